What follows belongs to an exercise in optimizing a design on an open flow for small area; a production flow would make more cautious choices.
At most, simulation tests tie the RTL to the original design; equivalence was not proved.
The runs stand in the order in which they began. Some may have run side by side, so a run need not build on the results above it, and the first need not be the original design.
Not every run is shown, and edits may drop behaviour that the tests do not exercise.
Function not checked in runs 1, 2, 5 to 8, 12, 14 and 16 to 18: the RTL went through the layout flow alone.
No driver is modelled on the clock port, so clocking that relies on it looks cheaper here than on a real chip.
Power figures rest on the tool's default switching activity, not on a simulated workload.

==> flow/design.v <==
module lab5 (input clk, SWO, input [15:0] IR_in, output logic [3:0] OPCODE, output logic [7:0] PC, alu_out, W_REG);
localparam IF=3'b000, ID=3'b001, FD=3'b010, EX=3'b011, RWB=3'b100, HLT=3'b101;
logic [2:0] state, next_state;
logic [15:0] IR;
logic reset;
logic [3:0] RA, RB, RD;
logic [7:0] D,A,B,next_PC;
assign IR = IR_in;
assign OPCODE = IR [15:12];
assign RA = IR [11:8];
assign RB = IR [7:4];
assign RD = IR [3:0];
assign reset = SWO;
		always_ff @ (posedge clk or posedge reset) begin
			if (reset) begin
			   state <= 3'b0;
			   PC <= 8'b0;
			   W_REG <= 8'b0;
			end
			else begin
			   state <= next_state;
			   PC <= next_PC;
			   W_REG <= alu_out;
			end
		   end
		always_comb begin
			next_state = state;
			case(state)
			   IF : next_state = ID;
			   ID : next_state = FD;
			   FD : next_state = EX;
			   EX : next_state = RWB;
			   default : next_state = state;
			   endcase
			if (state == RWB && OPCODE == 4'b0000) begin
				next_state = RWB;
				end
			if (state == RWB && OPCODE != 4'b0000)begin
				next_state = IF;
	       		        end
			end
		always_ff @ (posedge reset or posedge clk) begin
			if (reset)
			   next_PC <= 8'b0;
			else if ((state == RWB) && ~((OPCODE == 4'b0000)||(OPCODE == 4'b1101)||(OPCODE == 4'b1110)))
			   next_PC <= PC + 1;
			else if (state == RWB && OPCODE == 4'b0000)
			   next_PC <= PC;
			else if (state == RWB && OPCODE == 4'b1101)
			   next_PC <= {RA,RB};
			else if (state == RWB && OPCODE == 4'b1110) begin
			        if (A>=B)
				next_PC <= PC + RD;
				else 
				next_PC <= PC + 1;
		           end
			end
RegFile R1 (reset, clk, RA, RB, RD, OPCODE, state, W_REG, A, B);
ALU A1 (OPCODE, RA, RB, A, B, alu_out);
endmodule
module RegFile (input reset, clk, input [3:0] RA, RB, RD, OPCODE, input [2:0] current_state, input [7:0] RF_data_in, output logic [7:0] RF_data_out0, RF_data_out1);
localparam One = 8'd1, Zero = 8'd0, one = 1'b1, zero = 1'b0;
logic [7:0] RF [15:0];
parameter IF = 3'b000;
parameter ID = 3'b001;
parameter FD = 3'b010;
parameter EX = 3'b011;
parameter RWB = 3'b100;
parameter HLT = 3'b101;
	always_ff @ (posedge reset or posedge clk) begin
		if (reset) begin
		   RF_data_out0 <= Zero;
		   RF_data_out1 <= Zero;
		   for (int i = 0; i < 16; i = i + 1) RF[i] <= Zero;
		end
		else begin
		   RF_data_out0 <= RF[RA];
		   RF_data_out1 <= RF[RB];
		if ((current_state == RWB) && ~((OPCODE == 4'd13) || (OPCODE == 4'd14) || (OPCODE == 4'd15)))
		   RF[RD] <= RF_data_in;
	end
   end
endmodule
module ALU (input [3:0] OPCODE, RA, RB, input [7:0] A, B, output logic [7:0] alu_out);
always_comb begin
	alu_out = 8'b0;
	case (OPCODE)
	4'b0000 : alu_out = alu_out;  
	4'b0001 : alu_out = {RA,RB};  
	4'b0010 : alu_out = A + B;  
	4'b0011 : alu_out = A + RB;  
	4'b0100 : alu_out = A - B;  
	4'b0101 : alu_out = A*B;  
	4'b0110 : alu_out = (B == 8'd0) ? 8'd0 : A/B;  
	4'b0111 : alu_out = B + 1;  
	4'b1000 : alu_out = B - 1;  
	4'b1001 : alu_out = ~(A | B);  
	4'b1010 : alu_out = ~(A & B);  
	4'b1011 : alu_out = A^B;  
	4'b1100 : alu_out = ~B;  
	default : alu_out = 8'b0;
	endcase
end
endmodule
==> flow/run.sh <==
#!/bin/bash
# synth_recipe.tcl (not shown) runs the flow's synth.tcl, then flattens the netlist and writes it again
# the make line also repeats each setting of config.mk as NAME=value (left out here)
make -C /OpenROAD-flow-scripts/flow DESIGN_CONFIG=/design/flow/config.mk WORK_HOME=/design/flow/orfs CLKGATE_MAP_FILE= SYNTH_SCRIPT=/design/flow/synth_recipe.tcl finish
==> flow/config.mk <==
export PLATFORM = sky130hd
export DESIGN_NAME = lab5
export DESIGN_NICKNAME = lab5
export VERILOG_FILES = /design/flow/design.v
export SDC_FILE = /design/flow/constraint.sdc
export NUM_CORES = 4
export LEC_CHECK = 0
export CAP_MARGIN = 20
export CORE_MARGIN = 2
export CORE_UTILIZATION = 40
export SLEW_MARGIN = 20
==> flow/constraint.sdc <==
create_clock -name core_clock -period 17.0 [get_ports {clk}]
set_input_delay 3.4000 -clock core_clock [delete_from_list [all_inputs] [get_ports {clk}]]
set_output_delay 3.4000 -clock core_clock [all_outputs]
set_load 0.01 [all_outputs]
==> results of run 1 <==
==> registers in the layout, summed over array words and instances (netlist names) <==
name	flops
PC	8
R1.RF	128
R1.RF_data_out0	8
R1.RF_data_out1	8
W_REG	8
state	3
next_PC	8
==> through the flow <==
| step | hold WS, ns | setup WS [ns] | area [µm²] | util | power (mW) |
|---|---|---|---|---|---|
| global placement | 0.359 | 2.37 | 14200 | 0.433 | 2.12 |
| CTS | 0.376 | 1.52 | 14700 | 0.451 | 2.55 |
| detailed placement | 0.362 | 2.08 | 14200 | 0.433 | 2.14 |
| floorplan | 0.349 | 3.88 | 13300 | - | 1.75 |
| finish | 0.376 | 1.50 | 14800 | 0.451 | 2.55 |
| global route | 0.387 | 0.136 | 14800 | 0.451 | 2.76 |
==> routing by layer <==
metal,vias to the layer above,GRT usage,share of wire
met5,-,0,0.00027
met4,2,0.112,0.040
met3,106,0.0406,0.072
met2,504,0.405,0.45
met1,5699,0.353,0.44
li1,5258,-,-
==> placed cells by master (no fill, tap or decap), drive strengths merged, types with 6 or more instances in the layout <==
cell type / instances
nand3: 41
o221ai: 10
xnor2: 46
a311oi: 6
o21a: 15
a221oi: 14
nor2: 132
ha: 96
mux2i: 33
inv: 70
a2bb2oi: 6
or3: 6
nor2b: 25
xor2: 12
clkdlybuf4s50: 39
dfrtp: 171
nand2: 91
nor3: 34
o211ai: 7
fa: 16
buf: 29
a31oi: 17
and2: 9
nand2b: 18
mux2: 153
a22o: 11
a21oi: 84
a21o: 14
a22oi: 28
clkbuf: 18
o21ai: 89
a211oi: 9
o22ai: 16
==> logic make-up after synthesis <==
kind of cell | Yosys count | share of synthesized area
compound gates | 375 | 0.188
flops | 171 | 0.321
xor+xnor | 58 | 0.0381
simple gates | 385 | 0.137
buf+inv | 145 | 0.0430
fa+ha+maj | 112 | 0.114
mux | 189 | 0.159
==> cell type report <==
type / instances / area [µm²] / share of cell area
Multi-Input combinational cell: 1119 / 8500 / 0.576
Timing Repair Buffer: 68 / 593 / 0.0402
Sequential cell: 171 / 4280 / 0.290
Clock inverter: 14 / 154 / 0.0104
Clock buffer: 18 / 429 / 0.0291
Tap cell: 442 / 553 / 0.0375
Inverter: 64 / 245 / 0.0166
==> final timing paths <==
check / start / endpoint / slack, ns / cells after the start
worst max register to register: R1.RF_data_out1[6]$_DFF_PP0_ / W_REG[0]$_DFF_PP0_ / 5.77 / 49
worst min register to register: next_PC[6]$_DFFE_PP0P_ / PC[6]$_DFF_PP0_ / 0.38 / 0
worst min-delay path: next_PC[6]$_DFFE_PP0P_ / PC[6]$_DFF_PP0_ / 0.38 / 0
max in group asynchronous: SWO / R1.RF[10][0]$_DFFE_PP0P_ / 12.36 / 3
min in group asynchronous: SWO / R1.RF[10][2]$_DFFE_PP0P_ / 3.44 / 2
worst max-delay path: R1.RF_data_out1[6]$_DFF_PP0_ / alu_out[0] / 1.50 / 48
==> power by group <==
group	internal [mW]	total, mW	leakage, nW	switching, mW
Combinational	0.674	1.42	3.98	0.749
Clock	0.208	0.398	0.279	0.190
Sequential	0.551	0.732	2.27	0.181
==> flow_metrics.tcl, run 1 <==
set metrics [dict create \
    run_status "no timing/DRC/antenna violations" \
    row_count 66 \
    timing.final.max_slew_violations 0 \
    pwr_density_cell_mw_per_mm2 173 \
    timing.critical_path.mode_cell "o21ai_0" \
    synth_sequential_area_ratio 0.321 \
    groute.usage.overall 0.258 \
    worstHoldPathType "flip-flop to flip-flop" \
    via_per_inst 6.10 \
    most_frequently_used_cell_type_in_the_post_synthesis_netlist "dfrtp_1" \
    hold_fix_buffers_at_cts 0 \
    boundaryPins 46 \
    grt_antenna_before_repair 1 \
    worst-endpoint-required_ns 13.60 \
    fp.dieW_um 187 \
    drt_pass1_iterations 5 \
    place_congestion 0.962 \
    synth_seq_cells 171 \
    n_antenna_cell 0 \
    final-instance-count-excl-fill 1896 \
    worst_stage_delay_on_the_critical_path_ns 0.60 \
    cts_setup_buffers 0 \
    die-area_mm2 0.0348 \
    synth_cell_types 86 \
    slowest_cell_on_the_critical_path "clkdlybuf4s50_1" \
    grt_first_pass_wirelength_um 69400 \
    final_nets 1571 \
    vdd_drop_max_mv 0.0950 \
    cts.sinks 171 \
    synth_area_leaders "dfrtp_1, mux2_2, ha_1, nor2_1, o21ai_0" \
    worst_setup_path_start_kind "flip-flop" \
    cts_root_buf "clkbuf_16" \
    dominantRegCellSynth "dfrtp_1" \
    minimum_clock_period_ns 15.50 \
    clock_tree.htree_level_count 4 \
    critPathBufInv 1 \
    grt_pass1_vias 11315 \
    synth_top_cell_by_area "dfrtp_1" \
    max-slew-margin-rel 0.214 \
    hpwl_um 30800 \
    synth_edf_count 0 \
    cts_tree "built" \
    synthesis.area_mm2 0.0133 \
    mappedNetlistNets 1565 \
    worst-endpoint-arrival_ns 12.10 \
    synthArstFlopShare 1.00 \
    synth.avg_cell_area_um2 9.30 \
    hold_viol 0 \
    dp.cells 1864 \
    yosys.area.top_type_share 0.321 \
    worst_skew_ns 0.0111 \
    initial_utilization 0.408 \
    place.port_buffers 45 \
    clkSlewWorstSetupHoldPaths_ns 0.07 \
    final-setup-viol-count 0 \
    cts-resized-gates 0 \
    globalRouteOverflowTotal 0 \
    via_count 11569 \
    fmaxAchievable_ghz 0.0645 \
    insertion_delay_ns 0.44 \
    proportion_of_layout_cells_with_a_drive_suffix_above_1 0.165 \
    cpLargestDelayFamily "compound AO/OA/AOI/OAI gates" \
    cts.path.max_buffers 2 \
    crit_fanout 11 \
    grt_max_degree 73 \
    timing_worst_setup_path_type "flip-flop to output port" \
    leakage_power_nw 6.53 \
    critical_path.endpoint_type "output port" \
    fp.coreArea_mm2 0.0327 \
    finalCritPeriodShare 0.912 \
    detail_route.wirelength_um 45100 \
    synth_cell_count_leaders "dfrtp_1, mux2_2, nor2_1, ha_1, nand2_1" \
    drt-initial-drc-count 1080 \
    syn2layout_area_growth_pct 10.5 \
    drv_cap 0 \
    synth.yosys.warnings 4 \
    final_layout_fill_cell_count 3189 \
    tightestPinTransition_ns 1.17 \
    syn-instance-count 1435 \
    vertical_extent_of_the_die_um 187 \
    cts_inserted_buffers 17 \
    post_drt_wl_per_cell_um 23.8 \
    post-route-drc-count 0 \
    antenna_violating_nets_post_route 0 \
    rsz0062_at_grt "false" \
    finalSetupTns_ns 0 \
]
==> run 2: changes to the inputs <==
==> flow/design.v (replaced) <==
module lab5 (input clk, SWO, input [15:0] IR_in, output logic [3:0] OPCODE, output logic [7:0] PC, alu_out, W_REG);
localparam logic [2:0] IF0 = 3'd0, ID = 3'd1, FD = 3'd2, EX = 3'd3, RWB = 3'd4, IF = 3'd5;
logic [2:0] state;
logic [3:0] OP, RA, RB, RD;
logic [7:0] A, B;
logic [7:0] RF [0:15];
assign OP = IR_in[15:12];
assign RA = IR_in[11:8];
assign RB = IR_in[7:4];
assign RD = IR_in[3:0];
assign OPCODE = OP;
logic [7:0] ap, aq, asum;
logic [8:0] ac;
logic use_b;
always_comb begin
  use_b = (OP == 4'd7) || (OP == 4'd8);
  ap = use_b ? B : A;
  case (OP)
    4'd3:    aq = {4'b0, RB};
    4'd4, 4'd14: aq = ~B;
    4'd7:    aq = 8'h00;
    4'd8:    aq = 8'hFF;
    default: aq = B;
  endcase
  ac[0] = (OP == 4'd4) || (OP == 4'd7) || (OP == 4'd14);
  for (int i = 0; i < 8; i++) begin
    asum[i] = ap[i] ^ aq[i] ^ ac[i];
    ac[i+1] = (ap[i] & aq[i]) | (ap[i] & ac[i]) | (aq[i] & ac[i]);
  end
end
logic [7:0] mul;
always_comb begin
  logic [7:0] acc, row;
  logic c;
  acc = A & {8{B[0]}};
  for (int i = 1; i < 8; i++) begin
    row = (A << i) & {8{B[i]}};
    c = 1'b0;
    for (int j = i; j < 8; j++) begin
      logic s;
      s = acc[j] ^ row[j] ^ c;
      c = (acc[j] & row[j]) | (acc[j] & c) | (row[j] & c);
      acc[j] = s;
    end
  end
  mul = acc;
end
logic [7:0] quo;
always_comb begin
  logic [7:0] r, x, d;
  logic [8:0] c;
  logic bnz;
  r = 8'b0;
  for (int k = 7; k >= 0; k--) begin
    x = {r[6:0], A[k]};
    c[0] = 1'b1;
    for (int i = 0; i < 8 - k; i++) begin
      d[i] = x[i] ^ ~B[i] ^ c[i];
      c[i+1] = (x[i] & ~B[i]) | (x[i] & c[i]) | (~B[i] & c[i]);
    end
    quo[k] = c[8-k] && ((B >> (8 - k)) == 8'b0);
    r = 8'b0;
    for (int i = 0; i < 8 - k; i++) r[i] = quo[k] ? d[i] : x[i];
  end
  bnz = |B;
  quo = quo & {8{bnz}};
end
always_comb begin
  case (OP)
    4'd1:  alu_out = {RA, RB};
    4'd2, 4'd3, 4'd4, 4'd7, 4'd8: alu_out = asum;
    4'd5:  alu_out = mul;
    4'd6:  alu_out = quo;
    4'd9:  alu_out = ~(A | B);
    4'd10: alu_out = ~(A & B);
    4'd11: alu_out = A ^ B;
    4'd12: alu_out = ~B;
    default: alu_out = 8'b0;
  endcase
end
logic wr;
assign wr = (state == RWB) && !(OP == 4'd13 || OP == 4'd14 || OP == 4'd15);
logic [7:0] pc_inc, pc_next;
always_comb begin
  pc_inc = (OP == 4'd14 && ac[8]) ? {4'b0, RD} : 8'd1;
  pc_next = (OP == 4'd13) ? {RA, RB} : PC + pc_inc;
end
always_ff @(posedge clk or posedge SWO) begin
  if (SWO) begin
    state <= IF0;
    PC <= 8'b0;
    W_REG <= 8'b0;
    A <= 8'b0;
    B <= 8'b0;
  end else begin
    W_REG <= alu_out;
    A <= RF[RA];
    B <= RF[RB];
    if (state == IF) PC <= pc_next;
    case (state)
      IF0, IF: state <= ID;
      ID:      state <= FD;
      FD:      state <= EX;
      EX:      state <= RWB;
      default: state <= (OP == 4'd0) ? RWB : IF;
    endcase
  end
end
always_ff @(posedge clk or posedge SWO) begin
  if (SWO) begin
    for (int i = 0; i < 16; i++) RF[i] <= 8'b0;
  end else if (wr) begin
    RF[RD] <= W_REG;
  end
end
endmodule
--- a/flow/config.mk
+++ b/flow/config.mk
@@ -5,6 +5,7 @@
 export SDC_FILE = /design/flow/constraint.sdc
 export NUM_CORES = 4
 export LEC_CHECK = 0
+export ABC_AREA = 1
 export CAP_MARGIN = 20
 export CORE_MARGIN = 2
 export CORE_UTILIZATION = 40
==> run 2 against run 1 <==
  * Still clean
  * Power shrank 6.8%
  * Core utilization up 1.3 points
  * Critical path depth rose by 20
  * First-iteration DRC count shrank 9.2%
  * Combinational power about the same
  * Global-route usage increased by 0.62 points
  * Maximum frequency down 3.6%
  * Wire length down 18%
  * Register-to-register slack lost 1.0 ns
  * Final area fell by 15%
  * Via count shrank 11%
  * Synthesized cell count fell by 1.6%
  * Critical endpoint unchanged
==> flow_metrics.tcl, run 2 <==
set metrics [dict create \
    run_status "no timing/DRC/antenna violations" \
    detail_route.wirelength_um 37000 \
    insertion_delay_ns 0.43 \
    multi_input_combinational_cell_area_mm2 0.00615 \
    most_frequently_used_cell_type_in_the_post_synthesis_netlist "nand2_1" \
    synth-xor-area-share 0.0183 \
    syn-instance-count 1412 \
    drt_pass1_iterations 6 \
    finalSetupTns_ns 0 \
    slowest_cell_on_the_critical_path "fa_1" \
    clock_tree.htree_level_count 4 \
    synth_cell_count_leaders "nand2_1, o21ai_0, dfrtp_1, inv_1, nor2_1" \
    worst-endpoint-arrival_ns 12.68 \
    worst_setup_path_start_kind "flip-flop" \
    fmaxAchievable_ghz 0.0622 \
    p_total_mw 2.38 \
    timing.final.max_slew_violations 0 \
    drt-initial-drc-count 981 \
    grt_antenna_before_repair 1 \
    synthArstFlopShare 1.00 \
    layout.cells.most_common "nand2_1" \
    place.port_buffers 45 \
    grt_max_degree 105 \
    boundaryPins 46 \
    via_per_inst 5.67 \
    minimum_clock_period_ns 16.08 \
    holdPathStages 2 \
    hold_viol 0 \
    globalRouteOverflowTotal 0 \
    syn2layout_area_growth_pct 13.6 \
    synth_cell_types 52 \
    clkSlewWorstSetupHoldPaths_ns 0.07 \
    dominantRegCellSynth "dfrtp_1" \
    tightestPinTransition_ns 1.19 \
    synth_area_leaders "dfrtp_1, nand2_1, o21ai_0, fa_1, inv_1" \
    place_congestion 0.979 \
    rsz0062_at_grt "false" \
    cts_inserted_buffers 17 \
    yosys.area.top_type_share 0.371 \
    max-slew-margin-rel 0.185 \
    fp.coreArea_mm2 0.0270 \
    proportion_of_layout_cells_with_a_drive_suffix_above_1 0.0695 \
    hold_end "RF[2][6]$_DFFE_PP0P_" \
    hp-start "RF[2][6]$_DFFE_PP0P_" \
    initial_utilization 0.408 \
    cts_tree "built" \
    cts.path.max_buffers 2 \
    synth_top_cell_by_area "dfrtp_1" \
    crit_fanout 9 \
    final_nets 1559 \
    pwr_density_cell_mw_per_mm2 190 \
    finalCritPeriodShare 0.946 \
    worst-r2r-cell-count 67 \
    cts.sinks 163 \
    final_layout_fill_cell_count 2690 \
    ff2ff_setup_slack_ns 4.76 \
    crit-reg2reg-capture "W_REG[0]$_DFF_PP0_" \
    complex_gate_fraction_of_the_synthesized_area 0.170 \
    synth_sequential_area_ratio 0.371 \
    largest_register_ff_count 128 \
    grt_pass1_vias 9747 \
    critical_path.endpoint_type "output port" \
    fp.dieW_um 170 \
    worst-endpoint-required_ns 13.60 \
    worst_skew_ns 0.0104 \
    worst_stage_delay_on_the_critical_path_ns 0.44 \
    mappedNetlistNets 1516 \
    die-area_mm2 0.0289 \
    hpwl_um 27200 \
    hold_fix_buffers_at_cts 0 \
    timing.critical_path.mode_cell "nand2_1" \
    synth.avg_cell_area_um2 7.79 \
    synthesis.area_mm2 0.0110 \
    final-setup-viol-count 0 \
    post-route-drc-count 0 \
    yosys.area_share.simple 0.243 \
    main_combinational_cell_family_by_area_after_synthesis "simple AND/OR/NAND/NOR gates" \
    muxShareOfSynthArea 0 \
    synth_edf_count 0 \
    grt_first_pass_wirelength_um 57700 \
    leakage_power_nw 5.71 \
    regToRegStartpoint "B[7]$_DFF_PP0_" \
    regMostFlops "RF" \
    sequential_cell_area_mm2 0.00408 \
    drv_cap 0 \
    via_count 10264 \
    timing_worst_setup_path_type "flip-flop to output port" \
    synthAdderAreaFrac 0.124 \
    vdd_drop_max_mv 0.171 \
    synth.yosys.warnings 2 \
    groute.usage.overall 0.264 \
    final_cell_mix "nand2_1, o21ai_0, dfrtp_1" \
    vertical_extent_of_the_die_um 170 \
    post_drt_wl_per_cell_um 20.4 \
    row_count 60 \
    antenna_violating_nets_post_route 0 \
    cts_root_buf "clkbuf_16" \
    synth_seq_cells 163 \
    worstHoldPathType "flip-flop to flip-flop" \
]
## run 2: cell types whose count changed in the layout (fill, tap and decap cells not counted), sizes merged, moves of 28 or more
cell and change:
o21ai +90, nor2 -28, xnor2 -37, ha -49, nand2 +317, mux2 -153, a21oi -63, inv +105
mux2i -33
## run 2: repair_timing
action / in CTS / in global routing
setup buffers: 0 / 7
endpoints found under the setup margin: 0 / 2
gates resized for setup: 0 / 11
## run 2: power by group
group,internal (mW),switching [mW],total (mW)
Clock,0.209,0.185,0.394
Combinational,0.581,0.818,1.40
Sequential,0.488,0.0980,0.586
Total,1.28,1.10,2.38
## run 2: through the flow
step                hold slack (ns)  setup slack [ns]  cell area, µm²  utilization  instances
floorplan                     0.453              1.60           11000            -       1412
global placement              0.468             0.777           11800        0.438       1769
detailed placement            0.474             0.454           11800        0.438       1769
CTS                           0.491            0.0250           12400        0.460       1801
global route                  0.507           0.00250           12500        0.464       1809
finish                        0.485             0.919           12500        0.464       1810
## run 2: how the worst max path moves through the flow
| stage | from | to | slack (ns) | depth (start not counted) |
|---|---|---|---|---|
| 2_1_floorplan | B[2]$_DFF_PP0_ | alu_out[0] | 1.60 | 67 |
| 3_3_place_gp | B[6]$_DFF_PP0_ | alu_out[0] | 0.78 | 67 |
| 3_5_place_dp | B[6]$_DFF_PP0_ | alu_out[0] | 0.45 | 67 |
| 4_1_cts | B[6]$_DFF_PP0_ | alu_out[0] | 0.02 | 67 |
| 5_1_grt | B[7]$_DFF_PP0_ | alu_out[0] | 0.002 | 68 |
| 6_report | B[7]$_DFF_PP0_ | alu_out[0] | 0.92 | 68 |
## run 2: logic make-up after synthesis
logic type                 after synthesis
and+or+nand+nor                        623
AOI/OAI and AO/OA                      307
adders and majority gates               86
buffers and inverters                  210
xor gates and xnor gates                23
DFF                                    163
## run 2: layout make-up
type	count	area share
diodes	1	0.000200
clock buffers	18	0.0343
clock inverters	14	0.0129
inverters	169	0.0515
multi-input cells	1039	0.491
flip-flops and latches	163	0.326
well taps	341	0.0341
repair buffers	65	0.0492
## run 2: metal layers
layer,vias up,track usage,wire length [µm]
li1,4758,-,-
met1,4941,0.367,16300
met2,479,0.411,16800
met3,86,0.0421,2440
met4,0,0.110,1440
met5,-,0,0
## run 2: critical path: cells and delay by family, from the launching register on
family,cells,cell delay [ns]
flops,1,0.36
compound gates,11,1.14
fa+ha+maj,21,7.02
buf+inv,6,0.61
simple gates,30,3.09
==> run 3: changes to the inputs <==
--- a/flow/design.v
+++ b/flow/design.v
@@ -3,7 +3,9 @@
 logic [2:0] state;
 logic [3:0] OP, RA, RB, RD;
 logic [7:0] A, B;
-logic [7:0] RF [0:15];
+logic ph;
+logic [7:0] S0 [0:7];
+logic [7:0] S1 [0:7];
 assign OP = IR_in[15:12];
 assign RA = IR_in[11:8];
 assign RB = IR_in[7:4];
@@ -77,13 +79,19 @@
     4'd12: alu_out = ~B;
     default: alu_out = 8'b0;
   endcase
+  if (state == IF) alu_out = W_REG;
 end
 logic wr;
-assign wr = (state == RWB) && !(OP == 4'd13 || OP == 4'd14 || OP == 4'd15);
+assign wr = (state == EX || state == RWB) && (RD[0] != ph) && !(OP == 4'd13 || OP == 4'd14 || OP == 4'd15);
 logic [7:0] pc_inc, pc_next;
 always_comb begin
   pc_inc = (OP == 4'd14 && ac[8]) ? {4'b0, RD} : 8'd1;
   pc_next = (OP == 4'd13) ? {RA, RB} : PC + pc_inc;
+end
+logic [7:0] rda, rdb;
+always_comb begin
+  rda = (RA[0] ^ ph) ? S1[RA[3:1]] : S0[RA[3:1]];
+  rdb = (RB[0] ^ ph) ? S1[RB[3:1]] : S0[RB[3:1]];
 end
 always_ff @(posedge clk or posedge SWO) begin
   if (SWO) begin
@@ -92,10 +100,12 @@
     W_REG <= 8'b0;
     A <= 8'b0;
     B <= 8'b0;
+    ph <= 1'b0;
   end else begin
     W_REG <= alu_out;
-    A <= RF[RA];
-    B <= RF[RB];
+    A <= rda;
+    B <= rdb;
+    ph <= ~ph;
     if (state == IF) PC <= pc_next;
     case (state)
       IF0, IF: state <= ID;
@@ -108,9 +118,15 @@
 end
 always_ff @(posedge clk or posedge SWO) begin
   if (SWO) begin
-    for (int i = 0; i < 16; i++) RF[i] <= 8'b0;
-  end else if (wr) begin
-    RF[RD] <= W_REG;
+    for (int m = 0; m < 8; m++) begin
+      S0[m] <= 8'b0;
+      S1[m] <= 8'b0;
+    end
+  end else begin
+    for (int m = 0; m < 8; m++) begin
+      S1[m] <= S0[m];
+      S0[m] <= (wr && RD[3:1] == 3'(m)) ? W_REG : S1[m];
+    end
   end
 end
 endmodule
--- a/flow/config.mk
+++ b/flow/config.mk
@@ -9,4 +9,5 @@
 export CAP_MARGIN = 20
 export CORE_MARGIN = 2
 export CORE_UTILIZATION = 40
+export CTS_BUF_LIST = sky130_fd_sc_hd__clkbuf_8
 export SLEW_MARGIN = 20
==> run 3 against run 2 <==
  * Count of clock-buffer cells in the layout up 1
  * Register-to-register slack better by 0.03 ns
  * Final area down 5.0%
  * Global-route usage down 0.12 points
  * Still clean on timing, DRC and antenna
  * First-iteration DRC count down 0.82%
  * Combinational power down 15%
  * Highest routed layer unchanged
  * Worst hold slack worse by 0.10 ns
  * Core utilization up 0.52 points
  * Critical endpoint unchanged
  * Sequential share of layout area up 1.9 points
  * Die area down 5.7%
  * Wire length down 7.1%
==> flow_metrics.tcl, run 3 <==
set metrics [dict create \
    run_status "no timing/DRC/antenna violations" \
    grt_antenna_before_repair 0 \
    leakage_power_nw 5.63 \
    worstHoldPathType "flip-flop to flip-flop" \
    proportion_of_layout_cells_with_a_drive_suffix_above_1 0.0881 \
    critical_path.endpoint_type "output port" \
    syn2layout_area_growth_pct 14.7 \
    drt-initial-drc-count 973 \
    mappedNetlistNets 1345 \
    critPathBufInv 4 \
    insertion_delay_ns 0.49 \
    finalSetupTns_ns 0 \
    worst_stage_delay_on_the_critical_path_ns 0.50 \
    clock_tree.htree_level_count 4 \
    cpLargestDelayFamily "adder cells" \
    dominantRegCellSynth "dfrtp_1" \
    initial_utilization 0.409 \
    timing.critical_path.mode_cell "nand2_1" \
    synth_edf_count 0 \
    cts.sinks 164 \
    vdd_drop_max_mv 0.139 \
    synth.avg_cell_area_um2 8.35 \
    cts_inserted_buffers 17 \
    finalWorstSetupSlack_ns 0.823 \
    synth_cell_types 49 \
    synth.yosys.warnings 3 \
    synthArstFlopShare 1.00 \
    grt_first_pass_wirelength_um 53600 \
    antenna_violating_nets_post_route 0 \
    cts_root_buf "clkbuf_8" \
    drt_pass1_iterations 6 \
    pwr_density_cell_mw_per_mm2 189 \
    minimum_clock_period_ns 16.18 \
    post-route-drc-count 0 \
    detail_route.wirelength_um 34400 \
    final_nets 1409 \
    groute.usage.overall 0.263 \
    timing_worst_setup_path_type "flip-flop to output port" \
    cts_tree "built" \
    fp.dieW_um 165 \
    globalRouteOverflowTotal 0 \
    hpwl_um 24700 \
    max-slew-margin-rel 0.223 \
    final_cell_mix "nand2_1, inv_1, dfrtp_1" \
    place_congestion 0.989 \
    crit_fanout 7 \
    worst-endpoint-required_ns 13.60 \
    drv_cap 0 \
    clkSlewWorstSetupHoldPaths_ns 0.10 \
    place.port_buffers 45 \
    layout.cells.most_common "nand2_1" \
    post_drt_wl_per_cell_um 20.9 \
    synth_seq_cells 164 \
    syn-instance-count 1241 \
    fmaxAchievable_ghz 0.0618 \
    most_frequently_used_cell_type_in_the_post_synthesis_netlist "nand2_1" \
    slowest_cell_on_the_critical_path "dfrtp_2" \
    fp.coreArea_mm2 0.0253 \
    synth_top_cell_by_area "dfrtp_1" \
    hold_viol 0 \
    top_regs "S0: 64 flops, S1: 64 flops" \
    via_per_inst 5.63 \
    grt_pass1_vias 9161 \
    yosys.area.top_type_share 0.396 \
    die-area_mm2 0.0272 \
    worst_setup_path_start_kind "flip-flop" \
    finalCritPeriodShare 0.952 \
    cts.path.max_buffers 2 \
    via_count 9278 \
    synth_area_leaders "dfrtp_1, nand2_1, fa_1, o21ai_0, inv_1" \
    setup.worst_path.start "B[6]$_DFF_PP0_" \
    boundaryPins 46 \
    grt_max_degree 98 \
    regToRegStartpoint "B[6]$_DFF_PP0_" \
    vertical_extent_of_the_die_um 165 \
    row_count 58 \
    synth_cell_count_leaders "nand2_1, inv_1, dfrtp_1, o21ai_0, nor2_1" \
    hold_fix_buffers_at_cts 0 \
    final_layout_fill_cell_count 2480 \
    detailedPlace.worstSlack_ns 0.387 \
    synth_sequential_area_ratio 0.396 \
    synthesis.area_mm2 0.0104 \
    worst_skew_ns 0.0153 \
    final-setup-viol-count 0 \
    tightestPinTransition_ns 1.16 \
    worst-endpoint-arrival_ns 12.78 \
    timing.final.max_slew_violations 0 \
    hp-start "S0[4][1]$_DFF_PP0_" \
]
[run 3: cell type report]
cell class	instances	area (µm²)	share of cell area
diodes	1	2.50	0.000211
clock buffers	19	262	0.0220
clock inverters	12	240	0.0202
inverters	173	657	0.0553
multi-input cells	865	5460	0.459
flip-flops and latches	164	4110	0.346
well taps	330	413	0.0347
repair buffers	84	746	0.0628
[run 3: cells by family (layout without fill, tap and decap cells)]
family,Yosys count,in the layout,share of synthesized area
compound gates,297,297,0.179
other cells,0,1,0
flops,164,164,0.396
simple gates,457,457,0.191
fa+ha+maj,86,86,0.132
buf+inv,212,288,0.0803
xor+xnor,25,25,0.0211
[run 3: routing by layer]
metal	part of all wire	track usage	wire length (µm)
met1	0.44	0.363	15100
met3	0.081	0.0507	2780
met2	0.45	0.415	15400
met5	0	0	0
met4	0.033	0.0893	1140
[run 3: through the flow]
| stage | util | hold slack (ns) | cell area, µm² | total power [mW] | std cells |
|---|---|---|---|---|---|
| floorplan | - | 0.354 | 10400 | 1.46 | 1241 |
| global placement | 0.444 | 0.359 | 11300 | 1.81 | 1604 |
| detailed placement | 0.444 | 0.360 | 11300 | 1.83 | 1604 |
| CTS | 0.464 | 0.386 | 11800 | 2.20 | 1635 |
| global route | 0.469 | 0.392 | 11900 | 2.43 | 1647 |
| finish | 0.469 | 0.385 | 11900 | 2.24 | 1648 |
[run 3: path summary, 6_finish.rpt]
| path | to | cells after the start | slack [ns] |
|---|---|---|---|
| worst max-delay path | alu_out[0] | 72 | 0.82 |
| worst min-delay path | S1[4][1]$_DFF_PP0_ | 0 | 0.38 |
| worst max register to register | W_REG[0]$_DFF_PP0_ | 72 | 4.79 |
| worst min register to register | S1[4][1]$_DFF_PP0_ | 0 | 0.38 |
| max in group asynchronous | B[6]$_DFF_PP0_ | 3 | 12.06 |
| min in group asynchronous | S0[4][1]$_DFF_PP0_ | 2 | 3.47 |
[run 3: power breakdown]
part           switching, mW  leakage [nW]  total [mW]  internal, mW
clock                  0.165         0.257       0.366         0.201
sequential             0.145          2.19       0.690         0.544
combinational          0.709          3.18        1.19         0.477
total                   1.02          5.63        2.24          1.22
[run 3: what timing repair did]
| item | in CTS | in global routing |
|---|---|---|
| cloned | 0 | 0 |
| setup buffers | 0 | 12 |
| gates resized for setup | 3 | 11 |
| pin swaps | 0 | 3 |
| setup endpoints to repair | 1 | 1 |
[run 3: worst reg2reg max path: cells and delay by family (launching register included)]
kind / cells / cell delay [ns]
adder cells (fa/ha/maj): 21 / 7.09
AND/OR/NAND/NOR: 39 / 3.47
buffers and inverters: 4 / 0.33
flip-flops: 1 / 0.50
AO/OA/AOI/OAI: 8 / 0.71
==> run 4: changes to the inputs <==
==> flow/flow/run.sh (new file) <==
#!/bin/bash
# Own layout flow: the standard flow (standard.sh) with three changes.
#  - Synthesis maps the logic with an area-oriented ABC script (flow/abc_area.script)
#    and without Yosys's full-adder extraction; registers are mapped exactly as in the
#    standard synthesis (same script, same dfflibmap step).
#  - Port buffers use the smallest buffer cell.
#  - Clock tree synthesis uses small clock buffers and no dummy loads.
# Each make call's full output goes to a log file in the work folder.
set -euo pipefail
W=$PWD
rm -rf "$W/scripts_area"
cp -r "$FLOW_HOME/scripts" "$W/scripts_area"
cp "$W/flow/abc_area.script" "$W/scripts_area/abc_area.script"
KNOBS=(SCRIPTS_DIR="$W/scripts_area" ADDER_MAP_FILE= ABC_AREA=1
  BUFFER_PORTS_ARGS="-buffer_cell sky130_fd_sc_hd__buf_1"
  CTS_ARGS="-sink_clustering_enable -repair_clock_nets -dont_use_dummy_load -buf_list sky130_fd_sc_hd__clkbuf_8")
bash standard.sh "${KNOBS[@]}" synth > "$W/log_synth.txt" 2>&1
bash standard.sh "${KNOBS[@]}" finish > "$W/log_layout.txt" 2>&1
==> flow/flow/abc_area.script (new file) <==
strash
&get -n
&dch
&nf -R 1000
&put
topo
==> flow/standard.sh (new file) <==
#!/bin/bash
# synth_recipe.tcl (not shown) runs the flow's synth.tcl, then flattens the netlist and writes it again
# the make line also repeats each setting of config.mk as NAME=value (left out here)
make -C /OpenROAD-flow-scripts/flow DESIGN_CONFIG=/design/flow/config.mk WORK_HOME=/design/flow/orfs CLKGATE_MAP_FILE= SYNTH_SCRIPT=/design/flow/synth_recipe.tcl "${@:-finish}"
--- a/flow/config.mk
+++ b/flow/config.mk
@@ -8,6 +8,6 @@
 export ABC_AREA = 1
 export CAP_MARGIN = 20
 export CORE_MARGIN = 2
-export CORE_UTILIZATION = 40
-export CTS_BUF_LIST = sky130_fd_sc_hd__clkbuf_8
+export CORE_UTILIZATION = 60
+export GPL_TIMING_DRIVEN = 0
 export SLEW_MARGIN = 20
removed: flow/run.sh
==> run 4 against run 3 <==
  * Final cell count down 24%
  * Sequential power up 5.1%
  * Via count down 10%
  * Flip-flop and latch count unchanged
  * Core utilization up 22 points
  * First-iteration DRC count up 13%
  * Wire length down 20%
  * Register-to-register slack worse by 0.46 ns
  * Largest power group unchanged
==> flow_metrics.tcl, run 4 <==
set metrics [dict create \
    run_status "no timing/DRC/antenna violations" \
    multi_input_combinational_cell_area_mm2 0.00535 \
    drv_cap 0 \
    pwr_density_cell_mw_per_mm2 169 \
    synthesis.area_mm2 0.00942 \
    grt_max_degree 72 \
    utilization 0.692 \
    antenna_violating_nets_post_route 0 \
    final_nets 1066 \
    crit_fanout 12 \
    synth.yosys.warnings 3 \
    most_frequently_used_cell_type_in_the_post_synthesis_netlist "dfrtp_1" \
    critical_path.endpoint_type "output port" \
    post-route-drc-count 0 \
    via_count 8315 \
    final_layout_fill_cell_count 1200 \
    synth_cell_types 43 \
    boundaryPins 46 \
    sequential_cell_area_mm2 0.00412 \
    worstHoldPathType "flip-flop to flip-flop" \
    detailedPlace.worstSlack_ns -1.38 \
    worst-endpoint-arrival_ns 13.22 \
    minimum_clock_period_ns 16.62 \
    worst-endpoint-required_ns 13.60 \
    hold_viol 0 \
    fp.coreArea_mm2 0.0153 \
    final-setup-viol-count 0 \
    synth_edf_count 0 \
    finalWorstSetupSlack_ns 0.383 \
    clock_tree.htree_level_count 4 \
    place.port_buffers 45 \
    cts.sinks 164 \
    mappedNetlistNets 971 \
    n_antenna_cell 0 \
    top_regs "S0: 64 flops, S1: 64 flops" \
    timing.final.max_slew_violations 0 \
    vdd_drop_max_mv 0.151 \
    drt_pass1_iterations 8 \
    synth.avg_cell_area_um2 9.89 \
    syn2layout_area_growth_pct 12.0 \
    worst_skew_ns 0.0320 \
    grt_pass1_vias 7555 \
    cpLargestDelayFamily "adder cells" \
    max-slew-margin-rel 0.241 \
    cts_inserted_buffers 17 \
    synth_seq_cells 164 \
    proportion_of_layout_cells_with_a_drive_suffix_above_1 0.0851 \
    grt_antenna_before_repair 0 \
    vertical_extent_of_the_die_um 129 \
    die-area_mm2 0.0167 \
    synth_cell_count_leaders "dfrtp_1, nand2_1, nor2_1, a21oi_1, mux2_1" \
    timing_worst_setup_path_type "flip-flop to output port" \
    hold_fix_buffers_at_cts 0 \
    cts_tree "built" \
    detail_route.wirelength_um 27600 \
    cts.path.max_buffers 2 \
    grt_first_pass_wirelength_um 42200 \
    critPathBufInv 1 \
    cts_root_buf "clkbuf_8" \
    tightestPinTransition_ns 1.13 \
    hpwl_um 18700 \
    leakage_power_nw 4.38 \
    finalCritPeriodShare 0.977 \
    layout.cells.most_common "dfrtp_1" \
    worst_setup_path_start_kind "flip-flop" \
    synth_area_leaders "dfrtp_1, mux2_1, xnor2_1, a22oi_1, nand2_1" \
    final_cell_mix "dfrtp_1, nand2_1, nor2_1" \
    clkSlewWorstSetupHoldPaths_ns 0.08 \
    fp.dieW_um 129 \
    dominantRegCellSynth "dfrtp_1" \
    timing.critical_path.mode_cell "maj3_1" \
    slowest_cell_on_the_critical_path "dfrtp_2" \
    synth_sequential_area_ratio 0.436 \
    synthArstFlopShare 1.00 \
    fmaxAchievable_ghz 0.0602 \
    worst_stage_delay_on_the_critical_path_ns 0.52 \
    insertion_delay_ns 0.48 \
    post_drt_wl_per_cell_um 22.0 \
    row_count 45 \
    synth_top_cell_by_area "dfrtp_1" \
    initial_utilization 0.618 \
    syn-instance-count 953 \
    yosys.area.top_type_share 0.436 \
    drt-initial-drc-count 1102 \
    groute.usage.overall 0.336 \
    globalRouteOverflowTotal 0 \
    place_congestion 0.850 \
    via_per_inst 6.61 \
]
==> run 4: cell count changes in the layout (fill, tap and decap cells not counted), sizes merged, moves of 26 or more <==
cell,previous run,this run
a221oi,37,10
clkdlybuf4s50,44,0
ha,47,0
inv,179,0
nand2,294,93
maj3,0,32
xnor2,10,66
mux2,0,67
fa,39,0
o21ai,141,60
a21oi,35,67
a22oi,24,59
buf,39,80
a222oi,0,26
==> run 4: routing by layer <==
layer / GRT usage / part of all wire / up-vias
met5: 0 / 0 / -
met4: 0.123 / 0.036 / 0
met3: 0.0661 / 0.078 / 87
met2: 0.526 / 0.46 / 426
met1: 0.469 / 0.42 / 4021
li1: - / - / 3781
==> run 4: power by group <==
part	total, mW	switching (mW)	internal, mW
clock	0.210	0.122	0.0881
combinational	0.850	0.471	0.379
sequential	0.725	0.184	0.540
==> run 4: repair_timing <==
| item | in CTS | in global routing |
|---|---|---|
| gates resized for setup | 23 | 8 |
| endpoints found under the setup margin | 2 | 1 |
| pin swaps | 1 | 2 |
| endpoints found under the hold margin | 0 | 0 |
| buffers inserted | 1 | 16 |
==> run 4: final timing paths <==
| kind | from | end | slack [ns] | cells after the start |
|---|---|---|---|---|
| worst max-delay path | B[7]$_DFF_PP0_ | alu_out[0] | 0.38 | 49 |
| worst min-delay path | S0[3][6]$_DFF_PP0_ | S1[3][6]$_DFF_PP0_ | 0.38 | 0 |
| worst max register to register | B[7]$_DFF_PP0_ | W_REG[0]$_DFF_PP0_ | 4.33 | 48 |
| worst min register to register | S0[3][6]$_DFF_PP0_ | S1[3][6]$_DFF_PP0_ | 0.38 | 0 |
| max in group asynchronous | SWO | S0[0][3]$_DFF_PP0_ | 13.10 | 4 |
| min in group asynchronous | SWO | S0[7][5]$_DFF_PP0_ | 2.89 | 2 |
==> run 4: layout make-up <==
type,instances,share of cell area
multi-input cells,766,0.507
clock buffers,17,0.0222
repair buffers,76,0.0458
inverters,19,0.00723
plain buffers,4,0.00284
flip-flops and latches,164,0.390
well taps,211,0.0250
==> run 4: cells by family after synthesis <==
group | after synthesis | synth area share
AOI/OAI and AO/OA | 291 | 0.209
and+or+nand+nor | 271 | 0.131
DFF | 164 | 0.436
xor gates and xnor gates | 93 | 0.0864
muxes | 79 | 0.0928
adders and majority gates | 32 | 0.0340
buffers and inverters | 23 | 0.0108
==> run 4: metrics by stage <==
stage	TNS [ns]	power (mW)	instance area [µm²]	hold slack [ns]	std cells
floorplan	0	1.28	9420	0.373	953
global placement	-1.30	1.47	9860	0.382	1209
detailed placement	-1.38	1.50	10100	0.384	1223
CTS	0	1.74	10400	0.381	1241
global route	-0.168	1.91	10600	0.401	1257
finish	0	1.79	10600	0.380	1257
==> run 5: changes to the inputs <==
--- a/flow/design.v
+++ b/flow/design.v
@@ -13,18 +13,23 @@
 assign OPCODE = OP;
 logic [7:0] ap, aq, asum;
 logic [8:0] ac;
-logic use_b;
+logic ge_s;
 always_comb begin
-  use_b = (OP == 4'd7) || (OP == 4'd8);
-  ap = use_b ? B : A;
-  case (OP)
-    4'd3:    aq = {4'b0, RB};
-    4'd4, 4'd14: aq = ~B;
-    4'd7:    aq = 8'h00;
-    4'd8:    aq = 8'hFF;
-    default: aq = B;
-  endcase
-  ac[0] = (OP == 4'd4) || (OP == 4'd7) || (OP == 4'd14);
+  if (state == IF) begin
+    ap = PC;
+    aq = (OP == 4'd14 && ge_s) ? {4'b0, RD} : 8'd1;
+    ac[0] = 1'b0;
+  end else begin
+    ap = (OP == 4'd7 || OP == 4'd8) ? B : A;
+    case (OP)
+      4'd3:    aq = {4'b0, RB};
+      4'd4, 4'd14: aq = ~B;
+      4'd7:    aq = 8'h00;
+      4'd8:    aq = 8'hFF;
+      default: aq = B;
+    endcase
+    ac[0] = (OP == 4'd4) || (OP == 4'd7) || (OP == 4'd14);
+  end
   for (int i = 0; i < 8; i++) begin
     asum[i] = ap[i] ^ aq[i] ^ ac[i];
     ac[i+1] = (ap[i] & aq[i]) | (ap[i] & ac[i]) | (aq[i] & ac[i]);
@@ -83,11 +88,9 @@
 end
 logic wr;
 assign wr = (state == EX || state == RWB) && (RD[0] != ph) && !(OP == 4'd13 || OP == 4'd14 || OP == 4'd15);
-logic [7:0] pc_inc, pc_next;
-always_comb begin
-  pc_inc = (OP == 4'd14 && ac[8]) ? {4'b0, RD} : 8'd1;
-  pc_next = (OP == 4'd13) ? {RA, RB} : PC + pc_inc;
-end
+always_ff @(posedge clk) ge_s <= ac[8];
+logic [7:0] pc_next;
+assign pc_next = (OP == 4'd13) ? {RA, RB} : asum;
 logic [7:0] rda, rdb;
 always_comb begin
   rda = (RA[0] ^ ph) ? S1[RA[3:1]] : S0[RA[3:1]];
--- a/flow/config.mk
+++ b/flow/config.mk
@@ -8,6 +8,5 @@
 export ABC_AREA = 1
 export CAP_MARGIN = 20
 export CORE_MARGIN = 2
-export CORE_UTILIZATION = 60
-export GPL_TIMING_DRIVEN = 0
+export CORE_UTILIZATION = 40
 export SLEW_MARGIN = 20
==> run 5 against run 4 <==
  * Die area up 48%
  * Final area down 0.34%
  * Via count up 1.1%
  * Synthesized cell count up 1.7%
  * Critical endpoint unchanged
  * Critical path type unchanged
  * Clock power up 4%
  * Clock skew up 0.010 ns
==> flow_metrics.tcl, run 5 <==
set metrics [dict create \
    vdd_drop_max_mv 0.131 \
    final_cell_mix "dfrtp_1, nand2_1, nor2_1" \
    timing.final.max_slew_violations 0 \
    grt_pass1_vias 8135 \
    clkSlewWorstSetupHoldPaths_ns 0.10 \
    worst_setup_path_start_kind "flip-flop" \
    grt_max_degree 85 \
    groute.usage.overall 0.254 \
    syn-instance-count 969 \
    synthArstFlopShare 0.994 \
    row_count 56 \
    yosys.area.top_type_share 0.437 \
    most_frequently_used_cell_type_in_the_post_synthesis_netlist "dfrtp_1" \
    finalCritPeriodShare 0.964 \
    critical_path.endpoint_type "output port" \
    synth_area_leaders "dfrtp_1, mux2_1, xnor2_1, a22oi_1, o21ai_0" \
    insertion_delay_ns 0.47 \
    holdPathStages 0 \
    synthesis.area_mm2 0.00938 \
    timing_worst_setup_path_type "flip-flop to output port" \
    pwr_density_cell_mw_per_mm2 197 \
    netSwitchingPower_mw 0.946 \
    post-route-drc-count 0 \
    post_drt_wl_per_cell_um 22.2 \
    synth_edf_count 0 \
    timing.critical_path.mode_cell "maj3_1" \
    cts.sinks 165 \
    via_per_inst 6.09 \
    worst_stage_delay_on_the_critical_path_ns 0.42 \
    leakage_power_nw 4.35 \
    cts.path.max_buffers 2 \
    dominantRegCellSynth "dfrtp_1" \
    drv_cap 0 \
    worstHoldPathType "flip-flop to flip-flop" \
    grt_antenna_before_repair 0 \
    synth_cell_count_leaders "dfrtp_1, nand2_1, nor2_1, o21ai_0, a21oi_1" \
    switching_share 0.456 \
    synth_seq_cells 165 \
    max-slew-margin-rel 0.332 \
    fp.dieW_um 157 \
    globalRouteOverflowTotal 0 \
    fmaxAchievable_ghz 0.0610 \
    worst-endpoint-arrival_ns 12.98 \
    worst-r2r-cell-count 49 \
    tightestPinTransition_ns 0.995 \
    synth_sequential_area_ratio 0.439 \
    hold_viol 0 \
    crit_fanout 8 \
    n_antenna_cell 0 \
    power_frac_clock 0.105 \
    slowest_cell_on_the_critical_path "or3_4" \
    run_status "no timing/DRC/antenna violations" \
    final-setup-viol-count 0 \
    syn2layout_area_growth_pct 12.1 \
    final_nets 1081 \
    hpwl_um 20300 \
    synth_cell_types 43 \
    clock_tree.htree_level_count 4 \
    place_congestion 0.924 \
    via_count 8410 \
    detailedPlace.worstSlack_ns 0.261 \
    seq_power_share 0.340 \
    initial_utilization 0.403 \
    fp.coreArea_mm2 0.0233 \
    synth.avg_cell_area_um2 9.68 \
    place.port_buffers 45 \
    detail_route.wirelength_um 30700 \
    utilization 0.452 \
    finalWorstSetupSlack_ns 0.615 \
    antenna_violating_nets_post_route 0 \
    comb_power_share 0.555 \
    drt_pass1_iterations 6 \
    top_regs "S0: 64 flops, S1: 64 flops" \
    final_layout_fill_cell_count 2265 \
    grt_first_pass_wirelength_um 47700 \
    mappedNetlistNets 987 \
    p_int_mw 1.13 \
    layout.cells.most_common "dfrtp_1" \
    cts_inserted_buffers 17 \
    synth.yosys.warnings 3 \
    vertical_extent_of_the_die_um 157 \
    minimum_clock_period_ns 16.38 \
    cts_root_buf "clkbuf_8" \
    proportion_of_layout_cells_with_a_drive_suffix_above_1 0.0735 \
    drt-initial-drc-count 879 \
    boundaryPins 46 \
    die-area_mm2 0.0247 \
    worst-endpoint-required_ns 13.60 \
    worst_skew_ns 0.0421 \
    cts_tree "built" \
    synth_top_cell_by_area "dfrtp_1" \
]
==> run 5: cell types whose count changed in the layout (fill, tap and decap cells not counted), sizes merged, moves of 8 or more <==
| cell | change |
|---|---|
| a211oi | -10 |
| mux2i | -9 |
| nand2 | +8 |
| nor2 | +12 |
| o21ai | +24 |
==> run 5: metrics by stage <==
step                      cell area, µm²  total power, mW  hold slack, ns  TNS, ns  instances
after floorplan                     9380             1.48           0.369        0        969
after global placement             10200             1.77           0.381        0       1358
after detailed placement           10200             1.79           0.385        0       1358
after CTS                          10400             2.01           0.373        0       1375
after global routing               10500             2.24           0.392  -0.0368       1380
final                              10500             2.07           0.361        0       1380
==> run 5: logic make-up after synthesis <==
logic type,synth area share
fa+ha+maj,0.0299
simple gates,0.138
mux,0.0824
flops,0.439
compound gates,0.220
buf+inv,0.00880
xor+xnor,0.0812
==> run 5: path summary, 6_finish.rpt <==
kind / startpoint / slack (ns) / to
max in group asynchronous: SWO / 12.70 / W_REG[0]$_DFF_PP0_
hold reg to reg: S0[7][1]$_DFF_PP0_ / 0.36 / S1[7][1]$_DFF_PP0_
setup reg to reg: B[6]$_DFF_PP0_ / 4.53 / W_REG[0]$_DFF_PP0_
setup / recovery: B[6]$_DFF_PP0_ / 0.62 / alu_out[0]
min in group asynchronous: SWO / 3.07 / S0[5][3]$_DFF_PP0_
hold / removal: S0[7][1]$_DFF_PP0_ / 0.36 / S1[7][1]$_DFF_PP0_
==> run 5: repair_timing <==
action / CTS / global route
hold buffers: 0 / 0
setup buffers: 0 / 5
endpoints found under the setup margin: 1 / 1
pin swaps: 0 / 5
resized for setup: 3 / 18
gates cloned: 0 / 0
==> run 5: cell type report <==
type,instances,area [µm²],share of cell area
Inverter,14,57.6,0.00547
Tap cell,319,399,0.0379
Clock buffer,17,234,0.0222
Multi-Input combinational cell,786,5280,0.501
Sequential cell,165,4130,0.392
Timing Repair Buffer,79,429,0.0408
==> run 5: power groups by stage <==
stage	sequential [mW]	combinational (mW)	clock, mW
final	0.704	1.15	0.219
after detailed placement	0.708	1.08	0
after global placement	0.705	1.07	0
after floorplan	0.680	0.800	0
after CTS	0.701	1.09	0.223
after global routing	0.727	1.28	0.238
==> run 5: worst max-delay path, delay by kind of cell (launching register included) <==
family	cells	cell delay [ns]
xor+xnor	5	0.91
fa+ha+maj	17	6.47
buf+inv	2	0.33
flops	1	0.39
compound gates	14	2.53
simple gates	12	1.90
==> run 5: per-layer routing <==
metal | vias to the layer above | wire [µm] | global-route usage
li1 | 3849 | - | -
met1 | 4089 | 13200 | 0.344
met2 | 396 | 14200 | 0.409
met3 | 76 | 2330 | 0.0454
met4 | 0 | 994 | 0.0944
met5 | - | 0 | 0
==> run 6: changes to the inputs <==
--- a/flow/flow/run.sh
+++ b/flow/flow/run.sh
@@ -13,6 +13,6 @@
 cp "$W/flow/abc_area.script" "$W/scripts_area/abc_area.script"
 KNOBS=(SCRIPTS_DIR="$W/scripts_area" ADDER_MAP_FILE= ABC_AREA=1
   BUFFER_PORTS_ARGS="-buffer_cell sky130_fd_sc_hd__buf_1"
-  CTS_ARGS="-sink_clustering_enable -repair_clock_nets -dont_use_dummy_load -buf_list sky130_fd_sc_hd__clkbuf_8")
+  CTS_ARGS="-sink_clustering_enable -repair_clock_nets -dont_use_dummy_load -buf_list sky130_fd_sc_hd__clkbuf_8 -sink_clustering_size 24 -sink_clustering_max_diameter 100")
 bash standard.sh "${KNOBS[@]}" synth > "$W/log_synth.txt" 2>&1
 bash standard.sh "${KNOBS[@]}" finish > "$W/log_layout.txt" 2>&1
==> run 6 against run 5 <==
  * Clock skew unchanged
  * Via count unchanged
  * Flip-flop and latch count is the same
  * Worst hold slack unchanged
  * Synthesized area unchanged
  * Count of clock-buffer cells in the layout is the same
  * Core utilization unchanged
  * Still clean
  * Clock power about the same
  * Final area stayed put
  * Combinational power about the same
  * First-iteration DRC count did not move
  * Global-route usage unchanged
==> flow_metrics.tcl, run 6 <==
set metrics [dict create \
    run_status "no timing/DRC/antenna violations" \
    timing.critical_path.mode_cell "maj3_1" \
    synth_edf_count 0 \
    drt_pass1_iterations 6 \
    synth_seq_cells 165 \
    utilization 0.452 \
    worst_stage_delay_on_the_critical_path_ns 0.42 \
    row_count 56 \
    minimum_clock_period_ns 16.38 \
    dominantRegCellSynth "dfrtp_1" \
    grt_max_degree 85 \
    most_frequently_used_cell_type_in_the_post_synthesis_netlist "dfrtp_1" \
    proportion_of_layout_cells_with_a_drive_suffix_above_1 0.0735 \
    p_total_mw 2.07 \
    synth_cell_types 43 \
    cts_inserted_buffers 17 \
    finalCritPeriodShare 0.964 \
    drt-initial-drc-count 879 \
    dp.cells 1358 \
    leakage_power_nw 4.35 \
    final_layout_fill_cell_count 2265 \
    place_congestion 0.924 \
    worst-endpoint-required_ns 13.60 \
    fmaxAchievable_ghz 0.0610 \
    synth.yosys.warnings 3 \
    globalRouteOverflowTotal 0 \
    worst_setup_path_start_kind "flip-flop" \
    initial_utilization 0.403 \
    clkSlewWorstSetupHoldPaths_ns 0.10 \
    synthesis.area_mm2 0.00938 \
    routed-wl-met2_um 14200 \
    fp.coreArea_mm2 0.0233 \
    boundaryPins 46 \
    layout.cells.most_common "dfrtp_1" \
    worstHoldPathType "flip-flop to flip-flop" \
    place_area_mm2 0.0102 \
    top_regs "S0: 64 flops, S1: 64 flops" \
    syn-instance-count 969 \
    synth_area_leaders "dfrtp_1, mux2_1, xnor2_1, a22oi_1, o21ai_0" \
    crit_fanout 8 \
    pwr_density_cell_mw_per_mm2 197 \
    clock_tree.htree_level_count 4 \
    timing.final.max_slew_violations 0 \
    final-setup-viol-count 0 \
    multi_input_combinational_cell_area_mm2 0.00528 \
    grt_first_pass_wirelength_um 47700 \
    synth_cell_count_leaders "dfrtp_1, nand2_1, nor2_1, o21ai_0, a21oi_1" \
    synth_top_cell_by_area "dfrtp_1" \
    final_cell_mix "dfrtp_1, nand2_1, nor2_1" \
    grt_pass1_vias 8135 \
    detail_route.wirelength_um 30700 \
    cts_root_buf "clkbuf_8" \
    route.top_layer_used "met4" \
    hold_viol 0 \
    slowest_cell_on_the_critical_path "or3_4" \
    n_antenna_cell 0 \
    groute.usage.overall 0.254 \
    yosys.area.top_type_share 0.437 \
    place.port_buffers 45 \
    ff2ff_setup_slack_ns 4.53 \
    die-area_mm2 0.0247 \
    synthArstFlopShare 0.994 \
    tightestPinTransition_ns 0.995 \
    worst-endpoint-arrival_ns 12.98 \
    drv_cap 0 \
    via_per_inst 6.09 \
    synth.avg_cell_area_um2 9.68 \
    final-instance-count-excl-fill 1380 \
    syn2layout_area_growth_pct 12.1 \
    insertion_delay_ns 0.47 \
    layout.cell_area.non_filler_mm2 0.0105 \
    mappedNetlistNets 987 \
    via_count 8410 \
    timing_worst_setup_path_type "flip-flop to output port" \
    met3RoutedLength_um 2330 \
    sequential_cell_area_mm2 0.00413 \
    post-route-drc-count 0 \
    vdd_drop_max_mv 0.131 \
    worst_skew_ns 0.0421 \
    cts_tree "built" \
    antenna_violating_nets_post_route 0 \
    cts.sinks 165 \
    fp.dieW_um 157 \
    grt_antenna_before_repair 0 \
    routedLengthMet1_um 13200 \
    final_nets 1081 \
    hpwl_um 20300 \
    cts.path.max_buffers 2 \
    post_drt_wl_per_cell_um 22.2 \
    vertical_extent_of_the_die_um 157 \
    critical_path.endpoint_type "output port" \
    synth_sequential_area_ratio 0.439 \
    max-slew-margin-rel 0.332 \
]
## run 6: cell counts after synthesis
Identical to the previous run, type by type.
## run 6: timing repair
item                                    4_1_cts  5_1_grt
endpoints found under the setup margin        1        1
gates cloned                                  0        0
resized for setup                             3       18
pin swaps                                     0        5
setup buffers                                 0        5
hold buffers                                  0        0
## run 6: critical path, delay by kind of cell, from the launching register on
kind,cells,cell delay (ns)
flops,1,0.39
simple gates,12,1.90
buf+inv,2,0.33
compound gates,14,2.53
xor+xnor,5,0.91
fa+ha+maj,17,6.47
## run 6: final cells by class
type | count | area share
multi-input cells | 786 | 0.501
flip-flops and latches | 165 | 0.392
repair buffers | 79 | 0.0408
clock buffers | 17 | 0.0222
inverters | 14 | 0.00547
well taps | 319 | 0.0379
## run 6: final timing paths
kind                                    start  depth (start not counted)            endpoint
setup / recovery               B[6]$_DFF_PP0_                         50          alu_out[0]
hold / removal             S0[7][1]$_DFF_PP0_                          0  S1[7][1]$_DFF_PP0_
setup reg to reg               B[6]$_DFF_PP0_                         49  W_REG[0]$_DFF_PP0_
hold reg to reg            S0[7][1]$_DFF_PP0_                          0  S1[7][1]$_DFF_PP0_
max in group asynchronous                 SWO                          3  W_REG[0]$_DFF_PP0_
min in group asynchronous                 SWO                          2  S0[5][3]$_DFF_PP0_
## run 6: logic make-up (layout without fill, tap and decap cells)
logic type / Yosys count / in the layout / share of synthesized area
buffers and inverters: 18 / 110 / 0.00880
AOI/OAI and AO/OA: 314 / 314 / 0.220
muxes: 69 / 69 / 0.0824
DFF: 165 / 165 / 0.439
xor gates and xnor gates: 87 / 87 / 0.0812
adders and majority gates: 28 / 28 / 0.0299
and+or+nand+nor: 288 / 288 / 0.138
## run 6: per-stage QoR
| stage | hold WS (ns) | TNS, ns | worst slack (ns) |
|---|---|---|---|
| detailed placement | 0.385 | 0 | 0.261 |
| CTS | 0.373 | 0 | 0.0384 |
| global route | 0.392 | -0.0368 | -0.0368 |
| floorplan | 0.369 | 0 | 0.507 |
| finish | 0.361 | 0 | 0.615 |
| global placement | 0.381 | 0 | 0.439 |
## run 6: routing by layer
| layer | vias to the layer above | GRT usage |
|---|---|---|
| met5 | - | 0 |
| met4 | 0 | 0.0944 |
| met3 | 76 | 0.0454 |
| met2 | 396 | 0.409 |
| met1 | 4089 | 0.344 |
| li1 | 3849 | - |
## run 6: where the power goes
| group | internal, mW | switching, mW | total, mW | leakage, nW |
|---|---|---|---|---|
| registers | 0.542 | 0.162 | 0.704 | 2.20 |
| clock network | 0.0885 | 0.130 | 0.219 | 0.122 |
| logic | 0.496 | 0.654 | 1.15 | 2.02 |
==> run 7: changes to the inputs <==
--- a/flow/design.v
+++ b/flow/design.v
@@ -1,5 +1,5 @@
 module lab5 (input clk, SWO, input [15:0] IR_in, output logic [3:0] OPCODE, output logic [7:0] PC, alu_out, W_REG);
-localparam logic [2:0] IF0 = 3'd0, ID = 3'd1, FD = 3'd2, EX = 3'd3, RWB = 3'd4, IF = 3'd5;
+localparam logic [2:0] IF0 = 3'd0, ID = 3'd1, FD = 3'd2, EX = 3'd3, RWB = 3'd4, IF = 3'd5, ID0 = 3'd6;
 logic [2:0] state;
 logic [3:0] OP, RA, RB, RD;
 logic [7:0] A, B;
@@ -91,6 +91,8 @@
 always_ff @(posedge clk) ge_s <= ac[8];
 logic [7:0] pc_next;
 assign pc_next = (OP == 4'd13) ? {RA, RB} : asum;
+logic clr;
+assign clr = (state == IF0) || (state == ID0);
 logic [7:0] rda, rdb;
 always_comb begin
   rda = (RA[0] ^ ph) ? S1[RA[3:1]] : S0[RA[3:1]];
@@ -106,30 +108,24 @@
     ph <= 1'b0;
   end else begin
     W_REG <= alu_out;
-    A <= rda;
-    B <= rdb;
+    A <= clr ? 8'b0 : rda;
+    B <= clr ? 8'b0 : rdb;
     ph <= ~ph;
     if (state == IF) PC <= pc_next;
     case (state)
-      IF0, IF: state <= ID;
-      ID:      state <= FD;
+      IF0:     state <= ID0;
+      IF:      state <= ID;
+      ID, ID0: state <= FD;
       FD:      state <= EX;
       EX:      state <= RWB;
       default: state <= (OP == 4'd0) ? RWB : IF;
     endcase
   end
 end
-always_ff @(posedge clk or posedge SWO) begin
-  if (SWO) begin
-    for (int m = 0; m < 8; m++) begin
-      S0[m] <= 8'b0;
-      S1[m] <= 8'b0;
-    end
-  end else begin
-    for (int m = 0; m < 8; m++) begin
-      S1[m] <= S0[m];
-      S0[m] <= (wr && RD[3:1] == 3'(m)) ? W_REG : S1[m];
-    end
+always_ff @(posedge clk) begin
+  for (int m = 0; m < 8; m++) begin
+    S1[m] <= S0[m];
+    S0[m] <= (wr && RD[3:1] == 3'(m)) ? W_REG : (clr ? 8'b0 : S1[m]);
   end
 end
 endmodule
--- a/flow/flow/run.sh
+++ b/flow/flow/run.sh
@@ -13,6 +13,6 @@
 cp "$W/flow/abc_area.script" "$W/scripts_area/abc_area.script"
 KNOBS=(SCRIPTS_DIR="$W/scripts_area" ADDER_MAP_FILE= ABC_AREA=1
   BUFFER_PORTS_ARGS="-buffer_cell sky130_fd_sc_hd__buf_1"
-  CTS_ARGS="-sink_clustering_enable -repair_clock_nets -dont_use_dummy_load -buf_list sky130_fd_sc_hd__clkbuf_8 -sink_clustering_size 24 -sink_clustering_max_diameter 100")
+  CTS_ARGS="-sink_clustering_enable -repair_clock_nets -dont_use_dummy_load -buf_list sky130_fd_sc_hd__clkbuf_8")
 bash standard.sh "${KNOBS[@]}" synth > "$W/log_synth.txt" 2>&1
 bash standard.sh "${KNOBS[@]}" finish > "$W/log_layout.txt" 2>&1
==> run 7 against run 6 <==
  * Clock skew is 0.013 ns lower
  * Non-clock buffer count is 11 lower
  * Still clean on timing, DRC and antenna
  * Clock power hardly changed
  * Critical endpoint unchanged
  * Power is 13% lower
  * Largest power group unchanged
==> flow_metrics.tcl, run 7 <==
set metrics [dict create \
    finalCritPeriodShare 0.968 \
    final_cell_mix "nand2_1, dfxtp_1, o21ai_0" \
    drv_cap 0 \
    antenna_violating_nets_post_route 0 \
    crit_fanout 12 \
    clkSlewWorstSetupHoldPaths_ns 0.08 \
    leakage_power_nw 3.45 \
    pwr_density_cell_mw_per_mm2 181 \
    groute.usage.overall 0.242 \
    post_drt_wl_per_cell_um 19.6 \
    final_layout_fill_cell_count 2241 \
    row_count 54 \
    cts_inserted_buffers 17 \
    worstHoldPathType "flip-flop to flip-flop" \
    clock_tree.htree_level_count 4 \
    globalRouteOverflowTotal 0 \
    p_total_mw 1.80 \
    synth_area_leaders "dfxtp_1, dfrtp_1, nand2_1, o21ai_0, xnor2_1" \
    hpwl_um 20300 \
    synth_edf_count 0 \
    drt-initial-drc-count 1207 \
    initial_utilization 0.407 \
    synth_cell_count_leaders "nand2_1, dfxtp_1, o21ai_0, nor2_1, xnor2_1" \
    detail_route.wirelength_um 28600 \
    post-route-drc-count 0 \
    top_regs "S0: 64 flops, S1: 64 flops" \
    grt_first_pass_wirelength_um 45500 \
    final-instance-count-excl-fill 1454 \
    dp.cells 1433 \
    die-area_mm2 0.0234 \
    critical_path.endpoint_type "output port" \
    synth.avg_cell_area_um2 8.13 \
    run_status "no timing/DRC/antenna violations" \
    syn-instance-count 1093 \
    synth.yosys.warnings 3 \
    max-slew-margin-rel 0.205 \
    synth_sequential_area_ratio 0.392 \
    synth_top_cell_by_area "dfxtp_1" \
    proportion_of_layout_cells_with_a_drive_suffix_above_1 0.0605 \
    fp.coreArea_mm2 0.0218 \
    grt_pass1_vias 8087 \
    cts_tree "built" \
    vertical_extent_of_the_die_um 153 \
    vdd_drop_max_mv 0.0783 \
    syn2layout_area_growth_pct 11.8 \
    worst_setup_path_start_kind "flip-flop" \
    timing_worst_setup_path_type "flip-flop to output port" \
    cts.path.max_buffers 2 \
    layout.cells.most_common "nand2_1" \
    via_per_inst 5.90 \
    dominantRegCellSynth "dfxtp_1" \
    drt_pass1_iterations 10 \
    slowest_cell_on_the_critical_path "or3_4" \
    finalWorstSetupSlack_ns 0.550 \
    synthArstFlopShare 0.218 \
    minimum_clock_period_ns 16.45 \
    most_frequently_used_cell_type_in_the_post_synthesis_netlist "nand2_1" \
    synth_cell_types 43 \
    place_congestion 0.913 \
    boundaryPins 46 \
    via_count 8580 \
    fmaxAchievable_ghz 0.0608 \
    hold_fix_buffers_at_cts 0 \
    hold_viol 0 \
    n_antenna_cell 0 \
    worst-endpoint-arrival_ns 13.05 \
    worst-endpoint-required_ns 13.60 \
    insertion_delay_ns 0.46 \
    cts.sinks 165 \
    grt_antenna_before_repair 0 \
    timing.final.max_slew_violations 0 \
    synthesis.area_mm2 0.00888 \
    final_nets 1194 \
    synth_seq_cells 165 \
    fp.dieW_um 153 \
    detailedPlace.worstSlack_ns 0.0619 \
    mappedNetlistNets 1111 \
    final-setup-viol-count 0 \
    yosys.area.top_type_share 0.291 \
    timing.critical_path.mode_cell "maj3_1" \
    grt_max_degree 64 \
    tightestPinTransition_ns 1.19 \
    worst_skew_ns 0.0289 \
    place.port_buffers 45 \
    worst_stage_delay_on_the_critical_path_ns 0.44 \
    cts_root_buf "clkbuf_8" \
]
-- run 7: cells by family (layout without fill, tap and decap cells) --
| group | count (synthesis) | in the layout | synth area share |
|---|---|---|---|
| DFF | 165 | 165 | 0.392 |
| adders and majority gates | 31 | 31 | 0.0349 |
| muxes | 2 | 2 | 0.00239 |
| xor gates and xnor gates | 90 | 90 | 0.0888 |
| buffers and inverters | 21 | 102 | 0.0106 |
| and+or+nand+nor | 428 | 428 | 0.204 |
| AOI/OAI and AO/OA | 356 | 356 | 0.268 |
-- run 7: final timing paths --
check / slack, ns / cells after the start / endpoint / start
setup / recovery: 0.55 / 53 / alu_out[0] / B[6]$_DFF_PP0_
hold / removal: 0.36 / 0 / S1[2][4]$_DFF_P_ / S0[2][4]$_DFF_P_
setup reg to reg: 4.42 / 52 / W_REG[0]$_DFF_PP0_ / B[6]$_DFF_PP0_
hold reg to reg: 0.36 / 0 / S1[2][4]$_DFF_P_ / S0[2][4]$_DFF_P_
max in group asynchronous: 13.61 / 3 / A[0]$_DFF_PP0_ / SWO
min in group asynchronous: 3.02 / 3 / PC[7]$_DFFE_PP0P_ / SWO
-- run 7: cell type report --
| type | instances | area (µm²) | share of cell area |
|---|---|---|---|
| clock buffers | 17 | 234 | 0.0236 |
| inverters | 17 | 63.8 | 0.00643 |
| multi-input cells | 907 | 5450 | 0.549 |
| flip-flops and latches | 165 | 3480 | 0.351 |
| well taps | 280 | 350 | 0.0353 |
| repair buffers | 68 | 342 | 0.0344 |
-- run 7: layer usage --
| metal | global-route usage | vias to the layer above | wire length (µm) |
|---|---|---|---|
| met5 | 0 | - | 0 |
| met4 | 0.0670 | 0 | 484 |
| met3 | 0.0420 | 40 | 1940 |
| met2 | 0.391 | 336 | 13300 |
| met1 | 0.336 | 4005 | 12800 |
| li1 | - | 4199 | - |
-- run 7: critical path, delay by kind of cell (launching register included) --
kind,cells,cell delay [ns]
XOR/XNOR,5,0.88
flip-flops,1,0.38
buffers and inverters,4,0.59
AND/OR/NAND/NOR,12,1.82
AO/OA/AOI/OAI,14,2.29
adder cells (fa/ha/maj),17,6.50
multiplexers,1,0.17
-- run 7: stage by stage --
stage                     hold WS [ns]  utilization  cell area (µm²)  TNS [ns]
final                            0.361        0.455             9930         0
after global routing             0.364        0.455             9930   -0.0228
after CTS                        0.359        0.449             9800         0
after detailed placement         0.359        0.438             9560         0
after global placement           0.355        0.437             9550         0
after floorplan                  0.349            -             8880         0
-- run 7: power by group --
part / internal (mW) / switching [mW] / leakage, nW
clock: 0.0885 / 0.128 / 0.122
sequential: 0.483 / 0.115 / 1.50
combinational: 0.391 / 0.596 / 1.83
-- run 7: what timing repair did --
item | in CTS | in global routing
endpoints found under the setup margin | 1 | 1
gates resized for setup | 5 | 18
setup buffers | 0 | 4
pin swaps | 0 | 4
cloned | 0 | 0
==> run 8: changes to the inputs <==
--- a/flow/flow/run.sh
+++ b/flow/flow/run.sh
@@ -13,6 +13,6 @@
 cp "$W/flow/abc_area.script" "$W/scripts_area/abc_area.script"
 KNOBS=(SCRIPTS_DIR="$W/scripts_area" ADDER_MAP_FILE= ABC_AREA=1
   BUFFER_PORTS_ARGS="-buffer_cell sky130_fd_sc_hd__buf_1"
-  CTS_ARGS="-sink_clustering_enable -repair_clock_nets -dont_use_dummy_load -buf_list sky130_fd_sc_hd__clkbuf_8")
+  CTS_ARGS="-repair_clock_nets -dont_use_dummy_load -buf_list sky130_fd_sc_hd__clkbuf_8")
 bash standard.sh "${KNOBS[@]}" synth > "$W/log_synth.txt" 2>&1
 bash standard.sh "${KNOBS[@]}" finish > "$W/log_layout.txt" 2>&1
==> run 8 against run 7 <==
  * Final area unchanged
  * Combinational power about the same
  * Largest power group unchanged
  * Non-clock buffer count stayed put
  * Wire length did not move
  * Die area unchanged
  * Synthesized cell count is the same
  * Worst hold slack is the same
  * Register-to-register slack barely moved
  * Clock power about the same
  * Synthesized area did not move
==> flow_metrics.tcl, run 8 <==
set metrics [dict create \
    dominantRegCellSynth "dfxtp_1" \
    timing_worst_setup_path_type "flip-flop to output port" \
    synth_sequential_area_ratio 0.392 \
    pwr_density_cell_mw_per_mm2 181 \
    tightestPinTransition_ns 1.19 \
    critical_path.endpoint_type "output port" \
    fp.dieW_um 153 \
    grt_antenna_before_repair 0 \
    synthesis.area_mm2 0.00888 \
    timing.critical_path.mode_cell "maj3_1" \
    synth.avg_cell_area_um2 8.13 \
    vdd_drop_max_mv 0.0783 \
    post-route-drc-count 0 \
    critPathBufInv 4 \
    clock_tree.htree_level_count 4 \
    synth_seq_cells 165 \
    cpLargestDelayFamily "adder cells" \
    minimum_clock_period_ns 16.45 \
    most_frequently_used_cell_type_in_the_post_synthesis_netlist "nand2_1" \
    finalSetupTns_ns 0 \
    boundaryPins 46 \
    crit_fanout 12 \
    synthArstFlopShare 0.218 \
    row_count 54 \
    antenna_violating_nets_post_route 0 \
    initial_utilization 0.407 \
    cts_inserted_buffers 17 \
    worstHoldPathType "flip-flop to flip-flop" \
    via_per_inst 5.90 \
    synth.yosys.warnings 3 \
    final_nets 1194 \
    die-area_mm2 0.0234 \
    hold_fix_buffers_at_cts 0 \
    via_count 8580 \
    place_congestion 0.913 \
    hold_viol 0 \
    whs_ns 0.361 \
    clkSlewWorstSetupHoldPaths_ns 0.08 \
    worst-endpoint-required_ns 13.60 \
    final_cell_mix "nand2_1, dfxtp_1, o21ai_0" \
    fp.coreArea_mm2 0.0218 \
    cts.sinks 165 \
    yosys.area.top_type_share 0.291 \
    synth_area_leaders "dfxtp_1, dfrtp_1, nand2_1, o21ai_0, xnor2_1" \
    synth_cell_count_leaders "nand2_1, dfxtp_1, o21ai_0, nor2_1, xnor2_1" \
    final_layout_fill_cell_count 2241 \
    layout.cells.most_common "nand2_1" \
    multi_input_combinational_cell_area_mm2 0.00545 \
    p_total_mw 1.80 \
    synth_cell_types 43 \
    max-slew-margin-rel 0.205 \
    fmaxAchievable_ghz 0.0608 \
    proportion_of_layout_cells_with_a_drive_suffix_above_1 0.0605 \
    timing.final.max_slew_violations 0 \
    place.port_buffers 45 \
    syn2layout_area_growth_pct 11.8 \
    worst_skew_ns 0.0289 \
    mappedNetlistNets 1111 \
    detail_route.wirelength_um 28600 \
    post_drt_wl_per_cell_um 19.6 \
    groute.usage.overall 0.242 \
    cts_tree "built" \
    worst_stage_delay_on_the_critical_path_ns 0.44 \
    drt_pass1_iterations 10 \
    drt-initial-drc-count 1207 \
    syn-instance-count 1093 \
    top_regs "S0: 64 flops, S1: 64 flops" \
    hp-start "S0[2][4]$_DFF_P_" \
    cts.path.max_buffers 2 \
    globalRouteOverflowTotal 0 \
    grt_first_pass_wirelength_um 45500 \
    synth_edf_count 0 \
    drv_cap 0 \
    hpwl_um 20300 \
    leakage_power_nw 3.45 \
    cts_root_buf "clkbuf_8" \
    finalCritPeriodShare 0.968 \
    regToRegStartpoint "B[6]$_DFF_PP0_" \
    final-setup-viol-count 0 \
    grt_max_degree 64 \
    n_antenna_cell 0 \
    ff2ff_setup_slack_ns 4.42 \
    vertical_extent_of_the_die_um 153 \
    worst-endpoint-arrival_ns 13.05 \
    setup.worst_path.start "B[6]$_DFF_PP0_" \
    worst_setup_path_start_kind "flip-flop" \
    synth_top_cell_by_area "dfxtp_1" \
    grt_pass1_vias 8087 \
    slowest_cell_on_the_critical_path "or3_4" \
    sequential_cell_area_mm2 0.00348 \
    insertion_delay_ns 0.46 \
    run_status "no timing/DRC/antenna violations" \
]
==> run 8: cell counts after synthesis <==
No cell type changed its count.
==> run 8: cell type report <==
cell class	count	area share
timing repair buffer	68	0.0344
inverter	17	0.00643
multi-input combinational	907	0.549
tap	280	0.0353
clock buffer	17	0.0236
sequential	165	0.351
==> run 8: worst paths after layout <==
check                                           to  depth (start not counted)
worst max-delay path                    alu_out[0]                         53
worst min-delay path              S1[2][4]$_DFF_P_                          0
worst max register to register  W_REG[0]$_DFF_PP0_                         52
worst min register to register    S1[2][4]$_DFF_P_                          0
max in group asynchronous           A[0]$_DFF_PP0_                          3
min in group asynchronous        PC[7]$_DFFE_PP0P_                          3
==> run 8: through the flow <==
stage / util / worst slack, ns / area (µm²) / cells
final: 0.455 / 0.550 / 9930 / 1454
after CTS: 0.449 / 0.0353 / 9800 / 1450
after global placement: 0.437 / 0.366 / 9550 / 1432
after detailed placement: 0.438 / 0.0619 / 9560 / 1433
after global routing: 0.455 / -0.0228 / 9930 / 1454
after floorplan: - / 0.567 / 8880 / 1093
==> run 8: metal layers <==
layer | wire length (µm) | GRT usage
met5 | 0 | 0
met4 | 484 | 0.0670
met2 | 13300 | 0.391
met1 | 12800 | 0.336
met3 | 1940 | 0.0420
==> run 8: where the power goes <==
| part | internal, mW | leakage, nW | switching, mW | total [mW] |
|---|---|---|---|---|
| combinational | 0.391 | 1.83 | 0.596 | 0.987 |
| clock | 0.0885 | 0.122 | 0.128 | 0.216 |
| sequential | 0.483 | 1.50 | 0.115 | 0.598 |
| total | 0.962 | 3.45 | 0.839 | 1.80 |
==> run 8: cell families (layout without fill, tap and decap cells) <==
kind of cell | count (synthesis) | count (layout) | synth area share
fa+ha+maj | 31 | 31 | 0.0349
simple gates | 428 | 428 | 0.204
buf+inv | 21 | 102 | 0.0106
compound gates | 356 | 356 | 0.268
mux | 2 | 2 | 0.00239
flops | 165 | 165 | 0.392
xor+xnor | 90 | 90 | 0.0888
==> run 8: timing repair <==
| action | CTS | global route |
|---|---|---|
| endpoints found under the setup margin | 1 | 1 |
| setup buffers | 0 | 4 |
| pin swaps | 0 | 4 |
| gates resized for setup | 5 | 18 |
| endpoints found under the hold margin | 0 | 0 |
==> run 9: changes to the inputs <==
--- a/flow/design.v
+++ b/flow/design.v
@@ -122,10 +122,16 @@
     endcase
   end
 end
+logic [7:0] ld, hold;
+always_comb
+  for (int m = 0; m < 8; m++) begin
+    ld[m] = wr && RD[3:1] == 3'(m);
+    hold[m] = !ld[m] && !clr;
+  end
 always_ff @(posedge clk) begin
   for (int m = 0; m < 8; m++) begin
     S1[m] <= S0[m];
-    S0[m] <= (wr && RD[3:1] == 3'(m)) ? W_REG : (clr ? 8'b0 : S1[m]);
+    S0[m] <= (W_REG & {8{ld[m]}}) | (S1[m] & {8{hold[m]}});
   end
 end
 endmodule
--- a/flow/flow/run.sh
+++ b/flow/flow/run.sh
@@ -13,6 +13,6 @@
 cp "$W/flow/abc_area.script" "$W/scripts_area/abc_area.script"
 KNOBS=(SCRIPTS_DIR="$W/scripts_area" ADDER_MAP_FILE= ABC_AREA=1
   BUFFER_PORTS_ARGS="-buffer_cell sky130_fd_sc_hd__buf_1"
-  CTS_ARGS="-repair_clock_nets -dont_use_dummy_load -buf_list sky130_fd_sc_hd__clkbuf_8")
+  CTS_ARGS="-sink_clustering_enable -repair_clock_nets -dont_use_dummy_load -buf_list sky130_fd_sc_hd__clkbuf_8")
 bash standard.sh "${KNOBS[@]}" synth > "$W/log_synth.txt" 2>&1
 bash standard.sh "${KNOBS[@]}" finish > "$W/log_layout.txt" 2>&1
==> flow/flow/abc_area.script (replaced) <==
strash
dch -f
&get -n
&dch -f
&nf -R 1000
&put
topo
--- a/flow/config.mk
+++ b/flow/config.mk
@@ -7,6 +7,8 @@
 export LEC_CHECK = 0
 export ABC_AREA = 1
 export CAP_MARGIN = 20
+export CELL_PAD_IN_SITES_DETAIL_PLACEMENT = 1
+export CELL_PAD_IN_SITES_GLOBAL_PLACEMENT = 1
 export CORE_MARGIN = 2
-export CORE_UTILIZATION = 40
+export CORE_UTILIZATION = 35
 export SLEW_MARGIN = 20
==> run 9 against run 8 <==
  * Still clean
  * Maximum frequency is 4.1% higher
  * Clock skew is 0.0088 ns higher
  * Sequential power is 11% lower
  * Flip-flop and latch count stayed put
  * Critical path depth is 8 higher
  * First-iteration DRC count is 11% lower
  * Wire length is 25% higher
  * Highest routed layer is now met5
==> flow_metrics.tcl, run 9 <==
set metrics [dict create \
    vdd_drop_max_mv 0.0942 \
    hp-start "S0[2][0]$_DFF_P_" \
    muxShareOfSynthArea 0.0144 \
    fmaxAchievable_ghz 0.0633 \
    complex_gate_fraction_of_the_synthesized_area 0.329 \
    drv_cap 0 \
    timing_worst_setup_path_type "flip-flop to output port" \
    synth_cell_count_leaders "dfxtp_1, nor2_1, nand2_1, a22o_1, o21ai_0" \
    netSwitchingPower_mw 0.833 \
    via_count 8551 \
    p_int_mw 0.880 \
    worst-endpoint-arrival_ns 12.39 \
    final_cell_mix "dfxtp_1, nor2_1, nand2_1" \
    switching_share 0.486 \
    leakage_power_nw 3.38 \
    yosys.area_share.simple 0.129 \
    initial_utilization 0.354 \
    synth_area_leaders "dfxtp_1, dfrtp_1, a222oi_1, a22o_1, xnor2_1" \
    finalCritPeriodShare 0.929 \
    synth_sequential_area_ratio 0.405 \
    final_nets 1045 \
    place_area_mm2 0.00946 \
    crit-reg2reg-capture "W_REG[0]$_DFF_PP0_" \
    synth.yosys.warnings 3 \
    proportion_of_layout_cells_with_a_drive_suffix_above_1 0.0663 \
    die-area_mm2 0.0258 \
    minimum_clock_period_ns 15.79 \
    mappedNetlistNets 946 \
    place_congestion 0.863 \
    layout.cells.most_common "dfxtp_1" \
    synth_seq_cells 165 \
    comb_power_share 0.563 \
    routedLengthMet1_um 15500 \
    post-route-drc-count 0 \
    syn-instance-count 928 \
    top_regs "S0: 64 flops, S1: 64 flops" \
    drt_pass1_iterations 8 \
    clock_tree.htree_level_count 4 \
    worst-endpoint-required_ns 13.60 \
    hold_fix_buffers_at_cts 0 \
    grt_max_degree 40 \
    clkSlewWorstSetupHoldPaths_ns 0.10 \
    grt_antenna_before_repair 2 \
    ff2ff_setup_slack_ns 5.09 \
    globalRouteOverflowTotal 0 \
    run_status "no timing/DRC/antenna violations" \
    antenna_violating_nets_post_route 0 \
    insertion_delay_ns 0.46 \
    cts.sinks 165 \
    fp.coreArea_mm2 0.0242 \
    fp.dieW_um 161 \
    tightestPinTransition_ns 1.16 \
    regToRegStartpoint "B[3]$_DFF_PP0_" \
    slowest_cell_on_the_critical_path "or4_1" \
    worst-r2r-cell-count 61 \
    most_frequently_used_cell_type_in_the_post_synthesis_netlist "dfxtp_1" \
    drt-initial-drc-count 1079 \
    synth-xor-area-share 0.0846 \
    hpwl_um 24200 \
    hold_viol 0 \
    synthAdderAreaFrac 0.0221 \
    dominantRegCellSynth "dfxtp_1" \
    max-slew-margin-rel 0.224 \
    worst_skew_ns 0.0377 \
    finalWorstSetupSlack_ns 1.21 \
    via_per_inst 6.34 \
    synth.avg_cell_area_um2 9.26 \
    syn2layout_area_growth_pct 13.0 \
    synth_edf_count 0 \
    critPathBufInv 7 \
    synth_cell_types 46 \
    main_combinational_cell_family_by_area_after_synthesis "compound AO/OA/AOI/OAI gates" \
    met3RoutedLength_um 2370 \
    hold_end "S1[2][0]$_DFF_P_" \
    route.top_layer_used "met5" \
    detailedPlace.worstSlack_ns 1.10 \
    layout.cell_area.non_filler_mm2 0.00972 \
    utilization 0.401 \
    cts_tree "built" \
    final-setup-viol-count 0 \
    cts_root_buf "clkbuf_8" \
    cts_inserted_buffers 17 \
    synth_top_cell_by_area "dfxtp_1" \
    boundaryPins 46 \
    worst_setup_path_start_kind "flip-flop" \
    holdPathStages 0 \
    n_antenna_cell 0 \
    yosys.area.top_type_share 0.300 \
    groute.usage.overall 0.275 \
    routed-wl-met2_um 16400 \
    grt_first_pass_wirelength_um 53900 \
    pwr_density_cell_mw_per_mm2 176 \
    synthArstFlopShare 0.218 \
    synthesis.area_mm2 0.00860 \
    vertical_extent_of_the_die_um 161 \
    seq_power_share 0.311 \
    place.port_buffers 45 \
    crit_fanout 22 \
    worstHoldPathType "flip-flop to flip-flop" \
    post_drt_wl_per_cell_um 26.4 \
    cts.path.max_buffers 2 \
    timing.critical_path.depth 61 \
    cpLargestDelayFamily "compound AO/OA/AOI/OAI gates" \
    timing.final.max_slew_violations 0 \
    detail_route.wirelength_um 35600 \
    worst_stage_delay_on_the_critical_path_ns 0.48 \
    critical_path.endpoint_type "output port" \
    row_count 57 \
    grt_pass1_vias 8706 \
    power_frac_clock 0.126 \
]
-- run 9: final cells by class --
cell class / count / area [µm²]
Clock buffer: 17 / 234
Fill cell: 2860 / 14500
Inverter: 30 / 113
Multi-Input combinational cell: 729 / 5020
Sequential cell: 165 / 3490
Tap cell: 324 / 405
Timing Repair Buffer: 84 / 462
-- run 9: power groups by stage --
stage | Combinational, mW | Clock [mW] | Sequential (mW)
2_1_floorplan | 0.631 | 0 | 0.526
3_5_place_dp | 0.948 | 0 | 0.539
6_report | 0.964 | 0.216 | 0.533
4_1_cts | 0.956 | 0.221 | 0.531
5_1_grt | 1.06 | 0.239 | 0.542
3_3_place_gp | 0.939 | 0 | 0.540
-- run 9: worst max path at each step --
stage	start	to	slack (ns)
floorplan	B[1]$_DFF_PP0_	alu_out[0]	2.18
global placement	B[4]$_DFF_PP0_	alu_out[0]	1.52
detailed placement	B[4]$_DFF_PP0_	alu_out[0]	1.10
CTS	B[4]$_DFF_PP0_	alu_out[0]	0.55
global route	B[3]$_DFF_PP0_	alu_out[0]	-0.01
finish	B[3]$_DFF_PP0_	alu_out[0]	1.21
-- run 9: cell families after synthesis --
| kind of cell | after synthesis |
|---|---|
| xor gates and xnor gates | 83 |
| and+or+nand+nor | 244 |
| buffers and inverters | 34 |
| AOI/OAI and AO/OA | 371 |
| muxes | 12 |
| DFF | 165 |
| adders and majority gates | 19 |
-- run 9: timing repair --
item                                    CTS  global route
endpoints found under the setup margin    0             1
resized for setup                         0             9
setup buffers                             0             1
endpoints found under the hold margin     0             0
-- run 9: metal layers --
metal / vias up / global-route usage
li1: 3851 / -
met1: 4227 / 0.363
met2: 386 / 0.456
met3: 85 / 0.0426
met4: 2 / 0.107
met5: - / 0
-- run 9: stage by stage --
stage	setup TNS (ns)	hold WS [ns]	instances	power [mW]
after floorplan	0	0.349	928	1.16
after global placement	0	0.356	1331	1.48
after detailed placement	0	0.360	1331	1.49
after CTS	0	0.319	1348	1.71
after global routing	-0.0109	0.311	1349	1.84
final	0	0.322	1349	1.71
==> run 10: changes to the inputs <==
--- a/flow/config.mk
+++ b/flow/config.mk
@@ -6,9 +6,10 @@
 export NUM_CORES = 4
 export LEC_CHECK = 0
 export ABC_AREA = 1
-export CAP_MARGIN = 20
+export CAP_MARGIN = 10
 export CELL_PAD_IN_SITES_DETAIL_PLACEMENT = 1
 export CELL_PAD_IN_SITES_GLOBAL_PLACEMENT = 1
 export CORE_MARGIN = 2
 export CORE_UTILIZATION = 35
-export SLEW_MARGIN = 20
+export GPL_TIMING_DRIVEN = 0
+export SLEW_MARGIN = 10
==> run 10 against run 9 <==
  * Critical path type unchanged
  * Final area increased by 0.24%
  * Highest routed layer is now met4
  * Flip-flop and latch count unchanged
  * Critical path depth decreased by 1
  * Still clean
  * Register-to-register slack got worse by 0.24 ns
  * Wire length decreased by 0.64%
==> flow_metrics.tcl, run 10 <==
set metrics [dict create \
    utilization 0.402 \
    finalWorstSetupSlack_ns 0.997 \
    cts.sinks 165 \
    fp.coreArea_mm2 0.0242 \
    post-route-drc-count 0 \
    grt_max_degree 40 \
    synthesis.area_mm2 0.00860 \
    finalCritPeriodShare 0.941 \
    layout.cells.most_common "dfxtp_1" \
    hp-start "S0[2][0]$_DFF_P_" \
    syn2layout_area_growth_pct 13.3 \
    grt_pass1_vias 8595 \
    leakage_power_nw 3.33 \
    run_status "no timing/DRC/antenna violations" \
    synth_cell_count_leaders "dfxtp_1, nor2_1, nand2_1, a22o_1, o21ai_0" \
    place.port_buffers 45 \
    cts_inserted_buffers 17 \
    fmaxAchievable_ghz 0.0625 \
    worst-r2r-cell-count 59 \
    pwr_density_cell_mw_per_mm2 177 \
    critical_path.endpoint_type "output port" \
    timing.final.max_slew_violations 0 \
    hold_viol 0 \
    worst_stage_delay_on_the_critical_path_ns 0.59 \
    minimum_clock_period_ns 16.00 \
    crit-reg2reg-capture "W_REG[0]$_DFF_PP0_" \
    final_layout_fill_cell_count 2851 \
    final_nets 1031 \
    synth_sequential_area_ratio 0.405 \
    top_regs "S0: 64 flops, S1: 64 flops" \
    worst_setup_path_start_kind "flip-flop" \
    crit_fanout 15 \
    hpwl_um 24100 \
    worstHoldPathType "flip-flop to flip-flop" \
    drv_cap 0 \
    cpLargestDelayFamily "compound AO/OA/AOI/OAI gates" \
    cts.path.max_buffers 2 \
    fp.dieW_um 161 \
    vdd_drop_max_mv 0.124 \
    via_per_inst 6.46 \
    place_congestion 0.848 \
    hold_fix_buffers_at_cts 0 \
    via_count 8632 \
    synth_area_leaders "dfxtp_1, dfrtp_1, a222oi_1, a22o_1, xnor2_1" \
    regToRegStartpoint "B[1]$_DFF_PP0_" \
    groute.usage.overall 0.269 \
    worst-endpoint-arrival_ns 12.60 \
    holdPathStages 0 \
    detail_route.wirelength_um 35300 \
    grt_antenna_before_repair 0 \
    post_drt_wl_per_cell_um 26.5 \
    insertion_delay_ns 0.44 \
    cts_tree "built" \
    proportion_of_layout_cells_with_a_drive_suffix_above_1 0.0712 \
    hold_end "S1[2][0]$_DFF_P_" \
    synthArstFlopShare 0.218 \
    slowest_cell_on_the_critical_path "dfrtp_4" \
    critPathBufInv 5 \
    synth_seq_cells 165 \
    yosys.area.top_type_share 0.300 \
    synth_edf_count 0 \
    vertical_extent_of_the_die_um 161 \
    synth_cell_types 46 \
    dp.cells 1312 \
    final-instance-count-excl-fill 1336 \
    synth_top_cell_by_area "dfxtp_1" \
    clock_tree.htree_level_count 4 \
    tightestPinTransition_ns 1.39 \
    timing_worst_setup_path_type "flip-flop to output port" \
    worst-endpoint-required_ns 13.60 \
    initial_utilization 0.354 \
    cts_root_buf "clkbuf_8" \
    boundaryPins 46 \
    final_cell_mix "dfxtp_1, nor2_1, nand2_1" \
    drt-initial-drc-count 1153 \
    antenna_violating_nets_post_route 0 \
    globalRouteOverflowTotal 0 \
    die-area_mm2 0.0258 \
    dominantRegCellSynth "dfxtp_1" \
    ff2ff_setup_slack_ns 4.85 \
    worst_skew_ns 0.0325 \
    clkSlewWorstSetupHoldPaths_ns 0.09 \
    final-setup-viol-count 0 \
    detailedPlace.worstSlack_ns -0.616 \
    syn-instance-count 928 \
    row_count 57 \
    most_frequently_used_cell_type_in_the_post_synthesis_netlist "dfxtp_1" \
    grt_first_pass_wirelength_um 52700 \
    synth.yosys.warnings 3 \
    synth.avg_cell_area_um2 9.26 \
    timing.critical_path.mode_cell "maj3_1" \
    drt_pass1_iterations 7 \
    max-slew-margin-rel 0.0709 \
    mappedNetlistNets 946 \
]
## run 10: cell counts after synthesis
Identical to the previous run, type by type.
## run 10: area by class of cell
class                      instances  area (µm²)  share of cell area
timing repair buffer              66         375              0.0385
sequential                       165        3500               0.359
multi-input combinational        729        5080               0.522
inverter                          30         114              0.0117
antenna                            1        2.50            0.000257
buffer                             4        30.0             0.00308
tap                              324         405              0.0416
clock buffer                      17         234              0.0240
## run 10: timing repair
| item | 4_1_cts | 5_1_grt |
|---|---|---|
| setup endpoints to repair | 1 | 1 |
| pin swaps | 1 | 2 |
| buffers inserted | 1 | 5 |
| resized for setup | 10 | 14 |
## run 10: worst reg2reg max path, delay by kind of cell, from the launching register on
family	cells	cell delay, ns
compound gates	30	5.39
flops	1	0.59
buf+inv	4	0.69
simple gates	16	2.08
fa+ha+maj	9	3.28
## run 10: worst max path at each step
| stage | cells after the start | endpoint | start | slack, ns |
|---|---|---|---|---|
| floorplan | 57 | alu_out[0] | B[1]$_DFF_PP0_ | 2.18 |
| global placement | 58 | alu_out[0] | B[2]$_DFF_PP0_ | -0.69 |
| detailed placement | 59 | alu_out[0] | B[0]$_DFF_PP0_ | -0.62 |
| CTS | 60 | alu_out[0] | B[1]$_DFF_PP0_ | 0.16 |
| global route | 60 | alu_out[0] | B[1]$_DFF_PP0_ | -0.05 |
| finish | 60 | alu_out[0] | B[1]$_DFF_PP0_ | 1.0 |
## run 10: report_power, final
group	internal, mW	leakage, nW	switching (mW)	total, mW
sequential	0.441	1.50	0.124	0.565
clock	0.0884	0.122	0.122	0.210
combinational	0.359	1.71	0.595	0.953
## run 10: metrics by stage
step	power [mW]	hold slack (ns)	setup TNS [ns]	cell area [µm²]
detailed placement	1.47	0.361	-0.616	9390
floorplan	1.16	0.349	0	8600
CTS	1.69	0.362	0	9650
global route	1.85	0.371	-0.0543	9740
finish	1.73	0.362	0	9740
global placement	1.44	0.358	-0.690	9170
## run 10: per-layer routing
layer	vias to the layer above	track usage	routed length (µm)
met2	390	0.459	17000
met1	4315	0.342	14800
met4	0	0.104	1320
met5	-	0	0
met3	100	0.0444	2300
li1	3827	-	-
## run 10: logic make-up (layout without fill, tap and decap cells)
family | after synthesis | after routing | share of synthesized area
AOI/OAI and AO/OA | 371 | 371 | 0.329
xor gates and xnor gates | 83 | 83 | 0.0846
adders and majority gates | 19 | 19 | 0.0221
buffers and inverters | 34 | 117 | 0.0166
DFF | 165 | 165 | 0.405
muxes | 12 | 12 | 0.0144
other | 0 | 1 | 0
and+or+nand+nor | 244 | 244 | 0.129
==> run 11: changes to the inputs <==
--- a/flow/config.mk
+++ b/flow/config.mk
@@ -6,10 +6,9 @@
 export NUM_CORES = 4
 export LEC_CHECK = 0
 export ABC_AREA = 1
-export CAP_MARGIN = 10
+export CAP_MARGIN = 0
 export CELL_PAD_IN_SITES_DETAIL_PLACEMENT = 1
 export CELL_PAD_IN_SITES_GLOBAL_PLACEMENT = 1
 export CORE_MARGIN = 2
 export CORE_UTILIZATION = 35
-export GPL_TIMING_DRIVEN = 0
-export SLEW_MARGIN = 10
+export SLEW_MARGIN = 0
==> run 11 against run 10 <==
  * Highest routed layer is now met5
  * Final cell count up 0.97%
  * Worst setup slack better by 0.21 ns
  * Critical path depth rose by 1
  * Wire length grew 0.64%
  * Worst hold slack got worse by 0.040 ns
  * Largest cell class unchanged
  * Clock power rose by 3%
  * Die area unchanged
  * Synthesized area stayed put
  * Register-to-register slack gained 0.24 ns
  * Via count down 0.94%
  * Largest power group unchanged
  * First-iteration DRC count is 6.4% lower
==> flow_metrics.tcl, run 11 <==
set metrics [dict create \
    run_status "no timing/DRC/antenna violations" \
    complex_gate_fraction_of_the_synthesized_area 0.329 \
    yosys.area_share.simple 0.129 \
    sequential_cell_area_mm2 0.00349 \
    n_antenna_cell 0 \
    timing_worst_setup_path_type "flip-flop to output port" \
    most_frequently_used_cell_type_in_the_post_synthesis_netlist "dfxtp_1" \
    worst_setup_path_start_kind "flip-flop" \
    max-slew-margin-rel 0.224 \
    drv_cap 0 \
    clock_tree.htree_level_count 4 \
    worst-r2r-cell-count 61 \
    layout.cells.most_common "dfxtp_1" \
    cts.sinks 165 \
    synthArstFlopShare 0.218 \
    timing.critical_path.depth 61 \
    synth_top_cell_by_area "dfxtp_1" \
    place_area_mm2 0.00946 \
    holdPathStages 0 \
    worst-endpoint-arrival_ns 12.39 \
    timing.final.max_slew_violations 0 \
    synth-xor-area-share 0.0846 \
    place.port_buffers 45 \
    critPathBufInv 7 \
    fmaxAchievable_ghz 0.0633 \
    cts.path.max_buffers 2 \
    cts_root_buf "clkbuf_8" \
    muxShareOfSynthArea 0.0144 \
    drt-initial-drc-count 1079 \
    synth_seq_cells 165 \
    worst_skew_ns 0.0377 \
    detail_route.wirelength_um 35600 \
    utilization 0.401 \
    via_per_inst 6.34 \
    grt_max_degree 40 \
    top_regs "S0: 64 flops, S1: 64 flops" \
    synth_sequential_area_ratio 0.405 \
    worst_stage_delay_on_the_critical_path_ns 0.48 \
    post_drt_wl_per_cell_um 26.4 \
    leakage_power_nw 3.38 \
    row_count 57 \
    globalRouteOverflowTotal 0 \
    post-route-drc-count 0 \
    dominantRegCellSynth "dfxtp_1" \
    proportion_of_layout_cells_with_a_drive_suffix_above_1 0.0663 \
    main_combinational_cell_family_by_area_after_synthesis "compound AO/OA/AOI/OAI gates" \
    hpwl_um 24200 \
    multi_input_combinational_cell_area_mm2 0.00502 \
    grt_first_pass_wirelength_um 53900 \
    groute.usage.overall 0.275 \
    hold_viol 0 \
    worstHoldPathType "flip-flop to flip-flop" \
    die-area_mm2 0.0258 \
    whs_ns 0.322 \
    grt.busiest_layer "met2" \
    globalRouteMet1Util 0.363 \
    place_congestion 0.863 \
    cpLargestDelayFamily "compound AO/OA/AOI/OAI gates" \
    initial_utilization 0.354 \
    finalCritPeriodShare 0.929 \
    synth_area_leaders "dfxtp_1, dfrtp_1, a222oi_1, a22o_1, xnor2_1" \
    synthesis.area_mm2 0.00860 \
    final_layout_fill_cell_count 2860 \
    crit_fanout 22 \
    p_total_mw 1.71 \
    minimum_clock_period_ns 15.79 \
    synth.avg_cell_area_um2 9.26 \
    cts_inserted_buffers 17 \
    worst-endpoint-required_ns 13.60 \
    pwr_density_cell_mw_per_mm2 176 \
    slowest_cell_on_the_critical_path "or4_1" \
    vdd_drop_max_mv 0.0942 \
    antenna_violating_nets_post_route 0 \
    groute.layer.met3.usage 0.0426 \
    final-setup-viol-count 0 \
    synth_edf_count 0 \
    boundaryPins 46 \
    global_routing_usage_on_met2 0.456 \
    detailedPlace.worstSlack_ns 1.10 \
    grt_pass1_vias 8706 \
    vertical_extent_of_the_die_um 161 \
    clkSlewWorstSetupHoldPaths_ns 0.10 \
    fp.coreArea_mm2 0.0242 \
    syn2layout_area_growth_pct 13.0 \
    fp.dieW_um 161 \
    tightestPinTransition_ns 1.16 \
    mappedNetlistNets 946 \
    synth_cell_count_leaders "dfxtp_1, nor2_1, nand2_1, a22o_1, o21ai_0" \
    yosys.area.top_type_share 0.300 \
    synth.yosys.warnings 3 \
    grt_antenna_before_repair 2 \
    via_count 8551 \
    insertion_delay_ns 0.46 \
    final_cell_mix "dfxtp_1, nor2_1, nand2_1" \
    critical_path.endpoint_type "output port" \
    cts_tree "built" \
    synthAdderAreaFrac 0.0221 \
    final_nets 1045 \
    drt_pass1_iterations 8 \
    syn-instance-count 928 \
    synth_cell_types 46 \
    layout.cell_area.non_filler_mm2 0.00972 \
    finalWorstSetupSlack_ns 1.21 \
]
==> run 11: where the power goes <==
group,switching [mW],total [mW],internal [mW]
Combinational,0.613,0.964,0.352
Clock,0.128,0.216,0.0884
Sequential,0.0925,0.533,0.440
Total,0.833,1.71,0.880
==> run 11: final cells by class <==
| class | instances | area share |
|---|---|---|
| Multi-Input combinational cell | 729 | 0.516 |
| Sequential cell | 165 | 0.359 |
| Timing Repair Buffer | 84 | 0.0475 |
| Tap cell | 324 | 0.0417 |
| Clock buffer | 17 | 0.0241 |
| Inverter | 30 | 0.0116 |
==> run 11: through the flow <==
| stage | TNS (ns) | instances |
|---|---|---|
| after CTS | 0 | 1348 |
| after floorplan | 0 | 928 |
| after global placement | 0 | 1331 |
| after global routing | -0.0109 | 1349 |
| final | 0 | 1349 |
| after detailed placement | 0 | 1331 |
==> run 11: layer usage <==
| layer | share of wire | routed length (µm) |
|---|---|---|
| met1 | 0.44 | 15500 |
| met5 | 0.00034 | 12 |
| met4 | 0.035 | 1260 |
| met2 | 0.46 | 16400 |
| met3 | 0.067 | 2370 |
==> run 11: final timing paths <==
| kind | from | to | slack, ns |
|---|---|---|---|
| max | B[3]$_DFF_PP0_ | alu_out[0] | 1.21 |
| min | S0[2][0]$_DFF_P_ | S1[2][0]$_DFF_P_ | 0.32 |
| max reg2reg | B[3]$_DFF_PP0_ | W_REG[0]$_DFF_PP0_ | 5.09 |
| min reg2reg | S0[2][0]$_DFF_P_ | S1[2][0]$_DFF_P_ | 0.32 |
| max in group asynchronous | SWO | B[4]$_DFF_PP0_ | 13.56 |
| min in group asynchronous | SWO | state[1]$_DFF_PP0_ | 3.01 |
==> run 11: cells by family after synthesis <==
group,after synthesis
simple gates,244
xor+xnor,83
mux,12
compound gates,371
fa+ha+maj,19
buf+inv,34
flops,165
==> run 11: timing repair <==
item,4_1_cts,5_1_grt
gates resized for setup,0,9
hold buffers,0,0
setup buffers,0,1
endpoints found under the setup margin,0,1
==> run 12: changes to the inputs <==
--- a/flow/design.v
+++ b/flow/design.v
@@ -3,6 +3,7 @@
 logic [2:0] state;
 logic [3:0] OP, RA, RB, RD;
 logic [7:0] A, B;
+logic [3:0] RAs, RBs;
 logic ph;
 logic [7:0] S0 [0:7];
 logic [7:0] S1 [0:7];
@@ -87,29 +88,32 @@
   if (state == IF) alu_out = W_REG;
 end
 logic wr;
-assign wr = (state == EX || state == RWB) && (RD[0] != ph) && !(OP == 4'd13 || OP == 4'd14 || OP == 4'd15);
+assign wr = (state == RWB || state == IF) && (RD[0] != ph) && !(OP == 4'd13 || OP == 4'd14 || OP == 4'd15);
 always_ff @(posedge clk) ge_s <= ac[8];
 logic [7:0] pc_next;
 assign pc_next = (OP == 4'd13) ? {RA, RB} : asum;
 logic clr;
 assign clr = (state == IF0) || (state == ID0);
-logic [7:0] rda, rdb;
 always_comb begin
-  rda = (RA[0] ^ ph) ? S1[RA[3:1]] : S0[RA[3:1]];
-  rdb = (RB[0] ^ ph) ? S1[RB[3:1]] : S0[RB[3:1]];
+  A = (RAs[0] ^ ph) ? S1[RAs[3:1]] : S0[RAs[3:1]];
+  B = (RBs[0] ^ ph) ? S1[RBs[3:1]] : S0[RBs[3:1]];
+  if (clr) begin
+    A = 8'b0;
+    B = 8'b0;
+  end
+end
+always_ff @(posedge clk) begin
+  RAs <= RA;
+  RBs <= RB;
 end
 always_ff @(posedge clk or posedge SWO) begin
   if (SWO) begin
     state <= IF0;
     PC <= 8'b0;
     W_REG <= 8'b0;
-    A <= 8'b0;
-    B <= 8'b0;
     ph <= 1'b0;
   end else begin
     W_REG <= alu_out;
-    A <= clr ? 8'b0 : rda;
-    B <= clr ? 8'b0 : rdb;
     ph <= ~ph;
     if (state == IF) PC <= pc_next;
     case (state)
--- a/flow/config.mk
+++ b/flow/config.mk
@@ -6,9 +6,9 @@
 export NUM_CORES = 4
 export LEC_CHECK = 0
 export ABC_AREA = 1
-export CAP_MARGIN = 0
+export CAP_MARGIN = 20
 export CELL_PAD_IN_SITES_DETAIL_PLACEMENT = 1
 export CELL_PAD_IN_SITES_GLOBAL_PLACEMENT = 1
 export CORE_MARGIN = 2
 export CORE_UTILIZATION = 35
-export SLEW_MARGIN = 0
+export SLEW_MARGIN = 20
==> run 12 against run 11 <==
  * Worst setup slack worse by 0.25 ns
  * Clock skew is 0.00080 ns lower
  * Global-route usage is 1.5 points higher
  * Critical path depth stayed put
==> flow_metrics.tcl, run 12 <==
set metrics [dict create \
    most_frequently_used_cell_type_in_the_post_synthesis_netlist "dfxtp_1" \
    post-route-drc-count 0 \
    muxShareOfSynthArea 0.00608 \
    place_congestion 0.935 \
    cts_tree "built" \
    synth_seq_cells 157 \
    leakage_power_nw 3.51 \
    hold_end "S1[7][3]$_DFF_P_" \
    cpLargestDelayFamily "compound AO/OA/AOI/OAI gates" \
    clock_tree.htree_level_count 4 \
    timing_worst_setup_path_type "flip-flop to output port" \
    vertical_extent_of_the_die_um 159 \
    worst-r2r-cell-count 60 \
    fmaxAchievable_ghz 0.0623 \
    minimum_clock_period_ns 16.04 \
    synth-xor-area-share 0.0874 \
    antenna_violating_nets_post_route 0 \
    crit-reg2reg-capture "W_REG[0]$_DFF_PP0_" \
    main_combinational_cell_family_by_area_after_synthesis "compound AO/OA/AOI/OAI gates" \
    fp.coreArea_mm2 0.0235 \
    syn-instance-count 956 \
    layout.cells.most_common "dfxtp_1" \
    initial_utilization 0.358 \
    worst_skew_ns 0.0369 \
    drv_cap 0 \
    synth_cell_count_leaders "dfxtp_1, nor2_1, nand2_1, a22o_1, a21oi_1" \
    via_count 8869 \
    synth.yosys.warnings 3 \
    cts_inserted_buffers 17 \
    mappedNetlistNets 974 \
    pwr_density_cell_mw_per_mm2 168 \
    grt_first_pass_wirelength_um 55900 \
    worst-endpoint-arrival_ns 12.64 \
    hpwl_um 26600 \
    syn2layout_area_growth_pct 16.0 \
    worst_setup_path_start_kind "flip-flop" \
    final_layout_fill_cell_count 2795 \
    synth_top_cell_by_area "dfxtp_1" \
    cts.path.max_buffers 2 \
    hold_viol 0 \
    critPathBufInv 6 \
    timing.critical_path.depth 61 \
    hp-start "S0[7][3]$_DFF_P_" \
    max-slew-margin-rel 0.216 \
    via_per_inst 6.39 \
    ff2ff_setup_slack_ns 4.82 \
    grt_antenna_before_repair 0 \
    boundaryPins 46 \
    synth_cell_types 47 \
    clkSlewWorstSetupHoldPaths_ns 0.10 \
    row_count 56 \
    fp.dieW_um 159 \
    globalRouteOverflowTotal 0 \
    holdPathStages 0 \
    finalSetupTns_ns 0 \
    worst_stage_delay_on_the_critical_path_ns 0.46 \
    final-setup-viol-count 0 \
    synthAdderAreaFrac 0.0226 \
    drt_pass1_iterations 9 \
    groute.usage.overall 0.290 \
    synthArstFlopShare 0.127 \
    top_regs "S0: 64 flops, S1: 64 flops" \
    worstHoldPathType "flip-flop to flip-flop" \
    synthesis.area_mm2 0.00843 \
    n_antenna_cell 0 \
    finalCritPeriodShare 0.944 \
    yosys.area_share.simple 0.167 \
    synth_sequential_area_ratio 0.385 \
    cts_root_buf "clkbuf_8" \
    run_status "no timing/DRC/antenna violations" \
    synth_edf_count 0 \
    final_nets 1089 \
    timing.final.max_slew_violations 0 \
    regToRegStartpoint "RBs[3]$_DFF_P_" \
    worst-endpoint-required_ns 13.60 \
    grt_max_degree 36 \
    insertion_delay_ns 0.47 \
    p_total_mw 1.65 \
    synth_area_leaders "dfxtp_1, a22o_1, a222oi_1, xnor2_1, dfrtp_1" \
    cts.sinks 157 \
    post_drt_wl_per_cell_um 26.9 \
    detail_route.wirelength_um 37400 \
    place.port_buffers 45 \
    hold_fix_buffers_at_cts 0 \
    synth.avg_cell_area_um2 8.82 \
    yosys.area.top_type_share 0.325 \
    slowest_cell_on_the_critical_path "nor3_4" \
    crit_fanout 11 \
    drt-initial-drc-count 1360 \
    tightestPinTransition_ns 1.17 \
    final_cell_mix "dfxtp_1, nor2_1, nand2_1" \
    vdd_drop_max_mv 0.170 \
    complex_gate_fraction_of_the_synthesized_area 0.319 \
    die-area_mm2 0.0254 \
    dominantRegCellSynth "dfxtp_1" \
    grt_pass1_vias 8968 \
    proportion_of_layout_cells_with_a_drive_suffix_above_1 0.0982 \
    critical_path.endpoint_type "output port" \
]
==> run 12: changes by cell type after synthesis, moves of 9 or more <==
cell | before | now
a31o_1 | 15 | 0
a31oi_1 | 17 | 8
dfrtp_1 | 36 | 20
a21oi_1 | 39 | 65
a222oi_1 | 64 | 55
nand3_1 | 6 | 47
==> run 12: worst register-to-register path, delay by kind of cell, from the launching register on <==
kind,cells,cell delay [ns]
AND/OR/NAND/NOR,20,2.83
adder cells (fa/ha/maj),9,3.42
multiplexers,1,0.32
flip-flops,1,0.38
XOR/XNOR,3,0.59
buffers and inverters,5,0.88
AO/OA/AOI/OAI,22,3.65
==> run 12: cell families after synthesis <==
family | count (synthesis)
compound gates | 363
buf+inv | 26
flops | 157
xor+xnor | 81
mux | 5
fa+ha+maj | 19
simple gates | 305
==> run 12: worst max path at each step <==
stage / from / endpoint / slack (ns)
after floorplan: RBs[3]$_DFF_P_ / alu_out[0] / 1.53
final: RBs[3]$_DFF_P_ / alu_out[0] / 0.96
after global placement: RBs[1]$_DFF_P_ / alu_out[0] / 0.83
after global routing: ph$_DFF_PP0_ / alu_out[0] / -0.1
after detailed placement: RBs[1]$_DFF_P_ / alu_out[0] / 0.27
after CTS: RBs[1]$_DFF_P_ / alu_out[0] / 0.09
==> run 12: through the flow <==
step                 util  cells  hold slack (ns)  setup slack, ns  instance area (µm²)
floorplan               -    956            0.350             1.53                 8430
global placement    0.398   1362            0.362            0.828                 9360
detailed placement  0.398   1362            0.361            0.274                 9360
CTS                 0.408   1379            0.346           0.0894                 9600
global route        0.416   1388            0.343          -0.0956                 9780
finish              0.416   1388            0.346            0.959                 9780
==> run 12: final cells by class <==
cell class,instances,area [µm²],share of cell area
tap,319,399,0.0408
sequential,157,3250,0.332
multi-input combinational,774,5240,0.536
inverter,22,82.6,0.00844
timing repair buffer,99,574,0.0587
clock buffer,17,234,0.0239
==> run 12: report_power, final <==
part | internal, mW | switching, mW | leakage, nW
sequential | 0.413 | 0.0707 | 1.36
clock | 0.0884 | 0.130 | 0.122
combinational | 0.355 | 0.592 | 2.04
total | 0.856 | 0.792 | 3.51
==> run 12: what timing repair did <==
item | 4_1_cts | 5_1_grt
gates resized for setup | 2 | 33
setup endpoints to repair | 1 | 2
cloned | 0 | 1
hold endpoints to repair | 0 | 0
pin swaps | 0 | 2
buffers inserted | 0 | 8
==> run 12: metal layers <==
metal / vias to the layer above / wire [µm] / GRT usage
met1: 4330 / 16200 / 0.381
met5: - / 0 / 0
li1: 3960 / - / -
met4: 0 / 1720 / 0.131
met3: 115 / 2640 / 0.0487
met2: 464 / 16900 / 0.467
==> run 13: changes to the inputs <==
--- a/flow/design.v
+++ b/flow/design.v
@@ -3,7 +3,6 @@
 logic [2:0] state;
 logic [3:0] OP, RA, RB, RD;
 logic [7:0] A, B;
-logic [3:0] RAs, RBs;
 logic ph;
 logic [7:0] S0 [0:7];
 logic [7:0] S1 [0:7];
@@ -88,32 +87,29 @@
   if (state == IF) alu_out = W_REG;
 end
 logic wr;
-assign wr = (state == RWB || state == IF) && (RD[0] != ph) && !(OP == 4'd13 || OP == 4'd14 || OP == 4'd15);
+assign wr = (state == EX || state == RWB) && (RD[0] != ph) && !(OP == 4'd13 || OP == 4'd14 || OP == 4'd15);
 always_ff @(posedge clk) ge_s <= ac[8];
 logic [7:0] pc_next;
 assign pc_next = (OP == 4'd13) ? {RA, RB} : asum;
 logic clr;
 assign clr = (state == IF0) || (state == ID0);
+logic [7:0] rda, rdb;
 always_comb begin
-  A = (RAs[0] ^ ph) ? S1[RAs[3:1]] : S0[RAs[3:1]];
-  B = (RBs[0] ^ ph) ? S1[RBs[3:1]] : S0[RBs[3:1]];
-  if (clr) begin
-    A = 8'b0;
-    B = 8'b0;
-  end
-end
-always_ff @(posedge clk) begin
-  RAs <= RA;
-  RBs <= RB;
+  rda = (RA[0] ^ ph) ? S1[RA[3:1]] : S0[RA[3:1]];
+  rdb = (RB[0] ^ ph) ? S1[RB[3:1]] : S0[RB[3:1]];
 end
 always_ff @(posedge clk or posedge SWO) begin
   if (SWO) begin
     state <= IF0;
     PC <= 8'b0;
     W_REG <= 8'b0;
+    A <= 8'b0;
+    B <= 8'b0;
     ph <= 1'b0;
   end else begin
     W_REG <= alu_out;
+    A <= clr ? 8'b0 : rda;
+    B <= clr ? 8'b0 : rdb;
     ph <= ~ph;
     if (state == IF) PC <= pc_next;
     case (state)
--- a/flow/config.mk
+++ b/flow/config.mk
@@ -11,4 +11,5 @@
 export CELL_PAD_IN_SITES_GLOBAL_PLACEMENT = 1
 export CORE_MARGIN = 2
 export CORE_UTILIZATION = 35
+export PLACE_DENSITY = 0.8
 export SLEW_MARGIN = 20
==> run 13 against run 12 <==
  * Critical path depth decreased by 1
  * Non-clock buffer count decreased by 16
  * Maximum frequency increased by 1.3%
  * Register-to-register slack improved by 0.27 ns
  * Via count increased by 0.11%
  * Worst setup slack improved by 0.21 ns
  * First-iteration DRC count decreased by 15%
  * Synthesized cell count decreased by 2.9%
  * Clock power about the same
  * Count of clock-buffer cells in the layout unchanged
  * Clock skew decreased by 0.0014 ns
  * Critical endpoint unchanged
  * Largest cell class unchanged
==> flow_metrics.tcl, run 13 <==
set metrics [dict create \
    cts.sinks 165 \
    vertical_extent_of_the_die_um 161 \
    drt-initial-drc-count 1154 \
    finalWorstSetupSlack_ns 1.17 \
    synth.avg_cell_area_um2 9.26 \
    grt_max_degree 40 \
    dominantRegCellSynth "dfxtp_1" \
    synth_cell_types 46 \
    final-instance-count-excl-fill 1348 \
    insertion_delay_ns 0.47 \
    cts_inserted_buffers 17 \
    grt_antenna_before_repair 0 \
    antenna_violating_nets_post_route 0 \
    clkSlewWorstSetupHoldPaths_ns 0.09 \
    dp.cells 1326 \
    p_int_mw 0.896 \
    synth.yosys.warnings 3 \
    timing.critical_path.mode_cell "maj3_1" \
    layout.cells.most_common "dfxtp_1" \
    fmaxAchievable_ghz 0.0632 \
    cts_root_buf "clkbuf_8" \
    via_count 8879 \
    syn2layout_area_growth_pct 13.0 \
    mappedNetlistNets 946 \
    final_cell_mix "dfxtp_1, nor2_1, nand2_1" \
    n_antenna_cell 0 \
    clock_tree.htree_level_count 4 \
    post-route-drc-count 0 \
    comb_power_share 0.565 \
    synth_sequential_area_ratio 0.405 \
    synth_area_leaders "dfxtp_1, dfrtp_1, a222oi_1, a22o_1, xnor2_1" \
    most_frequently_used_cell_type_in_the_post_synthesis_netlist "dfxtp_1" \
    whs_ns 0.369 \
    utilization 0.401 \
    place.port_buffers 45 \
    switching_share 0.483 \
    run_status "no timing/DRC/antenna violations" \
    synth_seq_cells 165 \
    post_drt_wl_per_cell_um 25.0 \
    timing.final.max_slew_violations 0 \
    synthesis.area_mm2 0.00860 \
    minimum_clock_period_ns 15.83 \
    place_area_mm2 0.00943 \
    worst-endpoint-arrival_ns 12.43 \
    hold_viol 0 \
    pwr_density_cell_mw_per_mm2 178 \
    syn-instance-count 928 \
    finalSetupTns_ns 0 \
    worst-endpoint-required_ns 13.60 \
    worst_setup_path_start_kind "flip-flop" \
    leakage_power_nw 3.37 \
    synth_top_cell_by_area "dfxtp_1" \
    worstHoldPathType "flip-flop to flip-flop" \
    detailedPlace.worstSlack_ns 0.707 \
    grt_pass1_vias 8862 \
    max-slew-margin-rel 0.221 \
    globalRouteOverflowTotal 0 \
    cts.path.max_buffers 2 \
    synthArstFlopShare 0.218 \
    proportion_of_layout_cells_with_a_drive_suffix_above_1 0.0654 \
    drv_cap 0 \
    drt_pass1_iterations 12 \
    hpwl_um 22600 \
    finalCritPeriodShare 0.931 \
    synth_cell_count_leaders "dfxtp_1, nor2_1, nand2_1, a22o_1, o21ai_0" \
    via_per_inst 6.59 \
    die-area_mm2 0.0258 \
    grt_first_pass_wirelength_um 51800 \
    fp.dieW_um 161 \
    worst_skew_ns 0.0355 \
    boundaryPins 46 \
    yosys.area.top_type_share 0.300 \
    crit_fanout 19 \
    vdd_drop_max_mv 0.146 \
    power_frac_clock 0.124 \
    p_total_mw 1.73 \
    tightestPinTransition_ns 1.16 \
    timing_worst_setup_path_type "flip-flop to output port" \
    seq_power_share 0.311 \
    detail_route.wirelength_um 33700 \
    cts_tree "built" \
    layout.cell_area.non_filler_mm2 0.00971 \
    critical_path.endpoint_type "output port" \
    fp.coreArea_mm2 0.0242 \
    top_regs "S0: 64 flops, S1: 64 flops" \
    slowest_cell_on_the_critical_path "or4_1" \
    final_nets 1044 \
    row_count 57 \
    synth_edf_count 0 \
    initial_utilization 0.354 \
    final-setup-viol-count 0 \
    groute.usage.overall 0.258 \
    worst_stage_delay_on_the_critical_path_ns 0.43 \
    place_congestion 0.912 \
    netSwitchingPower_mw 0.836 \
]
## run 13: kinds of logic after synthesis
| family | count (synthesis) | share of synthesized area |
|---|---|---|
| adder cells (fa/ha/maj) | 19 | 0.0221 |
| XOR/XNOR | 83 | 0.0846 |
| AND/OR/NAND/NOR | 244 | 0.129 |
| flip-flops | 165 | 0.405 |
| multiplexers | 12 | 0.0144 |
| AO/OA/AOI/OAI | 371 | 0.329 |
| buffers and inverters | 34 | 0.0166 |
## run 13: worst paths after layout
path	start	endpoint	slack (ns)	depth (start not counted)
min reg2reg	S0[4][7]$_DFF_P_	S1[4][7]$_DFF_P_	0.37	0
max reg2reg	B[4]$_DFF_PP0_	W_REG[0]$_DFF_PP0_	5.09	60
min in group asynchronous	SWO	state[0]$_DFF_PP0_	3.03	3
max in group asynchronous	SWO	B[6]$_DFF_PP0_	13.57	3
max	B[4]$_DFF_PP0_	alu_out[0]	1.17	60
min	S0[4][7]$_DFF_P_	S1[4][7]$_DFF_P_	0.37	0
## run 13: metal layers
| layer | vias up | part of all wire | global-route usage |
|---|---|---|---|
| li1 | 3855 | - | - |
| met1 | 4367 | 0.40 | 0.335 |
| met2 | 515 | 0.46 | 0.416 |
| met3 | 142 | 0.098 | 0.0573 |
| met4 | 0 | 0.045 | 0.110 |
| met5 | - | 0 | 0 |
## run 13: final cells by class
type	count	area, µm²
multi-input cells	729	5020
flip-flops and latches	165	3480
fillers	2912	14500
clock buffers	17	234
repair buffers	83	454
well taps	324	405
inverters	30	113
## run 13: power groups by stage
stage	registers, mW	logic [mW]	clock network (mW)
final	0.538	0.979	0.215
after global routing	0.546	1.07	0.233
after CTS	0.535	0.926	0.216
after detailed placement	0.542	0.920	0
after global placement	0.540	0.891	0
after floorplan	0.526	0.631	0
## run 13: worst max-delay path, delay by kind of cell, from the launching register on
kind / cells / cell delay (ns)
buf+inv: 6 / 0.98
compound gates: 29 / 5.09
flops: 1 / 0.37
simple gates: 15 / 1.84
mux: 1 / 0.38
fa+ha+maj: 9 / 3.34
## run 13: what timing repair did
action,CTS,global route
endpoints found under the setup margin,0,2
setup buffers,0,5
hold endpoints to repair,0,0
hold buffers,0,0
resized for setup,0,9
==> run 14: changes to the inputs <==
--- a/flow/design.v
+++ b/flow/design.v
@@ -58,7 +58,7 @@
   logic [8:0] c;
   logic bnz;
   r = 8'b0;
-  for (int k = 7; k >= 0; k--) begin
+  for (int k = 7; k >= 1; k--) begin
     x = {r[6:0], A[k]};
     c[0] = 1'b1;
     for (int i = 0; i < 8 - k; i++) begin
@@ -69,6 +69,7 @@
     r = 8'b0;
     for (int i = 0; i < 8 - k; i++) r[i] = quo[k] ? d[i] : x[i];
   end
+  quo[0] = {r[6:0], A[0]} >= B;
   bnz = |B;
   quo = quo & {8{bnz}};
 end
--- a/flow/config.mk
+++ b/flow/config.mk
@@ -11,5 +11,4 @@
 export CELL_PAD_IN_SITES_GLOBAL_PLACEMENT = 1
 export CORE_MARGIN = 2
 export CORE_UTILIZATION = 35
-export PLACE_DENSITY = 0.8
 export SLEW_MARGIN = 20
==> run 14 against run 13 <==
  * Still clean
  * Clock power is essentially flat
  * Register-to-register slack gained 0.04 ns
  * Power shrank 2.5%
  * Via count shrank 2.6%
  * Final area shrank 0.23%
  * Synthesized area shrank 0.51%
  * Maximum frequency grew 0.72%
  * Wire length grew 6.6%
  * Largest cell class unchanged
==> flow_metrics.tcl, run 14 <==
set metrics [dict create \
    run_status "no timing/DRC/antenna violations" \
    cts.sinks 165 \
    fp.coreArea_mm2 0.0242 \
    worst_setup_path_start_kind "flip-flop" \
    timing.critical_path.mode_cell "o21ai_0" \
    layout.cell_area.non_filler_mm2 0.00969 \
    post-route-drc-count 0 \
    detail_route.wirelength_um 35900 \
    p_total_mw 1.69 \
    leakage_power_nw 3.35 \
    synth.avg_cell_area_um2 9.27 \
    most_frequently_used_cell_type_in_the_post_synthesis_netlist "dfxtp_1" \
    final-instance-count-excl-fill 1344 \
    power_frac_clock 0.128 \
    synth_cell_count_leaders "dfxtp_1, nand2_1, nor2_1, a22o_1, o21ai_0" \
    minimum_clock_period_ns 15.72 \
    post_drt_wl_per_cell_um 26.7 \
    synthesis.area_mm2 0.00855 \
    worst-endpoint-arrival_ns 12.32 \
    timing.final.max_slew_violations 0 \
    worstHoldPathType "flip-flop to flip-flop" \
    detailedPlace.worstSlack_ns 0.533 \
    worst_skew_ns 0.0392 \
    rsz0062_at_grt "false" \
    syn2layout_area_growth_pct 13.3 \
    insertion_delay_ns 0.45 \
    syn-instance-count 923 \
    synthArstFlopShare 0.218 \
    drt_pass1_iterations 7 \
    synth_seq_cells 165 \
    hold_viol 0 \
    worst_stage_delay_on_the_critical_path_ns 0.57 \
    hpwl_um 24100 \
    final_layout_fill_cell_count 2794 \
    synth_sequential_area_ratio 0.407 \
    dominantRegCellSynth "dfxtp_1" \
    final_cell_mix "dfxtp_1, nand2_1, nor2_1" \
    netSwitchingPower_mw 0.812 \
    finalCritPeriodShare 0.925 \
    critical_path.endpoint_type "output port" \
    grt_pass1_vias 8703 \
    dp.cells 1325 \
    groute.usage.overall 0.279 \
    finalWorstSetupSlack_ns 1.28 \
    grt_first_pass_wirelength_um 54400 \
    clock_tree.htree_level_count 4 \
    drt-initial-drc-count 1107 \
    row_count 57 \
    max-slew-margin-rel 0.226 \
    clkSlewWorstSetupHoldPaths_ns 0.10 \
    layout.cells.most_common "dfxtp_1" \
    comb_power_share 0.545 \
    grt_antenna_before_repair 0 \
    final_nets 1040 \
    top_regs "S0: 64 flops, S1: 64 flops" \
    synth_edf_count 0 \
    mappedNetlistNets 941 \
    tightestPinTransition_ns 1.16 \
    synth_cell_types 48 \
    crit_fanout 29 \
    antenna_violating_nets_post_route 0 \
    via_count 8644 \
    cpLargestDelayFamily "compound AO/OA/AOI/OAI gates" \
    final-setup-viol-count 0 \
    cts_tree "built" \
    critPathBufInv 4 \
    hold_fix_buffers_at_cts 0 \
    place_area_mm2 0.00942 \
    initial_utilization 0.354 \
    cts_inserted_buffers 17 \
    globalRouteOverflowTotal 0 \
    cts.path.max_buffers 2 \
    synth_area_leaders "dfxtp_1, dfrtp_1, a222oi_1, a22o_1, xnor2_1" \
    worst-endpoint-required_ns 13.60 \
    vdd_drop_max_mv 0.0682 \
    n_antenna_cell 0 \
    whs_ns 0.349 \
    die-area_mm2 0.0257 \
    place.port_buffers 45 \
    fp.dieW_um 160 \
    seq_power_share 0.327 \
    fmaxAchievable_ghz 0.0636 \
    yosys.area.top_type_share 0.302 \
    boundaryPins 46 \
    drv_cap 0 \
    cts_root_buf "clkbuf_8" \
    grt_max_degree 43 \
    synth_top_cell_by_area "dfxtp_1" \
    place_congestion 0.854 \
    utilization 0.401 \
    synth.yosys.warnings 3 \
    timing_worst_setup_path_type "flip-flop to output port" \
    finalSetupTns_ns 0 \
    proportion_of_layout_cells_with_a_drive_suffix_above_1 0.0676 \
    p_int_mw 0.877 \
    slowest_cell_on_the_critical_path "or4_1" \
    switching_share 0.481 \
    vertical_extent_of_the_die_um 160 \
    via_per_inst 6.43 \
    pwr_density_cell_mw_per_mm2 174 \
]
==> run 14: power by group through the flow <==
| stage | clock network, mW | logic [mW] | registers, mW |
|---|---|---|---|
| floorplan | 0 | 0.587 | 0.551 |
| CTS | 0.223 | 0.902 | 0.550 |
| global placement | 0 | 0.882 | 0.557 |
| finish | 0.217 | 0.920 | 0.552 |
| global route | 0.241 | 1.01 | 0.562 |
| detailed placement | 0 | 0.896 | 0.557 |
==> run 14: per-layer routing <==
layer | vias to the layer above | wire length (µm) | GRT usage
li1 | 3871 | - | -
met1 | 4291 | 14900 | 0.349
met2 | 384 | 17400 | 0.474
met3 | 98 | 2170 | 0.0478
met4 | 0 | 1530 | 0.124
met5 | - | 0 | 0
==> run 14: worst register-to-register path: cells and delay by family (launching register included) <==
kind            cells  cell delay, ns
buf+inv             3            0.45
xor+xnor            1            0.19
flops               1            0.36
fa+ha+maj           8            2.85
simple gates       15            2.13
compound gates     29            5.77
==> run 14: timing repair <==
action,in CTS,in global routing
setup endpoints to repair,1,2
pin swaps,0,1
buffers inserted,0,1
gates resized for setup,1,8
==> run 14: cells by family (layout without fill, tap and decap cells) <==
logic type | Yosys count | count (layout) | share of synthesized area
simple gates | 264 | 264 | 0.143
flops | 165 | 165 | 0.407
fa+ha+maj | 17 | 17 | 0.0199
buf+inv | 23 | 120 | 0.0119
compound gates | 368 | 368 | 0.329
xor+xnor | 76 | 76 | 0.0778
mux | 10 | 10 | 0.0117
==> run 14: final timing paths <==
check                            startpoint                 end  slack [ns]  cells past startpoint
setup / recovery             B[1]$_DFF_PP0_          alu_out[0]        1.28                     57
hold / removal             S0[4][3]$_DFF_P_    S1[4][3]$_DFF_P_        0.35                      0
setup reg to reg             B[1]$_DFF_PP0_  W_REG[0]$_DFF_PP0_        5.13                     56
hold reg to reg            S0[4][3]$_DFF_P_    S1[4][3]$_DFF_P_        0.35                      0
max in group asynchronous               SWO      B[1]$_DFF_PP0_       13.58                      3
min in group asynchronous               SWO   PC[5]$_DFFE_PP0P_        3.02                      3
==> run 14: final cells by class <==
type | count | area, µm² | share of cell area
Clock buffer | 17 | 234 | 0.0241
Inverter | 19 | 71.3 | 0.00736
Multi-Input combinational cell | 735 | 5030 | 0.519
Sequential cell | 165 | 3480 | 0.360
Tap cell | 324 | 405 | 0.0418
Timing Repair Buffer | 84 | 462 | 0.0476
==> run 15: changes to the inputs <==
--- a/flow/design.v
+++ b/flow/design.v
@@ -58,7 +58,7 @@
   logic [8:0] c;
   logic bnz;
   r = 8'b0;
-  for (int k = 7; k >= 1; k--) begin
+  for (int k = 7; k >= 0; k--) begin
     x = {r[6:0], A[k]};
     c[0] = 1'b1;
     for (int i = 0; i < 8 - k; i++) begin
@@ -69,7 +69,6 @@
     r = 8'b0;
     for (int i = 0; i < 8 - k; i++) r[i] = quo[k] ? d[i] : x[i];
   end
-  quo[0] = {r[6:0], A[0]} >= B;
   bnz = |B;
   quo = quo & {8{bnz}};
 end
==> flow/flow/abc_area.script (replaced) <==
strash
dch -f
&get -n
&dch -f
&nf -R 1000
&put
topo
stime -c
upsize -c
dnsize -c
==> run 15 against run 14 <==
  * Core utilization grew 0.15 points
  * Clock skew shrank 0.0088 ns
  * Final cell count is the same
  * Sequential power shrank 3%
  * Still clean
  * Synthesized area grew 2.0%
  * Clock power is essentially flat
  * Wire length shrank 0.18%
  * Count of clock-buffer cells in the layout is the same
  * Via count shrank 0.78%
  * Worst hold slack gained 0.0058 ns
  * Synthesized cell count grew 0.54%
==> flow_metrics.tcl, run 15 <==
set metrics [dict create \
    finalCritPeriodShare 0.854 \
    crit_fanout 28 \
    final-setup-viol-count 0 \
    top_regs "S0: 64 flops, S1: 64 flops" \
    pwr_density_cell_mw_per_mm2 181 \
    clock_tree.htree_level_count 4 \
    final_layout_fill_cell_count 2886 \
    final_cell_mix "dfxtp_1, nor2_1, nand2_1" \
    vertical_extent_of_the_die_um 162 \
    n_antenna_cell 0 \
    globalRouteOverflowTotal 0 \
    synth_cell_count_leaders "dfxtp_1, nor2_1, nand2_1, a22o_1" \
    mappedNetlistNets 946 \
    fp.dieW_um 162 \
    detailedPlace.worstSlack_ns 3.04 \
    hold_fix_buffers_at_cts 0 \
    antenna_violating_nets_post_route 0 \
    run_status "no timing/DRC/antenna violations" \
    via_per_inst 6.38 \
    place.port_buffers 45 \
    cpLargestDelayFamily "compound AO/OA/AOI/OAI gates" \
    layout.cells.most_common "dfxtp_1" \
    synth_top_cell_by_area "dfxtp_1" \
    final_nets 1040 \
    holdPathStages 0 \
    minimum_clock_period_ns 14.51 \
    rsz0062_at_grt "false" \
    most_frequently_used_cell_type_in_the_post_synthesis_netlist "dfxtp_1" \
    synth_edf_count 0 \
    hpwl_um 24200 \
    hp-start "S0[1][0]$_DFF_P_" \
    row_count 57 \
    boundaryPins 46 \
    tightestPinTransition_ns 1.23 \
    worst_skew_ns 0.0303 \
    finalSetupTns_ns 0 \
    cts_setup_buffers 0 \
    synth_area_leaders "dfxtp_1, dfrtp_1, a222oi_1, a22o_1, xnor2_1" \
    leakage_power_nw 3.43 \
    cts_tree "built" \
    finalWorstSetupSlack_ns 2.49 \
    synthesis.area_mm2 0.00872 \
    fp.coreArea_mm2 0.0244 \
    critical_path.endpoint_type "output port" \
    worst-endpoint-required_ns 13.60 \
    cts.sinks 165 \
    worst-r2r-cell-count 58 \
    detail_route.wirelength_um 35900 \
    worst_stage_delay_on_the_critical_path_ns 0.54 \
    cts_inserted_buffers 17 \
    drv_cap 0 \
    yosys.area.top_type_share 0.296 \
    vdd_drop_max_mv 0.0820 \
    regToRegStartpoint "B[1]$_DFF_PP0_" \
    grt_max_degree 40 \
    grt_first_pass_wirelength_um 53800 \
    crit-reg2reg-capture "W_REG[0]$_DFF_PP0_" \
    die-area_mm2 0.0262 \
    groute.usage.overall 0.273 \
    grt_antenna_before_repair 0 \
    proportion_of_layout_cells_with_a_drive_suffix_above_1 0.102 \
    synth.yosys.warnings 3 \
    grt_pass1_vias 8515 \
    synth_sequential_area_ratio 0.399 \
    insertion_delay_ns 0.45 \
    critPathBufInv 5 \
    place_congestion 0.846 \
    initial_utilization 0.358 \
    post_drt_wl_per_cell_um 26.7 \
    cts.path.max_buffers 2 \
    drt-initial-drc-count 1025 \
    slowest_cell_on_the_critical_path "or4_1" \
    sequential_cell_area_mm2 0.00348 \
    timing.final.max_slew_violations 0 \
    syn2layout_area_growth_pct 12.5 \
    drt_pass1_iterations 8 \
    fmaxAchievable_ghz 0.0689 \
    via_count 8577 \
    timing.critical_path.mode_cell "maj3_2" \
    cts_root_buf "clkbuf_8" \
    timing_worst_setup_path_type "flip-flop to output port" \
    clkSlewWorstSetupHoldPaths_ns 0.08 \
    cts-resized-gates 0 \
    syn-instance-count 928 \
    max-slew-margin-rel 0.180 \
    dominantRegCellSynth "dfxtp_1" \
    synth.avg_cell_area_um2 9.40 \
    whs_ns 0.354 \
    worst_setup_path_start_kind "flip-flop" \
    worst-endpoint-arrival_ns 11.11 \
    synth_seq_cells 165 \
    multi_input_combinational_cell_area_mm2 0.00515 \
    hold_end "S1[1][0]$_DFF_P_" \
    ff2ff_setup_slack_ns 6.40 \
    hold_viol 0 \
    synth_cell_types 66 \
    synthArstFlopShare 0.218 \
    post-route-drc-count 0 \
    worstHoldPathType "flip-flop to flip-flop" \
]
[run 15: cell types whose count changed after synthesis, moves of 6 or more]
cell,delta
o21ai_2,+7
nand2_1,-10
maj3_1,-6
maj3_2,+8
xnor2_1,+9
inv_2,+7
o21ai_0,-13
a211oi_1,+6
[run 15: cells by family (layout without fill, tap and decap cells)]
logic type / after synthesis / in the layout / synth area share
fa+ha+maj: 19 / 19 / 0.0229
simple gates: 244 / 244 / 0.128
buf+inv: 34 / 126 / 0.0168
mux: 12 / 12 / 0.0146
flops: 165 / 165 / 0.399
compound gates: 371 / 371 / 0.335
xor+xnor: 83 / 83 / 0.0833
[run 15: metrics by stage]
| step | instance area, µm² | util | std cells | power (mW) |
|---|---|---|---|---|
| 6_report | 9810 | 0.402 | 1344 | 1.77 |
| 5_1_grt | 9810 | 0.402 | 1344 | 1.89 |
| 4_1_cts | 9800 | 0.402 | 1344 | 1.77 |
| 3_5_place_dp | 9570 | 0.392 | 1327 | 1.55 |
| 3_3_place_gp | 9570 | 0.392 | 1327 | 1.53 |
| 2_1_floorplan | 8720 | - | 928 | 1.23 |
[run 15: how the worst max path moves through the flow]
stage | from | endpoint | slack (ns) | cells after the start
2_1_floorplan | B[1]$_DFF_PP0_ | alu_out[0] | 4.00 | 57
3_3_place_gp | B[1]$_DFF_PP0_ | alu_out[0] | 3.36 | 59
3_5_place_dp | B[1]$_DFF_PP0_ | alu_out[0] | 3.04 | 59
4_1_cts | B[1]$_DFF_PP0_ | alu_out[0] | 2.52 | 59
5_1_grt | B[1]$_DFF_PP0_ | alu_out[0] | 1.79 | 59
6_report | B[1]$_DFF_PP0_ | alu_out[0] | 2.49 | 59
[run 15: power by group]
part,leakage [nW],internal (mW),switching [mW]
Sequential,1.50,0.440,0.0980
Clock,0.122,0.0886,0.130
Combinational,1.80,0.375,0.644
[run 15: final cells by class]
class | instances | share of cell area
inverters | 30 | 0.0119
flip-flops and latches | 165 | 0.355
repair buffers | 79 | 0.0432
multi-input cells | 729 | 0.525
clock buffers | 17 | 0.0238
well taps | 324 | 0.0413
[run 15: layer usage]
metal	wire (µm)	vias to the layer above	GRT usage	share of wire
met2	16400	401	0.441	0.46
li1	-	3854	-	-
met5	0	-	0	0
met1	15400	4223	0.360	0.43
met3	2500	99	0.0434	0.070
met4	1560	0	0.123	0.043
==> run 16: changes to the inputs <==
--- a/flow/design.v
+++ b/flow/design.v
@@ -14,21 +14,27 @@
 logic [7:0] ap, aq, asum;
 logic [8:0] ac;
 logic ge_s;
+logic [7:0] div_x;
 always_comb begin
   if (state == IF) begin
     ap = PC;
     aq = (OP == 4'd14 && ge_s) ? {4'b0, RD} : 8'd1;
     ac[0] = 1'b0;
   end else begin
-    ap = (OP == 4'd7 || OP == 4'd8) ? B : A;
+    case (OP)
+      4'd5:    ap = A & {8{B[0]}};
+      4'd6:    ap = div_x;
+      4'd7:    ap = 8'h00;
+      4'd8:    ap = 8'hFF;
+      default: ap = A;
+    endcase
     case (OP)
       4'd3:    aq = {4'b0, RB};
-      4'd4, 4'd14: aq = ~B;
-      4'd7:    aq = 8'h00;
-      4'd8:    aq = 8'hFF;
+      4'd4, 4'd6, 4'd14: aq = ~B;
+      4'd5:    aq = (A << 1) & {8{B[1]}};
       default: aq = B;
     endcase
-    ac[0] = (OP == 4'd4) || (OP == 4'd7) || (OP == 4'd14);
+    ac[0] = (OP == 4'd4) || (OP == 4'd6) || (OP == 4'd7) || (OP == 4'd14);
   end
   for (int i = 0; i < 8; i++) begin
     asum[i] = ap[i] ^ aq[i] ^ ac[i];
@@ -39,8 +45,8 @@
 always_comb begin
   logic [7:0] acc, row;
   logic c;
-  acc = A & {8{B[0]}};
-  for (int i = 1; i < 8; i++) begin
+  acc = asum;
+  for (int i = 2; i < 8; i++) begin
     row = (A << i) & {8{B[i]}};
     c = 1'b0;
     for (int j = i; j < 8; j++) begin
@@ -58,7 +64,7 @@
   logic [8:0] c;
   logic bnz;
   r = 8'b0;
-  for (int k = 7; k >= 0; k--) begin
+  for (int k = 7; k >= 1; k--) begin
     x = {r[6:0], A[k]};
     c[0] = 1'b1;
     for (int i = 0; i < 8 - k; i++) begin
@@ -69,6 +75,8 @@
     r = 8'b0;
     for (int i = 0; i < 8 - k; i++) r[i] = quo[k] ? d[i] : x[i];
   end
+  div_x = {r[6:0], A[0]};
+  quo[0] = ac[8];
   bnz = |B;
   quo = quo & {8{bnz}};
 end
@@ -78,10 +86,10 @@
     4'd2, 4'd3, 4'd4, 4'd7, 4'd8: alu_out = asum;
     4'd5:  alu_out = mul;
     4'd6:  alu_out = quo;
-    4'd9:  alu_out = ~(A | B);
-    4'd10: alu_out = ~(A & B);
-    4'd11: alu_out = A ^ B;
-    4'd12: alu_out = ~B;
+    4'd9:  alu_out = ~(ap | aq);
+    4'd10: alu_out = ~(ap & aq);
+    4'd11: alu_out = ap ^ aq;
+    4'd12: alu_out = ~aq;
     default: alu_out = 8'b0;
   endcase
   if (state == IF) alu_out = W_REG;
==> flow/flow/abc_area.script (replaced) <==
strash
dch -f
&get -n
&dch -f
&nf -R 1000
&put
topo
==> run 16 against run 15 <==
  * Wire length rose by 5.7%
  * Sequential share of layout area fell by 1.6 points
  * Clock power barely moved
  * Core utilization rose by 3.6 points
  * Maximum frequency fell by 11%
  * Combinational power rose by 25%
  * Power rose by 14%
  * Clock skew rose by 0.0021 ns
  * Count of clock-buffer cells in the layout did not move
  * Final cell count rose by 3.6%
  * Critical path type unchanged
  * Highest routed layer unchanged
==> flow_metrics.tcl, run 16 <==
set metrics [dict create \
    run_status "no timing/DRC/antenna violations" \
    via_count 8891 \
    synth_seq_cells 165 \
    synth_area_leaders "dfxtp_1, dfrtp_1, a222oi_1, a22o_1, xnor2_1" \
    grt_first_pass_wirelength_um 55200 \
    p_total_mw 2.01 \
    max-slew-margin-rel 0.143 \
    globalRouteOverflowTotal 0 \
    cts_inserted_buffers 17 \
    grt_antenna_before_repair 1 \
    vdd_drop_max_mv 0.128 \
    synth.avg_cell_area_um2 8.99 \
    detail_route.wirelength_um 37900 \
    dominantRegCellSynth "dfxtp_1" \
    most_frequently_used_cell_type_in_the_post_synthesis_netlist "dfxtp_1" \
    synthesis.area_mm2 0.00835 \
    drt_pass1_iterations 9 \
    worst-endpoint-arrival_ns 12.93 \
    worst_setup_path_start_kind "flip-flop" \
    grt_max_degree 37 \
    syn-instance-count 929 \
    antenna_violating_nets_post_route 0 \
    initial_utilization 0.356 \
    worst_skew_ns 0.0325 \
    crit_fanout 7 \
    proportion_of_layout_cells_with_a_drive_suffix_above_1 0.193 \
    critical_path.endpoint_type "output port" \
    leakage_power_nw 3.80 \
    clock_tree.htree_level_count 4 \
    insertion_delay_ns 0.45 \
    place.port_buffers 45 \
    top_regs "S0: 64 flops, S1: 64 flops" \
    synth_cell_types 43 \
    groute.usage.overall 0.300 \
    worst_stage_delay_on_the_critical_path_ns 0.39 \
    timing_worst_setup_path_type "flip-flop to output port" \
    die-area_mm2 0.0251 \
    worstHoldPathType "flip-flop to flip-flop" \
    fmaxAchievable_ghz 0.0612 \
    hold_viol 0 \
    syn2layout_area_growth_pct 23.0 \
    synth_top_cell_by_area "dfxtp_1" \
    synth_cell_count_leaders "dfxtp_1, nor2_1, nand2_1, a22o_1, o21ai_0" \
    synth_sequential_area_ratio 0.417 \
    place_congestion 0.866 \
    drv_cap 0 \
    synthArstFlopShare 0.218 \
    final-setup-viol-count 0 \
    whs_ns 0.359 \
    tightestPinTransition_ns 1.28 \
    via_per_inst 6.38 \
    layout.cells.most_common "dfxtp_1" \
    row_count 56 \
    pwr_density_cell_mw_per_mm2 196 \
    cts.path.max_buffers 2 \
    synth_edf_count 0 \
    mappedNetlistNets 947 \
    final_nets 1094 \
    hpwl_um 25100 \
    post-route-drc-count 0 \
    yosys.area.top_type_share 0.309 \
    timing.final.max_slew_violations 0 \
    grt_pass1_vias 8849 \
    cts_tree "built" \
    cts_root_buf "clkbuf_8" \
    worst-endpoint-required_ns 13.60 \
    finalCritPeriodShare 0.961 \
    drt-initial-drc-count 1166 \
    n_antenna_cell 0 \
    timing.critical_path.mode_cell "maj3_2" \
    final_cell_mix "dfxtp_1, nand2_1, nor2_1, buf_4, a22o_1" \
    synth.yosys.warnings 3 \
    boundaryPins 46 \
    post_drt_wl_per_cell_um 27.2 \
    vertical_extent_of_the_die_um 158 \
    cts.sinks 165 \
    slowest_cell_on_the_critical_path "dfrtp_1" \
    fp.coreArea_mm2 0.0235 \
    fp.dieW_um 158 \
    clkSlewWorstSetupHoldPaths_ns 0.08 \
    minimum_clock_period_ns 16.33 \
]
-- run 16: logic make-up (layout without fill, tap and decap cells) --
kind of cell | after synthesis | count (layout) | share of synthesized area
flops | 165 | 165 | 0.417
simple gates | 297 | 297 | 0.158
xor+xnor | 67 | 67 | 0.0703
fa+ha+maj | 11 | 11 | 0.0132
buf+inv | 21 | 166 | 0.0112
compound gates | 362 | 362 | 0.323
mux | 6 | 6 | 0.00764
-- run 16: per-layer routing --
metal,global-route usage,up-vias,routed length (µm)
li1,-,3917,-
met2,0.502,449,18000
met1,0.377,4427,15500
met3,0.0528,98,2670
met5,0,-,0
met4,0.137,0,1700
-- run 16: cell type report --
class / count / area (µm²)
tap: 319 / 399
fill: 2714 / 13200
multi-input combinational: 743 / 5270
clock buffer: 17 / 234
sequential: 165 / 3480
inverter: 17 / 63.8
timing repair buffer: 132 / 827
-- run 16: timing repair --
action                                  CTS  global route
buffers inserted                         21            13
pin swaps                                16            44
gates resized for setup                  31            90
hold endpoints to repair                  0             0
endpoints found under the setup margin    3             4
hold buffers                              0             0
-- run 16: per-stage QoR --
stage	cells	instance area, µm²	setup TNS, ns	util	worst slack, ns
after global placement	1342	9330	0	0.397	0.0995
after CTS	1380	9830	0	0.419	0.0230
after detailed placement	1342	9330	-0.577	0.397	-0.403
after floorplan	929	8350	0	-	0.145
final	1393	10300	0	0.438	0.671
after global routing	1393	10300	-0.353	0.438	-0.192
-- run 16: power by group --
group          switching [mW]  internal, mW
Clock                   0.130        0.0887
Sequential             0.0839         0.441
Combinational           0.756         0.515
-- run 16: final timing paths --
check	startpoint	slack, ns	end	cells past startpoint
max in group asynchronous	SWO	13.58	A[7]$_DFF_PP0_	3
max	B[7]$_DFF_PP0_	0.67	alu_out[6]	75
min	S0[5][5]$_DFF_P_	0.36	S1[5][5]$_DFF_P_	0
max reg2reg	B[7]$_DFF_PP0_	4.55	W_REG[6]$_DFF_PP0_	74
min in group asynchronous	SWO	3.03	W_REG[0]$_DFF_PP0_	3
min reg2reg	S0[5][5]$_DFF_P_	0.36	S1[5][5]$_DFF_P_	0
-- run 16: worst max-delay path: cells and delay by family (launching register included) --
family | cells | cell delay (ns)
AO/OA/AOI/OAI | 34 | 5.43
AND/OR/NAND/NOR | 22 | 2.83
adder cells (fa/ha/maj) | 7 | 2.27
flip-flops | 1 | 0.39
XOR/XNOR | 6 | 0.86
buffers and inverters | 6 | 0.73
==> run 17: changes to the inputs <==
--- a/flow/design.v
+++ b/flow/design.v
@@ -14,7 +14,7 @@
 logic [7:0] ap, aq, asum;
 logic [8:0] ac;
 logic ge_s;
-logic [7:0] div_x;
+logic [7:0] md_x;
 always_comb begin
   if (state == IF) begin
     ap = PC;
@@ -22,8 +22,7 @@
     ac[0] = 1'b0;
   end else begin
     case (OP)
-      4'd5:    ap = A & {8{B[0]}};
-      4'd6:    ap = div_x;
+      4'd5, 4'd6: ap = md_x;
       4'd7:    ap = 8'h00;
       4'd8:    ap = 8'hFF;
       default: ap = A;
@@ -31,7 +30,7 @@
     case (OP)
       4'd3:    aq = {4'b0, RB};
       4'd4, 4'd6, 4'd14: aq = ~B;
-      4'd5:    aq = (A << 1) & {8{B[1]}};
+      4'd5:    aq = A & {8{B[0]}};
       default: aq = B;
     endcase
     ac[0] = (OP == 4'd4) || (OP == 4'd6) || (OP == 4'd7) || (OP == 4'd14);
@@ -41,45 +40,30 @@
     ac[i+1] = (ap[i] & aq[i]) | (ap[i] & ac[i]) | (aq[i] & ac[i]);
   end
 end
-logic [7:0] mul;
+logic is_div;
+logic [7:0] quo, mul;
+assign is_div = OP == 4'd6;
 always_comb begin
-  logic [7:0] acc, row;
-  logic c;
-  acc = asum;
-  for (int i = 2; i < 8; i++) begin
-    row = (A << i) & {8{B[i]}};
-    c = 1'b0;
-    for (int j = i; j < 8; j++) begin
-      logic s;
-      s = acc[j] ^ row[j] ^ c;
-      c = (acc[j] & row[j]) | (acc[j] & c) | (row[j] & c);
-      acc[j] = s;
-    end
-  end
-  mul = acc;
-end
-logic [7:0] quo;
-always_comb begin
-  logic [7:0] r, x, d;
+  logic [7:0] r, x, q, d;
   logic [8:0] c;
-  logic bnz;
   r = 8'b0;
   for (int k = 7; k >= 1; k--) begin
-    x = {r[6:0], A[k]};
-    c[0] = 1'b1;
+    x = {r[6:0], A[k] & is_div};
+    c[0] = is_div;
     for (int i = 0; i < 8 - k; i++) begin
-      d[i] = x[i] ^ ~B[i] ^ c[i];
-      c[i+1] = (x[i] & ~B[i]) | (x[i] & c[i]) | (~B[i] & c[i]);
+      q[i] = is_div ? ~B[i] : (A[i] & B[k]);
+      d[i] = x[i] ^ q[i] ^ c[i];
+      c[i+1] = (x[i] & q[i]) | (x[i] & c[i]) | (q[i] & c[i]);
     end
     quo[k] = c[8-k] && ((B >> (8 - k)) == 8'b0);
     r = 8'b0;
-    for (int i = 0; i < 8 - k; i++) r[i] = quo[k] ? d[i] : x[i];
+    for (int i = 0; i < 8 - k; i++) r[i] = (quo[k] || !is_div) ? d[i] : x[i];
   end
-  div_x = {r[6:0], A[0]};
+  md_x = {r[6:0], A[0] & is_div};
   quo[0] = ac[8];
-  bnz = |B;
-  quo = quo & {8{bnz}};
+  quo = quo & {8{|B}};
 end
+assign mul = asum;
 always_comb begin
   case (OP)
     4'd1:  alu_out = {RA, RB};
==> run 17 against run 16 <==
  * Now fails the layout checks on setup timing
  * Core utilization is 3.8 points higher
  * Non-clock buffer count is 91 higher
  * Final area is 5.2% higher
  * Die area is 2.9% lower
  * First-iteration DRC count is 21% lower
  * Critical endpoint is now alu_out[3]
  * Largest cell class unchanged
  * Highest routed layer unchanged
==> flow_metrics.tcl, run 17 <==
set metrics [dict create \
    synth.avg_cell_area_um2 9.30 \
    cpLargestDelayFamily "compound AO/OA/AOI/OAI gates" \
    crit-reg2reg-capture "PC[5]$_DFFE_PP0P_" \
    critical_path.endpoint_type "output port" \
    post-route-drc-count 0 \
    timing.final.max_slew_violations 0 \
    netSwitchingPower_mw 0.671 \
    synth_seq_cells 165 \
    proportion_of_layout_cells_with_a_drive_suffix_above_1 0.276 \
    synth-xor-area-share 0.0454 \
    synth_sequential_area_ratio 0.430 \
    utilization 0.476 \
    setup.worst_path.start "IR_in[15]" \
    synth_cell_types 42 \
    seq_power_share 0.354 \
    layout.cells.most_common "buf_4" \
    drv_cap 0 \
    initial_utilization 0.357 \
    yosys.area.top_type_share 0.319 \
    fmaxAchievable_ghz 0.0576 \
    yosys.area_share.simple 0.140 \
    synth.yosys.warnings 3 \
    via_per_inst 6.60 \
    timing.critical_path.to "alu_out[3]" \
    fp.coreArea_mm2 0.0227 \
    timing.critical_path.mode_cell "maj3_2" \
    complex_gate_fraction_of_the_synthesized_area 0.361 \
    tightestPinTransition_ns 1.23 \
    vertical_extent_of_the_die_um 156 \
    synthArstFlopShare 0.218 \
    finalWorstSetupSlack_ns -0.353 \
    place_congestion 0.930 \
    final-instance-count-excl-fill 1392 \
    worst-r2r-cell-count 70 \
    top_regs "S0: 64 flops, S1: 64 flops" \
    worst-endpoint-required_ns 13.60 \
    antenna_violating_nets_post_route 0 \
    hold_viol 0 \
    mappedNetlistNets 889 \
    muxShareOfSynthArea 0.00124 \
    pwr_density_cell_mw_per_mm2 140 \
    grt_max_degree 32 \
    leakage_power_nw 4.23 \
    finalCritPeriodShare 1.02 \
    dominantRegCellSynth "dfxtp_1" \
    cts_root_buf "clkbuf_8" \
    slowest_cell_on_the_critical_path "maj3_2" \
    drt-initial-drc-count 925 \
    worst_stage_delay_on_the_critical_path_ns 0.35 \
    worstHoldPathType "flip-flop to flip-flop" \
    die-area_mm2 0.0244 \
    checkFailReasons "setup timing" \
    final_nets 1127 \
    timing_worst_setup_path_type "input port to output port" \
    boundaryPins 46 \
    p_total_mw 1.52 \
    synth_top_cell_by_area "dfxtp_1" \
    minimum_clock_period_ns 17.35 \
    n_antenna_cell 0 \
    cts_tree "built" \
    synth_area_leaders "dfxtp_1, dfrtp_1, a222oi_1, a22o_1, a21oi_1" \
    hpwl_um 25600 \
    syn-instance-count 871 \
    cts.sinks 165 \
    grt_pass1_vias 9622 \
    insertion_delay_ns 0.46 \
    final_cell_mix "buf_4, dfxtp_1, nand2_1" \
    synthAdderAreaFrac 0.00988 \
    power_frac_clock 0.141 \
    synthesis.area_mm2 0.00810 \
    worst_skew_ns 0.0484 \
    timing.critical_path.depth 64 \
    row_count 55 \
    most_frequently_used_cell_type_in_the_post_synthesis_netlist "dfxtp_1" \
    switching_share 0.442 \
    clkSlewWorstSetupHoldPaths_ns 0.11 \
    sequential_cell_area_mm2 0.00348 \
    worst_setup_path_start_kind "input port" \
    critPathBufInv 10 \
    max-slew-margin-rel 0.177 \
    synth_edf_count 0 \
    syn2layout_area_growth_pct 33.4 \
    via_count 9191 \
    crit_fanout 6 \
    drt_pass1_iterations 9 \
    place.port_buffers 45 \
    grt_first_pass_wirelength_um 57200 \
    synth_cell_count_leaders "dfxtp_1, nand2_1, a22o_1, nor2_1, a222oi_1" \
    cts_inserted_buffers 17 \
    ff2ff_setup_slack_ns 4.68 \
    regToRegStartpoint "B[7]$_DFF_PP0_" \
    clock_tree.htree_level_count 4 \
    multi_input_combinational_cell_area_mm2 0.00511 \
    comb_power_share 0.505 \
    groute.usage.overall 0.311 \
    finalSetupTns_ns -1.73 \
    rsz0062_at_grt "true" \
    main_combinational_cell_family_by_area_after_synthesis "compound AO/OA/AOI/OAI gates" \
    detailedPlace.worstSlack_ns -0.530 \
    worst-endpoint-arrival_ns 13.95 \
    dp.cells 1304 \
    globalRouteOverflowTotal 0 \
    post_drt_wl_per_cell_um 27.6 \
    p_int_mw 0.848 \
    fp.dieW_um 156 \
    final-setup-viol-count 7 \
    grt_antenna_before_repair 1 \
    vdd_drop_max_mv 0.0537 \
    cts.path.max_buffers 2 \
    run_status "complete, but fails checks" \
    final_layout_fill_cell_count 2594 \
    detail_route.wirelength_um 38400 \
]
run 17: cell types whose count changed after synthesis, sizes merged, moves of 9 or more:
| cell | previous run | this run |
|---|---|---|
| xnor2 | 46 | 33 |
| a21oi | 57 | 66 |
| nor2 | 104 | 70 |
| nand2 | 101 | 87 |
| xor2 | 21 | 9 |
| o21ai | 65 | 54 |
| a31o | 0 | 16 |
| a22oi | 11 | 2 |
run 17: worst min path at each step:
stage | start | to | cells after the start
after global routing | S0[6][2]$_DFF_P_ | S1[6][2]$_DFF_P_ | 0
final | S0[4][0]$_DFF_P_ | S1[4][0]$_DFF_P_ | 0
after detailed placement | S0[3][6]$_DFF_P_ | S1[3][6]$_DFF_P_ | 0
after floorplan | S0[2][5]$_DFF_P_ | S1[2][5]$_DFF_P_ | 0
after global placement | S0[2][3]$_DFF_P_ | S1[2][3]$_DFF_P_ | 0
after CTS | S0[5][6]$_DFF_P_ | S1[5][6]$_DFF_P_ | 0
run 17: power by group through the flow:
stage          Sequential [mW]  Clock (mW)  Combinational, mW
4_1_cts                  0.536       0.217              0.666
3_5_place_dp             0.544           0              0.615
3_3_place_gp             0.540           0              0.596
6_report                 0.538       0.213              0.767
5_1_grt                  0.547       0.235              0.813
2_1_floorplan            0.507           0              0.340
run 17: final cells by class:
| cell class | count | share of cell area |
|---|---|---|
| Clock buffer | 17 | 0.0216 |
| Tap cell | 285 | 0.0330 |
| Timing Repair Buffer | 223 | 0.144 |
| Inverter | 19 | 0.00660 |
| Sequential cell | 165 | 0.322 |
| Multi-Input combinational cell | 683 | 0.473 |
run 17: routing by layer:
metal / up-vias / global-route usage / routed length (µm)
met5: - / 0 / 0
met4: 0 / 0.159 / 1950
met3: 144 / 0.0522 / 2330
met2: 467 / 0.539 / 18800
met1: 4602 / 0.370 / 15300
li1: 3978 / - / -
run 17: repair_timing:
action | in CTS | in global routing
resized for setup | 38 | 58
setup buffers | 50 | 22
pin swaps | 49 | 46
endpoints found under the setup margin | 8 | 8
hold endpoints to repair | 0 | 0
hold buffers | 0 | 0
run 17: cells by family (layout without fill, tap and decap cells):
| logic type | after synthesis | count (layout) |
|---|---|---|
| xor gates and xnor gates | 42 | 42 |
| muxes | 1 | 1 |
| and+or+nand+nor | 247 | 247 |
| AOI/OAI and AO/OA | 385 | 385 |
| buffers and inverters | 23 | 259 |
| DFF | 165 | 165 |
| adders and majority gates | 8 | 8 |
run 17: through the flow:
stage,hold slack (ns),instance area (µm²)
after floorplan,0.349,8290
after global placement,0.360,9630
after detailed placement,0.362,9640
after CTS,0.348,10400
after global routing,0.355,10800
final,0.357,10800
==> run 18: changes to the inputs <==
--- a/flow/design.v
+++ b/flow/design.v
@@ -14,7 +14,6 @@
 logic [7:0] ap, aq, asum;
 logic [8:0] ac;
 logic ge_s;
-logic [7:0] md_x;
 always_comb begin
   if (state == IF) begin
     ap = PC;
@@ -22,48 +21,62 @@
     ac[0] = 1'b0;
   end else begin
     case (OP)
-      4'd5, 4'd6: ap = md_x;
+      4'd5:    ap = A & {8{B[0]}};
       4'd7:    ap = 8'h00;
       4'd8:    ap = 8'hFF;
       default: ap = A;
     endcase
     case (OP)
       4'd3:    aq = {4'b0, RB};
-      4'd4, 4'd6, 4'd14: aq = ~B;
-      4'd5:    aq = A & {8{B[0]}};
+      4'd4, 4'd14: aq = ~B;
+      4'd5:    aq = (A << 1) & {8{B[1]}};
       default: aq = B;
     endcase
-    ac[0] = (OP == 4'd4) || (OP == 4'd6) || (OP == 4'd7) || (OP == 4'd14);
+    ac[0] = (OP == 4'd4) || (OP == 4'd7) || (OP == 4'd14);
   end
   for (int i = 0; i < 8; i++) begin
     asum[i] = ap[i] ^ aq[i] ^ ac[i];
     ac[i+1] = (ap[i] & aq[i]) | (ap[i] & ac[i]) | (aq[i] & ac[i]);
   end
 end
-logic is_div;
-logic [7:0] quo, mul;
-assign is_div = OP == 4'd6;
+logic [7:0] mul;
 always_comb begin
-  logic [7:0] r, x, q, d;
+  logic [7:0] acc, row;
+  logic c;
+  acc = asum;
+  for (int i = 2; i < 8; i++) begin
+    row = (A << i) & {8{B[i]}};
+    c = 1'b0;
+    for (int j = i; j < 8; j++) begin
+      logic s;
+      s = acc[j] ^ row[j] ^ c;
+      c = (acc[j] & row[j]) | (acc[j] & c) | (row[j] & c);
+      acc[j] = s;
+    end
+  end
+  mul = acc;
+end
+logic [7:0] quo;
+always_comb begin
+  logic [7:0] r, x, d;
   logic [8:0] c;
+  logic bnz;
   r = 8'b0;
   for (int k = 7; k >= 1; k--) begin
-    x = {r[6:0], A[k] & is_div};
-    c[0] = is_div;
+    x = {r[6:0], A[k]};
+    c[0] = 1'b1;
     for (int i = 0; i < 8 - k; i++) begin
-      q[i] = is_div ? ~B[i] : (A[i] & B[k]);
-      d[i] = x[i] ^ q[i] ^ c[i];
-      c[i+1] = (x[i] & q[i]) | (x[i] & c[i]) | (q[i] & c[i]);
+      d[i] = x[i] ^ ~B[i] ^ c[i];
+      c[i+1] = (x[i] & ~B[i]) | (x[i] & c[i]) | (~B[i] & c[i]);
     end
     quo[k] = c[8-k] && ((B >> (8 - k)) == 8'b0);
     r = 8'b0;
-    for (int i = 0; i < 8 - k; i++) r[i] = (quo[k] || !is_div) ? d[i] : x[i];
+    for (int i = 0; i < 8 - k; i++) r[i] = quo[k] ? d[i] : x[i];
   end
-  md_x = {r[6:0], A[0] & is_div};
-  quo[0] = ac[8];
-  quo = quo & {8{|B}};
+  quo[0] = {r[6:0], A[0]} >= B;
+  bnz = |B;
+  quo = quo & {8{bnz}};
 end
-assign mul = asum;
 always_comb begin
   case (OP)
     4'd1:  alu_out = {RA, RB};
==> run 18 against run 17 <==
  * Now clean on timing, DRC and antenna
  * Critical path depth is 10 lower
  * Combinational power is 29% higher
  * Worst hold slack worse by 0.010 ns
  * Synthesized area is 1.9% higher
  * Clock skew is 0.00096 ns higher
  * Final area is 14% lower
==> flow_metrics.tcl, run 18 <==
set metrics [dict create \
    run_status "no timing/DRC/antenna violations" \
    initial_utilization 0.354 \
    synth_sequential_area_ratio 0.422 \
    clkSlewWorstSetupHoldPaths_ns 0.11 \
    worst_stage_delay_on_the_critical_path_ns 0.54 \
    synth_seq_cells 165 \
    ff2ff_setup_slack_ns 4.93 \
    n_antenna_cell 0 \
    cts_inserted_buffers 17 \
    timing.final.max_slew_violations 0 \
    hpwl_um 23700 \
    worst_skew_ns 0.0493 \
    place_congestion 0.852 \
    rsz0062_at_grt "false" \
    cts_root_buf "clkbuf_8" \
    hold_viol 0 \
    mappedNetlistNets 925 \
    top_regs "S0: 64 flops, S1: 64 flops" \
    vdd_drop_max_mv 0.0830 \
    grt_first_pass_wirelength_um 51000 \
    final_layout_fill_cell_count 2725 \
    grt_max_degree 35 \
    worst_setup_path_start_kind "flip-flop" \
    sequential_cell_area_mm2 0.00348 \
    drt-initial-drc-count 1010 \
    worst-endpoint-arrival_ns 12.54 \
    vertical_extent_of_the_die_um 158 \
    timing.critical_path.mode_cell "nor2_1" \
    detailedPlace.worstSlack_ns 0.511 \
    layout.cells.most_common "dfxtp_1" \
    worstHoldPathType "flip-flop to flip-flop" \
    most_frequently_used_cell_type_in_the_post_synthesis_netlist "dfxtp_1" \
    fp.coreArea_mm2 0.0233 \
    fmaxAchievable_ghz 0.0627 \
    via_per_inst 6.34 \
    synth.avg_cell_area_um2 9.10 \
    hold_end "S1[6][3]$_DFF_P_" \
    syn2layout_area_growth_pct 13.1 \
    worst-r2r-cell-count 53 \
    post_drt_wl_per_cell_um 26.1 \
    finalWorstSetupSlack_ns 1.06 \
    groute.usage.overall 0.278 \
    synth_cell_count_leaders "dfxtp_1, nor2_1, nand2_1, o21ai_0" \
    fp.dieW_um 158 \
    proportion_of_layout_cells_with_a_drive_suffix_above_1 0.0631 \
    holdPathStages 0 \
    row_count 56 \
    post-route-drc-count 0 \
    synthArstFlopShare 0.218 \
    drv_cap 0 \
    via_count 8357 \
    antenna_violating_nets_post_route 0 \
    minimum_clock_period_ns 15.94 \
    die-area_mm2 0.0248 \
    whs_ns 0.347 \
    max-slew-margin-rel 0.203 \
    final-setup-viol-count 0 \
    cts.sinks 165 \
    syn-instance-count 907 \
    worst-endpoint-required_ns 13.60 \
    crit-reg2reg-capture "W_REG[0]$_DFF_PP0_" \
    synth_top_cell_by_area "dfxtp_1" \
    final_nets 1019 \
    cts_tree "built" \
    dominantRegCellSynth "dfxtp_1" \
    crit_fanout 12 \
    synth_cell_types 45 \
    drt_pass1_iterations 8 \
    globalRouteOverflowTotal 0 \
    regToRegStartpoint "B[5]$_DFF_PP0_" \
    critical_path.endpoint_type "output port" \
    leakage_power_nw 3.39 \
    boundaryPins 46 \
    insertion_delay_ns 0.47 \
    pwr_density_cell_mw_per_mm2 186 \
    hold_fix_buffers_at_cts 0 \
    synth_area_leaders "dfxtp_1, dfrtp_1, a222oi_1, a22o_1, nor2_1" \
    hp-start "S0[6][3]$_DFF_P_" \
    clock_tree.htree_level_count 4 \
    synth.yosys.warnings 3 \
    grt_antenna_before_repair 0 \
    timing_worst_setup_path_type "flip-flop to output port" \
    final_cell_mix "dfxtp_1, nor2_1, nand2_1" \
    tightestPinTransition_ns 1.19 \
    grt_pass1_vias 8110 \
    yosys.area.top_type_share 0.313 \
    place.port_buffers 45 \
    detail_route.wirelength_um 34400 \
    finalCritPeriodShare 0.938 \
    synth_edf_count 0 \
    multi_input_combinational_cell_area_mm2 0.00474 \
    finalSetupTns_ns 0 \
    slowest_cell_on_the_critical_path "dfrtp_1" \
    synthesis.area_mm2 0.00825 \
    cts.path.max_buffers 2 \
]
-- run 18: routing by layer --
layer / up-vias / routed length [µm] / track usage
met5: - / 0 / 0
li1: 3756 / - / -
met2: 368 / 16400 / 0.467
met4: 0 / 811 / 0.0766
met3: 62 / 2320 / 0.0457
met1: 4171 / 14900 / 0.370
-- run 18: critical path: cells and delay by family, from the launching register on --
kind	cells	cell delay (ns)
adders and majority gates	8	2.84
buffers and inverters	2	0.27
AOI/OAI and AO/OA	24	5.60
xor gates and xnor gates	2	0.35
DFF	1	0.54
and+or+nand+nor	18	2.49
-- run 18: worst max-delay path by stage --
stage,cells past startpoint,to,slack (ns),from
final,54,alu_out[0],1.06,B[5]$_DFF_PP0_
after global routing,54,alu_out[0],0.007,B[5]$_DFF_PP0_
after CTS,53,alu_out[0],0.01,B[5]$_DFF_PP0_
after detailed placement,53,alu_out[0],0.51,B[5]$_DFF_PP0_
after global placement,53,alu_out[0],1.17,B[5]$_DFF_PP0_
after floorplan,53,alu_out[0],2.67,B[2]$_DFF_PP0_
-- run 18: power breakdown --
| part | switching, mW | internal, mW |
|---|---|---|
| registers | 0.0894 | 0.441 |
| clock network | 0.128 | 0.0885 |
| logic | 0.640 | 0.347 |
-- run 18: logic make-up (layout without fill, tap and decap cells) --
family / Yosys count / after routing / synth area share
compound gates: 336 / 336 / 0.307
xor+xnor: 61 / 61 / 0.0647
fa+ha+maj: 11 / 11 / 0.0133
buf+inv: 19 / 111 / 0.0105
flops: 165 / 165 / 0.422
mux: 2 / 2 / 0.00258
simple gates: 313 / 313 / 0.180
-- run 18: final cells by class --
type / instances / area share
Multi-Input combinational cell: 723 / 0.508
Sequential cell: 165 / 0.373
Timing Repair Buffer: 79 / 0.0454
Tap cell: 319 / 0.0428
Clock buffer: 17 / 0.0251
Inverter: 15 / 0.00603
-- run 18: through the flow --
step	util	instance area, µm²	total power, mW	cells
after CTS	0.399	9310	1.71	1316
final	0.400	9330	1.73	1318
after global placement	0.389	9080	1.48	1299
after detailed placement	0.389	9080	1.49	1299
after floorplan	-	8250	1.17	907
after global routing	0.400	9330	1.86	1318
-- run 18: timing repair --
| item | CTS | global route |
|---|---|---|
| endpoints found under the setup margin | 0 | 2 |
| resized for setup | 0 | 6 |
| setup buffers | 0 | 2 |
| hold endpoints to repair | 0 | 0 |
==> run 19: changes to the inputs <==
--- a/flow/design.v
+++ b/flow/design.v
@@ -21,7 +21,6 @@
     ac[0] = 1'b0;
   end else begin
     case (OP)
-      4'd5:    ap = A & {8{B[0]}};
       4'd7:    ap = 8'h00;
       4'd8:    ap = 8'hFF;
       default: ap = A;
@@ -29,7 +28,6 @@
     case (OP)
       4'd3:    aq = {4'b0, RB};
       4'd4, 4'd14: aq = ~B;
-      4'd5:    aq = (A << 1) & {8{B[1]}};
       default: aq = B;
     endcase
     ac[0] = (OP == 4'd4) || (OP == 4'd7) || (OP == 4'd14);
@@ -43,8 +41,8 @@
 always_comb begin
   logic [7:0] acc, row;
   logic c;
-  acc = asum;
-  for (int i = 2; i < 8; i++) begin
+  acc = A & {8{B[0]}};
+  for (int i = 1; i < 8; i++) begin
     row = (A << i) & {8{B[i]}};
     c = 1'b0;
     for (int j = i; j < 8; j++) begin
@@ -62,7 +60,7 @@
   logic [8:0] c;
   logic bnz;
   r = 8'b0;
-  for (int k = 7; k >= 1; k--) begin
+  for (int k = 7; k >= 0; k--) begin
     x = {r[6:0], A[k]};
     c[0] = 1'b1;
     for (int i = 0; i < 8 - k; i++) begin
@@ -73,7 +71,6 @@
     r = 8'b0;
     for (int i = 0; i < 8 - k; i++) r[i] = quo[k] ? d[i] : x[i];
   end
-  quo[0] = {r[6:0], A[0]} >= B;
   bnz = |B;
   quo = quo & {8{bnz}};
 end
==> run 19 against run 18 <==
  * Clock skew decreased by 0.0038 ns
  * Maximum frequency increased by 1.1%
  * Worst hold slack improved by 0.0038 ns
  * Global-route usage decreased by 0.66 points
  * Critical path depth increased by 5
==> flow_metrics.tcl, run 19 <==
set metrics [dict create \
    cts.sinks 165 \
    slowest_cell_on_the_critical_path "dfrtp_1" \
    fp.coreArea_mm2 0.0236 \
    cts.path.max_buffers 2 \
    max-slew-margin-rel 0.216 \
    synthesis.area_mm2 0.00847 \
    via_per_inst 6.47 \
    post-route-drc-count 0 \
    synth_top_cell_by_area "dfxtp_1" \
    hold_fix_buffers_at_cts 0 \
    vertical_extent_of_the_die_um 160 \
    worst-endpoint-required_ns 13.60 \
    crit_fanout 14 \
    via_count 8551 \
    final_nets 1023 \
    initial_utilization 0.359 \
    pwr_density_cell_mw_per_mm2 174 \
    sequential_cell_area_mm2 0.00348 \
    multi_input_combinational_cell_area_mm2 0.00496 \
    cts-resized-gates 0 \
    vdd_drop_max_mv 0.0840 \
    detailedPlace.worstSlack_ns 1.07 \
    synthArstFlopShare 0.218 \
    globalRouteOverflowTotal 0 \
    finalCritPeriodShare 0.928 \
    fmaxAchievable_ghz 0.0634 \
    critical_path.endpoint_type "output port" \
    place.port_buffers 45 \
    synth.avg_cell_area_um2 9.26 \
    boundaryPins 46 \
    grt_pass1_vias 8275 \
    worst_skew_ns 0.0456 \
    timing.critical_path.mode_cell "o21ai_0" \
    timing.final.max_slew_violations 0 \
    post_drt_wl_per_cell_um 26.7 \
    most_frequently_used_cell_type_in_the_post_synthesis_netlist "dfxtp_1" \
    n_antenna_cell 0 \
    yosys.area.top_type_share 0.305 \
    synth_cell_types 49 \
    grt_antenna_before_repair 0 \
    worst-endpoint-arrival_ns 12.37 \
    clock_tree.htree_level_count 4 \
    cts_root_buf "clkbuf_8" \
    place_congestion 0.875 \
    insertion_delay_ns 0.48 \
    run_status "no timing/DRC/antenna violations" \
    leakage_power_nw 3.36 \
    hpwl_um 23900 \
    top_regs "S0: 64 flops, S1: 64 flops" \
    groute.usage.overall 0.271 \
    place_area_mm2 0.00929 \
    final_layout_fill_cell_count 2784 \
    timing_worst_setup_path_type "flip-flop to output port" \
    layout.cells.most_common "dfxtp_1" \
    proportion_of_layout_cells_with_a_drive_suffix_above_1 0.0618 \
    tightestPinTransition_ns 1.17 \
    cts_inserted_buffers 17 \
    row_count 56 \
    minimum_clock_period_ns 15.77 \
    detail_route.wirelength_um 35300 \
    dominantRegCellSynth "dfxtp_1" \
    ff2ff_setup_slack_ns 5.18 \
    finalWorstSetupSlack_ns 1.23 \
    syn2layout_area_growth_pct 12.6 \
    p_total_mw 1.66 \
    hold_viol 0 \
    clkSlewWorstSetupHoldPaths_ns 0.12 \
    final-setup-viol-count 0 \
    synth_seq_cells 165 \
    cts_tree "built" \
    mappedNetlistNets 933 \
    final_cell_mix "dfxtp_1, nor2_1, nand2_1" \
    drv_cap 0 \
    worst_setup_path_start_kind "flip-flop" \
    synth_area_leaders "dfxtp_1, dfrtp_1, a222oi_1, a22o_1, xnor2_1" \
    synth_edf_count 0 \
    grt_max_degree 37 \
    grt_first_pass_wirelength_um 52500 \
    worst_stage_delay_on_the_critical_path_ns 0.53 \
    drt_pass1_iterations 8 \
    worstHoldPathType "flip-flop to flip-flop" \
    fp.dieW_um 160 \
    syn-instance-count 915 \
    antenna_violating_nets_post_route 0 \
    die-area_mm2 0.0255 \
    cts_setup_buffers 0 \
    synth_sequential_area_ratio 0.411 \
    synth_cell_count_leaders "dfxtp_1, nor2_1, nand2_1, a22o_1, a222oi_1" \
    layout.cell_area.non_filler_mm2 0.00954 \
    drt-initial-drc-count 1177 \
    synth.yosys.warnings 3 \
]
run 19: cell types whose count changed in the layout (fill, tap and decap cells not counted), moves of 13 or more:
cell     previous run  this run
nor2_1            107        90
and3_1             44         8
o21ai_0            62        48
nor3_1             27        14
a31o_1              0        16
nand2_1            71        85
a31oi_1             5        20
run 19: worst paths after layout:
check	start	to	depth (start not counted)
worst min-delay path	S0[2][2]$_DFF_P_	S1[2][2]$_DFF_P_	0
worst max-delay path	B[6]$_DFF_PP0_	alu_out[0]	59
worst max register to register	B[6]$_DFF_PP0_	W_REG[0]$_DFF_PP0_	58
min in group asynchronous	SWO	PC[3]$_DFFE_PP0P_	3
worst min register to register	S0[2][2]$_DFF_P_	S1[2][2]$_DFF_P_	0
max in group asynchronous	SWO	B[0]$_DFF_PP0_	3
run 19: logic make-up after synthesis:
group | Yosys count | share of synthesized area
and+or+nand+nor | 268 | 0.144
AOI/OAI and AO/OA | 369 | 0.336
muxes | 3 | 0.00369
buffers and inverters | 21 | 0.0111
xor gates and xnor gates | 76 | 0.0786
adders and majority gates | 13 | 0.0154
DFF | 165 | 0.411
run 19: worst max-delay path, delay by kind of cell, from the launching register on:
kind | cells | cell delay (ns)
AOI/OAI and AO/OA | 26 | 4.89
and+or+nand+nor | 19 | 2.72
adders and majority gates | 8 | 2.71
buffers and inverters | 5 | 0.69
DFF | 1 | 0.53
muxes | 1 | 0.36
run 19: per-layer routing:
metal	part of all wire	routed length [µm]	up-vias	global-route usage
li1	-	-	3827	-
met1	0.43	15100	4192	0.358
met2	0.46	16100	411	0.436
met3	0.068	2410	121	0.0417
met4	0.046	1630	0	0.127
met5	0	0	-	0
run 19: stage by stage:
| stage | utilization | hold slack [ns] | setup TNS [ns] | instances |
|---|---|---|---|---|
| after floorplan | - | 0.349 | 0 | 915 |
| after CTS | 0.403 | 0.357 | 0 | 1322 |
| after global placement | 0.393 | 0.358 | 0 | 1305 |
| final | 0.404 | 0.351 | 0 | 1322 |
| after global routing | 0.404 | 0.365 | -0.00483 | 1322 |
| after detailed placement | 0.393 | 0.360 | 0 | 1305 |
run 19: power breakdown:
part | total (mW) | switching [mW] | internal, mW | leakage, nW
clock network | 0.218 | 0.129 | 0.0884 | 0.122
registers | 0.542 | 0.103 | 0.439 | 1.50
logic | 0.900 | 0.583 | 0.317 | 1.73
total | 1.66 | 0.815 | 0.844 | 3.36
run 19: area by class of cell:
type | instances | share of cell area
Sequential cell | 165 | 0.365
Multi-Input combinational cell | 729 | 0.520
Timing Repair Buffer | 75 | 0.0413
Clock buffer | 17 | 0.0245
Tap cell | 319 | 0.0418
Inverter | 17 | 0.00669
==> run 20: changes to the inputs <==
--- a/flow/design.v
+++ b/flow/design.v
@@ -21,6 +21,7 @@
     ac[0] = 1'b0;
   end else begin
     case (OP)
+      4'd5:    ap = A & {8{B[0]}};
       4'd7:    ap = 8'h00;
       4'd8:    ap = 8'hFF;
       default: ap = A;
@@ -28,6 +29,7 @@
     case (OP)
       4'd3:    aq = {4'b0, RB};
       4'd4, 4'd14: aq = ~B;
+      4'd5:    aq = (A << 1) & {8{B[1]}};
       default: aq = B;
     endcase
     ac[0] = (OP == 4'd4) || (OP == 4'd7) || (OP == 4'd14);
@@ -41,8 +43,8 @@
 always_comb begin
   logic [7:0] acc, row;
   logic c;
-  acc = A & {8{B[0]}};
-  for (int i = 1; i < 8; i++) begin
+  acc = asum;
+  for (int i = 2; i < 8; i++) begin
     row = (A << i) & {8{B[i]}};
     c = 1'b0;
     for (int j = i; j < 8; j++) begin
@@ -60,17 +62,18 @@
   logic [8:0] c;
   logic bnz;
   r = 8'b0;
-  for (int k = 7; k >= 0; k--) begin
+  for (int k = 7; k >= 1; k--) begin
     x = {r[6:0], A[k]};
     c[0] = 1'b1;
     for (int i = 0; i < 8 - k; i++) begin
-      d[i] = x[i] ^ ~B[i] ^ c[i];
+      d[i] = ~B[i] ^ c[i];
       c[i+1] = (x[i] & ~B[i]) | (x[i] & c[i]) | (~B[i] & c[i]);
     end
     quo[k] = c[8-k] && ((B >> (8 - k)) == 8'b0);
     r = 8'b0;
-    for (int i = 0; i < 8 - k; i++) r[i] = quo[k] ? d[i] : x[i];
+    for (int i = 0; i < 8 - k; i++) r[i] = x[i] ^ (d[i] & quo[k]);
   end
+  quo[0] = {r[6:0], A[0]} >= B;
   bnz = |B;
   quo = quo & {8{bnz}};
 end
==> flow/flow/run.sh (replaced) <==
#!/bin/bash
# Own layout flow: the standard flow (standard.sh) with three changes.
#  - Synthesis maps the logic with an area-oriented ABC script (flow/abc_area.script)
#    and extracts only full adders (half adders are left to ABC: the half-adder cells
#    are added to the don't-use list); registers are mapped exactly as in the
#    standard synthesis (same script, same dfflibmap step).
#  - Port buffers use the smallest buffer cell.
#  - Clock tree synthesis uses small clock buffers and no dummy loads.
# Each make call's full output goes to a log file in the work folder.
set -euo pipefail
W=$PWD
rm -rf "$W/scripts_area"
cp -r "$FLOW_HOME/scripts" "$W/scripts_area"
cp "$W/flow/abc_area.script" "$W/scripts_area/abc_area.script"
DONT_USE=$(printf 'include %s\nprint:\n\t@echo $(DONT_USE_CELLS)\n' "$FLOW_HOME/platforms/sky130hd/config.mk" | make -s -f - print)
KNOBS=(SCRIPTS_DIR="$W/scripts_area" ABC_AREA=1
  DONT_USE_CELLS="$DONT_USE sky130_fd_sc_hd__ha_1 sky130_fd_sc_hd__ha_2 sky130_fd_sc_hd__ha_4"
  BUFFER_PORTS_ARGS="-buffer_cell sky130_fd_sc_hd__buf_1"
  CTS_ARGS="-sink_clustering_enable -repair_clock_nets -dont_use_dummy_load -buf_list sky130_fd_sc_hd__clkbuf_8")
bash standard.sh "${KNOBS[@]}" synth > "$W/log_synth.txt" 2>&1
bash standard.sh "${KNOBS[@]}" finish > "$W/log_layout.txt" 2>&1
==> run 20 against run 19 <==
  * Still clean
  * Count of clock-buffer cells in the layout unchanged
  * First-iteration DRC count down 14%
  * Power down 1.4%
  * Core utilization is essentially flat
  * Final cell count fell by 3.9%
  * Combinational power decreased by 3.6%
  * Register-to-register slack better by 0.37 ns
  * Largest power group unchanged
  * Highest routed layer unchanged
==> flow_metrics.tcl, run 20 <==
set metrics [dict create \
    cts_inserted_buffers 17 \
    vdd_drop_max_mv 0.0594 \
    vertical_extent_of_the_die_um 157 \
    synth_area_leaders "dfxtp_1, dfrtp_1, a222oi_1, a22o_1, nand2_1" \
    final_layout_fill_cell_count 2658 \
    cts_root_buf "clkbuf_8" \
    dominantRegCellSynth "dfxtp_1" \
    setup.worst_path.start "IR_in[12]" \
    layout.cell_area.non_filler_mm2 0.00920 \
    grt_max_degree 32 \
    tightestPinTransition_ns 1.18 \
    post_drt_wl_per_cell_um 27.1 \
    post-route-drc-count 0 \
    synth.yosys.warnings 3 \
    synth_sequential_area_ratio 0.426 \
    multi_input_combinational_cell_area_mm2 0.00462 \
    rsz0062_at_grt "false" \
    muxShareOfSynthArea 0.00612 \
    worst_setup_path_start_kind "input port" \
    synth_edf_count 0 \
    worstHoldPathType "flip-flop to flip-flop" \
    synth_cell_types 41 \
    syn-instance-count 874 \
    place_area_mm2 0.00895 \
    route.top_layer_used "met4" \
    synth_cell_count_leaders "dfxtp_1, nand2_1, nor2_1, a22o_1, a222oi_1" \
    max-slew-margin-rel 0.211 \
    final_cell_mix "dfxtp_1, nand2_1, nor2_1" \
    timing.critical_path.mode_cell "fa_1" \
    globalRouteOverflowTotal 0 \
    layout.cells.most_common "dfxtp_1" \
    most_frequently_used_cell_type_in_the_post_synthesis_netlist "dfxtp_1" \
    final-setup-viol-count 0 \
    worst-endpoint-required_ns 13.60 \
    synthAdderAreaFrac 0.0465 \
    synth_seq_cells 165 \
    cts.path.max_buffers 2 \
    n_antenna_cell 0 \
    top_regs "S0: 64 flops, S1: 64 flops" \
    timing_worst_setup_path_type "input port to output port" \
    fp.coreArea_mm2 0.0228 \
    worst_skew_ns 0.0304 \
    die-area_mm2 0.0246 \
    drt_pass1_iterations 9 \
    hp-start "S0[2][2]$_DFF_P_" \
    finalCritPeriodShare 0.923 \
    yosys.area.top_type_share 0.316 \
    fmaxAchievable_ghz 0.0637 \
    antenna_violating_nets_post_route 0 \
    row_count 55 \
    mappedNetlistNets 910 \
    syn2layout_area_growth_pct 12.5 \
    synth_top_cell_by_area "dfxtp_1" \
    synthArstFlopShare 0.218 \
    cts.sinks 165 \
    final_nets 996 \
    timing.final.max_slew_violations 0 \
    sequential_cell_area_mm2 0.00348 \
    complex_gate_fraction_of_the_synthesized_area 0.303 \
    place_congestion 0.906 \
    via_count 8061 \
    synthesis.area_mm2 0.00817 \
    hpwl_um 23400 \
    minimum_clock_period_ns 15.70 \
    yosys.area_share.simple 0.164 \
    place.port_buffers 45 \
    cpLargestDelayFamily "adder cells" \
    pwr_density_cell_mw_per_mm2 178 \
    critical_path.endpoint_type "output port" \
    drt-initial-drc-count 1012 \
    worst_stage_delay_on_the_critical_path_ns 0.81 \
    drv_cap 0 \
    proportion_of_layout_cells_with_a_drive_suffix_above_1 0.0564 \
    cts_tree "built" \
    hold_viol 0 \
    routed-wl-met2_um 16400 \
    synth.avg_cell_area_um2 9.35 \
    clock_tree.htree_level_count 4 \
    worst-endpoint-arrival_ns 12.30 \
    leakage_power_nw 3.25 \
    boundaryPins 46 \
    whs_ns 0.352 \
    routedLengthMet1_um 14600 \
    slowest_cell_on_the_critical_path "nor3b_1" \
    grt_pass1_vias 8141 \
    critPathBufInv 5 \
    main_combinational_cell_family_by_area_after_synthesis "compound AO/OA/AOI/OAI gates" \
    insertion_delay_ns 0.46 \
    finalSetupTns_ns 0 \
    grt_first_pass_wirelength_um 51900 \
    regToRegStartpoint "B[5]$_DFF_PP0_" \
    detail_route.wirelength_um 34400 \
    hold_fix_buffers_at_cts 0 \
    clkSlewWorstSetupHoldPaths_ns 0.09 \
    fp.dieW_um 157 \
    met3RoutedLength_um 2360 \
    via_per_inst 6.34 \
    cts-resized-gates 0 \
    crit_fanout 14 \
    run_status "no timing/DRC/antenna violations" \
    synth-xor-area-share 0.0386 \
    groute.usage.overall 0.287 \
    grt_antenna_before_repair 0 \
    cts_setup_buffers 0 \
    initial_utilization 0.359 \
]
## run 20: power breakdown
group          switching [mW]  internal [mW]  total (mW)
Clock                   0.127         0.0884       0.216
Sequential              0.107          0.444       0.551
Combinational           0.560          0.308       0.868
Total                   0.795          0.840        1.64
## run 20: cell families (layout without fill, tap and decap cells)
logic type | Yosys count | in the layout
fa+ha+maj | 20 | 20
mux | 5 | 5
xor+xnor | 36 | 36
simple gates | 292 | 292
buf+inv | 30 | 114
flops | 165 | 165
compound gates | 326 | 326
## run 20: per-stage QoR
stage	total power [mW]	setup WS [ns]	util	std cells
after floorplan	1.08	2.98	-	874
after global placement	1.41	1.63	0.393	1253
after detailed placement	1.42	1.42	0.393	1254
after CTS	1.64	1.41	0.403	1271
after global routing	1.76	0.105	0.404	1271
final	1.64	1.30	0.404	1271
## run 20: path summary, 6_finish.rpt
check	end	slack [ns]	cells after the start
max	alu_out[7]	1.30	30
min	S1[2][2]$_DFF_P_	0.35	0
max reg2reg	W_REG[0]$_DFF_PP0_	5.55	61
min reg2reg	S1[2][2]$_DFF_P_	0.35	0
max in group asynchronous	W_REG[7]$_DFF_PP0_	13.50	3
min in group asynchronous	PC[7]$_DFFE_PP0P_	2.83	2
## run 20: cell type report
type	instances	area share
timing repair buffer	71	0.0396
tap	313	0.0426
clock buffer	17	0.0254
multi-input combinational	679	0.503
sequential	165	0.379
inverter	26	0.0106
## run 20: layer usage
layer | global-route usage | vias up
met5 | 0 | -
met4 | 0.111 | 0
met3 | 0.0454 | 75
met2 | 0.472 | 366
met1 | 0.377 | 4036
li1 | - | 3584
==> run 21: changes to the inputs <==
==> flow/flow/run.sh (replaced) <==
#!/bin/bash
# Own layout flow: the standard flow (standard.sh) with three changes.
#  - Synthesis maps the logic with an area-oriented ABC script (flow/abc_area.script)
#    and without Yosys's full-adder extraction; registers are mapped exactly as in the
#    standard synthesis (same script, same dfflibmap step).
#  - Port buffers use the smallest buffer cell.
#  - Clock tree synthesis uses small clock buffers and no dummy loads.
# Each make call's full output goes to a log file in the work folder.
set -euo pipefail
W=$PWD
rm -rf "$W/scripts_area"
cp -r "$FLOW_HOME/scripts" "$W/scripts_area"
cp "$W/flow/abc_area.script" "$W/scripts_area/abc_area.script"
KNOBS=(SCRIPTS_DIR="$W/scripts_area" ADDER_MAP_FILE= ABC_AREA=1
  BUFFER_PORTS_ARGS="-buffer_cell sky130_fd_sc_hd__buf_1"
  CTS_ARGS="-sink_clustering_enable -repair_clock_nets -dont_use_dummy_load -buf_list sky130_fd_sc_hd__clkbuf_8")
bash standard.sh "${KNOBS[@]}" synth > "$W/log_synth.txt" 2>&1
bash standard.sh "${KNOBS[@]}" finish > "$W/log_layout.txt" 2>&1
==> run 21 against run 20 <==
  * Still clean
  * Synthesized area is 0.17% higher
  * Final cell count is 1.7% higher
  * Non-clock buffer count is 4 higher
  * Power is 1.7% higher
  * Core utilization is 0.12 points higher
  * Combinational power is 5.6% higher
==> flow_metrics.tcl, run 21 <==
set metrics [dict create \
    crit_fanout 13 \
    groute.usage.overall 0.286 \
    drt_pass1_iterations 9 \
    cts_setup_buffers 0 \
    leakage_power_nw 3.31 \
    top_regs "S0: 64 flops, S1: 64 flops" \
    insertion_delay_ns 0.46 \
    synthArstFlopShare 0.218 \
    fp.dieW_um 157 \
    globalRouteOverflowTotal 0 \
    cts_root_buf "clkbuf_8" \
    post_drt_wl_per_cell_um 26.7 \
    synth_cell_count_leaders "dfxtp_1, nand2_1, nor2_1, a22o_1, a222oi_1" \
    layout.cells.most_common "dfxtp_1" \
    worst_setup_path_start_kind "flip-flop" \
    hold_viol 0 \
    grt_first_pass_wirelength_um 52100 \
    timing_worst_setup_path_type "flip-flop to output port" \
    row_count 55 \
    fp.coreArea_mm2 0.0228 \
    dominantRegCellSynth "dfxtp_1" \
    place.port_buffers 45 \
    drv_cap 0 \
    cts_inserted_buffers 17 \
    run_status "no timing/DRC/antenna violations" \
    n_antenna_cell 0 \
    synth_seq_cells 165 \
    max-slew-margin-rel 0.147 \
    synth_sequential_area_ratio 0.425 \
    cts.sinks 165 \
    synth_cell_types 45 \
    final_layout_fill_cell_count 2674 \
    worst-endpoint-required_ns 13.60 \
    grt_pass1_vias 8292 \
    critical_path.endpoint_type "output port" \
    p_total_mw 1.66 \
    hpwl_um 23500 \
    timing.final.max_slew_violations 0 \
    cts-resized-gates 0 \
    worstHoldPathType "flip-flop to flip-flop" \
    initial_utilization 0.359 \
    critPathBufInv 2 \
    place_congestion 0.845 \
    syn-instance-count 891 \
    cts_tree "built" \
    proportion_of_layout_cells_with_a_drive_suffix_above_1 0.0582 \
    synth_top_cell_by_area "dfxtp_1" \
    via_count 8348 \
    via_per_inst 6.46 \
    die-area_mm2 0.0246 \
    final-setup-viol-count 0 \
    yosys.area.top_type_share 0.315 \
    final_cell_mix "dfxtp_1, nand2_1, nor2_1" \
    drt-initial-drc-count 985 \
    fmaxAchievable_ghz 0.0642 \
    cpLargestDelayFamily "compound AO/OA/AOI/OAI gates" \
    pwr_density_cell_mw_per_mm2 180 \
    synth.yosys.warnings 3 \
    slowest_cell_on_the_critical_path "o21ai_0" \
    tightestPinTransition_ns 1.27 \
    vdd_drop_max_mv 0.0615 \
    synth_area_leaders "dfxtp_1, dfrtp_1, a222oi_1, a22o_1, a221oi_1" \
    hold_fix_buffers_at_cts 0 \
    detail_route.wirelength_um 34500 \
    worst_skew_ns 0.0437 \
    timing.critical_path.mode_cell "nor2_1" \
    antenna_violating_nets_post_route 0 \
    final_nets 999 \
    mappedNetlistNets 909 \
    synth_edf_count 0 \
    cts.path.max_buffers 2 \
    synthesis.area_mm2 0.00819 \
    worst_stage_delay_on_the_critical_path_ns 0.57 \
    rsz0062_at_grt "false" \
    boundaryPins 46 \
    most_frequently_used_cell_type_in_the_post_synthesis_netlist "dfxtp_1" \
    vertical_extent_of_the_die_um 157 \
    finalCritPeriodShare 0.916 \
    grt_antenna_before_repair 1 \
    synth.avg_cell_area_um2 9.19 \
    multi_input_combinational_cell_area_mm2 0.00465 \
    worst-endpoint-arrival_ns 12.18 \
    minimum_clock_period_ns 15.58 \
    finalSetupTns_ns 0 \
    grt_max_degree 37 \
    sequential_cell_area_mm2 0.00348 \
    clock_tree.htree_level_count 4 \
    clkSlewWorstSetupHoldPaths_ns 0.11 \
    syn2layout_area_growth_pct 12.6 \
    post-route-drc-count 0 \
]
run 21: cell count changes after synthesis, moves of 6 or more:
cell / previous run / this run
clkinv_1: 26 / 17
fa_1: 18 / 0
a221oi_1: 35 / 41
maj3_1: 2 / 9
xor2_1: 15 / 21
a22o_1: 65 / 71
a21o_1: 3 / 9
xnor2_1: 21 / 38
run 21: kinds of logic after synthesis:
family                   after synthesis  synth area share
AO/OA/AOI/OAI                        338             0.319
flip-flops                           165             0.425
AND/OR/NAND/NOR                      299             0.169
buffers and inverters                 21            0.0115
adder cells (fa/ha/maj)                9            0.0110
XOR/XNOR                              59            0.0631
run 21: stage by stage:
| step | hold WS (ns) | cells | area (µm²) | setup slack (ns) | utilization |
|---|---|---|---|---|---|
| 6_report | 0.364 | 1292 | 9220 | 1.42 | 0.405 |
| 5_1_grt | 0.368 | 1292 | 9220 | 0.164 | 0.405 |
| 4_1_cts | 0.356 | 1292 | 9220 | 1.31 | 0.405 |
| 3_5_place_dp | 0.360 | 1275 | 8990 | 1.88 | 0.395 |
| 3_3_place_gp | 0.357 | 1275 | 8980 | 2.35 | 0.394 |
| 2_1_floorplan | 0.349 | 891 | 8190 | 3.93 | - |
run 21: cell type report:
cell class	instances	share of cell area
multi-input combinational	705	0.505
timing repair buffer	75	0.0427
sequential	165	0.378
clock buffer	17	0.0254
tap	313	0.0425
inverter	17	0.00692
run 21: worst reg2reg max path, delay by kind of cell (launching register included):
family	cells	cell delay, ns
AO/OA/AOI/OAI	25	5.63
AND/OR/NAND/NOR	30	4.31
adder cells (fa/ha/maj)	3	0.79
flip-flops	1	0.52
XOR/XNOR	2	0.34
buffers and inverters	1	0.08
run 21: layer usage:
metal,part of all wire,up-vias,global-route usage
met5,0.00038,-,0
met4,0.048,2,0.146
met3,0.067,96,0.0487
met2,0.46,385,0.461
met1,0.43,4152,0.369
li1,-,3713,-
run 21: where the power goes:
part	internal [mW]	switching, mW
clock network	0.0885	0.128
logic	0.318	0.598
registers	0.441	0.0890
total	0.847	0.816
run 21: path summary, 6_finish.rpt:
path	to	start	slack (ns)	cells after the start
min in group asynchronous	PC[0]$_DFFE_PP0P_	SWO	3.02	3
worst max-delay path	alu_out[0]	B[5]$_DFF_PP0_	1.42	62
worst min-delay path	S1[1][4]$_DFF_P_	S0[1][4]$_DFF_P_	0.36	0
worst min register to register	S1[1][4]$_DFF_P_	S0[1][4]$_DFF_P_	0.36	0
worst max register to register	W_REG[0]$_DFF_PP0_	B[5]$_DFF_PP0_	5.37	61
max in group asynchronous	B[5]$_DFF_PP0_	SWO	13.59	3
==> run 22: changes to the inputs <==
==> flow/flow/abc_area.script (replaced) <==
strash
dch -f
&get -n
&dch -f
&nf -R 1000
&put
strash
dch -f
&get -n
&dch -f
&nf -R 1000
&put
topo
==> run 22 against run 21 <==
  * Still clean on timing, DRC and antenna
  * Final area is 0.18% lower
  * Synthesized area fell by 0.46%
  * Via count decreased by 0.56%
  * Final cell count down 0.39%
  * Synthesized cell count decreased by 0.67%
  * Maximum frequency rose by 0.72%
  * Largest cell class unchanged
==> flow_metrics.tcl, run 22 <==
set metrics [dict create \
    run_status "no timing/DRC/antenna violations" \
    cts.sinks 165 \
    slowest_cell_on_the_critical_path "dfrtp_1" \
    cts_inserted_buffers 17 \
    cts_root_buf "clkbuf_8" \
    power_frac_clock 0.138 \
    clkSlewWorstSetupHoldPaths_ns 0.09 \
    proportion_of_layout_cells_with_a_drive_suffix_above_1 0.0606 \
    switching_share 0.494 \
    worstHoldPathType "flip-flop to flip-flop" \
    place.port_buffers 45 \
    worst-endpoint-required_ns 13.60 \
    worst-endpoint-arrival_ns 12.07 \
    p_total_mw 1.60 \
    ff2ff_setup_slack_ns 5.44 \
    rsz0062_at_grt "false" \
    hp-start "S0[4][3]$_DFF_P_" \
    leakage_power_nw 3.22 \
    layout.cells.most_common "dfxtp_1" \
    grt_max_degree 33 \
    synth.avg_cell_area_um2 9.21 \
    critPathBufInv 1 \
    tightestPinTransition_ns 1.12 \
    post_drt_wl_per_cell_um 27.3 \
    worst_skew_ns 0.0295 \
    place_congestion 0.897 \
    hold_viol 0 \
    syn-instance-count 885 \
    synth_top_cell_by_area "dfxtp_1" \
    p_int_mw 0.812 \
    synthesis.area_mm2 0.00815 \
    hpwl_um 23900 \
    antenna_violating_nets_post_route 0 \
    worst_stage_delay_on_the_critical_path_ns 0.55 \
    initial_utilization 0.358 \
    mappedNetlistNets 903 \
    hold_end "S1[4][3]$_DFF_P_" \
    finalSetupTns_ns 0 \
    worst-r2r-cell-count 63 \
    grt_pass1_vias 8388 \
    yosys.area.top_type_share 0.317 \
    fp.coreArea_mm2 0.0228 \
    vdd_drop_max_mv 0.0701 \
    final-setup-viol-count 0 \
    holdPathStages 0 \
    pwr_density_cell_mw_per_mm2 174 \
    insertion_delay_ns 0.47 \
    globalRouteOverflowTotal 0 \
    fmaxAchievable_ghz 0.0647 \
    die-area_mm2 0.0245 \
    final_layout_fill_cell_count 2693 \
    boundaryPins 46 \
    fp.dieW_um 157 \
    dominantRegCellSynth "dfxtp_1" \
    drv_cap 0 \
    synth.yosys.warnings 3 \
    dp.cells 1270 \
    via_count 8301 \
    finalCritPeriodShare 0.910 \
    synth_seq_cells 165 \
    row_count 55 \
    via_per_inst 6.45 \
    seq_power_share 0.323 \
    timing.final.max_slew_violations 0 \
    clock_tree.htree_level_count 4 \
    synth_cell_count_leaders "dfxtp_1, nor2_1, nand2_1, a22o_1, a222oi_1" \
    max-slew-margin-rel 0.247 \
    drt-initial-drc-count 977 \
    vertical_extent_of_the_die_um 157 \
    netSwitchingPower_mw 0.792 \
    minimum_clock_period_ns 15.47 \
    timing_worst_setup_path_type "flip-flop to output port" \
    regToRegStartpoint "B[5]$_DFF_PP0_" \
    synth_sequential_area_ratio 0.427 \
    final_nets 994 \
    detail_route.wirelength_um 35200 \
    utilization 0.404 \
    cpLargestDelayFamily "simple AND/OR/NAND/NOR gates" \
    synth_edf_count 0 \
    crit-reg2reg-capture "W_REG[0]$_DFF_PP0_" \
    synthArstFlopShare 0.218 \
    synth_cell_types 42 \
    crit_fanout 13 \
    grt_first_pass_wirelength_um 52500 \
    syn2layout_area_growth_pct 13.0 \
    comb_power_share 0.539 \
    groute.usage.overall 0.289 \
    critical_path.endpoint_type "output port" \
    cts_setup_buffers 0 \
    cts_tree "built" \
    n_antenna_cell 0 \
    post-route-drc-count 0 \
    drt_pass1_iterations 8 \
    most_frequently_used_cell_type_in_the_post_synthesis_netlist "dfxtp_1" \
    final-instance-count-excl-fill 1287 \
    final_cell_mix "dfxtp_1, nor2_1, nand2_1" \
    synth_area_leaders "dfxtp_1, dfrtp_1, a22o_1, a222oi_1, nor2_1" \
    cts.path.max_buffers 2 \
    top_regs "S0: 64 flops, S1: 64 flops" \
    worst_setup_path_start_kind "flip-flop" \
    timing.critical_path.mode_cell "nor2_1" \
    grt_antenna_before_repair 0 \
    whs_ns 0.361 \
]
run 22: metrics by stage:
stage,cell area [µm²],setup WS [ns]
after floorplan,8150,4.05
after global placement,8950,1.44
after detailed placement,8950,1.66
after CTS,9190,1.17
after global routing,9210,0.0179
final,9210,1.53
run 22: repair_timing:
action                                  CTS  global route
hold buffers                              0             0
gates resized for setup                   0             3
endpoints found under the setup margin    0             1
run 22: area by class of cell:
| cell class | count | area [µm²] | share of cell area |
|---|---|---|---|
| Inverter | 15 | 56.3 | 0.00612 |
| Sequential cell | 165 | 3480 | 0.378 |
| Tap cell | 313 | 392 | 0.0425 |
| Multi-Input combinational cell | 701 | 4640 | 0.504 |
| Clock buffer | 17 | 234 | 0.0254 |
| Timing Repair Buffer | 76 | 402 | 0.0436 |
run 22: logic make-up after synthesis:
kind of cell    Yosys count  share of synthesized area
simple gates            280                      0.158
buf+inv                  19                     0.0106
compound gates          362                      0.340
fa+ha+maj                 4                    0.00491
xor+xnor                 55                     0.0591
flops                   165                      0.427
run 22: worst max path at each step:
| stage | startpoint | to | slack, ns | cells past startpoint |
|---|---|---|---|---|
| after global placement | B[5]$_DFF_PP0_ | alu_out[0] | 1.44 | 64 |
| final | B[5]$_DFF_PP0_ | alu_out[0] | 1.53 | 64 |
| after global routing | B[5]$_DFF_PP0_ | alu_out[0] | 0.02 | 64 |
| after floorplan | B[6]$_DFF_PP0_ | alu_out[0] | 4.05 | 64 |
| after CTS | B[5]$_DFF_PP0_ | alu_out[0] | 1.17 | 64 |
| after detailed placement | B[5]$_DFF_PP0_ | alu_out[0] | 1.66 | 64 |
run 22: power groups by stage:
| stage | Combinational [mW] | Sequential [mW] | Clock (mW) |
|---|---|---|---|
| after floorplan | 0.565 | 0.500 | 0 |
| after global placement | 0.839 | 0.524 | 0 |
| after detailed placement | 0.844 | 0.525 | 0 |
| after CTS | 0.850 | 0.517 | 0.222 |
| after global routing | 0.945 | 0.525 | 0.242 |
| final | 0.864 | 0.518 | 0.222 |
run 22: layer usage:
layer  share of wire  GRT usage  vias up  wire [µm]
met5               0          0        -          0
met4           0.040      0.126        0       1400
met3           0.067     0.0440       96       2360
met2            0.46      0.477      384      16300
met1            0.43      0.376     4128      15100
li1                -          -     3693          -
==> run 23: changes to the inputs <==
==> flow/flow/run.sh (replaced) <==
#!/bin/bash
# Own layout flow: the standard flow (standard.sh) with three changes.
#  - Synthesis maps the logic with an area-oriented ABC script (flow/abc_area.script)
#    and extracts only full adders (half adders are left to ABC: the half-adder cells
#    are added to the don't-use list); registers are mapped exactly as in the
#    standard synthesis (same script, same dfflibmap step).
#  - Port buffers use the smallest buffer cell.
#  - Clock tree synthesis uses small clock buffers and no dummy loads.
# Each make call's full output goes to a log file in the work folder.
set -euo pipefail
W=$PWD
rm -rf "$W/scripts_area"
cp -r "$FLOW_HOME/scripts" "$W/scripts_area"
cp "$W/flow/abc_area.script" "$W/scripts_area/abc_area.script"
DONT_USE=$(printf 'include %s\nprint:\n\t@echo $(DONT_USE_CELLS)\n' "$FLOW_HOME/platforms/sky130hd/config.mk" | make -s -f - print)
KNOBS=(SCRIPTS_DIR="$W/scripts_area" ABC_AREA=1
  DONT_USE_CELLS="$DONT_USE sky130_fd_sc_hd__ha_1 sky130_fd_sc_hd__ha_2 sky130_fd_sc_hd__ha_4"
  BUFFER_PORTS_ARGS="-buffer_cell sky130_fd_sc_hd__buf_1"
  CTS_ARGS="-sink_clustering_enable -repair_clock_nets -dont_use_dummy_load -buf_list sky130_fd_sc_hd__clkbuf_8")
bash standard.sh "${KNOBS[@]}" synth > "$W/log_synth.txt" 2>&1
bash standard.sh "${KNOBS[@]}" finish > "$W/log_layout.txt" 2>&1
==> run 23 against run 22 <==
  * Synthesized cell count fell by 4.3%
  * Worst setup slack worse by 0.68 ns
  * Count of clock-buffer cells in the layout did not move
  * Global-route usage is 0.19 points higher
  * Core utilization grew 0.11 points
  * Flip-flop and latch count stayed put
  * Combinational power about the same
  * Worst hold slack worse by 0.0040 ns
  * Critical path type is now input port to output port
  * Largest power group unchanged
  * Highest routed layer unchanged
==> flow_metrics.tcl, run 23 <==
set metrics [dict create \
    groute.usage.overall 0.291 \
    cts.path.max_buffers 2 \
    whs_ns 0.357 \
    cts_root_buf "clkbuf_8" \
    timing_worst_setup_path_type "input port to output port" \
    clkSlewWorstSetupHoldPaths_ns 0.10 \
    grt_antenna_before_repair 0 \
    finalSetupTns_ns 0 \
    cts.sinks 165 \
    netSwitchingPower_mw 0.788 \
    slowest_cell_on_the_critical_path "nor2_1" \
    initial_utilization 0.358 \
    final_layout_fill_cell_count 2639 \
    timing.final.max_slew_violations 0 \
    rsz0062_at_grt "false" \
    detail_route.wirelength_um 35400 \
    grt_first_pass_wirelength_um 53000 \
    final-instance-count-excl-fill 1247 \
    worst_skew_ns 0.0398 \
    ff2ff_setup_slack_ns 5.27 \
    mappedNetlistNets 883 \
    worst-endpoint-arrival_ns 12.74 \
    synth.avg_cell_area_um2 9.63 \
    power_frac_clock 0.139 \
    syn2layout_area_growth_pct 13.1 \
    fmaxAchievable_ghz 0.0619 \
    hold_viol 0 \
    vertical_extent_of_the_die_um 157 \
    insertion_delay_ns 0.48 \
    leakage_power_nw 3.28 \
    syn-instance-count 847 \
    post-route-drc-count 0 \
    synth_cell_count_leaders "dfxtp_1, nor2_1, a22o_1, nand2_1, a222oi_1" \
    synthArstFlopShare 0.218 \
    run_status "no timing/DRC/antenna violations" \
    synth_sequential_area_ratio 0.427 \
    die-area_mm2 0.0246 \
    final_cell_mix "dfxtp_1, nor2_1, a22o_1" \
    proportion_of_layout_cells_with_a_drive_suffix_above_1 0.0685 \
    finalCritPeriodShare 0.950 \
    antenna_violating_nets_post_route 0 \
    fp.dieW_um 157 \
    tightestPinTransition_ns 1.10 \
    pwr_density_cell_mw_per_mm2 174 \
    minimum_clock_period_ns 16.14 \
    layout.cells.most_common "dfxtp_1" \
    worst_setup_path_start_kind "input port" \
    fp.coreArea_mm2 0.0228 \
    place_congestion 0.908 \
    max-slew-margin-rel 0.265 \
    drt_pass1_iterations 9 \
    worst_stage_delay_on_the_critical_path_ns 0.85 \
    vdd_drop_max_mv 0.0705 \
    clock_tree.htree_level_count 4 \
    drt-initial-drc-count 1085 \
    dp.cells 1230 \
    most_frequently_used_cell_type_in_the_post_synthesis_netlist "dfxtp_1" \
    grt_pass1_vias 8532 \
    boundaryPins 46 \
    cts_inserted_buffers 17 \
    seq_power_share 0.326 \
    critical_path.endpoint_type "output port" \
    top_regs "S0: 64 flops, S1: 64 flops" \
    hold_fix_buffers_at_cts 0 \
    synth_edf_count 0 \
    globalRouteOverflowTotal 0 \
    via_per_inst 6.54 \
    cts_tree "built" \
    synth_top_cell_by_area "dfxtp_1" \
    final-setup-viol-count 0 \
    comb_power_share 0.535 \
    final_nets 972 \
    synth_area_leaders "dfxtp_1, dfrtp_1, a22o_1, a222oi_1, fa_1" \
    post_drt_wl_per_cell_um 28.4 \
    crit_fanout 12 \
    drv_cap 0 \
    worstHoldPathType "flip-flop to flip-flop" \
    row_count 55 \
    synth.yosys.warnings 3 \
    place.port_buffers 45 \
    synth_seq_cells 165 \
    via_count 8152 \
    switching_share 0.490 \
    grt_max_degree 30 \
    sequential_cell_area_mm2 0.00348 \
    worst-endpoint-required_ns 13.60 \
    dominantRegCellSynth "dfxtp_1" \
    hpwl_um 24200 \
    multi_input_combinational_cell_area_mm2 0.00459 \
    synthesis.area_mm2 0.00816 \
    yosys.area.top_type_share 0.316 \
    synth_cell_types 47 \
    p_int_mw 0.822 \
    timing.critical_path.mode_cell "fa_1" \
    n_antenna_cell 0 \
]
==> run 23: cell count changes after synthesis, sizes merged, moves of 10 or more <==
cell    previous run  this run
nor2             101        85
a21oi             51        41
xnor2             35        21
clkinv            15        36
nand2             83        71
fa                 0        18
==> run 23: cell families (layout without fill, tap and decap cells) <==
| group | after synthesis | count (layout) | share of synthesized area |
|---|---|---|---|
| compound gates | 336 | 336 | 0.321 |
| simple gates | 244 | 244 | 0.139 |
| flops | 165 | 165 | 0.427 |
| buf+inv | 40 | 127 | 0.0202 |
| xor+xnor | 35 | 35 | 0.0376 |
| fa+ha+maj | 19 | 19 | 0.0454 |
| mux | 8 | 8 | 0.0101 |
==> run 23: critical path: cells and delay by family <==
| family | cells | cell delay (ns) |
|---|---|---|
| and+or+nand+nor | 6 | 2.06 |
| AOI/OAI and AO/OA | 5 | 0.88 |
| adders and majority gates | 11 | 4.93 |
| xor gates and xnor gates | 2 | 0.27 |
| buffers and inverters | 8 | 1.21 |
==> run 23: worst paths after layout <==
path	startpoint	endpoint	cells after the start
min reg2reg	S0[3][1]$_DFF_P_	S1[3][1]$_DFF_P_	0
max in group asynchronous	SWO	A[0]$_DFF_PP0_	3
min	S0[3][1]$_DFF_P_	S1[3][1]$_DFF_P_	0
min in group asynchronous	SWO	W_REG[7]$_DFF_PP0_	2
max	IR_in[12]	alu_out[7]	32
max reg2reg	B[6]$_DFF_PP0_	W_REG[0]$_DFF_PP0_	64
==> run 23: power by group through the flow <==
stage / combinational, mW / clock [mW] / sequential (mW)
after CTS: 0.843 / 0.226 / 0.524
final: 0.861 / 0.223 / 0.525
after global routing: 0.944 / 0.243 / 0.535
after global placement: 0.811 / 0 / 0.530
after detailed placement: 0.839 / 0 / 0.533
after floorplan: 0.554 / 0 / 0.499
==> run 23: through the flow <==
stage	power [mW]	cell area [µm²]	setup slack (ns)	util
after floorplan	1.05	8160	2.77	-
after detailed placement	1.37	8970	0.784	0.394
after global routing	1.72	9230	0.0306	0.405
after global placement	1.34	8940	0.878	0.393
after CTS	1.59	9200	0.732	0.404
final	1.61	9230	0.858	0.405
==> run 23: final cells by class <==
type | instances | share of cell area
repair buffers | 74 | 0.0423
inverters | 36 | 0.0146
flip-flops and latches | 165 | 0.378
multi-input cells | 642 | 0.498
clock buffers | 17 | 0.0253
well taps | 313 | 0.0424
==> run 23: what timing repair did <==
item                                    in CTS  in global routing
endpoints found under the setup margin       0                  1
buffers inserted                             0                  0
resized for setup                            0                  8
endpoints found under the hold margin        0                  0
==> run 23: metal layers <==
layer	GRT usage	vias up	wire length, µm
li1	-	3523	-
met1	0.366	4092	14600
met2	0.478	416	16500
met3	0.0451	121	2320
met4	0.162	0	1990
met5	0	-	0
==> run 24: changes to the inputs <==
--- a/flow/config.mk
+++ b/flow/config.mk
@@ -10,5 +10,5 @@
 export CELL_PAD_IN_SITES_DETAIL_PLACEMENT = 1
 export CELL_PAD_IN_SITES_GLOBAL_PLACEMENT = 1
 export CORE_MARGIN = 2
-export CORE_UTILIZATION = 35
+export CORE_UTILIZATION = 65
 export SLEW_MARGIN = 20
==> run 24 against run 23 <==
  * The run now fails in global placement (3_3_place_gp)
  * Synthesized area is the same
  * Synthesized cell count is the same
==> flow_metrics.tcl, run 24 <==
set metrics [dict create \
    run_status "stopped before the end" \
    haltStage "global placement (3_3_place_gp)" \
    tool.error "[ERROR GPL-0301] Utilization 101.296 % exceeds 100%." \
    synth_area_leaders "dfxtp_1, dfrtp_1, a22o_1, a222oi_1, fa_1" \
    synth_cell_types 47 \
    synth.yosys.warnings 3 \
    most_frequently_used_cell_type_in_the_post_synthesis_netlist "dfxtp_1" \
    initial_utilization 0.674 \
    syn-instance-count 847 \
    boundaryPins 46 \
    synth_sequential_area_ratio 0.427 \
    place.port_buffers 45 \
    synth.avg_cell_area_um2 9.63 \
    mappedNetlistNets 883 \
    vertical_extent_of_the_die_um 116 \
    row_count 40 \
    synth_edf_count 0 \
    synth_top_cell_by_area "dfxtp_1" \
    yosys.area.top_type_share 0.316 \
    synth_seq_cells 165 \
    synthesis.area_mm2 0.00816 \
    fp.dieW_um 116 \
    dominantRegCellSynth "dfxtp_1" \
    synthArstFlopShare 0.218 \
    synth_cell_count_leaders "dfxtp_1, nor2_1, a22o_1, nand2_1, a222oi_1" \
]
## run 24: cells by family after synthesis
logic type | synth area share
and+or+nand+nor | 0.139
xor gates and xnor gates | 0.0376
adders and majority gates | 0.0454
buffers and inverters | 0.0202
muxes | 0.0101
AOI/OAI and AO/OA | 0.321
DFF | 0.427
==> run 25: changes to the inputs <==
--- a/flow/flow/run.sh
+++ b/flow/flow/run.sh
@@ -16,6 +16,6 @@
 KNOBS=(SCRIPTS_DIR="$W/scripts_area" ABC_AREA=1
   DONT_USE_CELLS="$DONT_USE sky130_fd_sc_hd__ha_1 sky130_fd_sc_hd__ha_2 sky130_fd_sc_hd__ha_4"
   BUFFER_PORTS_ARGS="-buffer_cell sky130_fd_sc_hd__buf_1"
-  CTS_ARGS="-sink_clustering_enable -repair_clock_nets -dont_use_dummy_load -buf_list sky130_fd_sc_hd__clkbuf_8")
+  CTS_ARGS="-sink_clustering_enable -repair_clock_nets -dont_use_dummy_load -buf_list sky130_fd_sc_hd__clkbuf_4")
 bash standard.sh "${KNOBS[@]}" synth > "$W/log_synth.txt" 2>&1
 bash standard.sh "${KNOBS[@]}" finish > "$W/log_layout.txt" 2>&1
==> run 25 against run 24 <==
  * Synthesized area unchanged
  * The flow again stops in global placement (3_3_place_gp)
  * Synthesized cell count unchanged
==> flow_metrics.tcl, run 25 <==
set metrics [dict create \
    syn-instance-count 847 \
    haltStage "global placement (3_3_place_gp)" \
    synth.avg_cell_area_um2 9.63 \
    synth_seq_cells 165 \
    mappedNetlistNets 883 \
    tool.error "[ERROR GPL-0301] Utilization 101.296 % exceeds 100%." \
    row_count 40 \
    dominantRegCellSynth "dfxtp_1" \
    vertical_extent_of_the_die_um 116 \
    boundaryPins 46 \
    synth_area_leaders "dfxtp_1, dfrtp_1, a22o_1, a222oi_1, fa_1" \
    synth_sequential_area_ratio 0.427 \
    yosys.area.top_type_share 0.316 \
    place.port_buffers 45 \
    synthesis.area_mm2 0.00816 \
    synth_top_cell_by_area "dfxtp_1" \
    synthArstFlopShare 0.218 \
    synth.yosys.warnings 3 \
    synth-xor-area-share 0.0376 \
    most_frequently_used_cell_type_in_the_post_synthesis_netlist "dfxtp_1" \
    synth_edf_count 0 \
    fp.dieW_um 116 \
    synth_cell_count_leaders "dfxtp_1, nor2_1, a22o_1, nand2_1, a222oi_1" \
    muxShareOfSynthArea 0.0101 \
    synth_cell_types 47 \
    complex_gate_fraction_of_the_synthesized_area 0.321 \
    synthAdderAreaFrac 0.0454 \
    yosys.area_share.simple 0.139 \
    run_status "stopped before the end" \
    main_combinational_cell_family_by_area_after_synthesis "compound AO/OA/AOI/OAI gates" \
    initial_utilization 0.674 \
]
run 25: cell counts after synthesis:
No cell type changed its count.
run 25: cells by family after synthesis:
group / count (synthesis)
flops: 165
fa+ha+maj: 19
compound gates: 336
xor+xnor: 35
mux: 8
simple gates: 244
buf+inv: 40
==> run 26: changes to the inputs <==
--- a/flow/flow/run.sh
+++ b/flow/flow/run.sh
@@ -16,6 +16,6 @@
 KNOBS=(SCRIPTS_DIR="$W/scripts_area" ABC_AREA=1
   DONT_USE_CELLS="$DONT_USE sky130_fd_sc_hd__ha_1 sky130_fd_sc_hd__ha_2 sky130_fd_sc_hd__ha_4"
   BUFFER_PORTS_ARGS="-buffer_cell sky130_fd_sc_hd__buf_1"
-  CTS_ARGS="-sink_clustering_enable -repair_clock_nets -dont_use_dummy_load -buf_list sky130_fd_sc_hd__clkbuf_4")
+  CTS_ARGS="-sink_clustering_enable -repair_clock_nets -dont_use_dummy_load -buf_list sky130_fd_sc_hd__clkbuf_8")
 bash standard.sh "${KNOBS[@]}" synth > "$W/log_synth.txt" 2>&1
 bash standard.sh "${KNOBS[@]}" finish > "$W/log_layout.txt" 2>&1
--- a/flow/config.mk
+++ b/flow/config.mk
@@ -10,5 +10,5 @@
 export CELL_PAD_IN_SITES_DETAIL_PLACEMENT = 1
 export CELL_PAD_IN_SITES_GLOBAL_PLACEMENT = 1
 export CORE_MARGIN = 2
-export CORE_UTILIZATION = 65
+export CORE_UTILIZATION = 55
 export SLEW_MARGIN = 20
==> run 26 against run 25 <==
  * Now clean on timing, DRC and antenna
  * Synthesized cell count stayed put
  * Synthesized area unchanged
==> flow_metrics.tcl, run 26 <==
set metrics [dict create \
    run_status "no timing/DRC/antenna violations" \
    vdd_drop_max_mv 0.0894 \
    sequential_cell_area_mm2 0.00348 \
    detailedPlace.worstSlack_ns 1.24 \
    final-instance-count-excl-fill 1110 \
    hold_viol 0 \
    most_frequently_used_cell_type_in_the_post_synthesis_netlist "dfxtp_1" \
    mappedNetlistNets 883 \
    finalSetupTns_ns 0 \
    detail_route.wirelength_um 33200 \
    critPathBufInv 3 \
    leakage_power_nw 3.23 \
    critical_path.endpoint_type "output port" \
    max-slew-margin-rel 0.166 \
    worst-endpoint-arrival_ns 12.50 \
    cts_tree "built" \
    synth_sequential_area_ratio 0.427 \
    place_congestion 1.00 \
    via_count 8525 \
    dominantRegCellSynth "dfxtp_1" \
    worstHoldPathType "flip-flop to flip-flop" \
    fp.dieW_um 126 \
    cts_setup_buffers 0 \
    fp.coreArea_mm2 0.0145 \
    synth_top_cell_by_area "dfxtp_1" \
    grt_pass1_vias 8796 \
    tightestPinTransition_ns 1.25 \
    proportion_of_layout_cells_with_a_drive_suffix_above_1 0.0551 \
    cts.sinks 165 \
    fmaxAchievable_ghz 0.0629 \
    worst_stage_delay_on_the_critical_path_ns 0.57 \
    yosys.area.top_type_share 0.316 \
    cpLargestDelayFamily "simple AND/OR/NAND/NOR gates" \
    hpwl_um 22600 \
    grt_first_pass_wirelength_um 50500 \
    worst_setup_path_start_kind "flip-flop" \
    layout.cells.most_common "dfxtp_1" \
    utilization 0.618 \
    timing.final.max_slew_violations 0 \
    minimum_clock_period_ns 15.90 \
    groute.usage.overall 0.417 \
    syn2layout_area_growth_pct 9.98 \
    cts.path.max_buffers 2 \
    final_cell_mix "dfxtp_1, nor2_1, a22o_1" \
    synth_cell_types 47 \
    final_layout_fill_cell_count 1675 \
    boundaryPins 46 \
    multi_input_combinational_cell_area_mm2 0.00457 \
    timing_worst_setup_path_type "flip-flop to output port" \
    pwr_density_cell_mw_per_mm2 178 \
    clock_tree.htree_level_count 4 \
    clkSlewWorstSetupHoldPaths_ns 0.08 \
    slowest_cell_on_the_critical_path "dfrtp_1" \
    cts-resized-gates 0 \
    final_nets 963 \
    grt_max_degree 30 \
    antenna_violating_nets_post_route 0 \
    synth.yosys.warnings 3 \
    rsz0062_at_grt "false" \
    synth.avg_cell_area_um2 9.63 \
    p_total_mw 1.59 \
    globalRouteOverflowTotal 0 \
    synthesis.area_mm2 0.00816 \
    finalCritPeriodShare 0.936 \
    whs_ns 0.359 \
    syn-instance-count 847 \
    worst-endpoint-required_ns 13.60 \
    initial_utilization 0.561 \
    top_regs "S0: 64 flops, S1: 64 flops" \
    post_drt_wl_per_cell_um 29.9 \
    dp.cells 1092 \
    via_per_inst 7.68 \
    synth_area_leaders "dfxtp_1, dfrtp_1, a22o_1, a222oi_1, fa_1" \
    synthArstFlopShare 0.218 \
    final-setup-viol-count 0 \
    cts_root_buf "clkbuf_8" \
    synth_seq_cells 165 \
    drt_pass1_iterations 8 \
    place_area_mm2 0.00871 \
    synth_cell_count_leaders "dfxtp_1, nor2_1, a22o_1, nand2_1, a222oi_1" \
    synth_edf_count 0 \
    place.port_buffers 45 \
    die-area_mm2 0.0158 \
    drt-initial-drc-count 1423 \
    row_count 44 \
    layout.cell_area.non_filler_mm2 0.00897 \
    timing.critical_path.mode_cell "nor2_1" \
    insertion_delay_ns 0.47 \
    post-route-drc-count 0 \
    vertical_extent_of_the_die_um 126 \
    finalWorstSetupSlack_ns 1.10 \
    hold_fix_buffers_at_cts 0 \
    drv_cap 0 \
    cts_inserted_buffers 17 \
    grt_antenna_before_repair 1 \
    worst_skew_ns 0.0240 \
    crit_fanout 11 \
]
## run 26: cell counts after synthesis
No cell type changed its count.
## run 26: worst paths after layout
path | startpoint | to | slack (ns) | depth (start not counted)
hold / removal | S0[1][4]$_DFF_P_ | S1[1][4]$_DFF_P_ | 0.36 | 0
setup reg to reg | B[6]$_DFF_PP0_ | W_REG[0]$_DFF_PP0_ | 4.98 | 60
min in group asynchronous | SWO | PC[3]$_DFFE_PP0P_ | 2.81 | 2
hold reg to reg | S0[1][4]$_DFF_P_ | S1[1][4]$_DFF_P_ | 0.36 | 0
max in group asynchronous | SWO | B[5]$_DFF_PP0_ | 13.53 | 3
setup / recovery | B[6]$_DFF_PP0_ | alu_out[0] | 1.10 | 61
## run 26: power by group
part / switching, mW / internal [mW]
clock network: 0.127 / 0.0882
logic: 0.554 / 0.296
registers: 0.0948 / 0.433
## run 26: per-layer routing
metal	up-vias	part of all wire	wire length (µm)	GRT usage
met4	0	0.070	2310	0.270
met2	633	0.46	15300	0.673
met5	-	0	0	0
li1	3508	-	-	-
met3	226	0.10	3450	0.105
met1	4158	0.36	12100	0.497
## run 26: logic make-up (layout without fill, tap and decap cells)
| kind of cell | after synthesis | in the layout | share of synthesized area |
|---|---|---|---|
| AOI/OAI and AO/OA | 336 | 336 | 0.321 |
| and+or+nand+nor | 244 | 244 | 0.139 |
| DFF | 165 | 165 | 0.427 |
| buffers and inverters | 40 | 118 | 0.0202 |
| xor gates and xnor gates | 35 | 35 | 0.0376 |
| adders and majority gates | 19 | 19 | 0.0454 |
| muxes | 8 | 8 | 0.0101 |
| other | 0 | 1 | 0 |
## run 26: worst reg2reg max path: cells and delay by family, from the launching register on
family | cells | cell delay, ns
adder cells (fa/ha/maj) | 1 | 0.39
XOR/XNOR | 2 | 0.44
AO/OA/AOI/OAI | 25 | 5.06
AND/OR/NAND/NOR | 30 | 5.12
buffers and inverters | 2 | 0.35
flip-flops | 1 | 0.57
## run 26: cell type report
type,instances,share of cell area
Clock buffer,17,0.0261
Antenna cell,1,0.000279
Timing Repair Buffer,65,0.0353
Inverter,36,0.0151
Sequential cell,165,0.388
Multi-Input combinational cell,642,0.509
Tap cell,184,0.0257
==> run 27: changes to the inputs <==
==> flow/flow/run.sh (replaced) <==
#!/bin/bash
set -euo pipefail
W=$PWD
rm -rf "$W/scripts_area"
cp -r "$FLOW_HOME/scripts" "$W/scripts_area"
cp "$W/flow/abc_area.script" "$W/scripts_area/abc_area.script"
python3 - "$W/scripts_area/cts.tcl" "$W/flow/fixslew.tcl" <<'PYEOF'
import sys
path, fix = sys.argv[1], sys.argv[2]
s = open(path).read()
anchor = "log_cmd clock_tree_synthesis {*}$cts_args\n"
assert s.count(anchor) == 1
s = s.replace(anchor, anchor + "set_propagated_clock [all_clocks]\nestimate_parasitics -placement\nsource {%s}\nfix_clock_slew 0.095 sky130_fd_sc_hd__clkbuf_8\n" % fix)
open(path, "w").write(s)
PYEOF
DONT_USE=$(printf 'include %s\nprint:\n\t@echo $(DONT_USE_CELLS)\n' "$FLOW_HOME/platforms/sky130hd/config.mk" | make -s -f - print)
KNOBS=(SCRIPTS_DIR="$W/scripts_area" ABC_AREA=1
  DONT_USE_CELLS="$DONT_USE sky130_fd_sc_hd__ha_1 sky130_fd_sc_hd__ha_2 sky130_fd_sc_hd__ha_4"
  BUFFER_PORTS_ARGS="-buffer_cell sky130_fd_sc_hd__buf_1"
  CTS_ARGS="-sink_clustering_enable -repair_clock_nets -dont_use_dummy_load -buf_list sky130_fd_sc_hd__clkbuf_4")
bash standard.sh "${KNOBS[@]}" synth > "$W/log_synth.txt" 2>&1
bash standard.sh "${KNOBS[@]}" finish > "$W/log_layout.txt" 2>&1
==> flow/flow/fixslew.tcl (new file) <==
# Upsize clock buffers whose flip-flop sinks see a clock slew above a limit.
proc fix_clock_slew { limit bigcell } {
  set block [ord::get_db_block]
  set big [[ord::get_db] findMaster $bigcell]
  set changed 0
  foreach inst [$block getInsts] {
    set m [[$inst getMaster] getName]
    if {![string match "*clkbuf*" $m]} { continue }
    set out [$inst findITerm X]
    set net [$out getNet]
    if {$net == "NULL"} { continue }
    set worst 0
    foreach it [$net getITerms] {
      if {[$it isOutputSignal]} { continue }
      set pin [get_pins -of_objects [get_cells [[$it getInst] getName]] -filter "name == [[$it getMTerm] getName]"]
      set s [get_property $pin slew_max]
      if {$s > $worst} { set worst $s }
    }
    if {$worst > $limit} {
      $inst swapMaster $big
      incr changed
    }
  }
  puts "fix_clock_slew: upsized $changed clock buffers"
  return $changed
}
==> run 27 against run 26 <==
  * Still clean
  * Final cell count barely moved
  * Clock power down 5%
  * Sequential power about the same
  * Worst hold slack got worse by 0.012 ns
==> flow_metrics.tcl, run 27 <==
set metrics [dict create \
    tightestPinTransition_ns 1.22 \
    synthesis.area_mm2 0.00816 \
    top_regs "S0: 64 flops, S1: 64 flops" \
    worst_stage_delay_on_the_critical_path_ns 0.57 \
    fmaxAchievable_ghz 0.0626 \
    post_drt_wl_per_cell_um 29.8 \
    synth_area_leaders "dfxtp_1, dfrtp_1, a22o_1, a222oi_1, fa_1" \
    groute.usage.overall 0.416 \
    synth.yosys.warnings 3 \
    p_total_mw 1.58 \
    ff2ff_setup_slack_ns 4.89 \
    timing.final.max_slew_violations 0 \
    yosys.area_share.simple 0.139 \
    crit_fanout 11 \
    antenna_violating_nets_post_route 0 \
    dp.cells 1092 \
    place.port_buffers 45 \
    timing.critical_path.mode_cell "nor2_1" \
    max-slew-margin-rel 0.184 \
    critical_path.endpoint_type "output port" \
    dominantRegCellSynth "dfxtp_1" \
    detail_route.wirelength_um 33100 \
    final_nets 963 \
    whs_ns 0.347 \
    post-route-drc-count 0 \
    hpwl_um 22600 \
    mappedNetlistNets 883 \
    p_int_mw 0.806 \
    final_cell_mix "dfxtp_1, nor2_1, a22o_1" \
    most_frequently_used_cell_type_in_the_post_synthesis_netlist "dfxtp_1" \
    leakage_power_nw 3.22 \
    drv_cap 0 \
    hold_viol 0 \
    synth_top_cell_by_area "dfxtp_1" \
    grt_max_degree 30 \
    proportion_of_layout_cells_with_a_drive_suffix_above_1 0.0541 \
    netSwitchingPower_mw 0.774 \
    synth_sequential_area_ratio 0.427 \
    final-setup-viol-count 0 \
    drt-initial-drc-count 1410 \
    run_status "no timing/DRC/antenna violations" \
    synthAdderAreaFrac 0.0454 \
    grt_first_pass_wirelength_um 50300 \
    synth_seq_cells 165 \
    timing.critical_path.depth 61 \
    boundaryPins 46 \
    via_count 8553 \
    fp.coreArea_mm2 0.0145 \
    slowest_cell_on_the_critical_path "dfrtp_1" \
    power_frac_clock 0.129 \
    grt_pass1_vias 8776 \
    row_count 44 \
    timing_worst_setup_path_type "flip-flop to output port" \
    finalCritPeriodShare 0.940 \
    worst-endpoint-required_ns 13.60 \
    place_area_mm2 0.00871 \
    final-instance-count-excl-fill 1111 \
    cts_tree "built" \
    finalSetupTns_ns 0 \
    synth-xor-area-share 0.0376 \
    seq_power_share 0.334 \
    die-area_mm2 0.0158 \
    cts_inserted_buffers 17 \
    worst_setup_path_start_kind "flip-flop" \
    complex_gate_fraction_of_the_synthesized_area 0.321 \
    drt_pass1_iterations 7 \
    grt.busiest_layer "met2" \
    cts-resized-gates 0 \
    vdd_drop_max_mv 0.0902 \
    layout.cell_area.non_filler_mm2 0.00895 \
    globalRouteMet1Util 0.490 \
    yosys.area.top_type_share 0.316 \
    syn-instance-count 847 \
    rsz0062_at_grt "false" \
    fp.dieW_um 126 \
    worst-endpoint-arrival_ns 12.57 \
    globalRouteOverflowTotal 0 \
    layout.cells.most_common "dfxtp_1" \
    initial_utilization 0.561 \
    place_congestion 1.00 \
    clkSlewWorstSetupHoldPaths_ns 0.10 \
    vertical_extent_of_the_die_um 126 \
    synthArstFlopShare 0.218 \
    pwr_density_cell_mw_per_mm2 177 \
    switching_share 0.490 \
    global_routing_usage_on_met2 0.673 \
    holdPathStages 0 \
    final_layout_fill_cell_count 1674 \
    groute.layer.met3.usage 0.106 \
    worst-r2r-cell-count 60 \
    synth_edf_count 0 \
    synth.avg_cell_area_um2 9.63 \
    hold_fix_buffers_at_cts 0 \
    synth_cell_types 47 \
    critPathBufInv 3 \
    cts.sinks 165 \
    syn2layout_area_growth_pct 9.64 \
    minimum_clock_period_ns 15.97 \
    grt_antenna_before_repair 2 \
    synth_cell_count_leaders "dfxtp_1, nor2_1, a22o_1, nand2_1, a222oi_1" \
    cpLargestDelayFamily "simple AND/OR/NAND/NOR gates" \
    muxShareOfSynthArea 0.0101 \
    main_combinational_cell_family_by_area_after_synthesis "compound AO/OA/AOI/OAI gates" \
    cts_setup_buffers 0 \
    worst_skew_ns 0.0292 \
    worstHoldPathType "flip-flop to flip-flop" \
    via_per_inst 7.70 \
    insertion_delay_ns 0.47 \
    comb_power_share 0.537 \
]
## run 27: per-stage QoR
stage,util,setup slack (ns)
global route,0.615,0.0439
detailed placement,0.599,1.24
finish,0.616,1.03
floorplan,-,2.77
CTS,0.614,0.720
global placement,0.599,1.70
## run 27: kinds of logic (layout without fill, tap and decap cells)
family                     after synthesis  in the layout
AOI/OAI and AO/OA                      336            336
and+or+nand+nor                        244            244
DFF                                    165            165
buffers and inverters                   40            118
xor gates and xnor gates                35             35
adders and majority gates               19             19
muxes                                    8              8
other                                    0              2
## run 27: power by group through the flow
stage / Clock, mW / Combinational (mW) / Sequential [mW]
global route: 0.216 / 0.916 / 0.532
detailed placement: 0 / 0.810 / 0.531
CTS: 0.202 / 0.816 / 0.523
floorplan: 0 / 0.554 / 0.499
global placement: 0 / 0.767 / 0.525
finish: 0.205 / 0.849 / 0.527
## run 27: final cells by class
cell class | instances | area [µm²] | area share
Multi-Input combinational cell | 642 | 4570 | 0.510
Sequential cell | 165 | 3480 | 0.389
Timing Repair Buffer | 65 | 317 | 0.0354
Tap cell | 184 | 230 | 0.0257
Clock buffer | 17 | 209 | 0.0234
Inverter | 36 | 135 | 0.0151
Antenna cell | 2 | 5.00 | 0.000559
## run 27: worst register-to-register path: cells and delay by family (launching register included)
kind / cells / cell delay (ns)
xor+xnor: 2 / 0.44
simple gates: 30 / 5.17
fa+ha+maj: 1 / 0.38
flops: 1 / 0.57
buf+inv: 2 / 0.35
compound gates: 25 / 5.09
## run 27: metal layers
metal	up-vias	wire, µm	share of wire
met3	228	3560	0.11
met1	4147	11700	0.35
li1	3507	-	-
met4	0	2240	0.068
met5	-	0	0
met2	671	15600	0.47
## run 27: path summary, 6_finish.rpt
check                            startpoint                  to
setup / recovery             B[6]$_DFF_PP0_          alu_out[0]
hold reg to reg            S0[7][4]$_DFF_P_    S1[7][4]$_DFF_P_
setup reg to reg             B[6]$_DFF_PP0_  W_REG[0]$_DFF_PP0_
max in group asynchronous               SWO      B[5]$_DFF_PP0_
min in group asynchronous               SWO   PC[4]$_DFFE_PP0P_
hold / removal             S0[7][4]$_DFF_P_    S1[7][4]$_DFF_P_
==> run 28: changes to the inputs <==
--- a/flow/config.mk
+++ b/flow/config.mk
@@ -10,5 +10,5 @@
 export CELL_PAD_IN_SITES_DETAIL_PLACEMENT = 1
 export CELL_PAD_IN_SITES_GLOBAL_PLACEMENT = 1
 export CORE_MARGIN = 2
-export CORE_UTILIZATION = 55
+export CORE_UTILIZATION = 50
 export SLEW_MARGIN = 20
==> run 28 against run 27 <==
  * Die area up 9.7%
  * Critical path depth down 31
  * Maximum frequency up 0.58%
  * Final area up 0.88%
  * Final cell count up 3.2%
  * Clock skew up 0.0016 ns
  * Wire length down 0.69%
  * Largest cell class unchanged
  * Synthesized area unchanged
==> flow_metrics.tcl, run 28 <==
set metrics [dict create \
    place.port_buffers 45 \
    clkSlewWorstSetupHoldPaths_ns 0.09 \
    worst_setup_path_start_kind "input port" \
    synth_edf_count 0 \
    post_drt_wl_per_cell_um 28.6 \
    tightestPinTransition_ns 1.33 \
    max-slew-margin-rel 0.106 \
    fp.dieW_um 132 \
    cts-resized-gates 0 \
    grt_max_degree 37 \
    minimum_clock_period_ns 15.88 \
    synth_seq_cells 165 \
    post-route-drc-count 0 \
    syn2layout_area_growth_pct 10.6 \
    worst_skew_ns 0.0308 \
    drv_cap 0 \
    dominantRegCellSynth "dfxtp_1" \
    worst-endpoint-required_ns 13.60 \
    yosys.area_share.simple 0.139 \
    final_cell_mix "dfxtp_1, nor2_1, a22o_1" \
    regToRegStartpoint "B[5]$_DFF_PP0_" \
    yosys.area.top_type_share 0.316 \
    finalCritPeriodShare 0.934 \
    synthesis.area_mm2 0.00816 \
    drt-initial-drc-count 1056 \
    antenna_violating_nets_post_route 0 \
    slowest_cell_on_the_critical_path "nor2_1" \
    cts_setup_buffers 0 \
    ff2ff_setup_slack_ns 4.98 \
    grt_first_pass_wirelength_um 49800 \
    worst_stage_delay_on_the_critical_path_ns 0.70 \
    globalRouteOverflowTotal 0 \
    finalSetupTns_ns 0 \
    worstHoldPathType "flip-flop to flip-flop" \
    proportion_of_layout_cells_with_a_drive_suffix_above_1 0.0569 \
    synth_top_cell_by_area "dfxtp_1" \
    grt_antenna_before_repair 1 \
    fp.coreArea_mm2 0.0159 \
    run_status "no timing/DRC/antenna violations" \
    synthArstFlopShare 0.218 \
    hold_end "S1[1][4]$_DFF_P_" \
    synth.yosys.warnings 3 \
    holdPathStages 0 \
    syn-instance-count 847 \
    grt_pass1_vias 8584 \
    row_count 46 \
    globalRouteMet1Util 0.459 \
    layout.cells.most_common "dfxtp_1" \
    leakage_power_nw 3.25 \
    critical_path.endpoint_type "output port" \
    final-instance-count-excl-fill 1147 \
    boundaryPins 46 \
    via_per_inst 7.28 \
    mappedNetlistNets 883 \
    synth-xor-area-share 0.0376 \
    synthAdderAreaFrac 0.0454 \
    hold_fix_buffers_at_cts 0 \
    cts_tree "built" \
    hold_viol 0 \
    rsz0062_at_grt "false" \
    final_nets 969 \
    place_area_mm2 0.00879 \
    detail_route.wirelength_um 32900 \
    via_count 8352 \
    synth_cell_types 47 \
    timing.final.max_slew_violations 0 \
    top_regs "S0: 64 flops, S1: 64 flops" \
    main_combinational_cell_family_by_area_after_synthesis "compound AO/OA/AOI/OAI gates" \
    die-area_mm2 0.0174 \
    complex_gate_fraction_of_the_synthesized_area 0.321 \
    groute.usage.overall 0.374 \
    p_total_mw 1.57 \
    muxShareOfSynthArea 0.0101 \
    insertion_delay_ns 0.47 \
    synth_sequential_area_ratio 0.427 \
    most_frequently_used_cell_type_in_the_post_synthesis_netlist "dfxtp_1" \
    timing_worst_setup_path_type "input port to output port" \
    layout.cell_area.non_filler_mm2 0.00903 \
    synth.avg_cell_area_um2 9.63 \
    cts.sinks 165 \
    vdd_drop_max_mv 0.103 \
    worst-r2r-cell-count 62 \
    hp-start "S0[1][4]$_DFF_P_" \
    grt.busiest_layer "met2" \
    pwr_density_cell_mw_per_mm2 174 \
    hpwl_um 22400 \
    synth_cell_count_leaders "dfxtp_1, nor2_1, a22o_1, nand2_1, a222oi_1" \
    crit_fanout 12 \
    fmaxAchievable_ghz 0.0630 \
    crit-reg2reg-capture "W_REG[0]$_DFF_PP0_" \
    vertical_extent_of_the_die_um 132 \
    global_routing_usage_on_met2 0.623 \
    synth_area_leaders "dfxtp_1, dfrtp_1, a22o_1, a222oi_1, fa_1" \
    cts_inserted_buffers 17 \
    final-setup-viol-count 0 \
    dp.cells 1128 \
    groute.layer.met3.usage 0.0769 \
    timing.critical_path.mode_cell "fa_1" \
    n_antenna_cell 0 \
    worst-endpoint-arrival_ns 12.48 \
    initial_utilization 0.512 \
    drt_pass1_iterations 8 \
    place_congestion 0.958 \
]
==> run 28: critical path: cells and delay by family <==
family                     cells  cell delay (ns)
and+or+nand+nor                6             1.91
adders and majority gates     11             5.06
buffers and inverters          6             0.97
xor gates and xnor gates       2             0.28
AOI/OAI and AO/OA              5             0.84
==> run 28: kinds of logic (layout without fill, tap and decap cells) <==
logic type / Yosys count / in the layout
AOI/OAI and AO/OA: 336 / 336
and+or+nand+nor: 244 / 244
DFF: 165 / 165
buffers and inverters: 40 / 124
xor gates and xnor gates: 35 / 35
adders and majority gates: 19 / 19
muxes: 8 / 8
==> run 28: worst max-delay path by stage <==
stage / to / start / slack (ns) / cells after the start
4_1_cts: alu_out[0] / B[5]$_DFF_PP0_ / 0.74 / 62
2_1_floorplan: alu_out[7] / IR_in[13] / 2.77 / 30
6_report: alu_out[7] / IR_in[12] / 1.12 / 30
3_5_place_dp: alu_out[7] / IR_in[12] / 1.28 / 30
3_3_place_gp: alu_out[7] / IR_in[12] / 1.76 / 32
5_1_grt: alu_out[0] / B[5]$_DFF_PP0_ / 0.006 / 63
==> run 28: through the flow <==
stage / hold WS, ns / setup WS (ns) / utilization
floorplan: 0.349 / 2.77 / -
global placement: 0.358 / 1.76 / 0.551
detailed placement: 0.358 / 1.28 / 0.551
CTS: 0.343 / 0.743 / 0.565
global route: 0.348 / 0.00589 / 0.566
finish: 0.345 / 1.12 / 0.566
==> run 28: power by group <==
part | switching, mW | internal [mW] | total, mW
combinational | 0.548 | 0.293 | 0.840
clock | 0.127 | 0.0787 | 0.206
sequential | 0.0911 | 0.433 | 0.524
==> run 28: cell type report <==
| cell class | count | area [µm²] |
|---|---|---|
| fillers | 1877 | 6920 |
| clock buffers | 17 | 209 |
| flip-flops and latches | 165 | 3480 |
| well taps | 216 | 270 |
| inverters | 36 | 135 |
| multi-input cells | 642 | 4570 |
| repair buffers | 71 | 362 |
==> run 28: per-layer routing <==
layer  routed length, µm  vias up
li1                    -     3520
met1               12600     4161
met2               15600      529
met3                3120      140
met4                1570        2
met5                  13        -
==> run 29: changes to the inputs <==
--- a/flow/flow/run.sh
+++ b/flow/flow/run.sh
@@ -10,7 +10,7 @@
 s = open(path).read()
 anchor = "log_cmd clock_tree_synthesis {*}$cts_args\n"
 assert s.count(anchor) == 1
-s = s.replace(anchor, anchor + "set_propagated_clock [all_clocks]\nestimate_parasitics -placement\nsource {%s}\nfix_clock_slew 0.095 sky130_fd_sc_hd__clkbuf_8\n" % fix)
+s = s.replace(anchor, anchor + "set_propagated_clock [all_clocks]\nestimate_parasitics -placement\nsource {%s}\nfix_clock_slew 0.105 sky130_fd_sc_hd__clkbuf_8\n" % fix)
 open(path, "w").write(s)
 PYEOF
 DONT_USE=$(printf 'include %s\nprint:\n\t@echo $(DONT_USE_CELLS)\n' "$FLOW_HOME/platforms/sky130hd/config.mk" | make -s -f - print)
--- a/flow/config.mk
+++ b/flow/config.mk
@@ -10,5 +10,5 @@
 export CELL_PAD_IN_SITES_DETAIL_PLACEMENT = 1
 export CELL_PAD_IN_SITES_GLOBAL_PLACEMENT = 1
 export CORE_MARGIN = 2
-export CORE_UTILIZATION = 50
+export CORE_UTILIZATION = 55
 export SLEW_MARGIN = 20
==> run 29 against run 28 <==
  * Final cell count down 3.3%
  * Register-to-register slack about the same
  * Maximum frequency about the same
  * Count of clock-buffer cells in the layout unchanged
  * Sequential share of layout area up 0.44 points
  * Critical path type unchanged
  * Largest cell class unchanged
  * Critical path depth unchanged
  * Power up 0.29%
==> flow_metrics.tcl, run 29 <==
set metrics [dict create \
    worst-endpoint-required_ns 13.60 \
    critical_path.endpoint_type "output port" \
    finalCritPeriodShare 0.934 \
    timing.final.max_slew_violations 0 \
    run_status "no timing/DRC/antenna violations" \
    timing.critical_path.mode_cell "fa_1" \
    fp.coreArea_mm2 0.0145 \
    synth_area_leaders "dfxtp_1, dfrtp_1, a22o_1, a222oi_1, fa_1" \
    final_nets 963 \
    drt_pass1_iterations 8 \
    synthArstFlopShare 0.218 \
    n_antenna_cell 0 \
    clkSlewWorstSetupHoldPaths_ns 0.09 \
    timing_worst_setup_path_type "input port to output port" \
    final_cell_mix "dfxtp_1, nor2_1, a22o_1" \
    minimum_clock_period_ns 15.88 \
    syn-instance-count 847 \
    worst_setup_path_start_kind "input port" \
    dominantRegCellSynth "dfxtp_1" \
    groute.usage.overall 0.415 \
    worstHoldPathType "flip-flop to flip-flop" \
    place_area_mm2 0.00871 \
    synth.yosys.warnings 3 \
    detail_route.wirelength_um 33100 \
    whs_ns 0.348 \
    vertical_extent_of_the_die_um 126 \
    layout.cells.most_common "dfxtp_1" \
    synth_top_cell_by_area "dfxtp_1" \
    crit_fanout 12 \
    worst_skew_ns 0.0315 \
    antenna_violating_nets_post_route 0 \
    globalRouteOverflowTotal 0 \
    setup.worst_path.start "IR_in[12]" \
    synth_cell_count_leaders "dfxtp_1, nor2_1, a22o_1, nand2_1, a222oi_1" \
    post_drt_wl_per_cell_um 29.8 \
    worst_stage_delay_on_the_critical_path_ns 0.75 \
    max-slew-margin-rel 0.176 \
    regToRegStartpoint "B[5]$_DFF_PP0_" \
    drv_cap 0 \
    synthesis.area_mm2 0.00816 \
    cts.sinks 165 \
    place_congestion 1.00 \
    finalSetupTns_ns 0 \
    layout.cell_area.non_filler_mm2 0.00893 \
    syn2layout_area_growth_pct 9.41 \
    grt_first_pass_wirelength_um 50300 \
    synth_cell_types 47 \
    cts_inserted_buffers 17 \
    synth_edf_count 0 \
    worst-endpoint-arrival_ns 12.48 \
    drt-initial-drc-count 1438 \
    synth_sequential_area_ratio 0.427 \
    grt_pass1_vias 8836 \
    leakage_power_nw 3.21 \
    rsz0062_at_grt "false" \
    via_per_inst 7.68 \
    row_count 44 \
    slowest_cell_on_the_critical_path "nor2_1" \
    post-route-drc-count 0 \
    synth.avg_cell_area_um2 9.63 \
    boundaryPins 46 \
    synth_seq_cells 165 \
    insertion_delay_ns 0.46 \
    fmaxAchievable_ghz 0.0630 \
    grt_antenna_before_repair 0 \
    vdd_drop_max_mv 0.0903 \
    hold_viol 0 \
    top_regs "S0: 64 flops, S1: 64 flops" \
    cts_setup_buffers 0 \
    cts_tree "built" \
    die-area_mm2 0.0158 \
    fp.dieW_um 126 \
    yosys.area.top_type_share 0.316 \
    proportion_of_layout_cells_with_a_drive_suffix_above_1 0.0551 \
    initial_utilization 0.561 \
    tightestPinTransition_ns 1.23 \
    via_count 8515 \
    most_frequently_used_cell_type_in_the_post_synthesis_netlist "dfxtp_1" \
    place.port_buffers 45 \
    final-setup-viol-count 0 \
    mappedNetlistNets 883 \
    grt_max_degree 30 \
    hold_fix_buffers_at_cts 0 \
    dp.cells 1092 \
    final-instance-count-excl-fill 1109 \
    pwr_density_cell_mw_per_mm2 176 \
    hpwl_um 22600 \
    hp-start "S0[7][4]$_DFF_P_" \
]
-- run 29: per-layer routing --
| metal | routed length, µm | global-route usage |
|---|---|---|
| met1 | 11900 | 0.492 |
| met2 | 15400 | 0.672 |
| met3 | 3330 | 0.0926 |
| met4 | 2460 | 0.289 |
| met5 | 0 | 0 |
-- run 29: layout make-up --
cell class / instances / area [µm²]
clock buffers: 17 / 190
multi-input cells: 642 / 4570
well taps: 184 / 230
repair buffers: 65 / 317
flip-flops and latches: 165 / 3480
inverters: 36 / 135
fillers: 1678 / 5610
-- run 29: final timing paths --
path	depth (start not counted)	slack [ns]	end
max	30	1.12	alu_out[7]
min	0	0.35	S1[7][4]$_DFF_P_
max reg2reg	60	4.97	W_REG[0]$_DFF_PP0_
min reg2reg	0	0.35	S1[7][4]$_DFF_P_
max in group asynchronous	3	13.51	W_REG[5]$_DFF_PP0_
min in group asynchronous	2	2.81	PC[7]$_DFFE_PP0P_
-- run 29: cells by family after synthesis --
| family | Yosys count | synth area share |
|---|---|---|
| XOR/XNOR | 35 | 0.0376 |
| AO/OA/AOI/OAI | 336 | 0.321 |
| multiplexers | 8 | 0.0101 |
| buffers and inverters | 40 | 0.0202 |
| flip-flops | 165 | 0.427 |
| AND/OR/NAND/NOR | 244 | 0.139 |
| adder cells (fa/ha/maj) | 19 | 0.0454 |
-- run 29: critical path: cells and delay by family --
family / cells / cell delay, ns
adders and majority gates: 11 / 5.06
and+or+nand+nor: 6 / 2.00
buffers and inverters: 6 / 0.94
AOI/OAI and AO/OA: 5 / 0.82
xor gates and xnor gates: 2 / 0.27
-- run 29: timing repair --
action | 4_1_cts | 5_1_grt
setup endpoints to repair | 0 | 1
resized for setup | 0 | 8
hold endpoints to repair | 0 | 0
-- run 29: power breakdown --
| group | internal, mW | leakage [nW] | total (mW) | switching [mW] |
|---|---|---|---|---|
| registers | 0.433 | 1.50 | 0.528 | 0.0951 |
| logic | 0.296 | 1.61 | 0.852 | 0.557 |
| clock network | 0.0713 | 0.104 | 0.195 | 0.123 |
| total | 0.800 | 3.21 | 1.57 | 0.775 |
-- run 29: per-stage QoR --
stage | total power [mW] | setup slack [ns] | utilization
after floorplan | 1.05 | 2.77 | -
after CTS | 1.53 | 0.731 | 0.613
after detailed placement | 1.34 | 1.24 | 0.599
after global placement | 1.29 | 1.70 | 0.599
after global routing | 1.66 | 0.0713 | 0.614
final | 1.57 | 1.12 | 0.614
==> run 30: changes to the inputs <==
--- a/flow/flow/run.sh
+++ b/flow/flow/run.sh
@@ -10,7 +10,7 @@
 s = open(path).read()
 anchor = "log_cmd clock_tree_synthesis {*}$cts_args\n"
 assert s.count(anchor) == 1
-s = s.replace(anchor, anchor + "set_propagated_clock [all_clocks]\nestimate_parasitics -placement\nsource {%s}\nfix_clock_slew 0.105 sky130_fd_sc_hd__clkbuf_8\n" % fix)
+s = s.replace(anchor, anchor + "set_propagated_clock [all_clocks]\nestimate_parasitics -placement\nsource {%s}\nfix_clock_slew 0.095 sky130_fd_sc_hd__clkbuf_8\n" % fix)
 open(path, "w").write(s)
 PYEOF
 DONT_USE=$(printf 'include %s\nprint:\n\t@echo $(DONT_USE_CELLS)\n' "$FLOW_HOME/platforms/sky130hd/config.mk" | make -s -f - print)
--- a/flow/config.mk
+++ b/flow/config.mk
@@ -7,8 +7,6 @@
 export LEC_CHECK = 0
 export ABC_AREA = 1
 export CAP_MARGIN = 20
-export CELL_PAD_IN_SITES_DETAIL_PLACEMENT = 1
-export CELL_PAD_IN_SITES_GLOBAL_PLACEMENT = 1
 export CORE_MARGIN = 2
 export CORE_UTILIZATION = 55
 export SLEW_MARGIN = 20
==> run 30 against run 29 <==
  * Critical path type unchanged
  * Wire length fell by 10%
  * Still clean
  * Sequential share of layout area fell by 0.17 points
  * Largest power group unchanged
  * Via count fell by 3.7%
  * Clock skew rose by 0.011 ns
  * Core utilization rose by 0.25 points
  * Worst hold slack got worse by 0.0071 ns
  * Highest routed layer unchanged
  * Final area rose by 0.41%
  * Clock power rose by 4%
  * First-iteration DRC count rose by 13%
  * Combinational power fell by 5.0%
  * Power fell by 2.7%
  * Flip-flop and latch count did not move
==> flow_metrics.tcl, run 30 <==
set metrics [dict create \
    run_status "no timing/DRC/antenna violations" \
    syn2layout_area_growth_pct 9.86 \
    synth_cell_types 47 \
    worst-endpoint-required_ns 13.60 \
    final-setup-viol-count 0 \
    whs_ns 0.341 \
    cts_inserted_buffers 17 \
    rsz0062_at_grt "false" \
    place.port_buffers 45 \
    most_frequently_used_cell_type_in_the_post_synthesis_netlist "dfxtp_1" \
    utilization 0.617 \
    pwr_density_cell_mw_per_mm2 171 \
    hold_viol 0 \
    worst_stage_delay_on_the_critical_path_ns 0.74 \
    via_count 8199 \
    cts_tree "built" \
    synth_edf_count 0 \
    antenna_violating_nets_post_route 0 \
    groute.usage.overall 0.370 \
    yosys.area.top_type_share 0.316 \
    minimum_clock_period_ns 15.75 \
    fp.coreArea_mm2 0.0145 \
    post_drt_wl_per_cell_um 26.6 \
    layout.cell_area.non_filler_mm2 0.00896 \
    timing.final.max_slew_violations 0 \
    grt_antenna_before_repair 0 \
    syn-instance-count 847 \
    cts-resized-gates 0 \
    worst_setup_path_start_kind "input port" \
    leakage_power_nw 3.24 \
    top_regs "S0: 64 flops, S1: 64 flops" \
    fp.dieW_um 126 \
    drt_pass1_iterations 17 \
    clkSlewWorstSetupHoldPaths_ns 0.11 \
    boundaryPins 46 \
    cts.sinks 165 \
    synth_sequential_area_ratio 0.427 \
    vdd_drop_max_mv 0.0987 \
    proportion_of_layout_cells_with_a_drive_suffix_above_1 0.0560 \
    n_antenna_cell 0 \
    synthArstFlopShare 0.218 \
    post-route-drc-count 0 \
    place_area_mm2 0.00874 \
    initial_utilization 0.561 \
    cts_setup_buffers 0 \
    synth_cell_count_leaders "dfxtp_1, nor2_1, a22o_1, nand2_1, a222oi_1" \
    vertical_extent_of_the_die_um 126 \
    grt_pass1_vias 7940 \
    critical_path.endpoint_type "output port" \
    drv_cap 0 \
    worst-endpoint-arrival_ns 12.35 \
    synth_top_cell_by_area "dfxtp_1" \
    crit_fanout 12 \
    layout.cells.most_common "dfxtp_1" \
    final_nets 966 \
    synth.avg_cell_area_um2 9.63 \
    tightestPinTransition_ns 1.27 \
    hold_fix_buffers_at_cts 0 \
    finalCritPeriodShare 0.926 \
    drt-initial-drc-count 1623 \
    grt_first_pass_wirelength_um 45400 \
    place_congestion 0.991 \
    fmaxAchievable_ghz 0.0635 \
    globalRouteOverflowTotal 0 \
    max-slew-margin-rel 0.153 \
    synth.yosys.warnings 3 \
    die-area_mm2 0.0158 \
    row_count 44 \
    mappedNetlistNets 883 \
    via_per_inst 7.37 \
    dominantRegCellSynth "dfxtp_1" \
    synthesis.area_mm2 0.00816 \
    synth_seq_cells 165 \
    worstHoldPathType "flip-flop to flip-flop" \
    final_cell_mix "dfxtp_1, nor2_1, a22o_1" \
    insertion_delay_ns 0.47 \
    synth_area_leaders "dfxtp_1, dfrtp_1, a22o_1, a222oi_1, fa_1" \
    timing_worst_setup_path_type "input port to output port" \
    grt_max_degree 37 \
    finalSetupTns_ns 0 \
    detail_route.wirelength_um 29600 \
    slowest_cell_on_the_critical_path "nor2_1" \
    hpwl_um 19700 \
    timing.critical_path.mode_cell "fa_1" \
    worst_skew_ns 0.0428 \
]
[run 30: area by class of cell]
| class | count | area [µm²] |
|---|---|---|
| repair buffers | 68 | 342 |
| inverters | 36 | 135 |
| multi-input cells | 642 | 4570 |
| fillers | 1254 | 5570 |
| flip-flops and latches | 165 | 3480 |
| well taps | 184 | 230 |
| clock buffers | 17 | 203 |
[run 30: final timing paths]
path / from / endpoint / slack, ns / cells past startpoint
setup / recovery: IR_in[12] / alu_out[7] / 1.25 / 32
hold / removal: S0[2][5]$_DFF_P_ / S1[2][5]$_DFF_P_ / 0.34 / 0
setup reg to reg: B[5]$_DFF_PP0_ / W_REG[0]$_DFF_PP0_ / 5.20 / 61
hold reg to reg: S0[2][5]$_DFF_P_ / S1[2][5]$_DFF_P_ / 0.34 / 0
max in group asynchronous: SWO / B[4]$_DFF_PP0_ / 13.62 / 3
min in group asynchronous: SWO / A[3]$_DFF_PP0_ / 3.00 / 3
[run 30: power breakdown]
group / internal [mW] / total (mW) / switching [mW]
Clock: 0.0763 / 0.202 / 0.125
Sequential: 0.433 / 0.522 / 0.0893
Combinational: 0.293 / 0.809 / 0.516
[run 30: critical path: cells and delay by family]
kind | cells | cell delay [ns]
adder cells (fa/ha/maj) | 11 | 4.92
AND/OR/NAND/NOR | 6 | 1.84
buffers and inverters | 8 | 1.08
AO/OA/AOI/OAI | 5 | 0.81
XOR/XNOR | 2 | 0.29
[run 30: kinds of logic (layout without fill, tap and decap cells)]
logic type / count (synthesis) / after routing / share of synthesized area
compound gates: 336 / 336 / 0.321
simple gates: 244 / 244 / 0.139
flops: 165 / 165 / 0.427
buf+inv: 40 / 121 / 0.0202
xor+xnor: 35 / 35 / 0.0376
fa+ha+maj: 19 / 19 / 0.0454
mux: 8 / 8 / 0.0101
[run 30: layer usage]
metal  vias up  wire length, µm  global-route usage
met5         -                0                   0
met4         0             1960               0.212
li1       3512                -                   -
met1      3886            11300               0.473
met2       609            13300               0.579
met3       192             3070              0.0862
[run 30: per-stage QoR]
| stage | setup slack (ns) | power (mW) | cells |
|---|---|---|---|
| final | 1.25 | 1.53 | 1112 |
| after global routing | 0.0745 | 1.63 | 1112 |
| after CTS | 1.00 | 1.50 | 1112 |
| after detailed placement | 1.36 | 1.31 | 1095 |
| after global placement | 1.49 | 1.29 | 1095 |
| after floorplan | 2.77 | 1.05 | 847 |

## afterwards: timing with drivers on the ports
In the flow no input, the clock included, has a driving cell. The finished layouts below were timed again as built, in two steps.
Step 1 (the two cells are an assumption about what drives the block):
set clk [get_ports {clk}]
set_driving_cell -lib_cell sky130_fd_sc_hd__clkbuf_16 $clk
set_driving_cell -lib_cell sky130_fd_sc_hd__buf_2 [delete_from_list [all_inputs] $clk]
Step 2 times the ports against the registers' clock, not the clock port: input delays grow and output delays shrink by t, the midpoint of the rising clock arrivals with the driver on.
Three values: ideal, step 1, step 2; two values: the first two.
| run | t (ns) | setup slack, ns | worst setup path after step 2 | cell pins on the clock port's net |
|---|---|---|---|---|
| run 1 | 0.482 | 1.495 / 1.446 / 1.928 | register to output | 1 |
| run 2 | 0.476 | 0.919 / 0.872 / 1.349 | register to output | 1 |
| run 3 | 0.522 | 0.823 / 0.780 / 1.302 | register to output | 1 |
| run 4 | 0.501 | 0.383 / 0.341 / 0.842 | register to output | 1 |
| run 5 | 0.487 | 0.615 / 0.576 / 1.063 | register to output | 1 |
| run 6 | 0.487 | 0.615 / 0.576 / 1.063 | register to output | 1 |
| run 7 | 0.483 | 0.550 / 0.510 / 0.993 | register to output | 1 |
| run 8 | 0.483 | 0.550 / 0.510 / 0.993 | register to output | 1 |
| run 9 | 0.489 | 1.205 / 1.162 / 1.651 | register to output | 1 |
| run 10 | 0.474 | 0.997 / 0.955 / 1.429 | register to output | 1 |
| run 11 | 0.489 | 1.205 / 1.162 / 1.651 | register to output | 1 |
| run 12 | 0.495 | 0.959 / 0.914 / 1.410 | register to output | 1 |
| run 13 | 0.489 | 1.168 / 1.126 / 1.615 | register to output | 1 |
| run 14 | 0.479 | 1.281 / 1.235 / 1.714 | register to output | 1 |
| run 15 | 0.482 | 2.487 / 2.443 / 2.925 | register to output | 1 |
| run 16 | 0.476 | 0.671 / 0.628 / 1.104 | register to output | 1 |
| run 17 | 0.490 | -0.353 / -0.385 / -0.385 | input to output | 1 |
| run 18 | 0.484 | 1.061 / 1.018 / 1.502 | register to output | 1 |
| run 19 | 0.496 | 1.228 / 1.182 / 1.678 | register to output | 1 |
| run 20 | 0.488 | 1.303 / 1.279 / 1.279 | input to output | 1 |
| run 21 | 0.484 | 1.422 / 1.378 / 1.862 | register to output | 1 |
| run 22 | 0.500 | 1.534 / 1.486 / 1.987 | register to output | 1 |
| run 23 | 0.496 | 0.858 / 0.830 / 0.830 | input to output | 1 |
| run 26 | 0.504 | 1.096 / 1.054 / 1.092 | input to output | 1 |
| run 27 | 0.496 | 1.028 / 0.988 / 1.123 | input to output | 1 |
| run 28 | 0.491 | 1.119 / 1.081 / 1.097 | input to output | 1 |
| run 29 | 0.490 | 1.115 / 1.078 / 1.086 | input to output | 1 |
| run 30 | 0.480 | 1.251 / 1.215 / 1.215 | input to output | 1 |
For run 30, which loses most, drivers alone change the setup slack by -0.036 ns; drivers and shift together by -0.036 ns.
